This is an optimization exercise on Yosys and OpenROAD, whose aim is small area, a short achievable clock period and few clock cycles per item, not a production implementation.
Function was checked by simulation only, so behaviour that the tests miss may differ from the original.
Runs are listed by start time; runs that overlapped did not see each other's results, and the first one shown may already differ from the original design.
The series may have gaps, and a smaller design here may also do less where the tests do not look.
Power figures rest on the tool's default switching activity, not on a simulated workload.

===== design/flow/design.v =====
module sram_dual_port #(parameter RAM_WIDTH = 40, RAM_ADDR_BITS = 16)(
input clka, 
input clkb, 
input we_A,
input we_B,
input en_A,  
input en_B,
input  [RAM_ADDR_BITS-1 : 0] addr_A, 
input  [RAM_ADDR_BITS-1 : 0] addr_B,
input  [RAM_WIDTH-1 : 0] data_iA,
input  [RAM_WIDTH-1 : 0] data_iB,
output reg [RAM_WIDTH-1 : 0] data_oA,
output reg [RAM_WIDTH-1 : 0] data_oB);
reg [0:RAM_WIDTH-1] RAM [(2**RAM_ADDR_BITS) -1:0];
always@(posedge clka)
begin
  if (en_A & we_A)
    data_oA <= data_iA;
  else
    data_oA <= RAM[addr_A];
end
always@(posedge clkb)
begin
  if (en_B & we_B)
    data_oB <= data_iB;
  else
    data_oB <= RAM[addr_B];
end
always@(posedge clka)
begin
  if (en_A & we_A)
    RAM[addr_A] <= data_iA;
end
always@(posedge clkb)
begin
  if (en_B & we_B)
    RAM[addr_B] <= data_iB;
end
endmodule
`timescale 1ns / 1ps
module free_circular_buffer
  #(parameter DEPTH_BITS = 4)
  (
  input             clk,
  input             rst,
  input             free_request_i,
  input [31:0]      free_address_i,
  input             idle,
  input             analysis,
  output reg        free_finish,
  output reg        free_request_o,
  output reg [31:0] free_address_o,
  output            empty_o
);
wire        we_a,we_b;
wire [31:0] data_iA;
wire [31:0] data_iB;
wire [31:0] data_oA;
wire [31:0] data_oB;
wire        full;
wire        empty;
reg         write_flag;
reg  [1:0]  cnt;
reg  [DEPTH_BITS-1:0]  read_ptr;
reg  [DEPTH_BITS-1:0]  write_ptr;
assign empty = read_ptr == write_ptr;
assign full = ((write_ptr + 1'b1) == read_ptr);
assign empty_o = empty;
assign data_iB = free_address_i;
assign we_b = (!full & free_request_i & !write_flag);
assign we_a = 1'b0;
always @(posedge clk)begin
  if(rst)
    free_finish <= 0;
  else if(!full & free_request_i)
    free_finish <= 1;
  else
    free_finish <= 0;
end
always @(posedge clk)begin
  if(rst)
    write_flag <= 0;
  else if(!full & free_request_i)
    write_flag <= 1;
  else
    write_flag <= 0;
end
always @(posedge clk)begin
  if(rst)
    cnt <= 0;
  else if(we_b)
    cnt <= 0;
  else
    cnt <= (cnt == 2) ? 2 : cnt+1 ;
end
always @(posedge clk)begin
  if(rst)
    read_ptr <= 0;
  else 
    read_ptr <= (analysis) ? read_ptr+1 : read_ptr;
end
always @(posedge clk)begin
  if(rst)
    write_ptr <= 0;
  else if(free_request_i & !write_flag) 
    write_ptr <= (full) ? write_ptr : write_ptr+1;
end
always @(posedge clk)begin
  if(rst)begin
    free_request_o <= 0;
    free_address_o <= 0;
  end
  else if(idle)begin
    free_request_o <= (!empty && cnt==2);
	free_address_o <= data_oA;
  end
  else begin
    free_request_o <= 0;
  end
end
sram_dual_port #(
  .RAM_WIDTH(32),      
  .RAM_ADDR_BITS(DEPTH_BITS))   
  s1
  (
   .clka(clk),
   .clkb(clk),
   .we_A(we_a),
   .we_B(we_b),
   .en_A(1'b1),
   .en_B(1'b1),
   .addr_A(read_ptr),
   .addr_B(write_ptr),
   .data_iA(32'd0),
   .data_iB(data_iB),
   .data_oA(data_oA),
   .data_oB(data_oB)
  );
endmodule
`timescale 1ns / 1ps
module newlib_based_allocator
#(parameter 
        HEAP_SIZE          = 32'h02000000  
  )
  (
  input clk,
  input rst,
  input stall_i,
  input                             allocate_request,
  input                             free_request,
  input [31:0]                      free_addr,
  input [31:0]                      allocate_size,
  input [31:0]                      heap_start_address,
  input                             read_valid,
  input [31:0]                      read_data,
  input                             write_valid,
  output reg [31:0]                 allocate_addr,
  output reg [2:0]                  allocate_finish,
  output reg                        read_request,
  output reg                        write_request,
  output reg [31:0]                 write_address,
  output reg [31:0]                 read_address,
  output reg [31:0]                 write_data,
  output                            state_idle,
  output reg [3 :0]                 write_len,
  output reg [3 :0]                 read_len,
  output                            state_analysis,
  output [31:0]                      mcounter,
  output [31:0]                      fcounter,
  output                            alloc_pending,
  output                            bc_we_a,
  output [9:0]                      bc_addr_a,
  output [31:0]                     bc_wdata_a,
  input  [31:0]                     bc_rdata_a,
  output                            bc_we_b,
  output [9:0]                      bc_addr_b,
  output [31:0]                     bc_wdata_b,
  input  [31:0]                     bc_rdata_b
);
reg [31:0] alloc_counter;
reg [31:0] free_counter;
reg [3:0] bstate;
assign mcounter = alloc_counter;
assign fcounter = free_counter;
reg allocate_request_r;
reg [1:0]idle_cnt;
reg [2:0] share_cnt;
reg [3:0]MAIN_ST;
reg [3:0]MAIN_NST;
reg [6:0] bin_at;
reg [6:0] bin_at_r;
reg [6:0] exact_bin_at;
reg [6:0] others_bin_at;
reg [7:0] search_bin_idx;
reg [7:0] search_bin_idx_r;
reg [31:0] allocate_size_align;
reg [31:0] allocate_size_r;
reg [31:0] top_size;
reg [0:127] bin_bitmap;
reg [0:127] bin_bitmap_tmp;
reg [0:127] bin_mask;
wire exact_bin_flag;
wire other_bin_flag;
wire top_bin_flag;
wire[31:0] allocate_size_tmp;
localparam INIT     = 0 ,  
           IDLE     = 1 ,  
		   BUFF     = 2 ,  
		   ANALYSIS = 3 ,  
		   EXACT    = 4 ,  
		   OTHERS   = 5 ,  
		   TOP      = 6 ,  
		   INSERT   = 7 ,  
		   FREE     = 8 ,  
		   FAIL     = 9 ,  
		   REALLOC  = 10,  
		   DONE     = 11   
		   ;
reg [2:0] MEM_CTRL_ST;
reg [2:0] MEM_CTRL_NST;
reg [2:0] read_len_cnt;
reg [2:0] write_len_cnt;
wire start_read;
wire start_write;
wire write_complete;
wire read_complete;
localparam 
  MEM_IDLE       = 0,  
  MEM_READ_REQ   = 1,  
  MEM_WAIT_READ  = 2,  
  MEM_WRITE_REQ  = 3,  
  MEM_WAIT_WRITE = 4,  
  MEM_DONE       = 5   
  ;
reg  [ 2:0] TOP_ST;
reg  [ 2:0] TOP_NST;
wire [31:0] top_allocate_address;
wire [31:0] top_write_addr;
wire [31:0] top_write_data;
wire top_write_len;
wire top_write_flag;
wire [31:0]top_addr;
localparam 
  TOP_IDLE     = 0,  
  TOP_OUTPUT   = 1,  
  TOP_SET_SIZE = 2,  
  TOP_UPDATE   = 3,  
  TOP_DONE     = 4   
  ;
reg  [ 2:0] EXACT_ST;
reg  [ 2:0] EXACT_NST;
reg  [31:0] alloc_chunk_info [0:3];
reg  [31:0] read_chunk_info;
wire last_fd;
wire last_bk;
wire exact_rw_flag;
wire exact_write_flag;
wire exact_read_flag;
wire exact_write_len;
wire [2:0]exact_read_len;
wire [31:0] exact_allocate_address;
wire [31:0] exact_write_addr;
wire [31:0] exact_write_data;
wire [31:0] exact_read_addr;
wire [31:0] exact_read_data;
localparam 
  EXACT_IDLE            = 0,  
  EXACT_OUTPUT          = 1,  
  EXACT_UNLINK_FD       = 2,  
  EXACT_UNLINK_BK       = 3,  
  EXACT_SET_NEXTCHUNK   = 4,  
  EXACT_UPDATE_EMPTY    = 5,  
  EXACT_UPDATE_NEW      = 6,  
  EXACT_DONE            = 7   
  ;
reg  [ 2:0] OTHERS_ST;
reg  [ 2:0] OTHERS_NST;
wire [ 2:0] others_read_len;
wire [31:0] others_allocate_address;
wire [31:0] others_write_addr;
wire [31:0] others_write_data;
wire [31:0] others_read_addr;
wire others_write_len;
wire others_write_flag;
wire others_read_flag;
localparam 
  OTHERS_IDLE            = 0,  
  OTHERS_OUTPUT          = 1,  
  OTHERS_SET_SIZE        = 2,  
  OTHERS_UNLINK_FD       = 3,  
  OTHERS_UNLINK_BK       = 4,  
  OTHERS_UPDATE_EMPTY    = 5,  
  OTHERS_UPDATE_NEW      = 6,  
  OTHERS_DONE            = 7
  ;
reg insert_update_cache;
reg [3:0] INSERT_ST;
reg [3:0] INSERT_NST;
reg [31:0]insert_address;
reg [31:0]insert_size;
reg [31:0]current_pointer;
reg [31:0]insert_chunk_info[0:3];
wire [31:0]insert_write_addr;
wire [31:0]insert_write_data;
wire [31:0]insert_read_addr;
wire insert_small_size;
wire search_success;
wire insert_not_empty_bin;
wire insert_smallest;
wire insert_write_flag;
wire insert_read_flag;
wire [1:0] insert_write_len;
wire [2:0] insert_read_len;
localparam 
  INSERT_IDLE           = 0 ,  
  INSERT_DELAY          = 1 ,  
  INSERT_READ_BIN       = 2 ,  
  INSERT_ANALYSIS       = 3 ,  
  INSERT_READ_CHUNK     = 4 ,  
  INSERT_LINK_FD        = 5 ,  
  INSERT_LINK_BK        = 6 ,  
  INSERT_SET_HEAD       = 7 ,  
  INSERT_SET_FOOT       = 8 ,  
  INSERT_UPDATE         = 9 ,  
  INSERT_DONE           = 10   
  ;
reg update_fd_cache;
reg previous_inuse;
reg top_check_complete;
reg [3:0] FREE_ST;
reg [3:0] FREE_NST;
reg [31:0]free_size_r;
reg [31:0]free_address_r;
wire in_top;
wire next_in_top;
wire free_write_flag;
wire free_read_flag;
wire [31:0]free_write_addr;
wire [31:0]free_write_data;
wire [31:0]free_read_addr;
wire [31:0]free_read_data;
wire [31:0]previous_address;
wire [2:0]free_read_len;
wire [2:0]free_write_len;		   
localparam 
  FREE_IDLE            = 0 ,  
  FREE_READ_SIZE       = 1 ,  
  FREE_INITIAL         = 2 ,  
  FREE_ANALYSIS        = 3 ,  
  FREE_READ_PREVIOUS   = 4 ,  
  FREE_UNLINK_FD       = 5 ,  
  FREE_UNLINK_BK       = 6 ,  
  FREE_UPDATE_EMPTY    = 7 ,  
  FREE_UPDATE_NEW      = 8 ,  
  FREE_CHECK_TOP       = 9 ,  
  FREE_UPDATE_TOP      = 10,  
  FREE_READ_NEXT       = 11,  
  FREE_CLEAR_USEBIT    = 12,  
  FREE_READ_USEBIT     = 13,  
  FREE_TOP_DONE        = 14,  
  FREE_NTOP_DONE       = 15   
  ;
integer i;
reg [8:0] bin_addr_w;
reg [8:0] bin_addr_r;
reg [31:0] bin_data_w;
reg [31:0] bin_data_r;
wire bin_we;
wire [9:0] bin_addr;
wire [31:0] bin_data_in;
wire [31:0] bin_data_out;
reg [8:0] chunk_ptr_addr_w;
reg [8:0] chunk_ptr_addr_r;
reg [31:0] chunk_ptr_w;
reg [31:0] chunk_ptr_r;
wire  chunk_ptr_we;
wire [9:0] chunk_ptr_addr;
wire [31:0] chunk_ptr_in;
wire [31:0] chunk_ptr_out;
wire [31:0]other_bin_size;
assign state_idle     = MAIN_ST == IDLE;
assign state_analysis = (MAIN_ST == FREE) & (FREE_ST == FREE_NTOP_DONE | FREE_ST == FREE_TOP_DONE);
always @(posedge clk)begin
  if(rst)begin
    allocate_addr <= 0;
	allocate_finish <= 0;
  end
  else if(TOP_ST == TOP_OUTPUT)begin
    allocate_addr <= top_allocate_address;
	allocate_finish <= 1;
  end
  else if(EXACT_ST == EXACT_OUTPUT & share_cnt == 0)begin
    allocate_addr <= exact_allocate_address;
	allocate_finish <= 1;
  end
  else if(OTHERS_ST == OTHERS_OUTPUT & share_cnt == 0)begin
    allocate_addr <= others_allocate_address;
	allocate_finish <= 1;
  end
  else if(MAIN_ST == FAIL)begin
    allocate_addr <= 0;
	allocate_finish <= 4;
  end
  else if(stall_i) begin
    allocate_addr <= allocate_addr;
    allocate_finish <= allocate_finish;
  end
  else begin
    allocate_addr <= allocate_addr;
    allocate_finish <= 0;
  end
end
assign exact_bin_flag =   
                        ((allocate_size_align<504 & (bin_bitmap[bin_at_r] | bin_bitmap[bin_at_r+1])) |  
						(bin_data_out >= allocate_size_r & bin_data_out < allocate_size_r+16 & bin_bitmap[bin_at_r] ) |
						(other_bin_size >= allocate_size_r & other_bin_size < allocate_size_r+16 & bin_bitmap[search_bin_idx_r] )
						);     
assign other_bin_flag = (MAIN_ST == ANALYSIS) & ((!search_bin_idx_r[7]) & (search_bin_idx_r >= 2 & other_bin_size >= allocate_size_r+16) | (bin_data_out >= allocate_size_r+16)) ; 
assign top_bin_flag   = (MAIN_ST == ANALYSIS) & top_size >= allocate_size_r; 
assign other_bin_size = chunk_ptr_out;
always @(*)begin
  if(allocate_size_align<504)
    exact_bin_at = bin_bitmap[bin_at_r] ? {bin_at_r} :{bin_at_r+7'd1};
  else if(bin_data_out >= allocate_size_r & bin_data_out < allocate_size_r+16 & bin_bitmap[bin_at_r])
    exact_bin_at = {bin_at_r};
  else 
    exact_bin_at = search_bin_idx_r[6:0];
end
always @(*)begin
  if(bin_data_out >= allocate_size_r+16)
    others_bin_at = bin_at_r;
  else 
    others_bin_at = search_bin_idx_r[6:0];
end
always @(posedge clk)begin
  if(MAIN_ST == INIT)
    idle_cnt <= 0;
  else if(MAIN_ST == IDLE)
    idle_cnt <= (idle_cnt == 2) ? 2'd2 : idle_cnt + 2'd1;
  else
    idle_cnt <= 0;
end
always @(posedge clk)begin
  if(MAIN_ST == INIT) begin
    free_counter <= 0;
    alloc_counter <= 0;
  end
  else begin
    if(MAIN_ST == TOP || MAIN_ST == EXACT || MAIN_ST == OTHERS || (bstate == OTHERS && MAIN_ST == INSERT))
      alloc_counter <= alloc_counter + 1;
    else
      alloc_counter <= alloc_counter;
    if(MAIN_ST == FREE || (bstate == FREE && MAIN_ST == INSERT))
      free_counter <= free_counter + 1;
    else
      free_counter <= free_counter;
  end
end
always @(posedge clk) begin
  if(MAIN_ST != MAIN_NST)
    bstate <= MAIN_ST;
  else
    bstate <= bstate;
end
always @(posedge clk)begin
  if(rst)
    MAIN_ST <= INIT;
  else 
    MAIN_ST <= MAIN_NST;
end
always @(*)begin
  case(MAIN_ST)
  INIT:
	  MAIN_NST = IDLE;
	IDLE:
	  if(allocate_request_r & idle_cnt == 2) MAIN_NST = BUFF;
	  else if(free_request)MAIN_NST = FREE;
	  else MAIN_NST = IDLE;
	BUFF:
	  MAIN_NST = ANALYSIS;
	ANALYSIS:
	  if(exact_bin_flag) MAIN_NST = EXACT;
	  else if(other_bin_flag) MAIN_NST = OTHERS;
	  else if(top_bin_flag)  MAIN_NST = TOP;
	  else MAIN_NST = FAIL;
	TOP:
	  if(TOP_ST == TOP_DONE) MAIN_NST = DONE;
	  else MAIN_NST = TOP;
	EXACT:
	  if(EXACT_ST == EXACT_DONE) MAIN_NST = DONE;
	  else MAIN_NST = EXACT;
	OTHERS:
	  if(OTHERS_ST == OTHERS_DONE) MAIN_NST = INSERT;
	  else MAIN_NST = OTHERS;
	INSERT:
	  if(INSERT_ST == INSERT_DONE) MAIN_NST = DONE;
	  else MAIN_NST = INSERT;
	FREE:
	  if(FREE_ST == FREE_TOP_DONE) MAIN_NST = DONE;
	  else if(FREE_ST == FREE_NTOP_DONE) MAIN_NST = INSERT;
	  else MAIN_NST = FREE;
	FAIL:
	  MAIN_NST = DONE;
	DONE:
	  MAIN_NST = IDLE;
	default:
	  MAIN_NST = INIT;
  endcase
end
assign bin_we = (EXACT_ST == EXACT_UPDATE_EMPTY) || (EXACT_ST == EXACT_UPDATE_NEW & read_valid) ||
				(OTHERS_ST == OTHERS_UPDATE_EMPTY) || (OTHERS_ST == OTHERS_UPDATE_NEW & read_valid ) ||
				(INSERT_ST == INSERT_UPDATE & share_cnt > 0) || (INSERT_ST == INSERT_LINK_BK & insert_update_cache) ||
				(FREE_ST == FREE_UPDATE_EMPTY) || (FREE_ST == FREE_UPDATE_NEW & read_valid ) || (FREE_ST == FREE_UNLINK_BK & update_fd_cache )
				;
assign bin_addr = {1'b0,bin_addr_w};
assign bin_data_in = bin_data_w;
always @(*)begin
  if(MAIN_ST == IDLE)
    bin_addr_w = {bin_at_r,2'd0}+9'd1;
  else if(MAIN_ST == BUFF)
    bin_addr_w = {bin_at_r,2'd0}+9'd1;
  else if(MAIN_ST == ANALYSIS)begin
    if(exact_bin_flag)
	  bin_addr_w = {exact_bin_at,2'd0}+9'd1;  
	else if(other_bin_flag)
	  bin_addr_w = {others_bin_at,2'd0}+9'd1;
	else  
      bin_addr_w = 0;
  end
  else if(FREE_ST == FREE_UNLINK_BK)  
    bin_addr_w = {bin_at_r,2'b11};    
  else if(INSERT_ST == INSERT_LINK_BK)  
    bin_addr_w = {bin_at_r,2'b11};    
  else 
    bin_addr_w = {bin_at_r,share_cnt[1:0]};
end
always @(*)begin
  if(EXACT_ST == EXACT_UPDATE_EMPTY)
    bin_data_w = 0;
  else if(EXACT_ST == EXACT_UPDATE_NEW & read_valid)
    bin_data_w = read_data;
  else if(OTHERS_ST == OTHERS_UPDATE_EMPTY)
    bin_data_w = 0;
  else if(FREE_ST == FREE_UPDATE_EMPTY)
    bin_data_w = 0;
  else if(OTHERS_ST == OTHERS_UPDATE_NEW & read_valid)
    bin_data_w = read_data;
  else if(FREE_ST == FREE_UPDATE_NEW & read_valid)
    bin_data_w = read_data;
  else if(FREE_ST == FREE_UNLINK_BK)
    bin_data_w = alloc_chunk_info[3];
  else if(INSERT_ST == INSERT_LINK_BK)
    bin_data_w = insert_address;
  else if(INSERT_ST == INSERT_UPDATE)
    bin_data_w = insert_chunk_info[share_cnt[1:0]];
  else 
    bin_data_w = bin_data_r;
end
always @(posedge clk)begin
  bin_data_r <= bin_data_w;
end
assign chunk_ptr_we = 
					  (EXACT_ST == EXACT_UPDATE_EMPTY) | (EXACT_ST == EXACT_UPDATE_NEW & read_valid) |
					  (OTHERS_ST == OTHERS_UPDATE_EMPTY) | (OTHERS_ST == OTHERS_UPDATE_NEW & read_valid) |
					  (FREE_ST == FREE_UPDATE_EMPTY) | (FREE_ST == FREE_UPDATE_NEW & read_valid) | 
					  (INSERT_ST == INSERT_UPDATE)
					  ;
assign chunk_ptr_in = chunk_ptr_w;
assign chunk_ptr_addr = (MAIN_ST == BUFF) ? {1'b0,chunk_ptr_addr_w} : {1'b1,chunk_ptr_addr_w};
always @(*)begin
  if(MAIN_ST == ANALYSIS)begin
    if(exact_bin_flag)
	  chunk_ptr_addr_w = exact_bin_at; 
	else if(other_bin_flag)
	  chunk_ptr_addr_w = others_bin_at;
	else  
      chunk_ptr_addr_w = 0;
  end
  else if(MAIN_ST == BUFF)
    chunk_ptr_addr_w = {search_bin_idx,2'd0}+9'd1;  
  else if(EXACT_ST == EXACT_UPDATE_EMPTY)
    chunk_ptr_addr_w = bin_at_r;
  else if(EXACT_ST == EXACT_UPDATE_NEW)
    chunk_ptr_addr_w = bin_at_r;
  else if(OTHERS_ST == OTHERS_UPDATE_EMPTY)
    chunk_ptr_addr_w = bin_at_r;
  else if(OTHERS_ST == OTHERS_UPDATE_NEW & read_valid)
    chunk_ptr_addr_w = bin_at_r;
  else if(FREE_ST == FREE_UPDATE_NEW & read_valid)
    chunk_ptr_addr_w = bin_at_r;
  else if(FREE_ST == FREE_READ_NEXT)
    chunk_ptr_addr_w = bin_at_r;
  else if(FREE_ST == FREE_READ_PREVIOUS)
    chunk_ptr_addr_w = bin_at_r;
  else if(INSERT_ST == INSERT_READ_BIN)
    chunk_ptr_addr_w = bin_at_r;
  else if(FREE_ST == FREE_UPDATE_EMPTY)
    chunk_ptr_addr_w = bin_at_r;
  else if(INSERT_ST == INSERT_UPDATE)
    chunk_ptr_addr_w = bin_at_r;
  else 
    chunk_ptr_addr_w = chunk_ptr_addr_r;    
end
always @(posedge clk)begin
  chunk_ptr_addr_r <= chunk_ptr_addr_w;
end
always @(*)begin
  if(EXACT_ST == EXACT_UPDATE_EMPTY)
    chunk_ptr_w = 0;
  else if(EXACT_ST == EXACT_UPDATE_NEW)
    chunk_ptr_w = alloc_chunk_info[3];
  else if(OTHERS_ST == OTHERS_UPDATE_EMPTY)
    chunk_ptr_w = 0;
  else if(FREE_ST == FREE_UPDATE_EMPTY)
    chunk_ptr_w = 0;
  else if(OTHERS_ST == OTHERS_UPDATE_NEW)
    chunk_ptr_w = alloc_chunk_info[3];
  else if(FREE_ST == FREE_UPDATE_NEW)
    chunk_ptr_w = alloc_chunk_info[3];
  else if(INSERT_ST == INSERT_UPDATE)
    chunk_ptr_w = insert_address;
  else
    chunk_ptr_w = chunk_ptr_r;
end
always @(posedge clk)begin
  chunk_ptr_r <= chunk_ptr_w;
end
always @(posedge clk)begin
  if(rst)
    allocate_request_r <= 0;
  else if(MAIN_ST == IDLE)
    allocate_request_r <= (allocate_request) ? allocate_request : 0;
  else if(MAIN_ST == ANALYSIS)
    allocate_request_r <= 0;
  else 
    allocate_request_r <= (allocate_request) ? allocate_request : allocate_request_r;
end
always @(posedge clk)begin
  if(MAIN_ST == IDLE)
	allocate_size_r <= allocate_size_align;
  else 
    allocate_size_r <= allocate_size_r;
end
always @(posedge clk)begin
  if(MAIN_ST == IDLE)
	bin_at_r <= bin_at;
  else if(MAIN_ST == ANALYSIS)begin
    if(exact_bin_flag)
	  bin_at_r <= exact_bin_at; 
	else if(other_bin_flag)
	  bin_at_r <= others_bin_at;
  end
  else if(MAIN_ST == INSERT || MAIN_ST == FREE)
    bin_at_r <= bin_at;
end
always @(posedge clk)begin
  if(MAIN_ST == BUFF)
	search_bin_idx_r <= search_bin_idx;
  else 
    search_bin_idx_r <= search_bin_idx_r;
end
assign start_write = top_write_flag | exact_write_flag | others_write_flag | free_write_flag | insert_write_flag ;
assign write_complete = write_valid & write_len_cnt==1;  
assign start_read = exact_read_flag | others_read_flag | free_read_flag | insert_read_flag;
assign read_complete = read_valid & read_len_cnt==1; 
always @(posedge clk)begin
  if(rst)
    MEM_CTRL_ST <= MEM_IDLE;
  else
    MEM_CTRL_ST <= MEM_CTRL_NST;
end
always @(*)begin
  case(MEM_CTRL_ST)
     MEM_IDLE:
	   if(start_read)
	     MEM_CTRL_NST = MEM_READ_REQ;
	   else if(start_write) MEM_CTRL_NST = MEM_WRITE_REQ;
	   else MEM_CTRL_NST = MEM_IDLE;
	 MEM_READ_REQ: 
	   MEM_CTRL_NST = MEM_WAIT_READ;
	 MEM_WAIT_READ:	 
	   if(read_complete) MEM_CTRL_NST = (exact_rw_flag) ? MEM_WRITE_REQ : MEM_DONE;
	   else MEM_CTRL_NST = MEM_WAIT_READ;
	 MEM_WRITE_REQ: 
	   MEM_CTRL_NST = MEM_WAIT_WRITE;
	 MEM_WAIT_WRITE:
	   if(write_complete) MEM_CTRL_NST = MEM_DONE;
	   else MEM_CTRL_NST = MEM_WAIT_WRITE;
     MEM_DONE:    
	   MEM_CTRL_NST = MEM_IDLE;
     default :
	   MEM_CTRL_NST = MEM_IDLE;
  endcase
end
always @(posedge clk)begin
  if(MEM_CTRL_ST == MEM_IDLE)
    read_request <= 0;
  else if(MEM_CTRL_ST == MEM_READ_REQ | ((MEM_CTRL_ST == MEM_WAIT_READ) && !read_complete))
    read_request <= 1;
  else
    read_request <= 0;
end
always @(posedge clk)begin
  if(MEM_CTRL_ST == MEM_IDLE)
    read_address <= 0;
  else if(MEM_CTRL_ST == MEM_READ_REQ)begin
    if(MAIN_ST == EXACT)
      read_address <= exact_read_addr;
    else if(MAIN_ST == OTHERS)
	  read_address <= others_read_addr;
    else if(MAIN_ST == INSERT)
      read_address <= insert_read_addr;
    else if(MAIN_ST == FREE)
      read_address <= free_read_addr;
  end
end
always @(posedge clk)begin
  if(MEM_CTRL_ST == MEM_IDLE)
    read_len <= 0;
  else if(MEM_CTRL_ST == MEM_READ_REQ)begin	
    if(MAIN_ST == EXACT)
	  read_len <= exact_read_len;
    else if(MAIN_ST == OTHERS)
	  read_len <= others_read_len;
    else if(MAIN_ST == FREE)
	  read_len <= free_read_len;
    else if(MAIN_ST == INSERT)
	  read_len <= insert_read_len;
  end
end
always @(posedge clk)begin
  if(MEM_CTRL_ST == MEM_IDLE)
    read_len_cnt <= 0;
  else if(MEM_CTRL_ST == MEM_READ_REQ)begin	
    if(MAIN_ST == EXACT)
	  read_len_cnt <= exact_read_len;
    else if(MAIN_ST == OTHERS)
	  read_len_cnt <= others_read_len;
    else if(MAIN_ST == FREE)
	  read_len_cnt <= free_read_len;
    else if(MAIN_ST == INSERT)
	  read_len_cnt <= insert_read_len;
  end
  else if(MEM_CTRL_ST == MEM_WAIT_READ & read_valid)
    read_len_cnt <= read_len_cnt - 3'd1;
end
always @(posedge clk)begin
  if(EXACT_ST == EXACT_OUTPUT)
    share_cnt <= share_cnt + 3'd1;
  else if(EXACT_ST == EXACT_UPDATE_EMPTY)
    share_cnt <= share_cnt + 3'd1;
  else if(EXACT_ST == EXACT_UPDATE_NEW & read_valid)
    share_cnt <= share_cnt + 3'd1;
  else if(OTHERS_ST == OTHERS_OUTPUT)
    share_cnt <= share_cnt + 3'd1;
  else if(OTHERS_ST == OTHERS_UPDATE_EMPTY)
    share_cnt <= share_cnt + 3'd1;
  else if(OTHERS_ST == OTHERS_UPDATE_NEW & read_valid)
    share_cnt <= share_cnt + 3'd1;
  else if(INSERT_ST == INSERT_READ_BIN)
    share_cnt <= share_cnt + 3'd1;
  else if(INSERT_ST == INSERT_SET_HEAD & write_valid)
    share_cnt <= share_cnt + 3'd1;
  else if(INSERT_ST == INSERT_READ_CHUNK & read_valid)
    share_cnt <= share_cnt + 3'd1;
  else if(INSERT_ST == INSERT_UPDATE)
    share_cnt <= share_cnt + 3'd1;
  else if(FREE_ST == FREE_UPDATE_EMPTY)
    share_cnt <= share_cnt + 3'd1;
  else if(FREE_ST == FREE_READ_PREVIOUS & read_valid)
    share_cnt <= share_cnt + 3'd1;
  else if(FREE_ST == FREE_READ_SIZE & read_valid)
    share_cnt <= share_cnt + 3'd1;
  else if(FREE_ST == FREE_READ_NEXT & read_valid)
    share_cnt <= share_cnt + 3'd1;
  else if(FREE_ST == FREE_UPDATE_NEW & read_valid)
    share_cnt <= share_cnt + 3'd1;
  else if(MEM_CTRL_ST == MEM_WAIT_READ)
    share_cnt <= share_cnt;
  else if(MEM_CTRL_ST == MEM_WAIT_WRITE)
    share_cnt <= share_cnt;
  else 
    share_cnt <= 0;
end
always @(posedge clk)begin
  if(EXACT_ST == EXACT_OUTPUT)
    alloc_chunk_info[share_cnt-1] <= bin_data_out;
  else if(OTHERS_ST == OTHERS_OUTPUT)
    alloc_chunk_info[share_cnt-1] <= bin_data_out;
  else if(INSERT_ST == INSERT_READ_BIN)
    alloc_chunk_info[share_cnt-1] <= bin_data_out;
  else if(INSERT_ST == INSERT_READ_CHUNK & read_valid)
    alloc_chunk_info[share_cnt] <= read_data;
  else if(FREE_ST == FREE_READ_PREVIOUS & read_valid)
    alloc_chunk_info[share_cnt] <= read_data;
  else if(FREE_ST == FREE_READ_SIZE & read_valid)
    alloc_chunk_info[share_cnt] <= read_data;
  else if(FREE_ST == FREE_READ_NEXT & read_valid)
    alloc_chunk_info[share_cnt] <= read_data;
end
always @(posedge clk)begin
  if(MEM_CTRL_ST == MEM_IDLE)
    write_request <= 0;
  else if(MEM_CTRL_ST == MEM_WRITE_REQ | ((MEM_CTRL_ST == MEM_WAIT_WRITE) && !write_complete))
    write_request <= 1;
  else
    write_request <= 0;
end
always @(posedge clk)begin
  if(MEM_CTRL_ST == MEM_IDLE)
    write_address <= 0;
  else if(MEM_CTRL_ST == MEM_WRITE_REQ)begin
    if(MAIN_ST == TOP) 
      write_address <= top_write_addr;
	else if(MAIN_ST == EXACT)
	  write_address <= exact_write_addr;
	else if(MAIN_ST == OTHERS)
	  write_address <= others_write_addr;
	else if(MAIN_ST == INSERT)
	  write_address <= insert_write_addr;
	else if(MAIN_ST == FREE)
	  write_address <= free_write_addr;
  end
end
always @(*)begin
  write_data = 0;
  if(MEM_CTRL_ST == MEM_WAIT_WRITE)begin
    if(MAIN_ST == TOP) 
      write_data = top_write_data;
	else if(MAIN_ST == EXACT)
	  write_data = exact_write_data;
	else if(MAIN_ST == OTHERS)
	  write_data = others_write_data;
	else if(MAIN_ST == INSERT)
	  write_data = insert_write_data;
	else if(MAIN_ST == FREE)
	  write_data = free_write_data;
  end
end
always @(posedge clk)begin
  if(MEM_CTRL_ST == MEM_IDLE)
    write_len <= 0;
  else if(MEM_CTRL_ST == MEM_WRITE_REQ)begin	
    if(MAIN_ST == TOP)
	  write_len <= top_write_len;	
    else if(MAIN_ST == EXACT)
	  write_len <= exact_write_len;
    else if(MAIN_ST == OTHERS)
	  write_len <= others_write_len;
    else if(MAIN_ST == FREE)
	  write_len <= free_write_len;
    else if(MAIN_ST == INSERT)
	  write_len <= insert_write_len;
  end
end
always @(posedge clk)begin
  if(MEM_CTRL_ST == MEM_IDLE)
    write_len_cnt <= 0;
  else if(MEM_CTRL_ST == MEM_WRITE_REQ)begin	
    if(MAIN_ST == TOP)
	  write_len_cnt <= top_write_len;	
    else if(MAIN_ST == EXACT)
	  write_len_cnt <= exact_write_len;
    else if(MAIN_ST == OTHERS)
	  write_len_cnt <= others_write_len;
    else if(MAIN_ST == FREE)
	  write_len_cnt <= free_write_len;
    else if(MAIN_ST == INSERT)
	  write_len_cnt <= insert_write_len;
  end
  else if(MEM_CTRL_ST == MEM_WAIT_WRITE & write_valid)
    write_len_cnt <= write_len_cnt - 3'd1;
end
assign top_allocate_address = top_addr+4;
assign top_write_addr = top_addr;
assign top_write_data = (allocate_size_r | 32'h1);  
assign top_write_flag = TOP_ST == TOP_SET_SIZE;
assign top_write_len = 1;
assign top_addr = heap_start_address + (HEAP_SIZE-top_size);
always @(posedge clk)begin
  if(MAIN_ST == INIT)
    top_size <= HEAP_SIZE;
  else if(TOP_ST == TOP_UPDATE)
    top_size <= top_size - allocate_size_r; 
  else if(FREE_ST == FREE_UPDATE_TOP)
    top_size <= top_size + {free_size_r[31:1],1'b0};
end 
always @(posedge clk)begin
  if(rst)
    TOP_ST <= TOP_IDLE;
  else
    TOP_ST <= TOP_NST;
end
always @(*)begin
  case(TOP_ST)
     TOP_IDLE:    
	   if(MAIN_ST == TOP) TOP_NST = TOP_OUTPUT;
	   else TOP_NST = TOP_IDLE;
	 TOP_OUTPUT:
	   TOP_NST = TOP_SET_SIZE;
	 TOP_SET_SIZE:
	   if(MEM_CTRL_ST == MEM_DONE) TOP_NST = TOP_UPDATE;
	   else TOP_NST = TOP_SET_SIZE;
	 TOP_UPDATE:
	   TOP_NST = TOP_DONE;
	 TOP_DONE:
	   TOP_NST = TOP_IDLE;
	 default: 
	   TOP_NST = TOP_IDLE;
  endcase
end
assign exact_allocate_address = chunk_ptr_out+8;
assign exact_write_addr = (EXACT_ST == EXACT_UNLINK_FD) ? alloc_chunk_info[2] + 12:
						  (EXACT_ST == EXACT_UNLINK_BK) ? alloc_chunk_info[3] +  8:
						   chunk_ptr_out + {alloc_chunk_info[1][31:1],1'b0} + 4;   
assign exact_write_data = (EXACT_ST == EXACT_UNLINK_FD) ? alloc_chunk_info[3] :
						  (EXACT_ST == EXACT_UNLINK_BK) ? alloc_chunk_info[2] :
						   {read_chunk_info[31:3],3'd1};  
assign exact_write_flag = (EXACT_ST == EXACT_UNLINK_FD & !last_fd) | (EXACT_ST == EXACT_UNLINK_BK & !last_bk);
assign exact_write_len = 1;
assign exact_read_addr = (EXACT_ST == EXACT_SET_NEXTCHUNK) ? (chunk_ptr_out + {alloc_chunk_info[1][31:1],1'b0} + 4) : 
                          alloc_chunk_info[3];  
assign exact_read_flag = (EXACT_ST == EXACT_SET_NEXTCHUNK) | (EXACT_ST == EXACT_UPDATE_NEW);
assign exact_rw_flag = EXACT_ST == EXACT_SET_NEXTCHUNK;
assign exact_read_len = (EXACT_ST == EXACT_SET_NEXTCHUNK) ? 3'd1 : 3'd4;
assign last_fd = alloc_chunk_info[2] == 0;
assign last_bk = alloc_chunk_info[3] == 0;
always @(posedge clk)begin
  if(EXACT_ST == EXACT_SET_NEXTCHUNK & read_valid)
    read_chunk_info <= read_data;
end
always @(posedge clk)begin
  if(rst)
    EXACT_ST <= EXACT_IDLE;
  else
    EXACT_ST <= EXACT_NST;
end
always @(*)begin
  case(EXACT_ST)
     EXACT_IDLE:    
	   if(MAIN_ST == EXACT) EXACT_NST = EXACT_OUTPUT;
	   else EXACT_NST = TOP_IDLE;
	 EXACT_OUTPUT:  
	   if(share_cnt == 4) EXACT_NST = EXACT_UNLINK_FD;
	   else EXACT_NST = EXACT_OUTPUT;
	 EXACT_UNLINK_FD:
	   if(MEM_CTRL_ST == MEM_DONE | last_fd) EXACT_NST = EXACT_UNLINK_BK;
	   else EXACT_NST = EXACT_UNLINK_FD;
	 EXACT_UNLINK_BK:
	   if(MEM_CTRL_ST == MEM_DONE | last_bk) EXACT_NST = EXACT_SET_NEXTCHUNK;
	   else EXACT_NST = EXACT_UNLINK_BK;
	 EXACT_SET_NEXTCHUNK:
	   if(MEM_CTRL_ST == MEM_DONE) EXACT_NST = (last_bk) ? EXACT_UPDATE_EMPTY : EXACT_UPDATE_NEW;
	   else EXACT_NST = EXACT_SET_NEXTCHUNK;
	 EXACT_UPDATE_EMPTY:
	   if(share_cnt == 3) EXACT_NST = EXACT_DONE;
	   else EXACT_NST = EXACT_UPDATE_EMPTY;
	 EXACT_UPDATE_NEW:
	   if(MEM_CTRL_ST == MEM_DONE) EXACT_NST = EXACT_DONE;
	   else EXACT_NST = EXACT_UPDATE_NEW;
	 EXACT_DONE:
	   EXACT_NST = EXACT_IDLE;
	 default: 
	   EXACT_NST = EXACT_IDLE;
  endcase
end
assign others_allocate_address = chunk_ptr_out+8;
assign others_write_addr = (OTHERS_ST == OTHERS_SET_SIZE) ? chunk_ptr_out+4 :  
						   (OTHERS_ST == OTHERS_UNLINK_FD) ? alloc_chunk_info[2] + 12 :
                           (OTHERS_ST == OTHERS_UNLINK_BK) ? alloc_chunk_info[3] +  8 : 0;
assign others_write_data = (OTHERS_ST == OTHERS_SET_SIZE) ? (allocate_size_r | 32'h1): 
						   (OTHERS_ST == OTHERS_UNLINK_FD) ? alloc_chunk_info[3] :
                           (OTHERS_ST == OTHERS_UNLINK_BK) ? alloc_chunk_info[2] : 0;
assign others_write_flag = (OTHERS_ST == OTHERS_SET_SIZE) | (OTHERS_ST == OTHERS_UNLINK_FD & !last_fd) | (OTHERS_ST == OTHERS_UNLINK_BK & !last_bk);
assign others_write_len = 1;
assign others_read_addr  = (OTHERS_ST == OTHERS_UPDATE_NEW) ? alloc_chunk_info[3] : 0; 		   
assign others_read_len   = 4;
assign others_read_flag = (OTHERS_ST == OTHERS_UPDATE_NEW);
always @(posedge clk)begin
  if(rst)
    OTHERS_ST <= OTHERS_IDLE;
  else
    OTHERS_ST <= OTHERS_NST;
end
always @(*)begin
  case(OTHERS_ST)
    OTHERS_IDLE:
	  if(MAIN_ST == OTHERS) OTHERS_NST = OTHERS_OUTPUT;
	  else OTHERS_NST = OTHERS_IDLE;
	OTHERS_OUTPUT:
      if(share_cnt == 4) OTHERS_NST = OTHERS_SET_SIZE;
	  else OTHERS_NST = OTHERS_OUTPUT;
	OTHERS_SET_SIZE:
	  if(MEM_CTRL_ST == MEM_DONE) OTHERS_NST = OTHERS_UNLINK_FD;
	  else OTHERS_NST = OTHERS_SET_SIZE;	
	OTHERS_UNLINK_FD:
	  if(MEM_CTRL_ST == MEM_DONE | last_fd) OTHERS_NST = OTHERS_UNLINK_BK;
	  else OTHERS_NST = OTHERS_UNLINK_FD;
	OTHERS_UNLINK_BK:
	  if(MEM_CTRL_ST == MEM_DONE | last_bk) OTHERS_NST = (last_bk) ? OTHERS_UPDATE_EMPTY : OTHERS_UPDATE_NEW;
	  else OTHERS_NST = OTHERS_UNLINK_BK;
	OTHERS_UPDATE_EMPTY:
	  if(share_cnt == 3) OTHERS_NST = OTHERS_DONE;
	  else OTHERS_NST = OTHERS_UPDATE_EMPTY;
	OTHERS_UPDATE_NEW: 
	  if(MEM_CTRL_ST == MEM_DONE) OTHERS_NST = OTHERS_DONE;
	  else OTHERS_NST = OTHERS_UPDATE_NEW;    
	OTHERS_DONE:
      OTHERS_NST = OTHERS_IDLE;
	default:
	  OTHERS_NST = OTHERS_IDLE;
  endcase
end
assign insert_small_size = insert_size<512;
assign insert_write_addr = (INSERT_ST == INSERT_LINK_BK & (!insert_smallest | insert_small_size)) ? current_pointer+8 :
                           (INSERT_ST == INSERT_SET_HEAD) ? insert_address+4 :  
						   (INSERT_ST == INSERT_SET_FOOT) ? insert_address+insert_size :  
						   (INSERT_ST == INSERT_LINK_BK & insert_smallest) ? current_pointer+12:
						   (INSERT_ST == INSERT_LINK_FD) ? alloc_chunk_info[2]+12 :
						   0;
assign insert_write_data = (INSERT_ST == INSERT_LINK_BK) ? insert_address :
                           (INSERT_ST == INSERT_SET_HEAD) ? insert_chunk_info[share_cnt+1] :
						   (INSERT_ST == INSERT_SET_FOOT) ? {insert_chunk_info[1][31:1],1'b0} :
						   (INSERT_ST == INSERT_LINK_FD) ? insert_address :
						   0;
assign insert_write_flag = (INSERT_ST == INSERT_LINK_BK) | (INSERT_ST == INSERT_SET_HEAD) | (INSERT_ST == INSERT_SET_FOOT) | (INSERT_ST == INSERT_LINK_FD);
assign insert_write_len  = (INSERT_ST == INSERT_SET_HEAD) ? 2'd3 : 2'd1;
assign insert_read_addr = (INSERT_ST == INSERT_READ_CHUNK) ? alloc_chunk_info[3] : 0;
assign insert_read_len  = (INSERT_ST == INSERT_READ_CHUNK) ? 3'd4 : 3'd0;
assign insert_read_flag = (INSERT_ST == INSERT_READ_CHUNK);
assign search_success = {alloc_chunk_info[1][31:1],1'b0} <= insert_size;
assign insert_not_empty_bin = bin_bitmap[bin_at_r];
assign insert_smallest = (alloc_chunk_info[3] ==  0 & {alloc_chunk_info[1][31:1],1'b0} > insert_size);
always @(posedge clk)begin
  if(OTHERS_ST == OTHERS_OUTPUT)  
    insert_size <= {alloc_chunk_info[1][31:1],1'b0} - allocate_size_r;
  else if(FREE_ST == FREE_NTOP_DONE)
    insert_size <= {free_size_r[31:1],1'b0};
end
always @(posedge clk)begin
  if(OTHERS_ST == OTHERS_OUTPUT)  
    insert_address <= chunk_ptr_out + allocate_size_r;
  else if(FREE_ST == FREE_NTOP_DONE)
    insert_address <= free_address_r;
end
always @(posedge clk)begin
  if(INSERT_ST == INSERT_READ_BIN)
    current_pointer <= chunk_ptr_out;
  else if(INSERT_ST == INSERT_ANALYSIS & !search_success & !insert_smallest)
    current_pointer <= alloc_chunk_info[3];
end
always @(posedge clk)begin
  if(INSERT_ST == INSERT_IDLE)
    insert_update_cache <= 0;
  else if(INSERT_ST == INSERT_ANALYSIS) 
    insert_update_cache <= (alloc_chunk_info[2] == 0 & alloc_chunk_info[3] == 0 & insert_smallest) | (chunk_ptr_out == alloc_chunk_info[2] & !insert_smallest);
  else if(INSERT_ST == INSERT_LINK_BK)
    insert_update_cache <= 0;
end
always @(posedge clk)begin
  if(INSERT_ST == INSERT_IDLE)begin
    insert_chunk_info[0] <= 0;
    insert_chunk_info[1] <= insert_size | 1'b1;
    insert_chunk_info[2] <= 0 ;
    insert_chunk_info[3] <= 0;	
  end 
  else if(INSERT_ST == INSERT_READ_BIN)begin
    insert_chunk_info[0] <= 0;
    insert_chunk_info[1] <= insert_size | 1'b1;
    insert_chunk_info[2] <= 0 ;
    insert_chunk_info[3] <= (insert_not_empty_bin) ? chunk_ptr_out : 0;	
  end 
  else if(INSERT_ST == INSERT_ANALYSIS)begin
    if(search_success)begin
      insert_chunk_info[2] <= alloc_chunk_info[2];
      insert_chunk_info[3] <= current_pointer;	  
	end
    else if(insert_smallest)begin
      insert_chunk_info[2] <= current_pointer;
      insert_chunk_info[3] <= 0;	  
	end
  end
end
always @(posedge clk)begin
  if(rst)
    INSERT_ST <= INSERT_IDLE;
  else
    INSERT_ST <= INSERT_NST;
end
always @(*)begin
  case(INSERT_ST)
    INSERT_IDLE:
      if(MAIN_ST == INSERT)INSERT_NST = INSERT_DELAY;
	  else INSERT_NST = INSERT_IDLE;
    INSERT_DELAY:
	  INSERT_NST = INSERT_READ_BIN;
    INSERT_READ_BIN:
      if(share_cnt == 4) begin	    
	    if(insert_not_empty_bin) INSERT_NST = (insert_small_size) ?  INSERT_LINK_BK : INSERT_ANALYSIS;
	    else INSERT_NST = INSERT_SET_HEAD;
	  end
	  else INSERT_NST = INSERT_READ_BIN;
    INSERT_ANALYSIS:
	  if(search_success)INSERT_NST = INSERT_LINK_FD;
	  else if(insert_smallest) INSERT_NST = INSERT_LINK_BK;
	  else INSERT_NST = INSERT_READ_CHUNK;
    INSERT_READ_CHUNK:
	  if(MEM_CTRL_ST == MEM_DONE) INSERT_NST = INSERT_ANALYSIS;
	  else INSERT_NST = INSERT_READ_CHUNK;  
    INSERT_LINK_FD:  
	  if(MEM_CTRL_ST == MEM_DONE | last_fd) INSERT_NST = INSERT_LINK_BK;
	  else INSERT_NST = INSERT_LINK_FD;  
    INSERT_LINK_BK:  
	  if(MEM_CTRL_ST == MEM_DONE) INSERT_NST = INSERT_SET_HEAD;
	  else INSERT_NST = INSERT_LINK_BK;     
    INSERT_SET_HEAD:
	  if(MEM_CTRL_ST == MEM_DONE) INSERT_NST = INSERT_SET_FOOT;
	  else INSERT_NST = INSERT_SET_HEAD;  
	INSERT_SET_FOOT:  
	  if(MEM_CTRL_ST == MEM_DONE) INSERT_NST = (insert_chunk_info[2] == 32'd0) ? INSERT_UPDATE : INSERT_DONE;
	  else INSERT_NST = INSERT_SET_FOOT;  
    INSERT_UPDATE:
	  if(share_cnt == 3)INSERT_NST = INSERT_DONE;
	  else INSERT_NST = INSERT_UPDATE;
    INSERT_DONE:
      INSERT_NST = 	INSERT_IDLE;
	default:
	  INSERT_NST = INSERT_IDLE;
  endcase
end
assign free_read_addr = (FREE_ST == FREE_READ_SIZE)     ? free_address_r :     
                        (FREE_ST == FREE_READ_PREVIOUS) ? free_address_r :   
                        (FREE_ST == FREE_READ_NEXT)     ? free_address_r + {free_size_r[31:1],1'b0} :
                        (FREE_ST == FREE_READ_USEBIT)   ? (free_address_r + {free_size_r[31:1],1'b0} + {alloc_chunk_info[1][31:1],1'b0})+4 : 
						(FREE_ST == FREE_UPDATE_NEW)    ? alloc_chunk_info[3] :
						0;
assign free_read_flag  = (FREE_ST == FREE_READ_SIZE) |(FREE_ST == FREE_READ_PREVIOUS) |(FREE_ST == FREE_READ_NEXT) |(FREE_ST == FREE_READ_USEBIT) | (FREE_ST == FREE_UPDATE_NEW);
assign free_read_len = (FREE_ST == FREE_READ_SIZE | FREE_ST == FREE_READ_PREVIOUS || FREE_ST == FREE_READ_NEXT || FREE_ST == FREE_UPDATE_NEW) ? 3'd4 : 3'd1;
assign free_write_addr  = (FREE_ST == FREE_UNLINK_FD)    ? alloc_chunk_info[2] + 12:  
						  (FREE_ST == FREE_UNLINK_BK)    ? alloc_chunk_info[3] +  8:  
						  (FREE_ST == FREE_CLEAR_USEBIT) ? free_address_r + {free_size_r[31:1],1'b0}+4 :		
						  (FREE_ST == FREE_INITIAL) ? free_address_r + 4 :		
                           0;						  
assign free_write_data  = (FREE_ST == FREE_UNLINK_FD)    ?  alloc_chunk_info[3] :  
						  (FREE_ST == FREE_UNLINK_BK)    ?  alloc_chunk_info[2] :
						  (FREE_ST == FREE_CLEAR_USEBIT) ? {alloc_chunk_info[1][31:1],1'b0} :
						  (FREE_ST == FREE_INITIAL)      ? 0 :
                           0;						  
assign free_write_flag = (FREE_ST == FREE_UNLINK_FD & !last_fd) |(FREE_ST == FREE_UNLINK_BK & !last_bk) |(FREE_ST == FREE_CLEAR_USEBIT) |(FREE_ST == FREE_INITIAL) ;
assign free_write_len  = (FREE_ST == FREE_UNLINK_FD  | FREE_ST == FREE_UNLINK_BK) |(FREE_ST == FREE_CLEAR_USEBIT) |(FREE_ST == FREE_INITIAL) ? 3'd1 : 3'd4;
assign in_top = (free_address_r + {free_size_r[31:1],1'b0} + 4) == top_addr;
assign next_in_top = (FREE_ST == FREE_CLEAR_USEBIT) & (({alloc_chunk_info[1][31:1],1'b0}+free_address_r + {free_size_r[31:1],1'b0}+4)==top_addr);
assign previous_address = free_address_r - alloc_chunk_info[0];
always @(posedge clk)begin
  if(FREE_ST == FREE_IDLE)begin
    free_size_r <= 0;
	free_address_r <= free_addr-8;
  end
  else if(FREE_ST == FREE_READ_SIZE & MEM_CTRL_ST == MEM_DONE)
    free_size_r <= alloc_chunk_info[1];
  else if(FREE_ST == FREE_ANALYSIS & free_size_r[0] == 0)begin
    free_address_r <= previous_address;
	free_size_r <= free_size_r + {alloc_chunk_info[0][31:1],1'b1}; 
  end
  else if(FREE_ST == FREE_READ_USEBIT & read_valid & !read_data[0]) 
    free_size_r <= free_size_r + {alloc_chunk_info[1][31:1],1'b0};
end
always @(posedge clk)begin
  if(FREE_ST == FREE_IDLE)
    previous_inuse <= 0;
  else if(FREE_ST == FREE_READ_USEBIT & read_valid)
    previous_inuse <= read_data[0];
end
always @(posedge clk)begin
  if(FREE_ST == FREE_IDLE)
    top_check_complete <= 0;
  else if(FREE_ST == FREE_CHECK_TOP)
    top_check_complete <= 1;
end
always @(posedge clk)begin
  if(FREE_ST == FREE_IDLE)
    update_fd_cache <= 0;
  else if(FREE_ST == FREE_UNLINK_FD)
    update_fd_cache <= (chunk_ptr_out == alloc_chunk_info[2]) ? 1'b1 : 1'b0;
  else if(FREE_ST == FREE_UNLINK_BK)
    update_fd_cache <= 0;
end
always @(posedge clk)begin
  if(rst)
    FREE_ST <= FREE_IDLE;
  else 
    FREE_ST <= FREE_NST;
end
always @(*)begin
  case(FREE_ST)
    FREE_IDLE:
	  if(MAIN_ST == FREE) FREE_NST = FREE_READ_SIZE;  
	  else FREE_NST = FREE_IDLE;
	FREE_READ_SIZE:
	  if(MEM_CTRL_ST == MEM_DONE)FREE_NST = FREE_INITIAL;
	  else FREE_NST = FREE_READ_SIZE;
	FREE_INITIAL:
	  if(MEM_CTRL_ST == MEM_DONE)FREE_NST = FREE_ANALYSIS;
	  else FREE_NST = FREE_INITIAL;	  
	FREE_ANALYSIS:
	  if(free_size_r[0] == 0) FREE_NST = FREE_READ_PREVIOUS;
	  else FREE_NST = FREE_CHECK_TOP;
	FREE_READ_PREVIOUS:
	  if(MEM_CTRL_ST == MEM_DONE)FREE_NST = FREE_UNLINK_FD;
	  else FREE_NST = FREE_READ_PREVIOUS;	
	FREE_UNLINK_FD:
	  if(MEM_CTRL_ST == MEM_DONE | last_fd) FREE_NST = FREE_UNLINK_BK;
	  else FREE_NST = FREE_UNLINK_FD;
	FREE_UNLINK_BK:
	  if(MEM_CTRL_ST == MEM_DONE | last_bk)begin
	    if(last_fd & last_bk) FREE_NST = FREE_UPDATE_EMPTY;
		else if(last_fd) FREE_NST = FREE_UPDATE_NEW;
		else if(top_check_complete) FREE_NST = FREE_NTOP_DONE;
		else FREE_NST = FREE_CHECK_TOP;
	  end
	  else FREE_NST = FREE_UNLINK_BK;
	FREE_CHECK_TOP:
	  if(in_top) FREE_NST = FREE_UPDATE_TOP;
	  else FREE_NST = FREE_READ_NEXT;
	FREE_READ_NEXT:
	  if(MEM_CTRL_ST == MEM_DONE)FREE_NST = FREE_CLEAR_USEBIT;
	  else FREE_NST = FREE_READ_NEXT;
	FREE_CLEAR_USEBIT:
	  if(MEM_CTRL_ST == MEM_DONE)FREE_NST = (next_in_top) ? FREE_NTOP_DONE : FREE_READ_USEBIT;
	  else FREE_NST = FREE_CLEAR_USEBIT;	  
	FREE_READ_USEBIT:
	  if(MEM_CTRL_ST == MEM_DONE)FREE_NST = (previous_inuse) ? FREE_NTOP_DONE : FREE_UNLINK_FD;
	  else FREE_NST = FREE_READ_USEBIT;	
	FREE_UPDATE_EMPTY:
	  if(share_cnt == 3) FREE_NST = (top_check_complete) ? FREE_NTOP_DONE : FREE_CHECK_TOP;
	  else FREE_NST = FREE_UPDATE_EMPTY;
	FREE_UPDATE_NEW: 
	  if(MEM_CTRL_ST == MEM_DONE) FREE_NST = (top_check_complete) ? FREE_NTOP_DONE : FREE_CHECK_TOP;
	  else FREE_NST = FREE_UPDATE_NEW;    
	FREE_UPDATE_TOP:
	  FREE_NST = FREE_TOP_DONE;
    FREE_NTOP_DONE:
	  FREE_NST = FREE_IDLE;
    FREE_TOP_DONE:
	  FREE_NST = FREE_IDLE;
	default:
	  FREE_NST = FREE_IDLE;
  endcase
end
assign bc_we_a      = bin_we;
assign bc_addr_a    = bin_addr;
assign bc_wdata_a   = bin_data_in;
assign bin_data_out = bc_rdata_a;
assign bc_we_b      = chunk_ptr_we;
assign bc_addr_b    = chunk_ptr_addr;
assign bc_wdata_b   = chunk_ptr_in;
assign chunk_ptr_out = bc_rdata_b;
assign alloc_pending = allocate_request_r;
assign allocate_size_tmp = allocate_size + 4;
always @(posedge clk)begin
  if(MAIN_ST == IDLE)begin
    if(allocate_size_tmp<16)
      allocate_size_align <= 16;
    else if(allocate_size_tmp[2:0] == 0)
      allocate_size_align <= allocate_size_tmp;
    else 
      allocate_size_align <= ((allocate_size_tmp+8) & 32'hFFFFFFF8); 
  end
  else if(MAIN_ST == INSERT) 
    allocate_size_align <= insert_size;
  else if(MAIN_ST == FREE) 
    allocate_size_align <= {alloc_chunk_info[1][31:1],1'b0};
end
always @(*)begin
  bin_at =                                                     
    (((allocate_size_align >> 9) ==    0) ?       (allocate_size_align >>  3): 
     ((allocate_size_align >> 9) <=    4) ?  7'd56  + (allocate_size_align >>  6): 
     ((allocate_size_align >> 9) <=   20) ?  7'd91  + (allocate_size_align >>  9): 
     ((allocate_size_align >> 9) <=   84) ?  7'd110 + (allocate_size_align >> 12): 
     ((allocate_size_align >> 9) <=  340) ?  7'd119 + (allocate_size_align >> 15): 
     ((allocate_size_align >> 9) <= 1364) ?  7'd124 + (allocate_size_align >> 18): 
                                             7'd126);
end
always @(posedge clk)begin
  if(MAIN_ST == INIT)
    bin_bitmap <= 0;
  else if(EXACT_ST == EXACT_UPDATE_EMPTY)
    bin_bitmap[bin_at_r] <= 0;
  else if(OTHERS_ST == OTHERS_UPDATE_EMPTY)
    bin_bitmap[bin_at_r] <= 0;
  else if(FREE_ST == FREE_UPDATE_EMPTY)
    bin_bitmap[bin_at_r ]  <= 0;
  else if(INSERT_ST == INSERT_UPDATE)
    bin_bitmap[bin_at_r] <= 1;
end
always @(*)begin
  for(i=0;i<128;i=i+1)begin
    bin_mask[i] = (i>bin_at_r) ? 1'b1 : 1'b0;
  end
end
always @(*)begin
  bin_bitmap_tmp = bin_bitmap & bin_mask;
end
always @(*)begin
         if (bin_bitmap_tmp[0  ])  search_bin_idx  =  0  ;
	else if (bin_bitmap_tmp[1  ])  search_bin_idx  =  1  ;
	else if (bin_bitmap_tmp[2  ])  search_bin_idx  =  2  ;
	else if (bin_bitmap_tmp[3  ])  search_bin_idx  =  3  ;
	else if (bin_bitmap_tmp[4  ])  search_bin_idx  =  4  ;
	else if (bin_bitmap_tmp[5  ])  search_bin_idx  =  5  ;
	else if (bin_bitmap_tmp[6  ])  search_bin_idx  =  6  ;
	else if (bin_bitmap_tmp[7  ])  search_bin_idx  =  7  ;
	else if (bin_bitmap_tmp[8  ])  search_bin_idx  =  8  ;
	else if (bin_bitmap_tmp[9  ])  search_bin_idx  =  9  ;
	else if (bin_bitmap_tmp[10 ])  search_bin_idx  =  10 ;
	else if (bin_bitmap_tmp[11 ])  search_bin_idx  =  11 ;
	else if (bin_bitmap_tmp[12 ])  search_bin_idx  =  12 ;
	else if (bin_bitmap_tmp[13 ])  search_bin_idx  =  13 ;
	else if (bin_bitmap_tmp[14 ])  search_bin_idx  =  14 ;
	else if (bin_bitmap_tmp[15 ])  search_bin_idx  =  15 ;
	else if (bin_bitmap_tmp[16 ])  search_bin_idx  =  16 ;
	else if (bin_bitmap_tmp[17 ])  search_bin_idx  =  17 ;
	else if (bin_bitmap_tmp[18 ])  search_bin_idx  =  18 ;
	else if (bin_bitmap_tmp[19 ])  search_bin_idx  =  19 ;
	else if (bin_bitmap_tmp[20 ])  search_bin_idx  =  20 ;
	else if (bin_bitmap_tmp[21 ])  search_bin_idx  =  21 ;
	else if (bin_bitmap_tmp[22 ])  search_bin_idx  =  22 ;
	else if (bin_bitmap_tmp[23 ])  search_bin_idx  =  23 ;
	else if (bin_bitmap_tmp[24 ])  search_bin_idx  =  24 ;
	else if (bin_bitmap_tmp[25 ])  search_bin_idx  =  25 ;
	else if (bin_bitmap_tmp[26 ])  search_bin_idx  =  26 ;
	else if (bin_bitmap_tmp[27 ])  search_bin_idx  =  27 ;
	else if (bin_bitmap_tmp[28 ])  search_bin_idx  =  28 ;
	else if (bin_bitmap_tmp[29 ])  search_bin_idx  =  29 ;
	else if (bin_bitmap_tmp[30 ])  search_bin_idx  =  30 ;
	else if (bin_bitmap_tmp[31 ])  search_bin_idx  =  31 ;
	else if (bin_bitmap_tmp[32 ])  search_bin_idx  =  32 ;
	else if (bin_bitmap_tmp[33 ])  search_bin_idx  =  33 ;
	else if (bin_bitmap_tmp[34 ])  search_bin_idx  =  34 ;
	else if (bin_bitmap_tmp[35 ])  search_bin_idx  =  35 ;
	else if (bin_bitmap_tmp[36 ])  search_bin_idx  =  36 ;
	else if (bin_bitmap_tmp[37 ])  search_bin_idx  =  37 ;
	else if (bin_bitmap_tmp[38 ])  search_bin_idx  =  38 ;
	else if (bin_bitmap_tmp[39 ])  search_bin_idx  =  39 ;
	else if (bin_bitmap_tmp[40 ])  search_bin_idx  =  40 ;
	else if (bin_bitmap_tmp[41 ])  search_bin_idx  =  41 ;
	else if (bin_bitmap_tmp[42 ])  search_bin_idx  =  42 ;
	else if (bin_bitmap_tmp[43 ])  search_bin_idx  =  43 ;
	else if (bin_bitmap_tmp[44 ])  search_bin_idx  =  44 ;
	else if (bin_bitmap_tmp[45 ])  search_bin_idx  =  45 ;
	else if (bin_bitmap_tmp[46 ])  search_bin_idx  =  46 ;
	else if (bin_bitmap_tmp[47 ])  search_bin_idx  =  47 ;
	else if (bin_bitmap_tmp[48 ])  search_bin_idx  =  48 ;
	else if (bin_bitmap_tmp[49 ])  search_bin_idx  =  49 ;
	else if (bin_bitmap_tmp[50 ])  search_bin_idx  =  50 ;
	else if (bin_bitmap_tmp[51 ])  search_bin_idx  =  51 ;
	else if (bin_bitmap_tmp[52 ])  search_bin_idx  =  52 ;
	else if (bin_bitmap_tmp[53 ])  search_bin_idx  =  53 ;
	else if (bin_bitmap_tmp[54 ])  search_bin_idx  =  54 ;
	else if (bin_bitmap_tmp[55 ])  search_bin_idx  =  55 ;
	else if (bin_bitmap_tmp[56 ])  search_bin_idx  =  56 ;
	else if (bin_bitmap_tmp[57 ])  search_bin_idx  =  57 ;
	else if (bin_bitmap_tmp[58 ])  search_bin_idx  =  58 ;
	else if (bin_bitmap_tmp[59 ])  search_bin_idx  =  59 ;
	else if (bin_bitmap_tmp[60 ])  search_bin_idx  =  60 ;
	else if (bin_bitmap_tmp[61 ])  search_bin_idx  =  61 ;
	else if (bin_bitmap_tmp[62 ])  search_bin_idx  =  62 ;
	else if (bin_bitmap_tmp[63 ])  search_bin_idx  =  63 ;
	else if (bin_bitmap_tmp[64 ])  search_bin_idx  =  64 ;
	else if (bin_bitmap_tmp[65 ])  search_bin_idx  =  65 ;
	else if (bin_bitmap_tmp[66 ])  search_bin_idx  =  66 ;
	else if (bin_bitmap_tmp[67 ])  search_bin_idx  =  67 ;
	else if (bin_bitmap_tmp[68 ])  search_bin_idx  =  68 ;
	else if (bin_bitmap_tmp[69 ])  search_bin_idx  =  69 ;
	else if (bin_bitmap_tmp[70 ])  search_bin_idx  =  70 ;
	else if (bin_bitmap_tmp[71 ])  search_bin_idx  =  71 ;
	else if (bin_bitmap_tmp[72 ])  search_bin_idx  =  72 ;
	else if (bin_bitmap_tmp[73 ])  search_bin_idx  =  73 ;
	else if (bin_bitmap_tmp[74 ])  search_bin_idx  =  74 ;
	else if (bin_bitmap_tmp[75 ])  search_bin_idx  =  75 ;
	else if (bin_bitmap_tmp[76 ])  search_bin_idx  =  76 ;
	else if (bin_bitmap_tmp[77 ])  search_bin_idx  =  77 ;
	else if (bin_bitmap_tmp[78 ])  search_bin_idx  =  78 ;
	else if (bin_bitmap_tmp[79 ])  search_bin_idx  =  79 ;
	else if (bin_bitmap_tmp[80 ])  search_bin_idx  =  80 ;
	else if (bin_bitmap_tmp[81 ])  search_bin_idx  =  81 ;
	else if (bin_bitmap_tmp[82 ])  search_bin_idx  =  82 ;
	else if (bin_bitmap_tmp[83 ])  search_bin_idx  =  83 ;
	else if (bin_bitmap_tmp[84 ])  search_bin_idx  =  84 ;
	else if (bin_bitmap_tmp[85 ])  search_bin_idx  =  85 ;
	else if (bin_bitmap_tmp[86 ])  search_bin_idx  =  86 ;
	else if (bin_bitmap_tmp[87 ])  search_bin_idx  =  87 ;
	else if (bin_bitmap_tmp[88 ])  search_bin_idx  =  88 ;
	else if (bin_bitmap_tmp[89 ])  search_bin_idx  =  89 ;
	else if (bin_bitmap_tmp[90 ])  search_bin_idx  =  90 ;
	else if (bin_bitmap_tmp[91 ])  search_bin_idx  =  91 ;
	else if (bin_bitmap_tmp[92 ])  search_bin_idx  =  92 ;
	else if (bin_bitmap_tmp[93 ])  search_bin_idx  =  93 ;
	else if (bin_bitmap_tmp[94 ])  search_bin_idx  =  94 ;
	else if (bin_bitmap_tmp[95 ])  search_bin_idx  =  95 ;
	else if (bin_bitmap_tmp[96 ])  search_bin_idx  =  96 ;
	else if (bin_bitmap_tmp[97 ])  search_bin_idx  =  97 ;
	else if (bin_bitmap_tmp[98 ])  search_bin_idx  =  98 ;
	else if (bin_bitmap_tmp[99 ])  search_bin_idx  =  99 ;
	else if (bin_bitmap_tmp[100])  search_bin_idx  =  100;
	else if (bin_bitmap_tmp[101])  search_bin_idx  =  101;
	else if (bin_bitmap_tmp[102])  search_bin_idx  =  102;
	else if (bin_bitmap_tmp[103])  search_bin_idx  =  103;
	else if (bin_bitmap_tmp[104])  search_bin_idx  =  104;
	else if (bin_bitmap_tmp[105])  search_bin_idx  =  105;
	else if (bin_bitmap_tmp[106])  search_bin_idx  =  106;
	else if (bin_bitmap_tmp[107])  search_bin_idx  =  107;
	else if (bin_bitmap_tmp[108])  search_bin_idx  =  108;
	else if (bin_bitmap_tmp[109])  search_bin_idx  =  109;
	else if (bin_bitmap_tmp[110])  search_bin_idx  =  110;
	else if (bin_bitmap_tmp[111])  search_bin_idx  =  111;
	else if (bin_bitmap_tmp[112])  search_bin_idx  =  112; 
	else if (bin_bitmap_tmp[113])  search_bin_idx  =  113;
	else if (bin_bitmap_tmp[114])  search_bin_idx  =  114;
	else if (bin_bitmap_tmp[115])  search_bin_idx  =  115;
	else if (bin_bitmap_tmp[116])  search_bin_idx  =  116;
	else if (bin_bitmap_tmp[117])  search_bin_idx  =  117;
	else if (bin_bitmap_tmp[118])  search_bin_idx  =  118;
	else if (bin_bitmap_tmp[119])  search_bin_idx  =  119;
	else if (bin_bitmap_tmp[120])  search_bin_idx  =  120;
	else if (bin_bitmap_tmp[121])  search_bin_idx  =  121;
	else if (bin_bitmap_tmp[122])  search_bin_idx  =  122;
	else if (bin_bitmap_tmp[123])  search_bin_idx  =  123;
	else if (bin_bitmap_tmp[124])  search_bin_idx  =  124;
	else if (bin_bitmap_tmp[125])  search_bin_idx  =  125;
	else if (bin_bitmap_tmp[126])  search_bin_idx  =  126;
	else if (bin_bitmap_tmp[127])  search_bin_idx  = 127;
	else search_bin_idx = 128;
end
endmodule
`timescale 1ns / 1ps
module memory_manager #(parameter XLEN = 32, parameter HEAP_SIZE = 32'h02000000
)
(
    input clk,
    input rst,
    input stall_i,
    input allocate_request,
    input [31:0] allocate_size,
    input free_request,
    input [31:0] free_addr,
    output [31:0] allocate_addr,
    output allocate_finish,
    output free_finish,
    output busy,
    output                     dmm_strobe,
    output                     dmm_rw,
    output  [XLEN-1 : 0]       dmm_addr,
    output  [XLEN-1 : 0]       dmm_data_o,
    input   [XLEN-1 : 0]       dmm_data_i,
    input                      dmm_ready_i,
    output                     bc_we_a,
    output  [9:0]              bc_addr_a,
    output  [31:0]             bc_wdata_a,
    input   [31:0]             bc_rdata_a,
    output                     bc_we_b,
    output  [9:0]              bc_addr_b,
    output  [31:0]             bc_wdata_b,
    input   [31:0]             bc_rdata_b
);
localparam Idle = 0,
           DMM = 1,
           CORE = 2;
reg  [1:0] S, S_nst;
wire                         state_idle;
wire                         state_analysis;
wire                         free_request_o;
wire [31:0]                  free_address_o;
wire                         read_request;
wire [31:0]                  read_address, read_address_tmp;
wire                         write_request;
wire [31:0]                  write_address, write_address_tmp;
wire                         write_valid;
wire [31:0]                  write_data;
wire [3:0]                   write_len;
wire [3:0]                   read_len;
wire                         read_valid;
wire [31:0]                  read_data;
reg  [3:0]                   read_cnt;
reg  [3:0]                   write_cnt;
wire                         mm_strobe;
wire                         mm_rw;
wire [31:0]                   mm_address;
wire                         mm_finish;
reg                          mm_strobe_r;
wire [2:0]  allocate_finish_w;
wire        alloc_pending;
wire        fifo_empty;
assign dmm_strobe = (S == DMM) ? mm_strobe_r : 1'b0;
assign dmm_rw     = (S == DMM) ? mm_rw : 1'b0;
assign dmm_addr   = (S == DMM) ? mm_address : 32'd0;
assign dmm_data_o = (S == DMM) ? write_data : 32'd0;
assign allocate_finish = |allocate_finish_w;
assign busy = !state_idle | alloc_pending | !fifo_empty | free_request_o | (S != Idle) | mm_strobe_r;
assign mm_strobe = write_request || read_request;
assign mm_rw = write_request ? 1 : 0;
assign mm_address = write_request ? write_address_tmp :
                    read_request ? read_address_tmp :
                    0;
assign mm_finish = write_request ? ((write_cnt == write_len-1) && dmm_ready_i) ||  (write_cnt == write_len):
                   read_request ? ((read_cnt == read_len-1) && dmm_ready_i)  ||  (read_cnt == read_len):
                   0;
assign write_valid = (S == DMM && dmm_ready_i);
assign read_valid = (S == DMM && dmm_ready_i);
assign read_data = dmm_data_i;
assign read_address_tmp = read_address + (read_cnt * 4);
assign write_address_tmp = write_address + (write_cnt * 4); 
always @(posedge clk) begin
    if (rst) S <= Idle;
    else     S <= S_nst;
end
always @(*) begin
    case(S)
        Idle:
            if(mm_strobe_r) S_nst = DMM;
            else S_nst = Idle;
        DMM:
            if(mm_finish) S_nst = Idle;
            else S_nst = DMM;
        default:
            S_nst = Idle;
  endcase
end
always @(posedge clk) begin
    if(rst) mm_strobe_r <= 0;
    else if(S == Idle) mm_strobe_r <= mm_strobe;
    else if(S == DMM && !mm_finish && dmm_ready_i) mm_strobe_r <= 1;
    else mm_strobe_r <= 0;
end
always @(posedge clk) begin
    if(S == Idle) write_cnt <= 0;
    else if (S == DMM && dmm_ready_i) write_cnt <= write_cnt + 1;
    else  write_cnt <= write_cnt;
end
always @(posedge clk) begin
    if(S == Idle) read_cnt <= 0;
    else if (S == DMM && dmm_ready_i) read_cnt <= read_cnt + 1;
    else  read_cnt <= read_cnt;
end
newlib_based_allocator #(.HEAP_SIZE(HEAP_SIZE)) allocator(
   .clk(clk), 
   .rst(rst), 
   .stall_i(stall_i),
   .allocate_request(allocate_request),
   .free_request(free_request_o), 
   .free_addr(free_address_o), 
   .allocate_size(allocate_size),
   .heap_start_address(32'h90110004),
   .allocate_addr(allocate_addr), 
   .allocate_finish(allocate_finish_w),
   .read_valid(read_valid),
   .read_data(read_data), 
   .write_valid(write_valid),  
   .read_request(read_request), 
   .write_request(write_request), 
   .read_address(read_address),  
   .write_address(write_address), 
   .write_data(write_data),
   .write_len(write_len),
   .read_len(read_len),
   .state_idle(state_idle), 
   .state_analysis(state_analysis),
   .mcounter(),
   .fcounter(),
   .alloc_pending(alloc_pending),
   .bc_we_a(bc_we_a),
   .bc_addr_a(bc_addr_a),
   .bc_wdata_a(bc_wdata_a),
   .bc_rdata_a(bc_rdata_a),
   .bc_we_b(bc_we_b),
   .bc_addr_b(bc_addr_b),
   .bc_wdata_b(bc_wdata_b),
   .bc_rdata_b(bc_rdata_b)
);
free_circular_buffer c1(
  .clk(clk), 
  .rst(rst), 
  .free_request_i(free_request), 
  .free_address_i(free_addr), 
  .idle(state_idle), 
  .analysis(state_analysis), 
  .free_finish(free_finish), 
  .free_request_o(free_request_o), 
  .free_address_o(free_address_o),
  .empty_o(fifo_empty)
);       
endmodule

===== design/flow/run.sh =====
#!/bin/bash
# synth_recipe.tcl (not shown) runs the flow's synth.tcl, then flattens the netlist and writes it again
# the make line also repeats each setting of config.mk as NAME=value (left out here)
make -C /OpenROAD-flow-scripts/flow DESIGN_CONFIG=/design/flow/config.mk WORK_HOME=/design/flow/orfs CLKGATE_MAP_FILE= SYNTH_SCRIPT=/design/flow/synth_recipe.tcl finish

===== design/flow/config.mk =====
export PLATFORM = sky130hd
export DESIGN_NAME = memory_manager
export DESIGN_NICKNAME = memory_manager
export VERILOG_FILES = /design/flow/design.v
export SDC_FILE = /design/flow/constraint.sdc
export NUM_CORES = 4
export LEC_CHECK = 0
export CAP_MARGIN = 40
export CORE_MARGIN = 2
export CORE_UTILIZATION = 30
export PLACE_DENSITY = 0.5
export SLEW_MARGIN = 30

===== design/flow/constraint.sdc =====
create_clock -name core_clock -period 10.0 [get_ports {clk}]
set_input_delay 2.0000 -clock core_clock [delete_from_list [all_inputs] [get_ports {clk}]]
set_output_delay 2.0000 -clock core_clock [all_outputs]
set_load 0.01 [all_outputs]

==> flow_metrics.env, run 1 <==
export IMPL_status="timing/DRC/antenna clean"
export IMPL_routed_via_count=108000
export IMPL_nFillCells=37200
export IMPL_post_drt_wl_per_cell_um=38.1
export IMPL_grt_first_pass_wirelength_um=874000
export IMPL_ys_ff_latch=1467
export IMPL_cp_num_buf_inv=2
export IMPL_post_route_drc_count=0
export IMPL_total_power_mw=22.8
export IMPL_synth_top_area_share_pct=25.3
export IMPL_clk_pin_slew_ns=0.06
export IMPL_ys_async_sr_fraction_pct=0
export IMPL_maxSlewHeadroom_pct=17.2
export IMPL_placed_cell_area_um2=120000
export IMPL_hold_path_class="reg2reg"
export IMPL_fin_skew_ns=0.0966
export IMPL_layout_nets=13100
export IMPL_ys_types=110
export IMPL_drv_slew=0
export IMPL_track_usage_pct=34.5
export IMPL_crit_arrival_ns=7.41
export IMPL_die_h_um=605
export IMPL_setup_violations=0
export IMPL_portBuffers=351
export IMPL_initial_core_util_pct=30.1
export IMPL_synth_ff_type="edfxtp_1"
export IMPL_synth_edf_count=910
export IMPL_cts_setup_buffers=0
export IMPL_place_inst=16800
export IMPL_boundaryPins=353
export IMPL_cts_resized=0
export IMPL_largestRegisters="c1.s1.RAM (512), allocator.alloc_chunk_info (128), allocator.insert_chunk_info (95)"
export IMPL_drt_iter0_markers=16300
export IMPL_cpMaxStageDelayCell="clkdlybuf4s50_1"
export IMPL_path_cells="clkdlybuf4s50_1 > ha_1 > nor2b_1 > o21a_1 > o21ai_0 > nand2b_1 > a221o_1 > a221o_1 > o21ai_0 > nand4_1 > a21boi_0 > o31ai_1 > o21bai_1 > a21boi_0 > clkdlybuf4s50_1"
export IMPL_core_area_um2=359000
export IMPL_final_area_um2=126000
export IMPL_slowest_delay_ns=0.71
export IMPL_ant_nets=0
export IMPL_die_w_um=605
export IMPL_power_leakage_nw=45.5
export IMPL_rsz0062_at_grt="no"
export IMPL_clk_path_buf_depth=4
export IMPL_antenna_found_initial=113
export IMPL_fp_row_count=220
export IMPL_critPathTopFamily="compound AO/OA/AOI/OAI gates"
export IMPL_syn_avg_cell_area_um2=9.07
export IMPL_htreeDepth=4
export IMPL_syn2layout_area_growth_pct=16.9
export IMPL_peakVddDrop_mv=0.154
export IMPL_clock_sinks=1467
export IMPL_cts_hold_buf=0
export IMPL_wl_um=656000
export IMPL_grt_max_degree=109
export IMPL_first_pass_iters=12
export IMPL_dieArea_um2=366000
export IMPL_drv_cap=0
export IMPL_top_register="c1.s1.RAM"
export IMPL_hold_violations=0
export IMPL_place_congestion=1.06
export IMPL_tightest_slew_ns=1.24
export IMPL_tritoncts="built"
export IMPL_drive_gt1_share_pct=11.4
export IMPL_synth_cells=11900
export IMPL_power_density_nw_per_um2=181
export IMPL_synth_seq_area_share_pct=35.6
export IMPL_yosys_area_top_type="edfxtp_1"
export IMPL_overflow=0
export IMPL_netlist_top_cells_area="edfxtp_1 (25%), dfxtp_1 (10%), ha_1 (7.7%)"
export IMPL_fmax_mhz=106
export IMPL_dp_hpwl_um=491000
export IMPL_path_class="in2out"
export IMPL_grt_pass1_vias=99400
export IMPL_fin_crit_sh_pct=94.1
export IMPL_fin_crit_ns=9.41
export IMPL_postLayoutCoreUtil_pct=35.2
export IMPL_finalSetupTns_ns=0
export IMPL_yosys_warnings=5
export IMPL_synth_most_common_cell="nand2_1"
export IMPL_fin_cells=17200
export IMPL_cts_root_buf="clkbuf_16"
export IMPL_numCtsBuffers=181
export IMPL_ys_top_cells_by_count="nand2_1 (1,305), nor2_1 (1,065), edfxtp_1 (910)"
export IMPL_worstPathRequired_ns=8.00
export IMPL_drt_vias_per_instance=6.29
export IMPL_largest_reg_flops=512
export IMPL_crit_fanout=6
export IMPL_synth_cell_area_um2=108000
export IMPL_start_kind="primary input"
export IMPL_insertion_delay_ns=0.94
export IMPL_end_kind="output port"
-- final cells by class --
| class | instances | area [um^2] | share of cell area [%] |
|---|---|---|---|
| inverters | 345 | 1300 | 1.03 |
| flip-flops and latches | 1467 | 38500 | 30.4 |
| multi-input cells | 9344 | 66400 | 52.5 |
| repair buffers | 909 | 8020 | 6.34 |
| clock buffers | 252 | 5170 | 4.09 |
| well taps | 4773 | 5970 | 4.72 |
| diodes | 63 | 158 | 0.125 |
| clock inverters | 81 | 972 | 0.769 |
-- worst paths after layout --
kind / slack, ns / start / cells after the start / to
setup / recovery: 0.59 / bc_rdata_b[1] / 15 / bc_addr_a[7]
hold / removal: 0.35 / allocator.allocate_size_align[2] / 0 / allocator.allocate_size_r[2]
setup reg to reg: 2.57 / allocator.free_address_r[2] / 23 / allocator.read_address[31]
hold reg to reg: 0.35 / allocator.allocate_size_align[2] / 0 / allocator.allocate_size_r[2]
-- cell usage in the layout (no fill, tap or decap), types with 121 or more instances in the layout --
cell type,n
nand2_1,1299
nor2_1,1029
edfxtp_1,910
a21oi_1,874
o21ai_0,835
ha_1,664
dfxtp_1,552
buf_4,484
xnor2_1,482
xor2_1,355
clkdlybuf4s50_1,350
inv_1,337
nand3_1,296
mux4_2,279
a211oi_1,210
nor3_1,207
o211ai_1,201
clkbuf_16,188
a21o_1,160
a222oi_1,146
a31oi_1,142
a221oi_1,138
nand4_1,132
mux2i_1,121
-- through the flow --
step / setup slack (ns) / hold slack [ns]
finish: 0.595 / 0.350
global route: 0.344 / 0.374
CTS: 0.753 / 0.352
detailed placement: 0.775 / 0.408
global placement: 0.706 / 0.404
floorplan: 2.78 / 0.399
-- cell families (layout without fill, tap and decap cells) --
logic type	after synthesis	count (layout)	share of synthesized area [%]
other cells	1	64	0.00347
fa+ha+maj	710	710	8.51
xor+xnor	883	883	7.35
compound gates	3496	3496	21.0
mux	443	443	7.37
flops	1467	1467	35.6
buf+inv	1121	1587	3.92
simple gates	3811	3811	16.3
-- per-layer routing --
metal  up-vias  global-route usage, %  part of all wire, %
met1     53800                   42.8                   38
met4        56                   25.8                  8.7
met2      7018                   50.6                   42
met3      1858                   10.3                   11
li1      45700                      -                    -
met5         -                  0.418                 0.17
-- power breakdown --
part,leakage [nW],internal [mW],switching [mW]
clock network,3.03,4.07,2.98
logic,29.5,2.52,5.74
registers,12.9,6.94,0.577
total,45.5,13.5,9.30
Testbench counts, summed over its fixed seeds: cycles 592,913, ops 8,878.
==> inputs of run 2 (changes only) <==
==> design/flow/design.v (replaced) <==
`timescale 1ns / 1ps
module memory_manager #(parameter XLEN = 32, parameter HEAP_SIZE = 32'h02000000
)
(
    input clk,
    input rst,
    input stall_i,
    input allocate_request,
    input [31:0] allocate_size,
    input free_request,
    input [31:0] free_addr,
    output [31:0] allocate_addr,
    output reg allocate_finish,
    output reg free_finish,
    output busy,
    output                     dmm_strobe,
    output                     dmm_rw,
    output  [XLEN-1 : 0]       dmm_addr,
    output  [XLEN-1 : 0]       dmm_data_o,
    input   [XLEN-1 : 0]       dmm_data_i,
    input                      dmm_ready_i,
    output reg                 bc_we_a,
    output reg [9:0]           bc_addr_a,
    output reg [31:0]          bc_wdata_a,
    input   [31:0]             bc_rdata_a,
    output reg                 bc_we_b,
    output reg [9:0]           bc_addr_b,
    output reg [31:0]          bc_wdata_b,
    input   [31:0]             bc_rdata_b
);
localparam [22:0] H_START = 23'h022000;
localparam [22:0] H_END   = H_START + HEAP_SIZE[25:3];
localparam [5:0]
  S_IDLE = 6'd0,
  S_AD0  = 6'd1,    
  S_AD1  = 6'd2,    
  S_AD1X = 6'd3,    
  S_AD1Y = 6'd4,
  S_AD1L = 6'd5,    
  S_AD1M = 6'd6,    
  S_AD1N = 6'd7,    
  S_AD2  = 6'd8,    
  S_AD2B = 6'd9,    
  S_AD3  = 6'd10,   
  S_TOPW = 6'd11,   
  S_XRN  = 6'd12,   
  S_XWN  = 6'd13,   
  S_XUNBK= 6'd14,   
  S_OSZ  = 6'd15,   
  S_OUNBK= 6'd16,   
  S_OCLR = 6'd17,   
  S_UPD1 = 6'd18,   
  S_UPD3 = 6'd19,   
  S_UPDW = 6'd20,   
  S_FRS  = 6'd21,   
  S_FRP  = 6'd22,   
  S_FPF  = 6'd23,   
  S_FPB  = 6'd24,   
  S_UFD  = 6'd25,   
  S_UBK  = 6'd26,   
  S_FCT  = 6'd27,   
  S_FRN  = 6'd28,   
  S_FCU  = 6'd29,   
  S_FRU  = 6'd30,   
  S_FNF  = 6'd31,   
  S_FNB  = 6'd32,   
  S_INS  = 6'd33,   
  S_I0   = 6'd34,   
  S_I1   = 6'd35,
  S_I2   = 6'd36,
  S_IAN  = 6'd37,   
  S_IRS  = 6'd38,
  S_IRB  = 6'd39,
  S_ILF  = 6'd40,   
  S_ILB  = 6'd41,   
  S_IH1  = 6'd42,   
  S_IH2  = 6'd43,   
  S_IH3  = 6'd44,   
  S_IFT  = 6'd45;   
localparam [1:0] LM_SUCC = 2'd0, LM_SMALLEST = 2'd1, LM_SMALL = 2'd2;
function [6:0] bin_of(input [22:0] s);
  reg [22:0] q;
  begin
    q = s >> 6;
    if (q == 0)          bin_of = s[6:0];
    else if (q <= 4)     bin_of = 7'd56  + s[9:3];
    else if (q <= 20)    bin_of = 7'd91  + s[12:6];
    else if (q <= 84)    bin_of = 7'd110 + s[15:9];
    else if (q <= 340)   bin_of = 7'd119 + s[18:12];
    else if (q <= 1364)  bin_of = 7'd124 + s[21:15];
    else                 bin_of = 7'd126;
  end
endfunction
function [1:0] word_of(input [22:0] s);
  begin
    if (s < 23'd32)       word_of = 2'd0;
    else if (s < 23'd64)  word_of = 2'd1;
    else if (s < 23'd320) word_of = 2'd2;
    else                  word_of = 2'd3;
  end
endfunction
function [2:0] ffs8(input [7:0] v);
  begin
    if      (v[0]) ffs8 = 3'd0;
    else if (v[1]) ffs8 = 3'd1;
    else if (v[2]) ffs8 = 3'd2;
    else if (v[3]) ffs8 = 3'd3;
    else if (v[4]) ffs8 = 3'd4;
    else if (v[5]) ffs8 = 3'd5;
    else if (v[6]) ffs8 = 3'd6;
    else           ffs8 = 3'd7;
  end
endfunction
function [4:0] ffs32(input [31:0] v);
  begin
    if      (|v[7:0])   ffs32 = {2'd0, ffs8(v[7:0])};
    else if (|v[15:8])  ffs32 = {2'd1, ffs8(v[15:8])};
    else if (|v[23:16]) ffs32 = {2'd2, ffs8(v[23:16])};
    else                ffs32 = {2'd3, ffs8(v[31:24])};
  end
endfunction
reg  [5:0]   st;
reg          pend;           
reg          rdw;            
reg  [22:0]  R_r;            
reg          r_big;          
reg  [22:0]  R_p;            
reg  [22:0]  R_s;            
reg  [22:0]  R_t;            
reg  [22:0]  R_fd, R_bk;     
reg  [22:0]  R_c;            
reg  [6:0]   u;              
reg  [6:0]   b_r;            
reg  [7:0]   srch_r;         
reg          bm_b;           
reg          sel_b1;         
reg  [22:0]  top_h;          
reg  [3:0]   nz;             
reg          is_free, is_oth, nphase, upd, dirty, iscached;
reg  [1:0]   lmode;
reg          fq_v;
reg  [22:0]  fq_a;
reg  [22:0]  res_h;          
reg          res_v;          
reg          fr_seen;
wire idle = (st == S_IDLE);
wire [22:0] res_u = res_h + 23'd1;
assign allocate_addr = res_v ? {6'b100100, res_u, 3'b000} : 32'd0;
wire new_free    = free_request & !fr_seen & !free_finish;
wire acc_alloc   = idle & allocate_request & !allocate_finish;
wire take_fifo   = idle & !acc_alloc & fq_v;
wire take_direct = idle & !acc_alloc & !fq_v & new_free;
wire fifo_push   = new_free & !fq_v & !take_direct;
wire fwait       = is_free & fr_seen & !fq_v;
assign busy = !idle | fq_v | pend;
wire [26:0] asz_sum = {1'b0, allocate_size[25:0]} + 27'd11;
wire        asz_big = (|allocate_size[31:26]) | asz_sum[26] | (asz_sum[25:3] > 23'h400000);
wire [22:0] asz_u   = (allocate_size[25:0] < 26'd5) ? 23'd2 : asz_sum[25:3];
wire [22:0] fa_h    = (take_fifo ? fq_a : free_addr[25:3]) - 23'd1;
wire        small_req = (R_r < 23'd63);
wire [63:0] bm64   = {bc_rdata_b, bc_rdata_a};           
wire [5:0]  rb     = R_r[5:0];
wire [5:0]  rb1    = rb + 6'd1;
wire        bm_b0  = bm64[rb];
wire        bm_b1  = bm64[rb1];
wire [63:0] m64    = bm64 & ({64{1'b1}} << rb);
wire        any_lo = |m64;
wire [5:0]  f_lo   = (|m64[31:0]) ? {1'b0, ffs32(m64[31:0])} : {1'b1, ffs32(m64[63:32])};
wire [1:0]  w_hi   = nz[2] ? 2'd2 : 2'd3;                 
wire [1:0]  bw     = b_r[6:5];
reg  [1:0]  w2;
reg         w2_v;
always @(*) begin
  w2_v = 1'b1;
  if      (bw < 2'd1 && nz[1]) w2 = 2'd1;
  else if (bw < 2'd2 && nz[2]) w2 = 2'd2;
  else if (bw < 2'd3 && nz[3]) w2 = 2'd3;
  else begin w2 = 2'd3; w2_v = 1'b0; end
end
wire [31:0] wa_gt  = bc_rdata_a & (32'hFFFFFFFE << b_r[4:0]);
wire [7:0]  srch   = (|wa_gt) ? {1'b0, bw, ffs32(wa_gt)} :
                     w2_v     ? {1'b0, w2, ffs32(bc_rdata_b)} : 8'd128;
wire [31:0] ubit   = 32'd1 << u[4:0];
wire [31:0] w_clr  = bc_rdata_a & ~ubit;
wire [31:0] w_set  = bc_rdata_a | ubit;
wire        bm_u   = bc_rdata_a[u[4:0]];
wire [22:0] rd     = dmm_data_i[25:3];         
wire [22:0] hsel   = sel_b1 ? bc_rdata_b[22:0] : bc_rdata_a[22:0];
wire        p_sub  = (st == S_FRP);
wire [22:0] p_b    = (st == S_FRP) ? rd : (st == S_OUNBK) ? R_r : R_s;
wire [22:0] addP   = R_p + (p_b ^ {23{p_sub}}) + {22'd0, p_sub};
wire        s_sub  = !((st == S_FRP) | (st == S_FNB));
wire [22:0] s_b    = (st == S_FRP) ? rd : (st == S_OUNBK) ? R_r : R_t;
wire [23:0] addS   = {1'b0, R_s} + {1'b0, s_b ^ {23{s_sub}}} + {23'd0, s_sub};
wire        c_ad3  = (st == S_AD3);
wire        c_fcu  = (st == S_FCU);
wire [22:0] c_a    = c_ad3 ? hsel : c_fcu ? R_c : top_h;
wire [22:0] c_b    = c_ad3 ? R_s  : c_fcu ? R_t : R_r;
wire [22:0] addC   = c_a + c_b;
wire        top_ok = !r_big & (addC <= H_END);            
wire        i_le   = addS[23];                            
wire        i_small = (R_bk == 23'd0) & !i_le;
wire        cp_eq  = (bc_rdata_b[22:0] == R_fd);          
wire [22:0] Ab1    = bm_b ? bc_rdata_a[22:0] : 23'd0;
wire [22:0] OS     = bc_rdata_b[22:0];
wire [23:0] d_a    = {1'b0, Ab1} - {1'b0, R_r};
wire [23:0] d_o    = {1'b0, OS} - {1'b0, R_r};
wire        a_in   = bm_b & !d_a[23] & (d_a[22:1] == 22'd0);
wire        a_big  = !d_a[23] & (d_a[22:1] != 22'd0);
wire        o_in   = !srch_r[7] & !d_o[23] & (d_o[22:1] == 22'd0);
wire        o_big  = !srch_r[7] & (srch_r >= 8'd2) & !d_o[23] & (d_o[22:1] != 22'd0);
wire [22:0] bin_in = (st == S_AD1) ? R_r : (st == S_INS) ? R_s : R_t;
wire [6:0]  bin_o  = bin_of(bin_in);
wire [1:0]  ins_w  = word_of(R_s);
reg        acc_en, acc_rw;
reg [22:0] wd_v;
reg        wd_b;
reg [1:0]  a_base;           
reg        a_p1, a_lo;       
always @(*) begin
  acc_en = 1'b0; acc_rw = 1'b0; wd_v = 23'd0; wd_b = 1'b0;
  a_base = 2'd0; a_p1 = 1'b0; a_lo = 1'b0;
  case (st)
    S_TOPW:  begin acc_en = 1'b1; acc_rw = 1'b1; wd_v = R_r; wd_b = 1'b1; a_base = 2'd1; a_lo = 1'b1; end
    S_XRN:   begin acc_en = 1'b1; a_base = 2'd1; a_lo = 1'b1; end
    S_XWN:   begin acc_en = 1'b1; acc_rw = 1'b1; wd_v = R_t; wd_b = 1'b1; a_base = 2'd1; a_lo = 1'b1; end
    S_XUNBK: begin acc_en = (R_bk != 23'd0); acc_rw = 1'b1; a_base = 2'd2; a_p1 = 1'b1; end
    S_OSZ:   begin acc_en = 1'b1; acc_rw = 1'b1; wd_v = R_r; wd_b = 1'b1; a_lo = 1'b1; end
    S_OUNBK: begin acc_en = (R_bk != 23'd0); acc_rw = 1'b1; a_base = 2'd2; a_p1 = 1'b1; end
    S_UPD1:  begin acc_en = u[6]; a_base = 2'd2; a_lo = 1'b1; end
    S_UPD3:  begin acc_en = 1'b1; a_base = 2'd2; a_p1 = 1'b1; a_lo = 1'b1; end
    S_FRS:   begin acc_en = 1'b1; a_lo = 1'b1; end
    S_FRP:   begin acc_en = 1'b1; end
    S_FPF:   begin acc_en = 1'b1; a_p1 = 1'b1; end
    S_FPB:   begin acc_en = 1'b1; a_p1 = 1'b1; a_lo = 1'b1; end
    S_UFD:   begin acc_en = (R_fd != 23'd0); acc_rw = 1'b1; wd_v = R_bk; a_base = 2'd3; a_p1 = 1'b1; a_lo = 1'b1; end
    S_UBK:   begin acc_en = (R_bk != 23'd0); acc_rw = 1'b1; wd_v = R_fd; a_base = 2'd2; a_p1 = 1'b1; end
    S_FRN:   begin acc_en = 1'b1; a_base = 2'd1; a_lo = 1'b1; end
    S_FCU:   begin acc_en = 1'b1; acc_rw = 1'b1; wd_v = R_t; a_base = 2'd1; a_lo = 1'b1; end
    S_FRU:   begin acc_en = 1'b1; a_base = 2'd3; a_lo = 1'b1; end
    S_FNF:   begin acc_en = 1'b1; a_base = 2'd1; a_p1 = 1'b1; end
    S_FNB:   begin acc_en = 1'b1; a_base = 2'd1; a_p1 = 1'b1; a_lo = 1'b1; end
    S_IRS:   begin acc_en = 1'b1; a_base = 2'd1; a_lo = 1'b1; end
    S_IRB:   begin acc_en = 1'b1; a_base = 2'd1; a_p1 = 1'b1; a_lo = 1'b1; end
    S_ILF:   begin acc_en = (R_fd != 23'd0); acc_rw = 1'b1; wd_v = R_p; a_base = 2'd3; a_p1 = 1'b1; a_lo = 1'b1; end
    S_ILB:   begin acc_en = 1'b1; acc_rw = 1'b1; wd_v = R_p; a_base = 2'd1; a_p1 = 1'b1; a_lo = (lmode == LM_SMALLEST); end
    S_IH1:   begin acc_en = dirty; acc_rw = 1'b1; wd_v = R_s; wd_b = 1'b1; a_lo = 1'b1; end
    S_IH2:   begin acc_en = 1'b1; acc_rw = 1'b1; wd_v = R_fd; a_p1 = 1'b1; end
    S_IH3:   begin acc_en = 1'b1; acc_rw = 1'b1; wd_v = R_bk; a_p1 = 1'b1; a_lo = 1'b1; end
    S_IFT:   begin acc_en = 1'b1; acc_rw = 1'b1; wd_v = R_s; a_base = 2'd1; end
    default: ;
  endcase
end
wire strobe  = acc_en & !pend & !rdw & !(acc_rw & fwait);
wire wr_go   = strobe & acc_rw;              
wire rd_done = rdw & dmm_ready_i;            
wire skip    = !acc_en;
wire res_ok  = !pend | dmm_ready_i;
wire [22:0] a_b = (a_base == 2'd0) ? R_p : (a_base == 2'd1) ? R_c :
                  (a_base == 2'd2) ? R_bk : R_fd;
wire [22:0] a_h = a_b + {22'd0, a_p1};
assign dmm_strobe = strobe;
assign dmm_rw     = acc_rw;
assign dmm_addr   = {6'b100100, a_h, a_lo, 2'b00};
assign dmm_data_o = {6'd0, wd_v, 2'b00, wd_b};
always @(*) begin
  bc_we_a = 1'b0; bc_addr_a = 10'd0; bc_wdata_a = 32'd0;
  bc_we_b = 1'b0; bc_addr_b = 10'd0; bc_wdata_b = 32'd0;
  case (st)
    S_IDLE, S_AD0: begin                
      bc_addr_a = 10'd0;
      bc_addr_b = 10'd4;
    end
    S_AD1: begin                        
      bc_addr_a = {4'b1000, rb};
      bc_addr_b = {4'b1000, rb1};
    end
    S_AD1X: bc_addr_a = {6'd0, w_hi, 2'd0};
    S_AD1L: begin
      bc_addr_a = {6'd0, bw, 2'd0};
      bc_addr_b = {6'd0, w2, 2'd0};
    end
    S_AD1N, S_AD2: begin
      bc_addr_a = {1'b0, b_r, 2'd1};
      bc_addr_b = {1'b0, srch_r[6:0], 2'd1};
    end
    S_AD2B: bc_addr_a = {3'b100, u};
    S_AD3, S_XRN, S_OSZ: begin
      bc_addr_a = {1'b0, u, 2'd1};
      bc_addr_b = {1'b0, u, 2'd3};
    end
    S_XWN, S_OUNBK: bc_addr_a = {6'd0, u[6:5], 2'd0};
    S_XUNBK: begin
      bc_we_a = (R_bk == 23'd0); bc_addr_a = {6'd0, u[6:5], 2'd0}; bc_wdata_a = w_clr;
    end
    S_OCLR: begin
      bc_we_a = 1'b1; bc_addr_a = {6'd0, u[6:5], 2'd0}; bc_wdata_a = w_clr;
    end
    S_UPD3: begin
      bc_we_a = 1'b1; bc_addr_a = {1'b0, u, 2'd1}; bc_wdata_a = {9'd0, u[6] ? R_t : {16'd0, u}};
      bc_we_b = 1'b1; bc_addr_b = {3'b100, u};     bc_wdata_b = {9'd0, R_bk};
    end
    S_UPDW: begin
      bc_we_a = 1'b1; bc_addr_a = {1'b0, u, 2'd3}; bc_wdata_a = {9'd0, R_t};
    end
    S_FPB, S_FNB: bc_addr_b = {3'b100, u};
    S_UFD: begin
      bc_addr_a = {6'd0, u[6:5], 2'd0};
      bc_addr_b = {3'b100, u};
    end
    S_UBK: begin
      if (R_fd == 23'd0 && R_bk == 23'd0) begin
        bc_we_a = 1'b1; bc_addr_a = {6'd0, u[6:5], 2'd0}; bc_wdata_a = w_clr;
      end else begin
        bc_we_a = iscached; bc_addr_a = {1'b0, u, 2'd3}; bc_wdata_a = {9'd0, R_bk};
      end
    end
    S_INS: bc_addr_a = {6'd0, ins_w, 2'd0};
    S_I0: begin
      if (bm_u) begin
        bc_addr_a = {1'b0, u, 2'd1};
        bc_addr_b = {3'b100, u};
      end else begin
        bc_we_a = 1'b1; bc_addr_a = {6'd0, u[6:5], 2'd0}; bc_wdata_a = w_set;
      end
    end
    S_I1: begin
      bc_addr_a = {1'b0, u, 2'd3};
      bc_addr_b = {3'b100, u};
    end
    S_I2, S_IAN, S_IRS, S_IRB: bc_addr_b = {3'b100, u};
    S_ILB: begin
      bc_we_a = upd; bc_addr_a = {1'b0, u, 2'd3}; bc_wdata_a = {9'd0, R_p};
    end
    S_IH2: begin
      bc_we_a = (R_fd == 23'd0); bc_addr_a = {1'b0, u, 2'd1}; bc_wdata_a = {9'd0, R_s};
      bc_we_b = (R_fd == 23'd0); bc_addr_b = {3'b100, u};     bc_wdata_b = {9'd0, R_p};
    end
    S_IH3: begin
      bc_we_a = (R_fd == 23'd0); bc_addr_a = {1'b0, u, 2'd3}; bc_wdata_a = {9'd0, R_bk};
    end
    default: ;
  endcase
end
always @(posedge clk) begin
  if (rst) begin
    st <= S_IDLE;
    pend <= 1'b0;
    rdw <= 1'b0;
    top_h <= H_START;
    nz <= 4'd0;
    allocate_finish <= 1'b0;
    res_v <= 1'b0;
    res_h <= 23'd0;
    free_finish <= 1'b0;
    fq_v <= 1'b0;
    fr_seen <= 1'b0;
    is_free <= 1'b0;
  end else begin
    if (strobe) begin
      pend <= 1'b1;
      rdw  <= !acc_rw;
    end else if (dmm_ready_i) begin
      pend <= 1'b0;
      rdw  <= 1'b0;
    end
    free_finish <= take_direct | fifo_push | (free_request & fr_seen);
    if (!free_request) fr_seen <= 1'b0;
    else if (take_direct | fifo_push) fr_seen <= 1'b1;
    if (fifo_push) begin
      fq_v <= 1'b1;
      fq_a <= free_addr[25:3];
    end else if (take_fifo)
      fq_v <= 1'b0;
    if (allocate_finish & !stall_i)
      allocate_finish <= 1'b0;
    if (bc_we_a && bc_addr_a[9:4] == 6'd0 && bc_addr_a[1:0] == 2'd0)
      nz[bc_addr_a[3:2]] <= |bc_wdata_a;
    case (st)
      S_IDLE: begin
        if (acc_alloc) begin
          R_r <= asz_u;
          r_big <= asz_big;
          is_free <= 1'b0;
          is_oth <= 1'b0;
          st <= S_AD1;
        end else if (take_fifo | take_direct) begin
          R_p <= fa_h;
          is_free <= 1'b1;
          is_oth <= 1'b0;
          nphase <= 1'b0;
          dirty <= 1'b0;
          st <= S_FRS;
        end
      end
      S_AD0: st <= S_AD1;
      S_AD1: begin
        b_r <= bin_o;
        if (!r_big & !small_req) begin
          st <= S_AD1L;
        end else if (!r_big & (bm_b0 | bm_b1)) begin   
          u <= {1'b0, bm_b0 ? rb : rb1};
          sel_b1 <= !bm_b0 & res_ok;
          R_s <= {17'd0, bm_b0 ? rb : rb1};
          st <= res_ok ? S_AD3 : S_AD2B;
        end else if (!r_big & any_lo) begin          
          u <= {1'b0, f_lo};
          sel_b1 <= 1'b0;
          is_oth <= 1'b1;
          st <= S_AD2B;
        end else if (!r_big & (nz[2] | nz[3])) begin  
          st <= S_AD1X;
        end else if (!res_ok) begin
          st <= S_AD0;
        end else begin
          if (top_ok) begin
            res_v <= 1'b1; res_h <= top_h; R_c <= top_h;
            st <= S_TOPW;
          end else begin
            res_v <= 1'b0;
            st <= S_IDLE;
          end
          allocate_finish <= 1'b1;
        end
      end
      S_AD1X: st <= S_AD1Y;
      S_AD1Y: begin
        u <= {w_hi, ffs32(bc_rdata_a)};
        sel_b1 <= 1'b0;
        is_oth <= 1'b1;
        st <= S_AD2B;
      end
      S_AD1L: st <= S_AD1M;
      S_AD1M: begin
        bm_b <= bc_rdata_a[b_r[4:0]];
        srch_r <= srch;
        st <= S_AD1N;
      end
      S_AD1N: st <= S_AD2;
      S_AD2: begin
        sel_b1 <= 1'b0;
        if (a_in | o_in) begin
          u <= a_in ? b_r : srch_r[6:0];
          R_s <= a_in ? Ab1 : OS;
          st <= S_AD2B;
        end else if (a_big | o_big) begin
          u <= a_big ? b_r : srch_r[6:0];
          is_oth <= 1'b1;
          st <= S_AD2B;
        end else if (res_ok) begin
          if (top_ok) begin
            res_v <= 1'b1; res_h <= top_h; R_c <= top_h;
            st <= S_TOPW;
          end else begin
            res_v <= 1'b0;
            st <= S_IDLE;
          end
          allocate_finish <= 1'b1;
        end
      end
      S_AD2B: if (res_ok) st <= S_AD3;
      S_AD3: begin
        R_p <= hsel;
        res_v <= 1'b1;
        res_h <= hsel;
        allocate_finish <= 1'b1;
        R_c <= addC;                                   
        st <= is_oth ? S_OSZ : S_XRN;
      end
      S_TOPW: if (wr_go) begin
        top_h <= addC;
        st <= S_IDLE;
      end
      S_XRN: begin
        R_bk <= bc_rdata_b[22:0];
        if (rd_done) begin
          R_t <= rd;
          st <= S_XWN;
        end
      end
      S_XWN: if (wr_go) st <= S_XUNBK;
      S_XUNBK: if (skip | wr_go) st <= (R_bk == 23'd0) ? S_IDLE : S_UPD1;
      S_OSZ: begin
        R_s <= bc_rdata_a[22:0];
        R_bk <= bc_rdata_b[22:0];
        if (wr_go) st <= S_OUNBK;
      end
      S_OUNBK: if (skip | wr_go) begin
        R_p <= addP;
        R_s <= addS[22:0];
        dirty <= 1'b1;
        st <= (R_bk == 23'd0) ? S_OCLR : S_UPD1;
      end
      S_OCLR: st <= S_INS;
      S_UPD1: if (skip | rd_done) begin
        if (rd_done) R_t <= rd;
        st <= S_UPD3;
      end
      S_UPD3: if (rd_done) begin
        R_t <= rd;
        st <= S_UPDW;
      end
      S_UPDW: begin
        if (is_free) st <= nphase ? S_INS : S_FCT;
        else if (is_oth) st <= S_INS;
        else st <= S_IDLE;
      end
      S_FRS: if (rd_done) begin
        R_s <= rd;
        st <= dmm_data_i[0] ? S_FCT : S_FRP;
      end
      S_FRP: if (rd_done) begin
        R_t <= rd;
        R_p <= addP;
        R_s <= addS[22:0];
        dirty <= 1'b1;
        st <= S_FPF;
      end
      S_FPF: begin
        u <= bin_o;
        if (rd_done) begin
          R_fd <= rd;
          st <= S_FPB;
        end
      end
      S_FPB: if (rd_done) begin
        R_bk <= rd;
        st <= S_UFD;
      end
      S_UFD: begin
        iscached <= cp_eq;
        if (skip | wr_go) st <= S_UBK;
      end
      S_UBK: if (skip | wr_go) begin
        if (R_fd == 23'd0 && R_bk != 23'd0)
          st <= S_UPD1;
        else
          st <= nphase ? S_INS : S_FCT;
      end
      S_FCT: begin
        if (addP == top_h) begin
          top_h <= R_p;
          st <= S_IDLE;
        end else begin
          R_c <= addP;
          st <= S_FRN;
        end
      end
      S_FRN: if (rd_done) begin
        R_t <= rd;
        st <= S_FCU;
      end
      S_FCU: begin
        nphase <= 1'b1;
        u <= bin_o;
        R_fd <= addC;                                  
        if (wr_go) st <= (addC == top_h) ? S_INS : S_FRU;
      end
      S_FRU: if (rd_done) st <= dmm_data_i[0] ? S_INS : S_FNF;
      S_FNF: if (rd_done) begin
        R_fd <= rd;
        st <= S_FNB;
      end
      S_FNB: if (rd_done) begin
        R_bk <= rd;
        R_s <= addS[22:0];
        dirty <= 1'b1;
        st <= S_UFD;
      end
      S_INS: begin
        u <= bin_o;
        st <= S_I0;
      end
      S_I0: begin
        if (bm_u) st <= S_I1;
        else begin
          R_fd <= 23'd0; R_bk <= 23'd0;
          st <= S_IH1;
        end
      end
      S_I1: begin
        R_c <= bc_rdata_b[22:0];
        R_t <= bc_rdata_a[22:0];
        if (R_s < 23'd64) begin
          R_fd <= 23'd0; R_bk <= bc_rdata_b[22:0];
          lmode <= LM_SMALL; upd <= 1'b0;
          st <= S_ILB;
        end else
          st <= S_I2;
      end
      S_I2: begin
        R_bk <= bc_rdata_a[22:0];
        R_fd <= 23'd0;
        st <= S_IAN;
      end
      S_IAN: begin
        upd <= ((R_fd == 23'd0) & (R_bk == 23'd0) & i_small) | (cp_eq & !i_small);
        if (i_le) begin
          lmode <= LM_SUCC;
          st <= S_ILF;
        end else if (i_small) begin
          lmode <= LM_SMALLEST;
          st <= S_ILB;
        end else begin
          R_fd <= R_c;
          R_c <= R_bk;
          st <= S_IRS;
        end
      end
      S_IRS: if (rd_done) begin
        R_t <= rd;
        st <= S_IRB;
      end
      S_IRB: if (rd_done) begin
        R_bk <= rd;
        st <= S_IAN;
      end
      S_ILF: if (skip | wr_go) st <= S_ILB;
      S_ILB: if (wr_go) begin
        if (lmode == LM_SUCC) begin
          R_bk <= R_c;
        end else if (lmode == LM_SMALLEST) begin
          R_fd <= R_c; R_bk <= 23'd0;
        end
        st <= S_IH1;
      end
      S_IH1: begin
        R_c <= addP;                                   
        if (skip | wr_go) st <= S_IH2;
      end
      S_IH2: if (wr_go) st <= S_IH3;
      S_IH3: if (wr_go) st <= S_IFT;
      S_IFT: if (wr_go) st <= S_IDLE;
      default: st <= S_IDLE;
    endcase
  end
end
endmodule
==> run 2 against run 1 <==
Still clean on timing, DRC and antenna. Critical path depth up 4. Setup slack better by 0.89 ns. Sequential power down 73%. Register-to-register slack worse by 0.52 ns. Die area down 65%. Sequential share of layout area down 13 points. Critical path type is now in2reg. Highest routed layer unchanged.
==> flow_metrics.env, run 2 <==
export IMPL_final_area_um2=44800
export IMPL_track_usage_pct=35.0
export IMPL_clock_sinks=279
export IMPL_power_switching_mw=5.62
export IMPL_crit_arrival_ns=8.84
export IMPL_layout_nets=5486
export IMPL_seq_power_share_pct=19.8
export IMPL_ys_top_cells_by_count="nand2_1 (524), nor2_1 (487), a21oi_1 (364)"
export IMPL_fin_skew_ns=0.0638
export IMPL_wl_um=238000
export IMPL_clk_pin_slew_ns=0.05
export IMPL_synth_top_area_share_pct=17.0
export IMPL_hold_path_class="reg2reg"
export IMPL_cts_hold_buf=0
export IMPL_htreeDepth=2
export IMPL_synth_cells=5021
export IMPL_place_congestion=1.06
export IMPL_drv_slew=0
export IMPL_power_density_nw_per_um2=232
export IMPL_dieArea_um2=130000
export IMPL_ys_async_sr_fraction_pct=0
export IMPL_slowest_delay_ns=0.82
export IMPL_drt_iter0_markers=8475
export IMPL_insertion_delay_ns=0.67
export IMPL_yosys_warnings=1
export IMPL_synth_most_common_cell="nand2_1"
export IMPL_antenna_found_initial=22
export IMPL_end_kind="flip-flop"
export IMPL_placed_cell_area_um2=43300
export IMPL_netlist_top_cells_area="edfxtp_1 (17%), nand2_1 (5.2%), nor2_1 (4.8%)"
export IMPL_fin_hold_ws_ns=0.522
export IMPL_synth_seq_area_share_pct=20.4
export IMPL_synth_ff_type="edfxtp_1"
export IMPL_syn2layout_area_growth_pct=17.6
export IMPL_crit_fanout=23
export IMPL_sw_frac_of_total_pct=54.1
export IMPL_path_cells="clkdlybuf4s50_1 > mux2i_1 > nor2_1 > o21bai_1 > fa_1 > a211oi_1 > o21bai_1 > buf_4 > a31oi_1 > xor2_1 > nand4_1 > nor4_1 > o311ai_0 > o32ai_2 > nand2_1 > nand2_1 > o211ai_1 > nor4_2 > buf_12"
export IMPL_overflow=0
export IMPL_postLayoutCoreUtil_pct=35.6
export IMPL_hold_violations=0
export IMPL_grt_max_degree=59
export IMPL_clk_path_buf_depth=3
export IMPL_finalSetupTns_ns=0
export IMPL_die_h_um=360
export IMPL_ant_nets=0
export IMPL_layout_common_cells="nand2_1 (524), nor2_1 (476), a21oi_1 (363), o21ai_0 (315), clkdlybuf4s50_1 (302)"
export IMPL_cpMaxStageDelayCell="o32ai_2"
export IMPL_path_class="in2reg"
export IMPL_cts_setup_buffers=0
export IMPL_first_pass_iters=11
export IMPL_ys_types=115
export IMPL_die_w_um=360
export IMPL_syn_avg_cell_area_um2=7.58
export IMPL_grt_first_pass_wirelength_um=329000
export IMPL_boundaryPins=353
export IMPL_dp_hpwl_um=184000
export IMPL_status="timing/DRC/antenna clean"
export IMPL_p_int_mw=4.77
export IMPL_p_clk_share_pct=14.9
export IMPL_peakVddDrop_mv=0.142
export IMPL_grt_pass1_vias=41700
export IMPL_critPathTopFamily="compound AO/OA/AOI/OAI gates"
export IMPL_power_leakage_nw=16.3
export IMPL_portBuffers=303
export IMPL_routed_via_count=46100
export IMPL_nFillCells=13200
export IMPL_fmax_mhz=117
export IMPL_numCtsBuffers=42
export IMPL_rsz0062_at_grt="no"
export IMPL_cts_root_buf="clkbuf_16"
export IMPL_drive_gt1_share_pct=10.3
export IMPL_synth_edf_count=216
export IMPL_core_area_um2=126000
export IMPL_post_drt_wl_per_cell_um=34.7
export IMPL_start_kind="primary input"
export IMPL_tritoncts="built"
export IMPL_synth_cell_area_um2=38100
export IMPL_yosys_area_top_type="edfxtp_1"
export IMPL_drv_cap=0
export IMPL_fin_crit_ns=8.52
export IMPL_fp_row_count=130
export IMPL_fin_crit_sh_pct=85.2
export IMPL_layout_commonest_cell="nand2_1"
export IMPL_worstPathRequired_ns=10.32
export IMPL_ys_ff_latch=279
export IMPL_setup_violations=0
export IMPL_post_route_drc_count=0
export IMPL_combPwrFrac_pct=65.4
export IMPL_drt_vias_per_instance=6.70
export IMPL_tightest_slew_ns=1.24
export IMPL_cts_resized=0
export IMPL_maxSlewHeadroom_pct=17.4
export IMPL_cp_num_buf_inv=3
export IMPL_initial_core_util_pct=30.3
[run 2: cell types whose count changed after synthesis, sizes merged, moves of 360 or more]
cell    change
a21oi     -516
clkbuf    -360
dfxtp     -494
edfxtp    -694
ha        -532
nand2     -781
nor2      -576
o21ai     -521
xnor2     -364
[run 2: path summary, 6_finish.rpt]
path	from	depth (start not counted)	slack (ns)	endpoint
worst max-delay path	bc_rdata_b[1]	19	1.48	R_c[8]
worst min-delay path	allocate_finish	2	0.52	allocate_finish
worst max register to register	st[2]	21	2.05	top_h[7]
worst min register to register	allocate_finish	2	0.52	allocate_finish
[run 2: tightest hold or removal path: cells and delay by family (launching register included)]
kind	cells	cell delay, ns
flip-flops	1	0.33
AND/OR/NAND/NOR	1	0.08
AO/OA/AOI/OAI	1	0.06
[run 2: area by class of cell]
class | instances | area (um^2) | share of cell area [%]
diodes | 10 | 25.0 | 0.0559
clock buffers | 55 | 1170 | 2.62
clock inverters | 20 | 176 | 0.394
inverters | 137 | 514 | 1.15
multi-input cells | 4188 | 28200 | 63.1
flip-flops and latches | 279 | 7750 | 17.3
well taps | 1650 | 2060 | 4.61
repair buffers | 533 | 4830 | 10.8
[run 2: routing by layer]
metal  up-vias  routed length (um)  track usage, %
li1      19500                   -               -
met1     22200               92600            45.5
met2      3616               95300            49.6
met3       776               33200            12.4
met4        10               17100            20.4
met5         -                  65               0
[run 2: power groups by stage]
stage / Sequential [mW] / Clock [mW] / Combinational, mW
6_report: 2.05 / 1.54 / 6.79
4_1_cts: 2.01 / 1.55 / 6.50
5_1_grt: 2.03 / 1.59 / 7.11
3_3_place_gp: 2.05 / 0 / 6.43
2_1_floorplan: 1.71 / 0 / 4.15
3_5_place_dp: 2.03 / 0 / 6.47
[run 2: cell families after synthesis]
family	count (synthesis)	synth area share, %
DFF	279	20.4
muxes	234	8.10
adders and majority gates	139	4.67
and+or+nand+nor	1827	23.4
AOI/OAI and AO/OA	1696	30.9
other	2	0.0197
buffers and inverters	584	6.38
xor gates and xnor gates	260	6.15
[run 2: through the flow]
stage               power, mW  std cells  worst slack (ns)
floorplan                5.85       5051              1.89
CTS                      10.1       6854              1.76
global route             10.7       6863              1.38
detailed placement       8.50       6779              1.34
finish                   10.4       6872              1.48
global placement         8.48       6751              1.29
Testbench counts for the RTL of run 2, summed over its fixed seeds: cycles 193,020, ops 8,878.
==> inputs of run 3 (changes only) <==
--- a/design/flow/design.v
+++ b/design/flow/design.v
@@ -32,7 +32,7 @@
 localparam [22:0] H_END   = H_START + HEAP_SIZE[25:3];
 localparam [5:0]
   S_IDLE = 6'd0,
-  S_AD0  = 6'd1,    
+  S_TWAIT= 6'd1,    
   S_AD1  = 6'd2,    
   S_AD1X = 6'd3,    
   S_AD1Y = 6'd4,
@@ -45,9 +45,8 @@
   S_TOPW = 6'd11,   
   S_XRN  = 6'd12,   
   S_XWN  = 6'd13,   
-  S_XUNBK= 6'd14,   
   S_OSZ  = 6'd15,   
-  S_OUNBK= 6'd16,   
+  S_OUN  = 6'd16,   
   S_OCLR = 6'd17,   
   S_UPD1 = 6'd18,   
   S_UPD3 = 6'd19,   
@@ -73,10 +72,11 @@
   S_IRB  = 6'd39,
   S_ILF  = 6'd40,   
   S_ILB  = 6'd41,   
-  S_IH1  = 6'd42,   
-  S_IH2  = 6'd43,   
-  S_IH3  = 6'd44,   
-  S_IFT  = 6'd45;   
+  S_IOB  = 6'd42,   
+  S_IH1  = 6'd43,   
+  S_IH2  = 6'd44,   
+  S_IH3  = 6'd45,   
+  S_IFT  = 6'd46;   
 localparam [1:0] LM_SUCC = 2'd0, LM_SMALLEST = 2'd1, LM_SMALL = 2'd2;
 function [6:0] bin_of(input [22:0] s);
   reg [22:0] q;
@@ -136,7 +136,11 @@
 reg          sel_b1;         
 reg  [22:0]  top_h;          
 reg  [3:0]   nz;             
-reg          is_free, is_oth, nphase, upd, dirty, iscached;
+reg          is_free, is_oth, nphase, upd, dirty;
+reg          xh;             
+reg          fdh;            
+reg          fru1;           
+reg          bmv;            
 reg  [1:0]   lmode;
 reg          fq_v;
 reg  [22:0]  fq_a;
@@ -153,6 +157,13 @@
 wire fifo_push   = new_free & !fq_v & !take_direct;
 wire fwait       = is_free & fr_seen & !fq_v;
 assign busy = !idle | fq_v | pend;
+wire [9:0]  asz_lo  = {1'b0, allocate_size[8:0]} + 10'd11;
+wire        asz_sml = (allocate_size[31:9] == 23'd0) & (allocate_size[8:0] < 9'd493);
+wire [5:0]  asz_b   = (allocate_size[8:0] < 9'd5) ? 6'd2 : asz_lo[8:3];
+wire        any_ge  = |({bc_rdata_b, bc_rdata_a} & ({64{1'b1}} << asz_b));
+wire        roomy   = top_h <= H_END - 23'd63;
+wire        res_ok0 = !pend | dmm_ready_i;
+wire        fast_top = bmv & asz_sml & !any_ge & !nz[2] & !nz[3] & roomy & res_ok0;
 wire [26:0] asz_sum = {1'b0, allocate_size[25:0]} + 27'd11;
 wire        asz_big = (|allocate_size[31:26]) | asz_sum[26] | (asz_sum[25:3] > 23'h400000);
 wire [22:0] asz_u   = (allocate_size[25:0] < 26'd5) ? 23'd2 : asz_sum[25:3];
@@ -187,10 +198,10 @@
 wire [22:0] rd     = dmm_data_i[25:3];         
 wire [22:0] hsel   = sel_b1 ? bc_rdata_b[22:0] : bc_rdata_a[22:0];
 wire        p_sub  = (st == S_FRP);
-wire [22:0] p_b    = (st == S_FRP) ? rd : (st == S_OUNBK) ? R_r : R_s;
+wire [22:0] p_b    = ((st == S_FRP) | (st == S_FRS)) ? rd : (st == S_OUN) ? R_r : R_s;
 wire [22:0] addP   = R_p + (p_b ^ {23{p_sub}}) + {22'd0, p_sub};
-wire        s_sub  = !((st == S_FRP) | (st == S_FNB));
-wire [22:0] s_b    = (st == S_FRP) ? rd : (st == S_OUNBK) ? R_r : R_t;
+wire        s_sub  = !((st == S_FRP) | (st == S_FNB) | (st == S_FRU));
+wire [22:0] s_b    = (st == S_FRP) ? rd : (st == S_OUN) ? R_r : R_t;
 wire [23:0] addS   = {1'b0, R_s} + {1'b0, s_b ^ {23{s_sub}}} + {23'd0, s_sub};
 wire        c_ad3  = (st == S_AD3);
 wire        c_fcu  = (st == S_FCU);
@@ -201,6 +212,8 @@
 wire        i_le   = addS[23];                            
 wire        i_small = (R_bk == 23'd0) & !i_le;
 wire        cp_eq  = (bc_rdata_b[22:0] == R_fd);          
+wire        hd_p   = (bc_rdata_b[22:0] == R_p);           
+wire        hd_n   = (bc_rdata_b[22:0] == R_c);           
 wire [22:0] Ab1    = bm_b ? bc_rdata_a[22:0] : 23'd0;
 wire [22:0] OS     = bc_rdata_b[22:0];
 wire [23:0] d_a    = {1'b0, Ab1} - {1'b0, R_r};
@@ -209,7 +222,7 @@
 wire        a_big  = !d_a[23] & (d_a[22:1] != 22'd0);
 wire        o_in   = !srch_r[7] & !d_o[23] & (d_o[22:1] == 22'd0);
 wire        o_big  = !srch_r[7] & (srch_r >= 8'd2) & !d_o[23] & (d_o[22:1] != 22'd0);
-wire [22:0] bin_in = (st == S_AD1) ? R_r : (st == S_INS) ? R_s : R_t;
+wire [22:0] bin_in = (st == S_AD1) ? R_r : ((st == S_INS) | (st == S_FRU)) ? R_s : rd;
 wire [6:0]  bin_o  = bin_of(bin_in);
 wire [1:0]  ins_w  = word_of(R_s);
 reg        acc_en, acc_rw;
@@ -224,17 +237,15 @@
     S_TOPW:  begin acc_en = 1'b1; acc_rw = 1'b1; wd_v = R_r; wd_b = 1'b1; a_base = 2'd1; a_lo = 1'b1; end
     S_XRN:   begin acc_en = 1'b1; a_base = 2'd1; a_lo = 1'b1; end
     S_XWN:   begin acc_en = 1'b1; acc_rw = 1'b1; wd_v = R_t; wd_b = 1'b1; a_base = 2'd1; a_lo = 1'b1; end
-    S_XUNBK: begin acc_en = (R_bk != 23'd0); acc_rw = 1'b1; a_base = 2'd2; a_p1 = 1'b1; end
     S_OSZ:   begin acc_en = 1'b1; acc_rw = 1'b1; wd_v = R_r; wd_b = 1'b1; a_lo = 1'b1; end
-    S_OUNBK: begin acc_en = (R_bk != 23'd0); acc_rw = 1'b1; a_base = 2'd2; a_p1 = 1'b1; end
     S_UPD1:  begin acc_en = u[6]; a_base = 2'd2; a_lo = 1'b1; end
     S_UPD3:  begin acc_en = 1'b1; a_base = 2'd2; a_p1 = 1'b1; a_lo = 1'b1; end
     S_FRS:   begin acc_en = 1'b1; a_lo = 1'b1; end
     S_FRP:   begin acc_en = 1'b1; end
     S_FPF:   begin acc_en = 1'b1; a_p1 = 1'b1; end
     S_FPB:   begin acc_en = 1'b1; a_p1 = 1'b1; a_lo = 1'b1; end
-    S_UFD:   begin acc_en = (R_fd != 23'd0); acc_rw = 1'b1; wd_v = R_bk; a_base = 2'd3; a_p1 = 1'b1; a_lo = 1'b1; end
-    S_UBK:   begin acc_en = (R_bk != 23'd0); acc_rw = 1'b1; wd_v = R_fd; a_base = 2'd2; a_p1 = 1'b1; end
+    S_UFD:   begin acc_en = (R_fd != 23'd0) & !fdh; acc_rw = 1'b1; wd_v = R_bk; a_base = 2'd3; a_p1 = 1'b1; a_lo = 1'b1; end
+    S_UBK:   begin acc_en = (R_bk != 23'd0) & !xh; acc_rw = 1'b1; wd_v = R_fd; a_base = 2'd2; a_p1 = 1'b1; end
     S_FRN:   begin acc_en = 1'b1; a_base = 2'd1; a_lo = 1'b1; end
     S_FCU:   begin acc_en = 1'b1; acc_rw = 1'b1; wd_v = R_t; a_base = 2'd1; a_lo = 1'b1; end
     S_FRU:   begin acc_en = 1'b1; a_base = 2'd3; a_lo = 1'b1; end
@@ -242,8 +253,9 @@
     S_FNB:   begin acc_en = 1'b1; a_base = 2'd1; a_p1 = 1'b1; a_lo = 1'b1; end
     S_IRS:   begin acc_en = 1'b1; a_base = 2'd1; a_lo = 1'b1; end
     S_IRB:   begin acc_en = 1'b1; a_base = 2'd1; a_p1 = 1'b1; a_lo = 1'b1; end
-    S_ILF:   begin acc_en = (R_fd != 23'd0); acc_rw = 1'b1; wd_v = R_p; a_base = 2'd3; a_p1 = 1'b1; a_lo = 1'b1; end
-    S_ILB:   begin acc_en = 1'b1; acc_rw = 1'b1; wd_v = R_p; a_base = 2'd1; a_p1 = 1'b1; a_lo = (lmode == LM_SMALLEST); end
+    S_ILF:   begin acc_en = (R_fd != 23'd0) & !upd; acc_rw = 1'b1; wd_v = R_p; a_base = 2'd3; a_p1 = 1'b1; a_lo = 1'b1; end
+    S_ILB:   begin acc_en = !((lmode == LM_SMALLEST) & upd); acc_rw = 1'b1; wd_v = R_p; a_base = 2'd1; a_p1 = 1'b1; a_lo = (lmode == LM_SMALLEST); end
+    S_IOB:   begin acc_en = 1'b1; acc_rw = 1'b1; wd_v = R_bk; a_base = 2'd1; a_p1 = 1'b1; a_lo = 1'b1; end
     S_IH1:   begin acc_en = dirty; acc_rw = 1'b1; wd_v = R_s; wd_b = 1'b1; a_lo = 1'b1; end
     S_IH2:   begin acc_en = 1'b1; acc_rw = 1'b1; wd_v = R_fd; a_p1 = 1'b1; end
     S_IH3:   begin acc_en = 1'b1; acc_rw = 1'b1; wd_v = R_bk; a_p1 = 1'b1; a_lo = 1'b1; end
@@ -251,7 +263,8 @@
     default: ;
   endcase
 end
-wire strobe  = acc_en & !pend & !rdw & !(acc_rw & fwait);
+localparam WR_OVERLAP = 1'b1;
+wire strobe  = acc_en & !rdw & (!pend | (WR_OVERLAP & dmm_ready_i & acc_rw)) & !(acc_rw & fwait);
 wire wr_go   = strobe & acc_rw;              
 wire rd_done = rdw & dmm_ready_i;            
 wire skip    = !acc_en;
@@ -267,7 +280,7 @@
   bc_we_a = 1'b0; bc_addr_a = 10'd0; bc_wdata_a = 32'd0;
   bc_we_b = 1'b0; bc_addr_b = 10'd0; bc_wdata_b = 32'd0;
   case (st)
-    S_IDLE, S_AD0: begin                
+    S_IDLE, S_TOPW: begin               
       bc_addr_a = 10'd0;
       bc_addr_b = 10'd4;
     end
@@ -285,12 +298,16 @@
       bc_addr_b = {1'b0, srch_r[6:0], 2'd1};
     end
     S_AD2B: bc_addr_a = {3'b100, u};
-    S_AD3, S_XRN, S_OSZ: begin
+    S_AD3, S_OSZ: begin
       bc_addr_a = {1'b0, u, 2'd1};
       bc_addr_b = {1'b0, u, 2'd3};
     end
-    S_XWN, S_OUNBK: bc_addr_a = {6'd0, u[6:5], 2'd0};
-    S_XUNBK: begin
+    S_XRN: begin
+      bc_addr_a = {6'd0, u[6:5], 2'd0};
+      bc_addr_b = {1'b0, u, 2'd3};
+    end
+    S_OUN: bc_addr_a = {6'd0, u[6:5], 2'd0};
+    S_XWN: begin
       bc_we_a = (R_bk == 23'd0); bc_addr_a = {6'd0, u[6:5], 2'd0}; bc_wdata_a = w_clr;
     end
     S_OCLR: begin
@@ -303,25 +320,29 @@
     S_UPDW: begin
       bc_we_a = 1'b1; bc_addr_a = {1'b0, u, 2'd3}; bc_wdata_a = {9'd0, R_t};
     end
-    S_FPB, S_FNB: bc_addr_b = {3'b100, u};
-    S_UFD: begin
-      bc_addr_a = {6'd0, u[6:5], 2'd0};
+    S_FPF, S_FPB, S_FCU: begin          
+      bc_addr_a = {1'b0, u, 2'd3};
       bc_addr_b = {3'b100, u};
     end
+    S_FRU: bc_addr_a = {6'd0, ins_w, 2'd0};
+    S_FNF, S_FNB: bc_addr_b = {3'b100, u};
+    S_UFD: begin
+      if (fdh) begin
+        bc_we_a = 1'b1; bc_addr_a = {1'b0, u, 2'd3}; bc_wdata_a = {9'd0, R_bk};
+      end else
+        bc_addr_a = {6'd0, u[6:5], 2'd0};
+    end
     S_UBK: begin
-      if (R_fd == 23'd0 && R_bk == 23'd0) begin
-        bc_we_a = 1'b1; bc_addr_a = {6'd0, u[6:5], 2'd0}; bc_wdata_a = w_clr;
-      end else begin
-        bc_we_a = iscached; bc_addr_a = {1'b0, u, 2'd3}; bc_wdata_a = {9'd0, R_bk};
-      end
+      bc_we_a = xh & (R_bk == 23'd0); bc_addr_a = {6'd0, u[6:5], 2'd0}; bc_wdata_a = w_clr;
     end
     S_INS: bc_addr_a = {6'd0, ins_w, 2'd0};
     S_I0: begin
       if (bm_u) begin
-        bc_addr_a = {1'b0, u, 2'd1};
+        bc_addr_a = {1'b0, u, !u[6], 1'b1};           
         bc_addr_b = {3'b100, u};
-      end else begin
+      end else begin                    
         bc_we_a = 1'b1; bc_addr_a = {6'd0, u[6:5], 2'd0}; bc_wdata_a = w_set;
+        bc_we_b = 1'b1; bc_addr_b = {3'b100, u};       bc_wdata_b = {9'd0, R_p};
       end
     end
     S_I1: begin
@@ -332,12 +353,12 @@
     S_ILB: begin
       bc_we_a = upd; bc_addr_a = {1'b0, u, 2'd3}; bc_wdata_a = {9'd0, R_p};
     end
-    S_IH2: begin
-      bc_we_a = (R_fd == 23'd0); bc_addr_a = {1'b0, u, 2'd1}; bc_wdata_a = {9'd0, R_s};
-      bc_we_b = (R_fd == 23'd0); bc_addr_b = {3'b100, u};     bc_wdata_b = {9'd0, R_p};
+    S_IOB: begin
+      bc_we_b = 1'b1; bc_addr_b = {3'b100, u}; bc_wdata_b = {9'd0, R_p};
     end
-    S_IH3: begin
-      bc_we_a = (R_fd == 23'd0); bc_addr_a = {1'b0, u, 2'd3}; bc_wdata_a = {9'd0, R_bk};
+    S_IFT: begin                        
+      bc_we_a = (R_fd == 23'd0); bc_addr_a = {1'b0, u, 2'd1}; bc_wdata_a = {9'd0, R_s};
+      bc_we_b = (R_fd == 23'd0); bc_addr_b = {1'b0, u, 2'd3}; bc_wdata_b = {9'd0, R_bk};
     end
     default: ;
   endcase
@@ -345,6 +366,7 @@
 always @(posedge clk) begin
   if (rst) begin
     st <= S_IDLE;
+    bmv <= 1'b0;
     pend <= 1'b0;
     rdw <= 1'b0;
     top_h <= H_START;
@@ -357,6 +379,7 @@
     fr_seen <= 1'b0;
     is_free <= 1'b0;
   end else begin
+    bmv <= (st == S_IDLE) | (st == S_TOPW);
     if (strobe) begin
       pend <= 1'b1;
       rdw  <= !acc_rw;
@@ -383,7 +406,12 @@
           r_big <= asz_big;
           is_free <= 1'b0;
           is_oth <= 1'b0;
-          st <= S_AD1;
+          if (fast_top) begin
+            res_v <= 1'b1; res_h <= top_h; R_c <= top_h;
+            allocate_finish <= 1'b1;
+            st <= S_TOPW;
+          end else
+            st <= S_AD1;
         end else if (take_fifo | take_direct) begin
           R_p <= fa_h;
           is_free <= 1'b1;
@@ -393,7 +421,16 @@
           st <= S_FRS;
         end
       end
-      S_AD0: st <= S_AD1;
+      S_TWAIT: if (res_ok) begin
+        if (top_ok) begin
+          res_v <= 1'b1; res_h <= top_h; R_c <= top_h;
+          st <= S_TOPW;
+        end else begin
+          res_v <= 1'b0;
+          st <= S_IDLE;
+        end
+        allocate_finish <= 1'b1;
+      end
       S_AD1: begin
         b_r <= bin_o;
         if (!r_big & !small_req) begin
@@ -411,7 +448,7 @@
         end else if (!r_big & (nz[2] | nz[3])) begin  
           st <= S_AD1X;
         end else if (!res_ok) begin
-          st <= S_AD0;
+          st <= S_TWAIT;
         end else begin
           if (top_ok) begin
             res_v <= 1'b1; res_h <= top_h; R_c <= top_h;
@@ -447,7 +484,9 @@
           u <= a_big ? b_r : srch_r[6:0];
           is_oth <= 1'b1;
           st <= S_AD2B;
-        end else if (res_ok) begin
+        end else if (!res_ok) begin
+          st <= S_TWAIT;
+        end else begin
           if (top_ok) begin
             res_v <= 1'b1; res_h <= top_h; R_c <= top_h;
             st <= S_TOPW;
@@ -478,14 +517,13 @@
           st <= S_XWN;
         end
       end
-      S_XWN: if (wr_go) st <= S_XUNBK;
-      S_XUNBK: if (skip | wr_go) st <= (R_bk == 23'd0) ? S_IDLE : S_UPD1;
+      S_XWN: if (wr_go) st <= (R_bk == 23'd0) ? S_IDLE : S_UPD1;
       S_OSZ: begin
         R_s <= bc_rdata_a[22:0];
         R_bk <= bc_rdata_b[22:0];
-        if (wr_go) st <= S_OUNBK;
+        if (wr_go) st <= S_OUN;
       end
-      S_OUNBK: if (skip | wr_go) begin
+      S_OUN: begin
         R_p <= addP;
         R_s <= addS[22:0];
         dirty <= 1'b1;
@@ -507,65 +545,95 @@
       end
       S_FRS: if (rd_done) begin
         R_s <= rd;
-        st <= dmm_data_i[0] ? S_FCT : S_FRP;
+        R_c <= addP;                                   
+        st <= dmm_data_i[0] ? S_FRN : S_FRP;
       end
-      S_FRP: if (rd_done) begin
+      S_FRP: if (rd_done) begin                        
         R_t <= rd;
         R_p <= addP;
         R_s <= addS[22:0];
         dirty <= 1'b1;
+        u <= bin_o;
         st <= S_FPF;
       end
-      S_FPF: begin
-        u <= bin_o;
-        if (rd_done) begin
+      S_FPF: if (rd_done) begin
+        xh <= hd_p;
+        if (hd_p) begin                                
+          R_fd <= 23'd0;
+          R_bk <= bc_rdata_a[22:0];
+          fdh <= 1'b0;
+          st <= S_UFD;
+        end else begin
           R_fd <= rd;
           st <= S_FPB;
         end
       end
-      S_FPB: if (rd_done) begin
-        R_bk <= rd;
-        st <= S_UFD;
-      end
-      S_UFD: begin
-        iscached <= cp_eq;
-        if (skip | wr_go) st <= S_UBK;
+      S_FPB: begin
+        fdh <= cp_eq;
+        if (rd_done) begin
+          R_bk <= rd;
+          st <= S_UFD;
+        end
       end
+      S_UFD: if (skip | wr_go) st <= S_UBK;
       S_UBK: if (skip | wr_go) begin
-        if (R_fd == 23'd0 && R_bk != 23'd0)
+        if (xh && R_bk != 23'd0)
           st <= S_UPD1;
         else
           st <= nphase ? S_INS : S_FCT;
       end
       S_FCT: begin
-        if (addP == top_h) begin
+        R_c <= addP;
+        st <= S_FRN;
+      end
+      S_FRN: if (rd_done) begin
+        if (R_c == top_h) begin                        
           top_h <= R_p;
           st <= S_IDLE;
         end else begin
-          R_c <= addP;
-          st <= S_FRN;
+          R_t <= rd;
+          u <= bin_o;
+          st <= S_FCU;
         end
       end
-      S_FRN: if (rd_done) begin
-        R_t <= rd;
-        st <= S_FCU;
-      end
       S_FCU: begin
         nphase <= 1'b1;
-        u <= bin_o;
         R_fd <= addC;                                  
+        fru1 <= 1'b1;
         if (wr_go) st <= (addC == top_h) ? S_INS : S_FRU;
       end
-      S_FRU: if (rd_done) st <= dmm_data_i[0] ? S_INS : S_FNF;
+      S_FRU: begin
+        fru1 <= 1'b0;
+        if (fru1) begin                                
+          xh <= hd_n;
+          R_bk <= bc_rdata_a[22:0];
+        end
+        if (rd_done) begin
+          if (dmm_data_i[0]) begin                     
+            u <= bin_o;
+            st <= S_I0;
+          end else if (xh) begin                       
+            R_fd <= 23'd0;
+            fdh <= 1'b0;
+            R_s <= addS[22:0];
+            dirty <= 1'b1;
+            st <= S_UFD;
+          end else
+            st <= S_FNF;
+        end
+      end
       S_FNF: if (rd_done) begin
         R_fd <= rd;
         st <= S_FNB;
       end
-      S_FNB: if (rd_done) begin
-        R_bk <= rd;
-        R_s <= addS[22:0];
-        dirty <= 1'b1;
-        st <= S_UFD;
+      S_FNB: begin
+        fdh <= cp_eq;
+        if (rd_done) begin
+          R_bk <= rd;
+          R_s <= addS[22:0];
+          dirty <= 1'b1;
+          st <= S_UFD;
+        end
       end
       S_INS: begin
         u <= bin_o;
@@ -575,18 +643,21 @@
         if (bm_u) st <= S_I1;
         else begin
           R_fd <= 23'd0; R_bk <= 23'd0;
-          st <= S_IH1;
+          R_c <= addP;                                 
+          st <= dirty ? S_IH1 : S_IFT;
         end
       end
       S_I1: begin
         R_c <= bc_rdata_b[22:0];
-        R_t <= bc_rdata_a[22:0];
-        if (R_s < 23'd64) begin
-          R_fd <= 23'd0; R_bk <= bc_rdata_b[22:0];
+        if (R_s < 23'd64) begin                        
+          R_bk <= bc_rdata_a[22:0];
+          R_fd <= 23'd0;
           lmode <= LM_SMALL; upd <= 1'b0;
           st <= S_ILB;
-        end else
+        end else begin
+          R_t <= bc_rdata_a[22:0];
           st <= S_I2;
+        end
       end
       S_I2: begin
         R_bk <= bc_rdata_a[22:0];
@@ -616,20 +687,33 @@
         st <= S_IAN;
       end
       S_ILF: if (skip | wr_go) st <= S_ILB;
-      S_ILB: if (wr_go) begin
-        if (lmode == LM_SUCC) begin
-          R_bk <= R_c;
-        end else if (lmode == LM_SMALLEST) begin
+      S_ILB: if (skip | wr_go) begin
+        if (lmode == LM_SMALLEST) begin
           R_fd <= R_c; R_bk <= 23'd0;
-        end
-        st <= S_IH1;
+          st <= dirty ? S_IH1 : S_IH2;
+        end else if (lmode == LM_SUCC && R_fd != 23'd0) begin
+          R_bk <= R_c;
+          st <= dirty ? S_IH1 : S_IH2;
+        end else
+          st <= S_IOB;                                 
       end
-      S_IH1: begin
+      S_IOB: if (wr_go) begin
+        R_bk <= R_c;
         R_c <= addP;                                   
-        if (skip | wr_go) st <= S_IH2;
+        st <= dirty ? S_IH1 : S_IFT;
+      end
+      S_IH1: begin
+        R_c <= addP;
+        if (wr_go) st <= (R_fd != 23'd0) ? S_IH2 : S_IFT;
+      end
+      S_IH2: begin
+        R_c <= addP;
+        if (wr_go) st <= S_IH3;
+      end
+      S_IH3: begin
+        R_c <= addP;
+        if (wr_go) st <= S_IFT;
       end
-      S_IH2: if (wr_go) st <= S_IH3;
-      S_IH3: if (wr_go) st <= S_IFT;
       S_IFT: if (wr_go) st <= S_IDLE;
       default: st <= S_IDLE;
     endcase
==> run 3 against run 2 <==
Core utilization rose by 0.078 points. Clock power rose by 12%. Count of clock-buffer cells in the layout fell by 4. Highest routed layer unchanged. Worst hold slack got worse by 0.031 ns. Critical endpoint is now dmm_addr[22]. Synthesized cell count rose by 8.9%. Largest power group unchanged.
==> flow_metrics.env, run 3 <==
export IMPL_status="timing/DRC/antenna clean"
export IMPL_ys_top_cells_by_count="nand2_1 (602), nor2_1 (529), clkbuf_1 (395)"
export IMPL_drv_slew=0
export IMPL_setup_violations=0
export IMPL_fin_cells=7425
export IMPL_hold_path_class="reg2reg"
export IMPL_dp_hpwl_um=199000
export IMPL_synth_top_area_share_pct=16.1
export IMPL_path_class="reg2out"
export IMPL_p_int_mw=5.12
export IMPL_numCtsBuffers=44
export IMPL_clk_pin_slew_ns=0.06
export IMPL_die_h_um=372
export IMPL_fin_crit_sh_pct=84.6
export IMPL_cts_setup_buffers=0
export IMPL_yosys_area_top_type="edfxtp_1"
export IMPL_syn_avg_cell_area_um2=7.42
export IMPL_drt_vias_per_instance=6.77
export IMPL_yosys_warnings=1
export IMPL_grt_pass1_vias=45200
export IMPL_tightest_slew_ns=1.03
export IMPL_p_clk_share_pct=15.6
export IMPL_crit_fanout=35
export IMPL_crit_arrival_ns=6.46
export IMPL_clk_path_buf_depth=3
export IMPL_cts_resized=0
export IMPL_combPwrFrac_pct=65.2
export IMPL_drv_cap=0
export IMPL_rsz0062_at_grt="no"
export IMPL_antenna_found_initial=15
export IMPL_synth_cells=5469
export IMPL_routed_via_count=50300
export IMPL_sw_frac_of_total_pct=53.6
export IMPL_ant_nets=0
export IMPL_worstPathRequired_ns=8.00
export IMPL_clock_sinks=282
export IMPL_initial_core_util_pct=30.3
export IMPL_start_kind="flip-flop"
export IMPL_dieArea_um2=138000
export IMPL_finalSetupTns_ns=0
export IMPL_power_switching_mw=5.93
export IMPL_syn2layout_area_growth_pct=17.7
export IMPL_post_route_drc_count=0
export IMPL_slowest_delay_ns=0.83
export IMPL_synth_most_common_cell="nand2_1"
export IMPL_insertion_delay_ns=0.67
export IMPL_drt_iter0_markers=9433
export IMPL_die_w_um=372
export IMPL_power_leakage_nw=17.5
export IMPL_setup_slack_ns=1.54
export IMPL_grt_max_degree=64
export IMPL_synth_seq_area_share_pct=19.3
export IMPL_layout_commonest_cell="nand2_1"
export IMPL_htreeDepth=2
export IMPL_layout_nets=5915
export IMPL_synth_ff_type="edfxtp_1"
export IMPL_boundaryPins=353
export IMPL_total_power_mw=11.1
export IMPL_power_density_nw_per_um2=231
export IMPL_layout_common_cells="nand2_1 (600), nor2_1 (520), o21ai_0 (336), a21oi_1 (306), clkdlybuf4s50_1 (302)"
export IMPL_fp_row_count=134
export IMPL_post_drt_wl_per_cell_um=35.4
export IMPL_peakVddDrop_mv=0.151
export IMPL_place_inst=7326
export IMPL_track_usage_pct=36.4
export IMPL_grt_first_pass_wirelength_um=360000
export IMPL_first_pass_iters=14
export IMPL_cts_root_buf="clkbuf_16"
export IMPL_netlist_top_cells_area="edfxtp_1 (16%), nand2_1 (5.6%), nor2_1 (4.9%)"
export IMPL_portBuffers=303
export IMPL_tritoncts="built"
export IMPL_ys_async_sr_fraction_pct=0
export IMPL_fmax_mhz=118
export IMPL_seq_power_share_pct=19.1
export IMPL_drive_gt1_share_pct=10.8
export IMPL_maxSlewHeadroom_pct=30.9
export IMPL_ys_types=107
export IMPL_end_kind="output port"
export IMPL_hold_violations=0
export IMPL_place_ws_ns=1.77
export IMPL_fin_skew_ns=0.0460
export IMPL_ys_ff_latch=282
export IMPL_place_congestion=1.06
export IMPL_wl_um=263000
export IMPL_core_area_um2=134000
export IMPL_path_cells="nand2b_1 > nor2_1 > o21ai_0 > nand2_1 > nor2_1 > a21oi_1 > ha_1 > inv_1 > or3_1 > nor3_2 > nand3_1 > or3_1 > nor4_1 > xnor2_1 > clkdlybuf4s50_1"
export IMPL_fin_crit_ns=8.46
export IMPL_overflow=0
export IMPL_synth_cell_area_um2=40600
export IMPL_synth_edf_count=218
export IMPL_cpMaxStageDelayCell="dfxtp_2"
export IMPL_cts_hold_buf=0
==> run 3: final timing paths <==
path | slack [ns] | depth (start not counted) | endpoint | start
hold reg to reg | 0.49 | 2 | nz[1] | nz[1]
setup reg to reg | 2.60 | 22 | res_h[10] | st[2]
setup / recovery | 1.54 | 15 | dmm_addr[22] | st[2]
hold / removal | 0.49 | 2 | nz[1] | nz[1]
==> run 3: cells by family after synthesis <==
group,count (synthesis),synth area share (%)
simple gates,2069,24.8
xor+xnor,300,6.48
flops,282,19.3
buf+inv,689,6.91
other cells,2,0.0185
mux,290,8.96
compound gates,1697,29.1
fa+ha+maj,140,4.41
==> run 3: metal layers <==
| metal | track usage (%) | vias up | share of wire (%) |
|---|---|---|---|
| met3 | 14.5 | 879 | 16 |
| met1 | 48.1 | 24200 | 39 |
| met4 | 22.2 | 6 | 7.6 |
| met5 | 0.874 | - | 0.072 |
| li1 | - | 20900 | - |
| met2 | 48.7 | 4321 | 38 |
==> run 3: power by group through the flow <==
stage / combinational, mW / sequential [mW] / clock, mW
5_1_grt: 7.51 / 2.10 / 1.76
4_1_cts: 6.86 / 2.07 / 1.72
6_report: 7.21 / 2.11 / 1.73
3_5_place_dp: 6.83 / 2.09 / 0
3_3_place_gp: 6.77 / 2.10 / 0
2_1_floorplan: 4.27 / 1.77 / 0
==> run 3: stage by stage <==
step	hold WS (ns)	area (um^2)	util, %
floorplan	0.446	40700	-
global route	0.512	47700	35.7
detailed placement	0.475	46100	34.5
global placement	0.464	45900	34.3
finish	0.490	47700	35.7
CTS	0.484	47600	35.6
==> run 3: layout make-up <==
class                      instances  area [um^2]
multi-input combinational       4528        30300
antenna                           12         30.0
tap                             1768         2210
sequential                       282         7840
clock buffer                      51         1150
clock inverter                    30          365
fill                           14200        86000
timing repair buffer             590         5260
inverter                         164          616
==> run 3: critical path, delay by kind of cell, from the launching register on <==
kind | cells | cell delay [ns]
AND/OR/NAND/NOR | 9 | 3.13
flip-flops | 1 | 0.83
AO/OA/AOI/OAI | 2 | 0.73
buffers and inverters | 2 | 0.62
adder cells (fa/ha/maj) | 1 | 0.29
XOR/XNOR | 1 | 0.19
Testbench counts for the RTL of run 3, summed over its fixed seeds: cycles 138,520, ops 8,878.
==> inputs of run 4 (changes only) <==
==> design/flow/design.v (replaced) <==
`timescale 1ns / 1ps
module memory_manager #(parameter XLEN = 32, parameter HEAP_SIZE = 32'h02000000
)
(
    input clk,
    input rst,
    input stall_i,
    input allocate_request,
    input [31:0] allocate_size,
    input free_request,
    input [31:0] free_addr,
    output [31:0] allocate_addr,
    output reg allocate_finish,
    output reg free_finish,
    output busy,
    output                     dmm_strobe,
    output                     dmm_rw,
    output  [XLEN-1 : 0]       dmm_addr,
    output  [XLEN-1 : 0]       dmm_data_o,
    input   [XLEN-1 : 0]       dmm_data_i,
    input                      dmm_ready_i,
    output reg                 bc_we_a,
    output reg [9:0]           bc_addr_a,
    output reg [31:0]          bc_wdata_a,
    input   [31:0]             bc_rdata_a,
    output reg                 bc_we_b,
    output reg [9:0]           bc_addr_b,
    output reg [31:0]          bc_wdata_b,
    input   [31:0]             bc_rdata_b
);
localparam [22:0] H_START = 23'h022000;
localparam [22:0] H_END   = H_START + HEAP_SIZE[25:3];
localparam NS = 51;
localparam [5:0]
  S_IDLE = 6'd0,
  S_TWAIT= 6'd1,    
  S_AD1  = 6'd2,    
  S_AD1X = 6'd3,    
  S_AD1Y = 6'd4,
  S_AD1L = 6'd5,    
  S_AD1M = 6'd6,    
  S_AD1N = 6'd7,    
  S_AD2  = 6'd8,    
  S_AD2B = 6'd9,    
  S_AD3  = 6'd10,   
  S_TOPW = 6'd11,   
  S_XRN  = 6'd12,   
  S_XWN  = 6'd13,   
  S_OSZ  = 6'd14,   
  S_OUN  = 6'd15,   
  S_OCLR = 6'd16,   
  S_OCL2 = 6'd17,
  S_UPD1 = 6'd18,   
  S_UPD3 = 6'd19,   
  S_UPDW = 6'd20,   
  S_FRS  = 6'd21,   
  S_FRP  = 6'd22,   
  S_FPA  = 6'd23,   
  S_FPF  = 6'd24,   
  S_FPB  = 6'd25,   
  S_UFD  = 6'd26,   
  S_UBK  = 6'd27,   
  S_UCLR = 6'd28,   
  S_FCT  = 6'd29,   
  S_FRN  = 6'd30,   
  S_FCU  = 6'd31,   
  S_FRU  = 6'd32,   
  S_FNF  = 6'd33,   
  S_FNB  = 6'd34,   
  S_INS  = 6'd35,   
  S_I0L  = 6'd36,   
  S_I0   = 6'd37,   
  S_I1   = 6'd38,
  S_I2   = 6'd39,
  S_IAN  = 6'd40,   
  S_IRS  = 6'd41,
  S_IRB  = 6'd42,
  S_ILF  = 6'd43,   
  S_ILB  = 6'd44,   
  S_IOB  = 6'd45,   
  S_IH1  = 6'd46,   
  S_IH2  = 6'd47,   
  S_IH3  = 6'd48,   
  S_IFT  = 6'd49,   
  S_AD2C = 6'd50;   
localparam [NS-1:0] ACCV =
  (64'd1 << S_TOPW) | (64'd1 << S_XRN) | (64'd1 << S_XWN) | (64'd1 << S_OSZ) |
  (64'd1 << S_UPD1) | (64'd1 << S_UPD3) | (64'd1 << S_FRS) | (64'd1 << S_FRP) |
  (64'd1 << S_FPF) | (64'd1 << S_FPB) | (64'd1 << S_UFD) | (64'd1 << S_UBK) |
  (64'd1 << S_FRN) | (64'd1 << S_FCU) | (64'd1 << S_FRU) | (64'd1 << S_FNF) |
  (64'd1 << S_FNB) | (64'd1 << S_IRS) | (64'd1 << S_IRB) | (64'd1 << S_ILF) |
  (64'd1 << S_ILB) | (64'd1 << S_IOB) | (64'd1 << S_IH1) | (64'd1 << S_IH2) |
  (64'd1 << S_IH3) | (64'd1 << S_IFT);
localparam [NS-1:0] WRV =
  (64'd1 << S_TOPW) | (64'd1 << S_XWN) | (64'd1 << S_OSZ) | (64'd1 << S_UFD) |
  (64'd1 << S_UBK) | (64'd1 << S_FCU) | (64'd1 << S_ILF) | (64'd1 << S_ILB) |
  (64'd1 << S_IOB) | (64'd1 << S_IH1) | (64'd1 << S_IH2) | (64'd1 << S_IH3) |
  (64'd1 << S_IFT);
localparam [1:0] LM_SUCC = 2'd0, LM_SMALLEST = 2'd1, LM_SMALL = 2'd2;
function [6:0] bin_of(input [22:0] s);
  reg [22:0] q;
  begin
    q = s >> 6;
    if (q == 0)          bin_of = s[6:0];
    else if (q <= 4)     bin_of = 7'd56  + s[9:3];
    else if (q <= 20)    bin_of = 7'd91  + s[12:6];
    else if (q <= 84)    bin_of = 7'd110 + s[15:9];
    else if (q <= 340)   bin_of = 7'd119 + s[18:12];
    else if (q <= 1364)  bin_of = 7'd124 + s[21:15];
    else                 bin_of = 7'd126;
  end
endfunction
function [1:0] lword_of(input [22:0] s);
  begin
    if (s < 23'd192)       lword_of = 2'd0;      
    else if (s < 23'd320)  lword_of = 2'd1;      
    else if (s < 23'd1344) lword_of = 2'd2;      
    else                   lword_of = 2'd3;
  end
endfunction
function [2:0] ffs8(input [7:0] v);
  begin
    if      (v[0]) ffs8 = 3'd0;
    else if (v[1]) ffs8 = 3'd1;
    else if (v[2]) ffs8 = 3'd2;
    else if (v[3]) ffs8 = 3'd3;
    else if (v[4]) ffs8 = 3'd4;
    else if (v[5]) ffs8 = 3'd5;
    else if (v[6]) ffs8 = 3'd6;
    else           ffs8 = 3'd7;
  end
endfunction
function [3:0] ffs16(input [15:0] v);
  begin
    if (|v[7:0]) ffs16 = {1'b0, ffs8(v[7:0])};
    else         ffs16 = {1'b1, ffs8(v[15:8])};
  end
endfunction
function [5:0] ffs64(input [63:0] v);
  begin
    if      (|v[15:0])  ffs64 = {2'd0, ffs16(v[15:0])};
    else if (|v[31:16]) ffs64 = {2'd1, ffs16(v[31:16])};
    else if (|v[47:32]) ffs64 = {2'd2, ffs16(v[47:32])};
    else                ffs64 = {2'd3, ffs16(v[63:48])};
  end
endfunction
function [NS-1:0] oh(input [5:0] x);
  begin
    oh = {{(NS-1){1'b0}}, 1'b1} << x;
  end
endfunction
reg  [5:0]   st;
reg  [NS-1:0] sh;            
reg          pend;           
reg          rdw;            
reg          ae;             
reg          rw_r;           
reg  [22:0]  ma_h;           
reg          ma_lo;
reg  [22:0]  R_r;            
reg          r_big;          
reg  [22:0]  R_p;            
reg  [22:0]  R_s;            
reg  [22:0]  R_t;            
reg  [22:0]  R_fd, R_bk;     
reg  [22:0]  R_c;            
reg  [6:0]   u;              
reg  [6:0]   b_r;            
reg  [7:0]   srch_r;         
reg          bm_b;           
reg          sel_b1;         
reg          bmu;            
reg  [22:0]  top_h;          
reg  [63:0]  bms;            
reg  [3:0]   nz;             
reg  [15:0]  bwr;            
reg          is_free, is_oth, nphase, upd, dirty;
reg          xh;             
reg          fdh;            
reg          fru1;           
reg  [1:0]   lmode;
reg          fq_v;
reg  [22:0]  fq_a;
reg  [22:0]  res_u;          
reg          res_v;
reg          fr_seen;
task go;
  input [5:0] x;
  begin
    st <= x;
    sh <= oh(x);
    ae <= ACCV[x];
    rw_r <= WRV[x];
  end
endtask
task ma;
  input [22:0] h;
  input lo;
  begin
    ma_h <= h;
    ma_lo <= lo;
  end
endtask
assign allocate_addr = {res_v, 2'b00, res_v, 2'b00, res_u, 3'b000};
wire idle        = sh[S_IDLE];
wire new_free    = free_request & !fr_seen & !free_finish;
wire acc_alloc   = idle & allocate_request & !allocate_finish;
wire take_fifo   = idle & !acc_alloc & fq_v;
wire take_direct = idle & !acc_alloc & !fq_v & new_free;
wire fifo_push   = new_free & !fq_v & !take_direct;
wire fwait       = is_free & fr_seen & !fq_v;
assign busy = !idle | fq_v | pend;
wire [26:0] asz_sum = {1'b0, allocate_size[25:0]} + 27'd11;
wire        asz_big = (|allocate_size[31:26]) | asz_sum[26] | (asz_sum[25:3] > 23'h400000);
wire [22:0] asz_u   = (allocate_size[25:0] < 26'd5) ? 23'd2 : asz_sum[25:3];
wire        asz_sml = (allocate_size[31:9] == 23'd0) & (allocate_size[8:0] < 9'd493);
reg  [5:0]  hs;
integer hi;
always @(*) begin
  hs = 6'd0;
  for (hi = 0; hi < 64; hi = hi + 1)
    if (bms[hi]) hs = hi;
end
wire [8:0]  hs_th   = {hs, 3'b000} - 9'd3;
wire        any_ge  = (bms != 64'd0) & (allocate_size[8:0] < hs_th);
wire        roomy   = top_h <= H_END - 23'd63;
wire        res_ok  = !pend | dmm_ready_i;
wire        fast_top = asz_sml & !any_ge & (nz == 4'd0) & roomy & res_ok;
wire [22:0] fa_h    = (take_fifo ? fq_a : free_addr[25:3]) - 23'd1;
wire        small_req = (R_r < 23'd63);
wire [5:0]  rb     = R_r[5:0];
wire [5:0]  rb1    = rb + 6'd1;
wire        bm_b0  = bms[rb];
wire        bm_b1  = bms[rb1];
wire [63:0] m64    = bms & ({64{1'b1}} << rb);
wire        any_lo = |m64;
wire [5:0]  f_lo   = ffs64(m64);
wire [1:0]  w_hi   = nz[0] ? 2'd0 : nz[1] ? 2'd1 : nz[2] ? 2'd2 : 2'd3;
wire [1:0]  lw     = b_r[5:4];
reg  [1:0]  w2;
reg         w2_v;
always @(*) begin
  w2_v = 1'b1;
  if      ((!b_r[6] || lw < 2'd0) && nz[0]) w2 = 2'd0;
  else if ((!b_r[6] || lw < 2'd1) && nz[1]) w2 = 2'd1;
  else if ((!b_r[6] || lw < 2'd2) && nz[2]) w2 = 2'd2;
  else if ((!b_r[6] || lw < 2'd3) && nz[3]) w2 = 2'd3;
  else begin w2 = 2'd3; w2_v = 1'b0; end
end
wire [15:0] wa_gt  = bc_rdata_a[15:0] & (16'hFFFE << b_r[3:0]);
wire [7:0]  srch   = (b_r[6] & (|wa_gt)) ? {2'b01, lw, ffs16(wa_gt)} :
                     w2_v ? {2'b01, w2, ffs16(bc_rdata_b[15:0])} : 8'd128;
wire [15:0] ubit   = 16'd1 << u[3:0];
wire [15:0] w_clr  = bc_rdata_a[15:0] & ~ubit;
wire [22:0] rd     = dmm_data_i[25:3];         
wire [22:0] hsel   = sel_b1 ? bc_rdata_b[22:0] : bc_rdata_a[22:0];
wire        p_sub  = sh[S_FRP];
wire [22:0] p_b    = (sh[S_FRP] | sh[S_FRS]) ? rd : sh[S_OUN] ? R_r : R_s;
wire [22:0] addP   = R_p + (p_b ^ {23{p_sub}}) + {22'd0, p_sub};
wire        s_sub  = sh[S_OUN];
wire [22:0] s_b    = sh[S_FRP] ? rd : sh[S_OUN] ? R_r : R_t;
wire [23:0] addS   = {1'b0, R_s} + {1'b0, s_b ^ {23{s_sub}}} + {23'd0, s_sub};
wire        c_fcu  = sh[S_FCU];
wire [22:0] c_a    = c_fcu ? R_c : top_h;
wire [22:0] c_b    = c_fcu ? R_t : R_r;
wire [22:0] addC   = c_a + c_b;
wire [22:0] nxt3   = hsel + R_s;                          
wire        top_ok = !r_big & (addC <= H_END);            
wire        i_le   = R_t <= R_s;                          
wire        i_small = (R_bk == 23'd0) & !i_le;
wire        cp_eq  = (bc_rdata_b[22:0] == R_fd);          
wire        hd_p   = (bc_rdata_b[22:0] == R_p);           
wire        hd_n   = (bc_rdata_b[22:0] == R_c);           
wire        upd_n  = ((R_fd == 23'd0) & (R_bk == 23'd0) & i_small) | (cp_eq & !i_small);
wire [22:0] Ab1    = R_t;                                 
wire [22:0] OS     = R_fd;
wire [23:0] d_a    = {1'b0, Ab1} - {1'b0, R_r};
wire [23:0] d_o    = {1'b0, OS} - {1'b0, R_r};
wire        a_in   = bm_b & !d_a[23] & (d_a[22:1] == 22'd0);
wire        a_big  = !d_a[23] & (d_a[22:1] != 22'd0);
wire        o_in   = !srch_r[7] & !d_o[23] & (d_o[22:1] == 22'd0);
wire        o_big  = !srch_r[7] & (srch_r >= 8'd2) & !d_o[23] & (d_o[22:1] != 22'd0);
wire        ilb_iob = !(lmode == LM_SMALLEST) & !((lmode == LM_SUCC) & (R_fd != 23'd0));
wire [22:0] inc_src = (sh[S_UPD1] | sh[S_UFD]) ? R_bk :
                      (sh[S_FPA] | sh[S_FPF] | sh[S_IH1] | sh[S_IH2] | (sh[S_ILB] & !ilb_iob)) ? R_p :
                      (sh[S_FPB] | sh[S_FNB] | (sh[S_IAN] & i_le)) ? R_fd :
                      sh[S_I1] ? bc_rdata_b[22:0] : R_c;
wire [22:0] ma_inc  = inc_src + 23'd1;
wire [22:0] bin_in = sh[S_AD1] ? R_r : (sh[S_INS] | sh[S_FRU]) ? R_s : rd;
wire [6:0]  bin_o  = bin_of(bin_in);
wire [1:0]  ins_w  = lword_of(R_s);
wire strobe  = ae & !pend & !(rw_r & fwait);
wire wr_go   = strobe & rw_r;                
wire rd_done = rdw & dmm_ready_i;            
wire skip    = !ae & !rdw;                   
reg [22:0] wd_v;
reg        wd_b;
always @(*) begin
  wd_v = ({23{sh[S_TOPW] | sh[S_OSZ]}} & R_r) |
         ({23{sh[S_XWN] | sh[S_FCU]}} & R_t) |
         ({23{sh[S_UFD] | sh[S_IH3] | sh[S_IOB]}} & R_bk) |
         ({23{sh[S_UBK] | sh[S_IH2]}} & R_fd) |
         ({23{sh[S_ILF] | sh[S_ILB]}} & R_p) |
         ({23{sh[S_IH1] | sh[S_IFT]}} & R_s);
  wd_b = sh[S_TOPW] | sh[S_OSZ] | sh[S_XWN] | sh[S_IH1];
end
assign dmm_strobe = strobe;
assign dmm_rw     = rw_r;
assign dmm_addr   = {6'b100100, ma_h, ma_lo, 2'b00};
assign dmm_data_o = {6'd0, wd_v, 2'b00, wd_b};
wire [9:0] A_SZ  = {1'b0, u, 2'd1};
wire [9:0] A_BK  = {1'b0, u, 2'd3};
wire [9:0] A_PTR = {3'b100, u};
wire [9:0] A_LWU = {6'd0, u[5:4], 2'd0};
wire       lrg   = u[6];
always @(*) begin
  bc_addr_a =
    ({10{sh[S_AD1]}}  & {4'b1000, rb}) |
    ({10{sh[S_AD1X]}} & {6'd0, w_hi, 2'd0}) |
    ({10{sh[S_AD1L]}} & {6'd0, lw, 2'd0}) |
    ({10{sh[S_AD1N] | sh[S_AD2]}} & {1'b0, b_r, 2'd1}) |
    ({10{sh[S_AD2B]}} & A_PTR) |
    ({10{sh[S_AD3] | sh[S_OSZ] | sh[S_UPD3]}} & A_SZ) |
    ({10{sh[S_XRN] | sh[S_OUN] | sh[S_OCL2] | sh[S_UBK] | sh[S_UCLR] | (sh[S_XWN] & lrg)}} & A_LWU) |
    ({10{sh[S_UPDW] | sh[S_FPA] | sh[S_FPF] | sh[S_FPB] | sh[S_FCU] | sh[S_I1]}} & A_BK) |
    ({10{sh[S_UFD]}} & (fdh ? A_BK : A_LWU)) |
    ({10{sh[S_INS]}} & {6'd0, ins_w, 2'd0}) |
    ({10{sh[S_FRU] & !fru1}} & {6'd0, ins_w, 2'd0}) |
    ({10{sh[S_I0]}} & (bmu ? {1'b0, u, !lrg, 1'b1} : A_LWU)) |
    ({10{sh[S_ILB] | sh[S_IFT]}} & (sh[S_IFT] ? A_SZ : A_BK));
  bc_we_a = (sh[S_XWN] & lrg & (R_bk == 23'd0)) | sh[S_OCL2] | sh[S_UCLR] |
            sh[S_UPD3] | sh[S_UPDW] | (sh[S_UFD] & fdh) |
            (sh[S_I0] & !bmu & lrg) | (sh[S_ILB] & upd) | (sh[S_IFT] & (R_fd == 23'd0));
  bc_wdata_a =
    ({32{sh[S_XWN] | sh[S_OCL2] | sh[S_UCLR] | sh[S_I0]}} & {16'd0, bwr}) |
    ({32{sh[S_UPD3]}} & {9'd0, lrg ? R_t : {16'd0, u}}) |
    ({32{sh[S_UPDW]}} & {9'd0, R_t}) |
    ({32{sh[S_UFD]}} & {9'd0, R_bk}) |
    ({32{sh[S_ILB]}} & {9'd0, R_p}) |
    ({32{sh[S_IFT]}} & {9'd0, R_s});
  bc_addr_b =
    ({10{sh[S_AD1]}}  & {4'b1000, rb1}) |
    ({10{sh[S_AD1L]}} & {6'd0, w2, 2'd0}) |
    ({10{sh[S_AD1N] | sh[S_AD2]}} & {1'b0, srch_r[6:0], 2'd1}) |
    ({10{sh[S_AD3] | sh[S_OSZ] | sh[S_XRN]}} & A_BK) |
    ({10{sh[S_UPD3] | sh[S_FPA] | sh[S_FPF] | sh[S_FPB] | sh[S_FCU] | sh[S_FNF] |
         sh[S_FNB] | sh[S_I0] | sh[S_I1] | sh[S_I2] | sh[S_IAN] | sh[S_IRS] |
         sh[S_IRB] | sh[S_IOB]}} & A_PTR) |
    ({10{sh[S_IFT]}} & A_BK);
  bc_we_b = sh[S_UPD3] | (sh[S_I0] & !bmu) | sh[S_IOB] | (sh[S_IFT] & (R_fd == 23'd0));
  bc_wdata_b =
    ({32{sh[S_UPD3] | sh[S_IFT]}} & {9'd0, R_bk}) |
    ({32{sh[S_I0] | sh[S_IOB]}} & {9'd0, R_p});
end
always @(posedge clk) begin
  if (rst) begin
    go(S_IDLE);
    pend <= 1'b0;
    rdw <= 1'b0;
    top_h <= H_START;
    bms <= 64'd0;
    nz <= 4'd0;
    allocate_finish <= 1'b0;
    res_v <= 1'b0;
    res_u <= 23'd0;
    free_finish <= 1'b0;
    fq_v <= 1'b0;
    fr_seen <= 1'b0;
    is_free <= 1'b0;
  end else begin
    if (strobe) begin
      pend <= 1'b1;
      rdw  <= !rw_r;
      ae   <= 1'b0;
    end else if (dmm_ready_i) begin
      pend <= 1'b0;
      rdw  <= 1'b0;
    end
    free_finish <= take_direct | fifo_push | (free_request & fr_seen);
    if (!free_request) fr_seen <= 1'b0;
    else if (take_direct | fifo_push) fr_seen <= 1'b1;
    if (fifo_push) begin
      fq_v <= 1'b1;
      fq_a <= free_addr[25:3];
    end else if (take_fifo)
      fq_v <= 1'b0;
    if (allocate_finish & !stall_i)
      allocate_finish <= 1'b0;
    if (bc_we_a && bc_addr_a[9:4] == 6'd0 && bc_addr_a[1:0] == 2'd0)
      nz[bc_addr_a[3:2]] <= |bc_wdata_a[15:0];
    case (st)
      S_IDLE: begin
        if (acc_alloc) begin
          R_r <= asz_u;
          r_big <= asz_big;
          is_free <= 1'b0;
          is_oth <= 1'b0;
          if (fast_top) begin
            res_v <= 1'b1; res_u <= top_h + 23'd1; R_c <= top_h;
            ma(top_h, 1'b1);
            allocate_finish <= 1'b1;
            go(S_TOPW);
          end else
            go(S_AD1);
        end else if (take_fifo | take_direct) begin
          R_p <= fa_h;
          ma(fa_h, 1'b1);
          is_free <= 1'b1;
          is_oth <= 1'b0;
          nphase <= 1'b0;
          dirty <= 1'b0;
          go(S_FRS);
        end
      end
      S_TWAIT: if (res_ok) begin
        if (top_ok) begin
          res_v <= 1'b1; res_u <= top_h + 23'd1; R_c <= top_h;
          ma(top_h, 1'b1);
          go(S_TOPW);
        end else begin
          res_v <= 1'b0; res_u <= 23'd0;
          go(S_IDLE);
        end
        allocate_finish <= 1'b1;
      end
      S_AD1: begin
        b_r <= bin_o;
        if (!r_big & !small_req) begin
          go(S_AD1L);
        end else if (!r_big & (bm_b0 | bm_b1)) begin   
          u <= {1'b0, bm_b0 ? rb : rb1};
          sel_b1 <= !bm_b0 & res_ok;
          R_s <= {17'd0, bm_b0 ? rb : rb1};
          go(res_ok ? S_AD3 : S_AD2B);
        end else if (!r_big & any_lo) begin          
          u <= {1'b0, f_lo};
          sel_b1 <= 1'b0;
          is_oth <= 1'b1;
          go(S_AD2B);
        end else if (!r_big & (nz != 4'd0)) begin    
          go(S_AD1X);
        end else if (!res_ok) begin
          go(S_TWAIT);
        end else begin
          if (top_ok) begin
            res_v <= 1'b1; res_u <= top_h + 23'd1; R_c <= top_h;
            ma(top_h, 1'b1);
            go(S_TOPW);
          end else begin
            res_v <= 1'b0; res_u <= 23'd0;
            go(S_IDLE);
          end
          allocate_finish <= 1'b1;
        end
      end
      S_AD1X: go(S_AD1Y);
      S_AD1Y: begin
        u <= {1'b1, w_hi, ffs16(bc_rdata_a[15:0])};
        sel_b1 <= 1'b0;
        is_oth <= 1'b1;
        go(S_AD2B);
      end
      S_AD1L: go(S_AD1M);
      S_AD1M: begin
        bm_b <= b_r[6] ? bc_rdata_a[b_r[3:0]] : bms[b_r[5:0]];
        srch_r <= srch;
        go(S_AD1N);
      end
      S_AD1N: go(S_AD2);
      S_AD2: begin
        R_t <= bm_b ? bc_rdata_a[22:0] : 23'd0;
        R_fd <= bc_rdata_b[22:0];
        go(S_AD2C);
      end
      S_AD2C: begin
        sel_b1 <= 1'b0;
        if (a_in | o_in) begin
          u <= a_in ? b_r : srch_r[6:0];
          R_s <= a_in ? Ab1 : OS;
          go(S_AD2B);
        end else if (a_big | o_big) begin
          u <= a_big ? b_r : srch_r[6:0];
          is_oth <= 1'b1;
          go(S_AD2B);
        end else
          go(S_TWAIT);
      end
      S_AD2B: if (res_ok) go(S_AD3);
      S_AD3: begin
        R_p <= hsel;
        res_v <= 1'b1;
        res_u <= hsel + 23'd1;
        allocate_finish <= 1'b1;
        if (is_oth) begin
          ma(hsel, 1'b1);
          go(S_OSZ);
        end else begin
          ma(nxt3, 1'b1);                              
          go(S_XRN);
        end
      end
      S_TOPW: if (wr_go) begin
        top_h <= addC;
        go(S_IDLE);
      end
      S_XRN: begin
        R_bk <= bc_rdata_b[22:0];
        bwr <= w_clr;
        if (rd_done) begin
          R_t <= rd;
          go(S_XWN);
        end
      end
      S_XWN: if (wr_go) begin
        if (R_bk == 23'd0) begin
          if (!lrg) bms[u] <= 1'b0;
          go(S_IDLE);
        end else begin
          ma(R_bk, 1'b1);
          go(S_UPD1);
          ae <= lrg;
        end
      end
      S_OSZ: begin
        R_s <= bc_rdata_a[22:0];
        R_bk <= bc_rdata_b[22:0];
        if (wr_go) go(S_OUN);
      end
      S_OUN: begin
        R_p <= addP;
        R_s <= addS[22:0];
        dirty <= 1'b1;
        if (R_bk == 23'd0)
          go(S_OCLR);
        else begin
          ma(R_bk, 1'b1);
          go(S_UPD1);
          ae <= lrg;
        end
      end
      S_OCLR: begin
        bwr <= w_clr;
        if (!lrg) begin
          bms[u] <= 1'b0;
          go(S_INS);
        end else
          go(S_OCL2);
      end
      S_OCL2: go(S_INS);
      S_UPD1: if (skip | rd_done) begin
        if (rd_done) R_t <= rd;
        ma(ma_inc, 1'b1);
        go(S_UPD3);
      end
      S_UPD3: if (rd_done) begin
        R_t <= rd;
        go(S_UPDW);
      end
      S_UPDW: begin
        if (is_free) begin
          if (nphase) go(S_INS);
          else go(S_FCT);
        end else if (is_oth) go(S_INS);
        else go(S_IDLE);
      end
      S_FRS: if (rd_done) begin
        R_s <= rd;
        R_c <= addP;                                   
        if (dmm_data_i[0]) begin
          ma(addP, 1'b1);
          go(S_FRN);
        end else begin
          ma(R_p, 1'b0);
          go(S_FRP);
        end
      end
      S_FRP: if (rd_done) begin                        
        R_t <= rd;
        R_p <= addP;
        R_s <= addS[22:0];
        dirty <= 1'b1;
        u <= bin_o;
        go(S_FPA);
      end
      S_FPA: begin
        ma(ma_inc, 1'b0);
        go(S_FPF);
      end
      S_FPF: if (rd_done) begin
        xh <= hd_p;
        if (hd_p) begin                                
          R_fd <= 23'd0;
          R_bk <= bc_rdata_a[22:0];
          fdh <= 1'b0;
          go(S_UFD);
          ae <= 1'b0;
        end else begin
          R_fd <= rd;
          ma(ma_inc, 1'b1);
          go(S_FPB);
        end
      end
      S_FPB: begin
        fdh <= cp_eq;
        if (rd_done) begin
          R_bk <= rd;
          ma(ma_inc, 1'b1);
          go(S_UFD);
          ae <= (R_fd != 23'd0) & !cp_eq;
        end
      end
      S_UFD: if (skip | wr_go) begin
        ma(ma_inc, 1'b0);
        go(S_UBK);
        ae <= (R_bk != 23'd0) & !xh;
      end
      S_UBK: begin
       bwr <= w_clr;
       if (skip | wr_go) begin
        if (xh && R_bk != 23'd0) begin
          ma(R_bk, 1'b1);
          go(S_UPD1);
          ae <= lrg;
        end else begin
          if (xh && !lrg) bms[u] <= 1'b0;
          if (xh && lrg) go(S_UCLR);
          else if (nphase) go(S_INS);
          else go(S_FCT);
        end
       end
      end
      S_UCLR: begin
        if (nphase) go(S_INS);
        else go(S_FCT);
      end
      S_FCT: begin
        R_c <= addP;
        ma(addP, 1'b1);
        go(S_FRN);
      end
      S_FRN: if (rd_done) begin
        if (R_c == top_h) begin                        
          top_h <= R_p;
          go(S_IDLE);
        end else begin
          R_t <= rd;
          u <= bin_o;
          go(S_FCU);
        end
      end
      S_FCU: begin
        nphase <= 1'b1;
        R_fd <= addC;                                  
        fru1 <= 1'b1;
        if (wr_go) begin
          if (addC == top_h) go(S_INS);
          else begin
            ma(addC, 1'b1);
            go(S_FRU);
          end
        end
      end
      S_FRU: begin
        fru1 <= 1'b0;
        if (fru1) begin                                
          xh <= hd_n;
          R_bk <= bc_rdata_a[22:0];
        end
        if (rd_done) begin
          if (dmm_data_i[0]) begin                     
            u <= bin_o;
            bmu <= bin_o[6] ? bc_rdata_a[bin_o[3:0]] : bms[bin_o[5:0]];
            bwr <= bc_rdata_a[15:0] | (16'd1 << bin_o[3:0]);
            go(S_I0);
          end else if (xh) begin                       
            R_fd <= 23'd0;
            fdh <= 1'b0;
            R_s <= addS[22:0];
            dirty <= 1'b1;
            go(S_UFD);
            ae <= 1'b0;
          end else begin
            ma(ma_inc, 1'b0);
            go(S_FNF);
          end
        end
      end
      S_FNF: if (rd_done) begin
        R_fd <= rd;
        ma(ma_inc, 1'b1);
        go(S_FNB);
      end
      S_FNB: begin
        fdh <= cp_eq;
        if (rd_done) begin
          R_bk <= rd;
          R_s <= addS[22:0];
          dirty <= 1'b1;
          ma(ma_inc, 1'b1);
          go(S_UFD);
          ae <= (R_fd != 23'd0) & !cp_eq;
        end
      end
      S_INS: begin
        u <= bin_o;
        bmu <= bms[bin_o[5:0]];
        if (bin_o[6]) go(S_I0L);
        else go(S_I0);
      end
      S_I0L: begin
        bmu <= bc_rdata_a[u[3:0]];
        bwr <= bc_rdata_a[15:0] | ubit;
        go(S_I0);
      end
      S_I0: begin
        if (bmu) go(S_I1);
        else begin                                     
          if (!lrg) bms[u] <= 1'b1;
          R_fd <= 23'd0; R_bk <= 23'd0;
          R_c <= addP;                                 
          if (dirty) begin
            ma(R_p, 1'b1);
            go(S_IH1);
          end else begin
            ma(addP, 1'b0);
            go(S_IFT);
          end
        end
      end
      S_I1: begin
        R_c <= bc_rdata_b[22:0];
        if (!lrg) begin                                
          R_bk <= bc_rdata_a[22:0];
          R_fd <= 23'd0;
          lmode <= LM_SMALL; upd <= 1'b0;
          ma(ma_inc, 1'b0);
          go(S_ILB);
        end else begin
          R_t <= bc_rdata_a[22:0];
          go(S_I2);
        end
      end
      S_I2: begin
        R_bk <= bc_rdata_a[22:0];
        R_fd <= 23'd0;
        go(S_IAN);
      end
      S_IAN: begin
        upd <= upd_n;
        if (i_le) begin
          lmode <= LM_SUCC;
          ma(ma_inc, 1'b1);
          go(S_ILF);
          ae <= (R_fd != 23'd0) & !upd_n;
        end else if (i_small) begin
          lmode <= LM_SMALLEST;
          ma(ma_inc, 1'b1);
          go(S_ILB);
          ae <= !upd_n;
        end else begin
          R_fd <= R_c;
          R_c <= R_bk;
          ma(R_bk, 1'b1);
          go(S_IRS);
        end
      end
      S_IRS: if (rd_done) begin
        R_t <= rd;
        ma(ma_inc, 1'b1);
        go(S_IRB);
      end
      S_IRB: if (rd_done) begin
        R_bk <= rd;
        go(S_IAN);
      end
      S_ILF: if (skip | wr_go) begin
        ma(ma_inc, 1'b0);
        go(S_ILB);
      end
      S_ILB: if (skip | wr_go) begin
        if (lmode == LM_SMALLEST) begin
          R_fd <= R_c; R_bk <= 23'd0;
          if (dirty) begin ma(R_p, 1'b1); go(S_IH1); end
          else begin ma(ma_inc, 1'b0); go(S_IH2); end
        end else if (lmode == LM_SUCC && R_fd != 23'd0) begin
          R_bk <= R_c;
          if (dirty) begin ma(R_p, 1'b1); go(S_IH1); end
          else begin ma(ma_inc, 1'b0); go(S_IH2); end
        end else begin                                 
          ma(ma_inc, 1'b1);
          go(S_IOB);
        end
      end
      S_IOB: if (wr_go) begin
        R_bk <= R_c;
        R_c <= addP;                                   
        if (dirty) begin ma(R_p, 1'b1); go(S_IH1); end
        else begin ma(addP, 1'b0); go(S_IFT); end
      end
      S_IH1: begin
        R_c <= addP;
        if (wr_go) begin
          if (R_fd != 23'd0) begin ma(ma_inc, 1'b0); go(S_IH2); end
          else begin ma(addP, 1'b0); go(S_IFT); end
        end
      end
      S_IH2: begin
        R_c <= addP;
        if (wr_go) begin ma(ma_inc, 1'b1); go(S_IH3); end
      end
      S_IH3: begin
        R_c <= addP;
        if (wr_go) begin ma(addP, 1'b0); go(S_IFT); end
      end
      S_IFT: if (wr_go) go(S_IDLE);
      default: go(S_IDLE);
    endcase
  end
end
endmodule
--- a/design/flow/config.mk
+++ b/design/flow/config.mk
@@ -9,4 +9,5 @@
 export CORE_MARGIN = 2
 export CORE_UTILIZATION = 30
 export PLACE_DENSITY = 0.5
+export SETUP_SLACK_MARGIN = 5
 export SLEW_MARGIN = 30
==> run 4 against run 3 <==
Still clean. Flip-flop and latch count rose by 150. Cell count rose by 17%. Register-to-register slack gained 2.0 ns. Sequential share of layout area rose by 1.8 points. Area after synthesis rose by 19%. First-iteration DRC count rose by 5.5%. Die area grew 18%. Highest routed layer unchanged.
==> flow_metrics.env, run 4 <==
export IMPL_status="timing/DRC/antenna clean"
export IMPL_ant_nets=0
export IMPL_setup_violations=0
export IMPL_hold_path_class="reg2reg"
export IMPL_tritoncts="built"
export IMPL_netlist_top_cells_area="edfxtp_1 (16%), dfxtp_1 (7.2%), a21oi_1 (5.0%)"
export IMPL_boundaryPins=353
export IMPL_first_pass_iters=14
export IMPL_yosys_area_top_type="edfxtp_1"
export IMPL_die_w_um=404
export IMPL_track_usage_pct=34.6
export IMPL_end_kind="flip-flop"
export IMPL_fin_skew_ns=0.0492
export IMPL_maxSlewHeadroom_pct=33.0
export IMPL_core_area_um2=159000
export IMPL_synth_most_common_cell="nand2_1"
export IMPL_insertion_delay_ns=0.73
export IMPL_drv_slew=0
export IMPL_power_density_nw_per_um2=207
export IMPL_total_power_mw=12.8
export IMPL_ys_async_sr_fraction_pct=0
export IMPL_layout_nets=6949
export IMPL_numCtsBuffers=61
export IMPL_cts_hold_buf=0
export IMPL_antenna_found_initial=20
export IMPL_die_h_um=404
export IMPL_drt_vias_per_instance=6.51
export IMPL_post_route_drc_count=0
export IMPL_synth_seq_area_share_pct=23.4
export IMPL_htreeDepth=2
export IMPL_dieArea_um2=163000
export IMPL_fin_cells=8712
export IMPL_start_kind="flip-flop"
export IMPL_fin_crit_ns=5.40
export IMPL_synth_edf_count=259
export IMPL_finalSetupTns_ns=0
export IMPL_rsz0062_at_grt="yes"
export IMPL_post_drt_wl_per_cell_um=34.2
export IMPL_grt_first_pass_wirelength_um=406000
export IMPL_cts_root_buf="clkbuf_16"
export IMPL_ys_top_cells_by_count="nand2_1 (609), nor2_1 (579), a21oi_1 (480)"
export IMPL_power_leakage_nw=23.3
export IMPL_layout_commonest_cell="nand2_1"
export IMPL_overflow=0
export IMPL_clock_sinks=432
export IMPL_fp_row_count=146
export IMPL_yosys_warnings=1
export IMPL_synth_cells=6182
export IMPL_dp_hpwl_um=220000
export IMPL_wl_um=298000
export IMPL_synth_top_area_share_pct=16.2
export IMPL_ys_types=122
export IMPL_ys_ff_latch=432
export IMPL_synth_cell_area_um2=48100
export IMPL_place_congestion=1.03
export IMPL_clk_pin_slew_ns=0.06
export IMPL_fmax_mhz=185
export IMPL_hold_violations=0
export IMPL_path_class="reg2reg"
export IMPL_worstPathRequired_ns=10.64
export IMPL_layout_common_cells="nand2_1 (593), nor2_1 (541), buf_4 (483), a21oi_1 (446), o21ai_0 (351)"
export IMPL_peakVddDrop_mv=0.159
export IMPL_drive_gt1_share_pct=21.9
export IMPL_fin_crit_sh_pct=54.0
export IMPL_syn2layout_area_growth_pct=29.0
export IMPL_grt_pass1_vias=51300
export IMPL_tightest_slew_ns=0.995
export IMPL_drv_cap=0
export IMPL_synth_ff_type="edfxtp_1"
export IMPL_crit_arrival_ns=6.05
export IMPL_syn_avg_cell_area_um2=7.78
export IMPL_clk_path_buf_depth=3
export IMPL_crit_fanout=7
export IMPL_grt_max_degree=112
export IMPL_portBuffers=276
export IMPL_place_inst=8202
export IMPL_routed_via_count=56700
export IMPL_drt_iter0_markers=9948
export IMPL_nFillCells=16200
export IMPL_initial_core_util_pct=30.3
## run 4: cell count changes after synthesis, sizes merged, moves of 47 or more
cell,before,now
nor3,121,168
nor2,530,583
a211oi,64,122
dfxtp,64,173
a22oi,109,59
ha,134,192
a222oi,89,165
a21oi,315,482
o21ai,371,447
## run 4: worst max-delay path, stage by stage, from the launching register on
cell and delay (ns):
dfxtp_4 0.37, nor2_4 0.13, o31ai_4 0.08, a211oi_2 0.20, o31ai_2 0.09, a21boi_1 0.21, o31ai_2 0.10, a211oi_2 0.30
o31ai_2 0.11, a211o_1 0.34, a21oi_2 0.20, o21ai_2 0.09, buf_4 0.15, nor4_4 0.22, buf_4 0.17, nor2_1 0.05
a2111oi_2 0.23, ha_2 0.26, a41oi_4 0.05, a2111oi_4 0.43, buf_6 0.23, a21oi_4 0.07, a221oi_4 0.23, buf_6 0.15
o31ai_4 0.09, buf_12 0.17, or3_4 0.43, o22ai_2 0.16
## run 4: routing by layer
metal / wire (um) / up-vias / GRT usage, %
li1: - / 24100 / -
met1: 119000 / 27600 / 46.2
met2: 122000 / 4119 / 50.1
met3: 33700 / 898 / 7.78
met4: 23300 / 6 / 21.5
met5: 32 / - / 0
## run 4: final timing paths
| kind | end | slack (ns) | start | depth (start not counted) |
|---|---|---|---|---|
| worst max register to register | res_u[21] | 4.60 | flip-flop | 27 |
| worst min register to register | sh[39] | 0.46 | sh[39] | 2 |
| worst max-delay path | res_u[21] | 4.60 | flip-flop | 27 |
| worst min-delay path | sh[39] | 0.46 | sh[39] | 2 |
## run 4: what timing repair did
| item | CTS | global route |
|---|---|---|
| gates resized for setup | 654 | 308 |
| buffers inserted | 250 | 107 |
| pin swaps | 147 | 157 |
| gates cloned | 16 | 3 |
| setup endpoints to repair | 281 | 226 |
## run 4: kinds of logic after synthesis
kind of cell             share of synthesized area (%)
AND/OR/NAND/NOR                                   20.9
AO/OA/AOI/OAI                                     28.0
buffers and inverters                             6.87
flip-flops                                        23.4
multiplexers                                      9.39
XOR/XNOR                                          6.14
adder cells (fa/ha/maj)                           5.25
other                                           0.0156
## run 4: metrics by stage
stage	instance area [um^2]	util (%)	setup slack (ns)	hold slack, ns
3_5_place_dp	53300	33.6	2.23	0.458
4_1_cts	59800	37.7	4.53	0.466
2_1_floorplan	48600	-	4.58	0.436
6_report	62000	39.1	4.60	0.465
5_1_grt	62000	39.1	4.30	0.492
3_3_place_gp	53000	33.4	2.12	0.453
## run 4: final cells by class
cell class              count  area (um^2)  area share [%]
flip-flops and latches    432        11300            18.2
inverters                 200          797            1.29
multi-input cells        5005        36900            59.6
well taps                2072         2590            4.18
repair buffers            885         8330            13.4
diodes                      6         15.0          0.0242
clock buffers              85         1770            2.86
clock inverters            27          277           0.446
## run 4: power by group
group          total (mW)  leakage [nW]  internal (mW)  switching, mW
registers            2.63          3.76           2.26          0.364
clock network        2.33          1.00           1.33          0.999
logic                7.86          18.6           2.86           5.00
total                12.8          23.3           6.46           6.36
Testbench counts for the RTL of run 4, summed over its fixed seeds: cycles 147,625, ops 8,878.
==> inputs of run 5 (changes only) <==
--- a/design/flow/config.mk
+++ b/design/flow/config.mk
@@ -9,5 +9,5 @@
 export CORE_MARGIN = 2
 export CORE_UTILIZATION = 30
 export PLACE_DENSITY = 0.5
-export SETUP_SLACK_MARGIN = 5
+export SETUP_SLACK_MARGIN = 4
 export SLEW_MARGIN = 30
==> run 5 against run 4 <==
Flip-flop and latch count stayed put. Critical path depth is 9 lower. Clock skew is 0.018 ns higher. Sequential share of layout area is 1.6 points higher. Critical path type is now in2reg. Maximum frequency is 11% lower. First-iteration DRC count is 9.0% lower. Area after synthesis stayed put. Count of clock-buffer cells in the layout is 7 lower. Largest power group unchanged. Critical endpoint is now bmu.
==> flow_metrics.env, run 5 <==
export IMPL_boundaryPins=353
export IMPL_yosys_warnings=1
export IMPL_antenna_found_initial=26
export IMPL_drive_gt1_share_pct=13.4
export IMPL_fin_skew_ns=0.0669
export IMPL_peakVddDrop_mv=0.162
export IMPL_synth_ff_type="edfxtp_1"
export IMPL_drv_slew=0
export IMPL_finalSetupTns_ns=0
export IMPL_netlist_top_cells_area="edfxtp_1 (16%), dfxtp_1 (7.2%), a21oi_1 (5.0%)"
export IMPL_layout_common_cells="nand2_1 (608), nor2_1 (566), a21oi_1 (468), o21ai_0 (398), buf_4 (291)"
export IMPL_rsz0062_at_grt="yes"
export IMPL_crit_arrival_ns=6.59
export IMPL_hold_violations=0
export IMPL_initial_core_util_pct=30.3
export IMPL_ant_nets=0
export IMPL_post_drt_wl_per_cell_um=36.7
export IMPL_tightest_slew_ns=1.11
export IMPL_overflow=0
export IMPL_power_leakage_nw=21.0
export IMPL_ys_types=122
export IMPL_synth_most_common_cell="nand2_1"
export IMPL_synth_top_area_share_pct=16.2
export IMPL_portBuffers=276
export IMPL_path_class="in2reg"
export IMPL_core_area_um2=159000
export IMPL_synth_cells=6182
export IMPL_fin_crit_sh_pct=60.8
export IMPL_htreeDepth=2
export IMPL_synth_cell_area_um2=48100
export IMPL_syn_avg_cell_area_um2=7.78
export IMPL_tritoncts="built"
export IMPL_post_route_drc_count=0
export IMPL_ys_top_cells_by_count="nand2_1 (609), nor2_1 (579), a21oi_1 (480)"
export IMPL_start_kind="primary input"
export IMPL_setup_violations=0
export IMPL_power_density_nw_per_um2=207
export IMPL_fp_row_count=146
export IMPL_worstPathRequired_ns=10.51
export IMPL_cp_common_cell="mux2i_1"
export IMPL_grt_pass1_vias=50800
export IMPL_cts_hold_buf=0
export IMPL_clk_pin_slew_ns=0.06
export IMPL_numCtsBuffers=60
export IMPL_hold_path_class="reg2reg"
export IMPL_die_h_um=404
export IMPL_maxSlewHeadroom_pct=26.3
export IMPL_routed_via_count=55800
export IMPL_grt_first_pass_wirelength_um=420000
export IMPL_slowest_delay_ns=0.54
export IMPL_die_w_um=404
export IMPL_drv_cap=0
export IMPL_layout_nets=6681
export IMPL_drt_vias_per_instance=6.60
export IMPL_clock_sinks=432
export IMPL_cp_num_buf_inv=2
export IMPL_fmax_mhz=165
export IMPL_critPathTopFamily="compound AO/OA/AOI/OAI gates"
export IMPL_final_area_um2=56900
export IMPL_synth_edf_count=259
export IMPL_status="timing/DRC/antenna clean"
export IMPL_placed_cell_area_um2=53400
export IMPL_cts_root_buf="clkbuf_16"
export IMPL_dp_hpwl_um=238000
export IMPL_yosys_area_top_type="edfxtp_1"
export IMPL_track_usage_pct=36.2
export IMPL_place_congestion=1.06
export IMPL_insertion_delay_ns=0.77
export IMPL_first_pass_iters=12
export IMPL_crit_fanout=9
export IMPL_drt_iter0_markers=9057
export IMPL_fin_hold_ws_ns=0.461
export IMPL_ys_ff_latch=432
export IMPL_wl_um=310000
export IMPL_cpMaxStageDelayCell="o311ai_4"
export IMPL_path_cells="clkdlybuf4s18_2 > or4b_1 > o311a_2 > ha_1 > o311ai_0 > nor4_2 > buf_4 > and4_1 > a22oi_2 > nor3_2 > o311ai_4 > nand2_4 > mux2i_1 > mux2i_1 > mux2i_1 > mux2i_1 > mux2_2 > a22oi_1"
export IMPL_postLayoutCoreUtil_pct=35.8
export IMPL_fin_crit_ns=6.08
export IMPL_clk_path_buf_depth=3
export IMPL_dieArea_um2=163000
export IMPL_layout_commonest_cell="nand2_1"
export IMPL_syn2layout_area_growth_pct=18.3
export IMPL_synth_seq_area_share_pct=23.4
export IMPL_end_kind="flip-flop"
export IMPL_ys_async_sr_fraction_pct=0
export IMPL_grt_max_degree=112
run 5: worst register-to-register path: stages (launching register included):
cell and delay (ns):
edfxtp_1 0.56, mux2_2 0.39, ha_1 0.23, fa_1 0.82, xor2_1 0.28, a2111oi_1 0.54
nand3_1 0.40, nor4b_1 0.40, nand4_1 0.21, and4b_1 0.32, and4b_1 0.29, nand4_1 0.11
buf_4 0.22, or2_2 0.35, nor4b_4 0.17, nor2b_2 0.18, buf_8 0.17
run 5: final cells by class:
type	count	area, um^2
fill	16700	102000
multi-input combinational	5000	34700
sequential	432	11300
timing repair buffer	623	5520
tap	2072	2590
clock buffer	78	1690
inverter	200	759
clock inverter	35	293
antenna	11	27.5
run 5: metal layers:
metal | part of all wire, % | global-route usage, % | wire, um | up-vias
met2 | 41 | 52.4 | 126000 | 4124
met1 | 38 | 45.7 | 119000 | 27100
met4 | 8.0 | 23.3 | 24800 | 28
met3 | 13 | 12.3 | 39800 | 983
met5 | 0.092 | 0 | 284 | -
li1 | - | - | - | 23600
run 5: what timing repair did:
item,4_1_cts,5_1_grt
pin swaps,11,28
setup buffers,27,34
gates resized for setup,122,118
gates cloned,2,1
setup endpoints to repair,160,131
run 5: final timing paths:
kind	slack, ns	to	cells after the start	from
setup / recovery	3.92	bmu	18	dmm_data_i[14]
hold / removal	0.46	sh[39]	2	sh[39]
setup reg to reg	4.02	ma_h[19]	16	R_c[0]
hold reg to reg	0.46	sh[39]	2	sh[39]
run 5: kinds of logic after synthesis:
group	share of synthesized area, %
simple gates	20.9
compound gates	28.0
buf+inv	6.87
flops	23.4
mux	9.39
xor+xnor	6.14
fa+ha+maj	5.25
other cells	0.0156
run 5: report_power, final:
group          switching (mW)  leakage, nW  internal, mW
registers               0.361         3.75          2.26
logic                    4.64         16.2          2.23
clock network            1.03        0.982          1.27
run 5: through the flow:
step | total power, mW | std cells | setup WS (ns)
3_5_place_dp | 8.95 | 8247 | 1.93
3_3_place_gp | 8.89 | 8220 | 1.92
4_1_cts | 11.4 | 8389 | 3.80
2_1_floorplan | 6.06 | 6221 | 4.02
6_report | 11.8 | 8451 | 3.92
5_1_grt | 12.1 | 8442 | 3.81

-- re-timing with driven ports --
How much do the figures lean on ideal ports? The routed layouts below were timed once more, with nothing changed but the port constraints. Step 1: set_driving_cell puts a clkbuf_16 on clk and a buf_2 on each other input, an assumption about the parent block. Step 2 times the ports against the registers' clock, not the clock port: input delays grow and output delays shrink by t, the midpoint of the rising clock arrivals with the driver on. Slacks: no drivers / after step 1 / after step 2; pairs: no drivers / after step 1.
| run | t, ns | setup slack, ns | worst data-port slew with drivers (ns) |
|---|---|---|---|
| run 1 | 0.991 | 0.595 / 0.531 / 0.565 | 0.10 |
| run 2 | 0.720 | 1.484 / 1.523 / 0.816 | 0.05 |
| run 3 | 0.727 | 1.538 / 1.460 / 1.457 | 0.19 |
| run 4 | 0.788 | 4.597 / 4.597 / 3.849 | 0.18 |
| run 5 | 0.815 | 3.923 / 3.944 / 3.163 | 0.19 |
After both steps setup and hold are still met in every run listed. For run 5, which loses most, drivers alone change the setup slack by +0.021 ns; drivers and shift together by -0.760 ns.
